From an optimization exercise on the open Yosys and OpenROAD flow, aimed at a short achievable clock period and few clock cycles; shortcuts taken in it are not production practice. Only simulation tests tie the RTL to the original design; equivalence was not proved. Order is by start time. A run may have started before the one above it ended, and the first run may already hold edits. The series may have gaps, and a smaller design here may also do less where the tests do not look.

File: flow/design.v
module CHIP(clk,
            rst_n,
            mem_wen_D,
            mem_addr_D,
            mem_wdata_D,
            mem_rdata_D,
            mem_addr_I,
            mem_rdata_I);
    input         clk, rst_n ;
    output        mem_wen_D  ;
    output [31:0] mem_addr_D ;
    output [31:0] mem_wdata_D;
    input  [31:0] mem_rdata_D;
    output [31:0] mem_addr_I ;
    input  [31:0] mem_rdata_I;
    reg    [31:0] PC          ;              
    reg    [31:0] PC_nxt      ;              
    wire          regWrite    ;              
    wire   [ 4:0] rs1, rs2, rd;              
    wire   [31:0] rs1_data    ;              
    wire   [31:0] rs2_data    ;              
    wire   [31:0] rd_data     ;              
	wire [31 : 0] PC_nxt_wire;
	wire[31 : 0] mux_for_jump;  
	reg [31 : 0] PC_plusfour;
	reg [31 : 0] PC_shift;
	reg [31 : 0] jump_address;
	integer i;
    wire Branch_control;
    wire MemRead_control;
    wire MemWrite_control;
	wire  [1 : 0] MemtoReg_control;
    wire  [1 : 0] MemtoReg_control_reg;
    wire  [1 : 0] ALUOp_control;
    wire ALUSrc_control_1;
    wire ALUSrc_control_2;
    wire jump_select;
    wire [31 : 0] imm_gen_output;
    wire [3 : 0]  ALU_operation;
    wire [31 : 0] ALU_input_1;
    wire [31 : 0] ALU_input_2;
    wire ALU_zero;
    wire [31 : 0] ALU_output;
    wire muldiv_ready;
	reg muldiv_valid;
	assign rs1 = mem_rdata_I[19 : 15];
    assign rs2 = mem_rdata_I[24 : 20];
    assign rd = mem_rdata_I[11 : 7];
	assign mem_wen_D = MemWrite_control;
    assign mem_addr_D = ALU_output; 
    assign mem_wdata_D = rs2_data;
    reg [31 : 0] mem_addr_I_reg;
    assign mem_addr_I = mem_addr_I_reg;
    reg [1 : 0] state;
    reg [1 : 0] state_nxt;
	always @(*)
    begin
        if ((state == 2'd2))
        begin
            mem_addr_I_reg = PC - 4;
			PC_nxt = PC_nxt_wire;
            PC_nxt = PC_nxt - 4;
        end
        else
        begin
            mem_addr_I_reg = PC;
			PC_nxt = PC_nxt_wire;
        end
    end
    reg_file reg0(                           
        .clk(clk),                           
        .rst_n(rst_n),                       
        .wen(regWrite),                      
        .a1(rs1),                            
        .a2(rs2),                            
        .aw(rd),                             
        .d(rd_data),                         
        .q1(rs1_data),                       
        .q2(rs2_data));                      
    Control Control (
        .rst_n(rst_n),
        .Op_input(mem_rdata_I[6 : 0]),
        .Branch_output(Branch_control),
        .MemRead_output(MemRead_control),
        .MemWrite_output(MemWrite_control),
        .MemtoReg_output(MemtoReg_control),
        .ALUOp_output(ALUOp_control),
        .ALUSrc_output_1(ALUSrc_control_1),
        .ALUSrc_output_2(ALUSrc_control_2),
        .RegWrite_output(regWrite),
        .jump_select_output(jump_select)
    );
    Sign_Extend Sign_Extend(
        .rst_n(rst_n),
        .inst_input (mem_rdata_I[31 : 0]),
        .imm_output (imm_gen_output)
    );
    MUX_2_to_1 MUX_reg_to_ALU(
        .data1_input(rs1_data),
        .data2_input(PC),
        .select_input(ALUSrc_control_1),
        .data_output(ALU_input_1)                 
    );
    MUX_2_to_1 MUX_reg_to_ALU_1(
        .data1_input(rs2_data),
        .data2_input(imm_gen_output),
        .select_input(ALUSrc_control_2),
        .data_output(ALU_input_2)                 
    );
    ALU_Control ALU_Control(
        .rst_n(rst_n),
        .ALUControl_op_input(ALUOp_control),
        .ALUControl_instruction_input(mem_rdata_I[31 : 0]),
        .ALUControl_output(ALU_operation)    
    );
    ALU ALU(
        .clk(clk),
        .rst_n(rst_n),
        .ALU_input_1(ALU_input_1),
        .ALU_input_2(ALU_input_2),
        .ALU_control_op_input(ALU_operation),
        .muldiv_valid(muldiv_valid),
        .muldiv_ready(muldiv_ready),
        .ALU_zero(ALU_zero),
        .ALU_output(ALU_output)
    );
    MUX_3_to_1 MUX_mem_to_reg(
        .data1_input(ALU_output),
        .data2_input(mem_rdata_D),
        .data3_input(PC_plusfour),                  
        .select_input(MemtoReg_control),
        .data_output(rd_data)            
    );
    wire branch_select;
    assign branch_select = Branch_control & ALU_zero;
	MUX_2_to_1 MUX_branch(
        .data1_input(PC_plusfour),
        .data2_input(PC_shift),
        .select_input(branch_select),
        .data_output(mux_for_jump)               
    );
	MUX_2_to_1 MUX_jump(
        .data1_input(mux_for_jump),
        .data2_input(ALU_output),
        .select_input(jump_select),
        .data_output(PC_nxt_wire)               
    );
	reg [5 : 0] counter;
	reg [5 : 0] counter_nxt;
	parameter IDLE = 2'd0;
    parameter SINGLE  = 2'd1;
    parameter MULTIPLE  = 2'd2;
    parameter OUT = 2'd3;
	always @(*) begin
		case(state)
			IDLE : begin
				case(ALU_operation)
					1 : begin
						state_nxt = SINGLE;
						muldiv_valid = 0;
					end
					2 : begin
						state_nxt = SINGLE;
						muldiv_valid = 0;
					end
					3 : begin
						state_nxt = SINGLE;
						muldiv_valid = 0;
					end
					4 : begin
						state_nxt = SINGLE;
						muldiv_valid = 0;
					end
					5 : begin
						state_nxt = SINGLE;
						muldiv_valid = 0;
					end
					6 : begin
						state_nxt = MULTIPLE;
						muldiv_valid = 1;
					end
					7 : begin
						state_nxt = MULTIPLE;
						muldiv_valid = 1;
					end
					default : begin
						state_nxt = state;
						muldiv_valid = 0;
					end
				endcase
			end
			SINGLE : begin
				case(ALU_operation)
					1 : begin
						state_nxt = IDLE;
						muldiv_valid = 0;
					end
					2 : begin
						state_nxt = IDLE;
						muldiv_valid = 0;
					end
					3 : begin
						state_nxt = IDLE;
						muldiv_valid = 0;
					end
					4 : begin
						state_nxt = IDLE;
						muldiv_valid = 0;
					end
					5 : begin
						state_nxt = IDLE;
						muldiv_valid = 0;
					end
					6 : begin
						state_nxt = MULTIPLE;
						muldiv_valid = 1;
					end
					7 : begin
						state_nxt = MULTIPLE;
						muldiv_valid = 1;
					end
					default : begin
						state_nxt = state;
						muldiv_valid = 0;
					end
				endcase
			end
			MULTIPLE : begin
				if(counter == 33)begin
					state_nxt = IDLE;
					muldiv_valid = 0;
				end
				else begin
					state_nxt = MULTIPLE;
					muldiv_valid = 0;
				end
			end
			default : begin
				state_nxt = state;
				muldiv_valid = 0;
			end
		endcase
	end
	always@(*)begin
		case(state_nxt)
			MULTIPLE : begin
				counter_nxt = counter+1;
			end
			default:begin
				counter_nxt = 0;
			end
		endcase
	end
	always@(*)begin
		PC_plusfour = PC + 4;
		PC_shift = PC + imm_gen_output;
	end
	always@(*)begin
		for(i=28; i<=31; i=i+1)begin
			jump_address[i] = PC_plusfour[i];
		end
		for(i=0; i<=25; i=i+1)begin
			jump_address[i+2] = mem_rdata_I[i];
		end
		for(i=0; i<=1; i=i+1)begin
			jump_address[i] = 0;
		end
	end
    always @(posedge clk or negedge rst_n) begin
        if (!rst_n) begin
            PC <= 32'h00010000;  
            state <= IDLE;
			counter <= 0;
        end
        else begin
            PC <= PC_nxt;
            state <= state_nxt;
			counter <= counter_nxt;
        end
    end
endmodule
module reg_file(clk, rst_n, wen, a1, a2, aw, d, q1, q2);
    parameter BITS = 32;
    parameter word_depth = 32;
    parameter addr_width = 5;  
    input clk, rst_n, wen;  
    input [BITS-1:0] d;
    input [addr_width-1:0] a1, a2, aw;
    output [BITS-1:0] q1, q2;
    reg [BITS-1:0] mem [0:word_depth-1];
    reg [BITS-1:0] mem_nxt [0:word_depth-1];
    integer i;
    assign q1 = mem[a1];
    assign q2 = mem[a2];
    always @(*) begin
        for (i=0; i<word_depth; i=i+1)
            mem_nxt[i] = (wen && (aw == i)) ? d : mem[i];
    end
    always @(posedge clk or negedge rst_n) begin
        if (!rst_n) begin
            mem[0] <= 0;
            for (i=1; i<word_depth; i=i+1) begin
                case(i)
                    32'd2: mem[i] <= 32'hbffffff0;
                    32'd3: mem[i] <= 32'h10008000;
                    default: mem[i] <= 32'h0;
                endcase
            end
        end
        else begin
            mem[0] <= 0;
            for (i=1; i<word_depth; i=i+1)
                mem[i] <= mem_nxt[i];
        end
    end
endmodule
module Control
(   rst_n,
    Op_input,
    Branch_output,
    MemRead_output,
    MemWrite_output,
    MemtoReg_output,
    ALUOp_output,
    ALUSrc_output_1,
	ALUSrc_output_2,
	RegWrite_output,
    jump_select_output
);
input rst_n;
input  [6 : 0] Op_input;
output reg [1 : 0] ALUOp_output;
output reg ALUSrc_output_1;
output reg ALUSrc_output_2;
output reg Branch_output;
output reg MemRead_output;
output reg MemWrite_output;
output reg [1 : 0] MemtoReg_output;
output reg RegWrite_output;
output reg jump_select_output;
always @(*)
begin
    ALUSrc_output_1 = (Op_input == 7'b0010111 || Op_input == 7'b1101111)? 1'b1 : 1'b0;  
    ALUSrc_output_2 = (Op_input == 7'b0000011 || Op_input == 7'b0100011 || Op_input == 7'b0010011 || Op_input == 7'b0010111 || Op_input == 7'b1100111 || Op_input == 7'b1101111)? 1'b1 : 1'b0;  
    Branch_output = (Op_input == 7'b1100011)? 1'b1 : 1'b0;                                                                                                                                       
    MemRead_output = (Op_input == 7'b0000011)? 1'b1 : 1'b0;                                                                                                                                      
    MemWrite_output = (Op_input == 7'b0100011)? 1'b1 : 1'b0;
    RegWrite_output = (Op_input == 7'b0000011 || Op_input == 7'b0110011 || Op_input == 7'b0010011 || Op_input == 7'b0010111 || Op_input == 7'b1100111 || Op_input == 7'b1101111)? 1'b1 : 1'b0;  
    jump_select_output = (Op_input == 7'b1100111 || Op_input == 7'b1101111)? 1'b1 : 1'b0;  
    if (Op_input == 7'b0110011)  
    begin
        ALUOp_output = 2'b10; 
        MemtoReg_output = 2'b00;  
    end
    else if (Op_input == 7'b0010011 || Op_input == 7'b0010111)  
    begin
        ALUOp_output = 2'b11;
        MemtoReg_output = 2'b00;  
    end
    else if (Op_input == 7'b0000011)  
    begin
        ALUOp_output = 2'b00;
        MemtoReg_output = 2'b01;  
    end
    else if (Op_input == 7'b0100011)  
    begin
        ALUOp_output = 2'b00;
		MemtoReg_output = 2'b00;
    end
    else if (Op_input == 7'b1100011)  
    begin
        ALUOp_output = 2'b01;
		MemtoReg_output = 2'b00;
    end
	else
    begin
        ALUOp_output = 2'b11;    
        MemtoReg_output = 2'b10;  
    end
end
endmodule
module Sign_Extend   
(   
    rst_n,
	inst_input,
	imm_output
);
    input rst_n;
	input  [31 : 0] inst_input;
	output [31 : 0] imm_output;
	reg [11 : 0] imm_reg;
    reg [19 : 0] imm_21_reg;
	reg [31 : 0] imm_output_reg;
    reg [31 : 0] imm_output_reg_temp;
	assign imm_output = imm_output_reg;
	always @(inst_input)
	begin
		imm_reg = 12'b0;
		imm_21_reg = 20'b0;
		imm_output_reg_temp = 32'b0;
		if (inst_input[6 : 0] == 7'b0010011 || inst_input[6 : 0] == 7'b0000011 || inst_input[6 : 0] == 7'b1100111)  
		begin
			imm_reg[11 : 0] = inst_input[31 : 20];
			imm_output_reg = {{20{imm_reg[11]}} , imm_reg[11 : 0]};
		end
		else if (inst_input[6 : 0] == 7'b0100011)  
		begin
			imm_reg[4 : 0] = inst_input[11 : 7];
			imm_reg[11 : 5] = inst_input[31 : 25];
			imm_output_reg = {{20{imm_reg[11]}} , imm_reg[11 : 0]};
		end
		else if (inst_input[6 : 0] == 7'b1100011)  
		begin
			imm_reg[3 : 0] = inst_input[11 : 8];
			imm_reg[9 : 4] = inst_input[30 : 25];
			imm_reg[10] = inst_input[7];
			imm_reg[11] = inst_input[31];
			imm_output_reg_temp = {{20{imm_reg[11]}} , imm_reg[11 : 0]};
            imm_output_reg = imm_output_reg_temp << 1;
		end
		else if (inst_input[6 : 0] == 7'b0010111)  
		begin
			imm_output_reg = {inst_input[31 : 12] , {12'b0}};
		end
		else if (inst_input[6 : 0] == 7'b1101111)  
		begin
            imm_21_reg[9 : 0] = inst_input[30 : 21];
			imm_21_reg[10] = inst_input[20];
			imm_21_reg[18 : 11] = inst_input[19 : 12];
			imm_21_reg[19] = inst_input[31];
			imm_output_reg_temp = {{12{imm_21_reg[19]}} , imm_21_reg[19 : 0] };
            imm_output_reg = imm_output_reg_temp << 1;
		end
        else
        begin
            imm_output_reg = 0;
        end
	end
endmodule
module MUX_2_to_1
(
	data1_input,
	data2_input,
	select_input,
	data_output
);
	input  [31 : 0] data1_input;
	input  [31 : 0] data2_input;
	input           select_input;
	output [31 : 0] data_output;
	assign data_output = (select_input == 1'b0)? data1_input : data2_input;
endmodule
module ALU_Control(
    rst_n,
    ALUControl_op_input,
    ALUControl_instruction_input,
    ALUControl_output
);
    input   rst_n;
    input  [1 : 0] ALUControl_op_input;
    input  [31 : 0] ALUControl_instruction_input;
    output [3 : 0] ALUControl_output;
    reg  [3 : 0] ALUControl_output_reg;
    assign ALUControl_output = ALUControl_output_reg;
    always @(ALUControl_op_input or ALUControl_instruction_input)
    begin
        case(ALUControl_op_input)
            2'b00: ALUControl_output_reg = 4'b0001; 
            2'b01: ALUControl_output_reg = 4'b0010; 
            2'b10: begin
                if      ({ALUControl_instruction_input[31:25],ALUControl_instruction_input[14:12]} == 10'b0000000000) ALUControl_output_reg = 4'b0001; 
                else if ({ALUControl_instruction_input[31:25],ALUControl_instruction_input[14:12]} == 10'b0100000000) ALUControl_output_reg = 4'b0010; 
                else if ({ALUControl_instruction_input[31:25],ALUControl_instruction_input[14:12]} == 10'b0000000111) ALUControl_output_reg = 4'b0011; 
                else if ({ALUControl_instruction_input[31:25],ALUControl_instruction_input[14:12]} == 10'b0000000110) ALUControl_output_reg = 4'b0100; 
                else if ({ALUControl_instruction_input[31:25],ALUControl_instruction_input[14:12]} == 10'b0000000100) ALUControl_output_reg = 4'b0101; 
                else if ({ALUControl_instruction_input[31:25],ALUControl_instruction_input[14:12]} == 10'b0000001000) ALUControl_output_reg = 4'b0110; 
				else  ALUControl_output_reg = 4'b0111; 
            end
            2'b11: begin
                if      ({ALUControl_instruction_input[14:12],ALUControl_instruction_input[6:0]} == 10'b0100010011)   ALUControl_output_reg = 4'b1000; 
                else if ({ALUControl_instruction_input[31:25],ALUControl_instruction_input[14:12]} == 10'b0100000101 && ALUControl_instruction_input[6:0] == 7'b0010011) ALUControl_output_reg = 4'b1001; 
                else if ({ALUControl_instruction_input[31:25],ALUControl_instruction_input[14:12]} == 10'b0000000001 && ALUControl_instruction_input[6:0] == 7'b0010011) ALUControl_output_reg = 4'b1010; 
                else ALUControl_output_reg = 4'b0001; 
            end
            default:
                ALUControl_output_reg = 4'b0;
        endcase
    end
endmodule
module mulDiv(clk, rst_n, valid, ready, mode, in_A, in_B, out);
    input         clk, rst_n;
    input         valid;
    input  [3:0]  mode;  
    output        ready;
    input  [31:0] in_A, in_B;
    output [31:0] out;
    parameter IDLE = 2'd0;
    parameter MUL  = 2'd1;
    parameter DIV  = 2'd2;
    parameter OUT  = 2'd3;
    reg  [ 2:0] state, state_nxt;
    reg  [ 4:0] counter, counter_nxt;
    reg  [63:0] shreg, shreg_nxt;
    reg  [31:0] alu_in, alu_in_nxt;
    reg  [32:0] alu_out;
    assign ready = (state == OUT) ? 1 : 0;
    assign out = (state == OUT) ? shreg[31:0] : 0;
    always @(*) begin
        case(state)
            IDLE: begin
                if (valid == 0) state_nxt = state;
                else begin
                    case(mode)
                        4'b0110: state_nxt = MUL;
                        4'b0111: state_nxt = DIV;
                        default: state_nxt = IDLE;
                    endcase
                end
            end
            MUL : begin
                if (counter != 31) state_nxt = MUL;
                else               state_nxt = OUT;
            end
            DIV : begin
                if (counter != 31) state_nxt = DIV;
                else               state_nxt = OUT;
            end
            OUT : state_nxt = IDLE;
            default : state_nxt = state;
        endcase
    end
    always @(*) begin
        if (state == MUL || state == DIV) counter_nxt = counter + 1;
        else                              counter_nxt = 0;
    end
    always @(*) begin
        case(state)
            IDLE: begin
                if (valid) alu_in_nxt = in_B;
                else       alu_in_nxt = 0;
            end
            OUT : alu_in_nxt = 0;
            default: alu_in_nxt = alu_in;
        endcase
    end
    always @(*) begin
        case(state)
            IDLE: alu_out = 0;
            MUL: begin
                if (shreg[0] == 1) alu_out = {33'b0} + (alu_in + shreg[63:32]);
                else               alu_out = {1'b0,shreg[63:32]};
            end
            DIV: begin
                if (shreg[63:32] >= alu_in) alu_out = {1'b1,shreg[63:32]-alu_in};
                else                        alu_out = {1'b0,shreg[63:32]};
            end
            OUT: alu_out = 0;
            default: alu_out = 0;
        endcase
    end
    always @(*) begin
        case(state)
            IDLE: begin
                if (valid) shreg_nxt = {32'b0,in_A};
                else       shreg_nxt = 0;
            end
            MUL: shreg_nxt = ({32'b0,shreg[31:0]} >> 1) + {alu_out,31'b0};
            DIV: begin
                if (alu_out[32] == 0) shreg_nxt = shreg << 1;
                else                  shreg_nxt = ({alu_out[31:0],shreg[31:0]} << 1) + {64'b1};
                if (counter == 31) begin
                    if (shreg_nxt[63:32] >= alu_in) begin
                        shreg_nxt[63:32] = shreg_nxt[63:32] - alu_in;
                        shreg_nxt[31:0] = (shreg_nxt[31:0] << 1) + {32'b1};
                    end
                    else shreg_nxt[31:0] = (shreg_nxt[31:0] << 1) + {32'b0};
                end
            end
            OUT: shreg_nxt = 0;
            default: shreg_nxt = 0;
        endcase
    end
    always @(posedge clk or negedge rst_n) begin
        if (!rst_n) begin
            state <= IDLE;
            counter <= 0;
            shreg <= 0;
        end
        else begin
            state <= state_nxt;
            counter <= counter_nxt;
            alu_in <= alu_in_nxt;
            shreg <= shreg_nxt;
        end
    end
endmodule
module ALU(
    clk,
    rst_n,
    ALU_input_1,
    ALU_input_2,
    ALU_control_op_input,
    muldiv_valid,
    muldiv_ready,
    ALU_zero,
    ALU_output
);
    input clk, rst_n;    
    input  [31 : 0] ALU_input_1;
    input  [31 : 0] ALU_input_2;
    input  [3 : 0] ALU_control_op_input;
    input  muldiv_valid;
    output muldiv_ready;
    output ALU_zero;
    output [31 : 0] ALU_output;
    reg ALU_zero_reg;
    reg  [31 : 0] ALU_output_reg;
    wire [31 : 0] ALU_output_wire;
    wire muldiv_ready_wire;
    assign ALU_zero = ALU_zero_reg;  
    assign muldiv_ready = muldiv_ready_wire;
    assign ALU_output = (muldiv_ready) ? ALU_output_wire : ALU_output_reg;
    mulDiv mulDiv(
        .clk(clk), 
        .rst_n(rst_n), 
        .valid(muldiv_valid),            
        .ready(muldiv_ready_wire), 
        .mode(ALU_control_op_input),   
        .in_A(ALU_input_1), 
        .in_B(ALU_input_2), 
        .out(ALU_output_wire)
    );
    always @(ALU_input_1, ALU_input_2, ALU_control_op_input)
    begin
        case(ALU_control_op_input)
            4'b0001: begin 
                ALU_output_reg = ALU_input_1 + ALU_input_2;
                ALU_zero_reg = 0;
            end
            4'b0010: begin
                ALU_output_reg = ALU_input_1 - ALU_input_2;
                if (ALU_output_reg == 32'b0) ALU_zero_reg = 1;
                else                         ALU_zero_reg = 0;
            end
            4'b0011: begin
                ALU_output_reg = ALU_input_1 & ALU_input_2;
                ALU_zero_reg = 0;
            end
            4'b0100: begin
                ALU_output_reg = ALU_input_1 | ALU_input_2;
                ALU_zero_reg = 0;
            end
            4'b0101: begin
                ALU_output_reg = ALU_input_1 ^ ALU_input_2;
                ALU_zero_reg = 0;
            end
            4'b1000: begin
                ALU_output_reg = ($signed(ALU_input_1) < $signed(ALU_input_2)) ? 32'd1 : 0;
                ALU_zero_reg = 0;
            end
            4'b1001: begin
                ALU_output_reg = $signed(ALU_input_1) >>> ALU_input_2[4:0];    
                ALU_zero_reg = 0;
            end
            4'b1010: begin
                ALU_output_reg = ALU_input_1 << ALU_input_2;
                ALU_zero_reg = 0;
            end
            default: begin
                ALU_output_reg = 0;
                ALU_zero_reg = 0;
            end
        endcase
    end
endmodule
module MUX_3_to_1(
    data1_input,
    data2_input,
    data3_input,
    select_input,
    data_output
);
    input  [31 : 0] data1_input;
    input  [31 : 0] data2_input;
    input  [31 : 0] data3_input;
    input  [1 : 0]  select_input;
    output [31 : 0] data_output;
    reg [31 : 0] data_output_reg;
    assign data_output = data_output_reg;
    always @(data1_input, data2_input, data3_input, select_input) begin
        case(select_input)
            2'b00: data_output_reg = data1_input;
            2'b01: data_output_reg = data2_input;
            2'b10: data_output_reg = data3_input;
            2'b11: data_output_reg = 0;
        endcase
    end
endmodule
File: flow/run.sh
#!/bin/bash
# synth_recipe.tcl (not shown) runs the flow's synth.tcl, then flattens the netlist and writes it again
# the make line also repeats each setting of config.mk as NAME=value (left out here)
make -C /OpenROAD-flow-scripts/flow DESIGN_CONFIG=/design/flow/config.mk WORK_HOME=/design/flow/orfs CLKGATE_MAP_FILE= SYNTH_SCRIPT=/design/flow/synth_recipe.tcl finish
File: flow/config.mk
export PLATFORM = sky130hd
export DESIGN_NAME = CHIP
export DESIGN_NICKNAME = CHIP
export VERILOG_FILES = /design/flow/design.v
export SDC_FILE = /design/flow/constraint.sdc
export NUM_CORES = 4
export LEC_CHECK = 0
export ABC_CLOCK_PERIOD_IN_PS = 9000
export CAP_MARGIN = 20
export CELL_PAD_IN_SITES_DETAIL_PLACEMENT = 1
export CELL_PAD_IN_SITES_GLOBAL_PLACEMENT = 2
export CORE_MARGIN = 2
export CORE_UTILIZATION = 30
export PLACE_DENSITY = 0.4
export SETUP_SLACK_MARGIN = 0.3
export SLEW_MARGIN = 20
File: flow/constraint.sdc
create_clock -name core_clock -period 13.0 [get_ports {clk}]
set_input_delay 2.6000 -clock core_clock [delete_from_list [all_inputs] [get_ports {clk}]]
set_output_delay 2.6000 -clock core_clock [all_outputs]
set_load 0.01 [all_outputs]
==> impl_metrics.env, run 1 <==
export IMPL_arrival_ns=10.05
export IMPL_met2_wirelength_mm=244
export IMPL_slew_violations=0
export IMPL_viasPerCell=6.51
export IMPL_hold_viol_final=0
export IMPL_area_delta_synth_final_pct=20.0
export IMPL_routed_top_layer="met5"
export IMPL_gp_congestion=1.03
export IMPL_avgSynthCellArea_sq_um=8.16
export IMPL_cp_end_kind="output pin"
export IMPL_wl_met1_mm=225
export IMPL_status="finished clean"
export IMPL_rsz0062_at_grt="yes"
export IMPL_cts_buffers=147
export IMPL_clk_latency_ns=0.87
export IMPL_final_nets=9997
export IMPL_hpwl_mm=405
export IMPL_dr_pass1_iters=7
export IMPL_final_area_sq_um=92500
export IMPL_setup_violations_final=0
export IMPL_final_seq_area_sq_um=28600
export IMPL_rows=186
export IMPL_multi_input_area_sq_um=45800
export IMPL_grt_antenna_before_repair=44
export IMPL_max_slew_margin_pct=17.6
export IMPL_syn_area_sq_um=77100
export IMPL_setup_tns_ns=0
export IMPL_synth_ff_type="dfrtp_1"
export IMPL_io_buffers=162
export IMPL_ios=163
export IMPL_antenna_left=0
export IMPL_core_area_sq_um=256000
export IMPL_cp_required_ns=10.40
export IMPL_hp_class="reg2reg"
export IMPL_vias=86100
export IMPL_drv_cap=0
export IMPL_clkSinkCount=1135
export IMPL_clockBufferDepth=3
export IMPL_async_reset_ff_share_pct=97.2
export IMPL_totalWireLength_mm=561
export IMPL_drc=0
export IMPL_synth_nets=9753
export IMPL_cp_max_fo=25
export IMPL_skew_ns=0.0627
export IMPL_start_kind="input pin"
export IMPL_dieWidth_um=511
export IMPL_fin_crit_ns=12.65
export IMPL_ys_types=120
export IMPL_met3_length_mm=44.7
export IMPL_grt_ovfl_total=0
export IMPL_synthCells=9446
export IMPL_worst_pin_slew_ns=1.23
export IMPL_grt_max_degree=158
export IMPL_synth_edf_count=32
export IMPL_yosysSeqAreaShare_pct=37.1
export IMPL_grt_pass1_vias=84200
export IMPL_fillers=29900
export IMPL_layout_worst_path_cycle_share_pct=97.3
export IMPL_layout_drive_gt1_share_pct=14.2
export IMPL_die_area_sq_um=261000
export IMPL_placed_cell_area_sq_um=87000
export IMPL_initial_core_util_pct=30.1
export IMPL_grt_first_pass_wirelength_mm=756
export IMPL_ctsHoldBuffers=0
export IMPL_wire_per_inst_um=42.5
export IMPL_root_buffer="clkbuf_16"
export IMPL_die_y_um=511
export IMPL_cts_max_level=4
export IMPL_clk_pin_slew_ns=0.06
export IMPL_ys_warnings_count=10
export IMPL_synth_seq_cells=1135
export IMPL_crit_type="in2out"
export IMPL_fmax_mhz=79.0
export IMPL_drt_initial_drc_count=10400
export IMPL_grt_usage_pct=41.6
export IMPL_cts_tree="done"
## path summary, 6_finish.rpt
kind | start | slack [ns] | cells past startpoint | endpoint
max | mem_rdata_I[15] | 0.35 | 28 | mem_addr_D[0]
min | ALU.mulDiv.counter[0] | 0.49 | 1 | ALU.mulDiv.counter[0]
max reg2reg | ALU.mulDiv.alu_in[0] | 2.14 | 31 | ALU.mulDiv.shreg[62]
min reg2reg | ALU.mulDiv.counter[0] | 0.49 | 1 | ALU.mulDiv.counter[0]
max in group asynchronous | rst_n | 8.68 | 3 | reg0.mem[13][15]
min in group asynchronous | rst_n | 1.62 | 1 | counter[2]
## logic make-up after synthesis
logic type	count (synthesis)	share of synthesized area [%]
AO/OA/AOI/OAI	3124	26.6
multiplexers	184	2.60
XOR/XNOR	230	2.61
buffers and inverters	1033	5.42
flip-flops	1135	37.1
adder cells (fa/ha/maj)	241	3.97
AND/OR/NAND/NOR	3499	21.8
## state kept, by name, indices dropped and copies added (netlist names)
name and flops:
ALU.mulDiv.alu_in 32, ALU.mulDiv.counter 5, ALU.mulDiv.shreg 64, ALU.mulDiv.state 2, PC 32, counter 6
reg0.mem 992, state 2
## layout by cell type (no fill, tap or decap), types with 85 or more instances in the layout
cell	synthesis	final
nor2_1	611	538
mux2i_1	109	107
ha_1	235	231
and3_1	322	321
clkbuf_16	0	147
xor2_1	85	85
a21oi_1	418	403
buf_4	17	707
a2111oi_0	95	90
inv_1	208	207
a22o_1	105	105
nand2_1	1353	1340
nor3_1	220	215
dfrtp_1	1073	1072
clkdlybuf4s50_1	0	151
nand4_1	170	170
a221oi_1	113	90
nand3_1	322	309
xnor2_1	145	145
a22oi_1	438	438
o21ai_0	1186	1184
## worst max-delay path, cell delays in order
cell	delay, ns
buf_6	0.27
buf_4	0.23
nand3_2	0.47
nor2_4	0.53
buf_4	0.58
a22oi_1	0.19
nand3_1	0.11
or4_1	0.42
a22oi_1	0.14
buf_4	0.20
inv_1	0.10
ha_1	0.33
o211ai_1	0.17
o211ai_1	0.18
o211ai_1	0.13
buf_4	0.18
o31ai_2	0.47
a311o_1	0.31
and2_1	0.21
nand3_1	0.08
a21boi_0	0.19
nor3_1	0.09
mux2i_4	0.38
buf_4	0.21
nor3_1	0.04
a2111oi_0	0.49
a21oi_1	0.14
clkdlybuf4s50_1	0.55
## metrics by stage
stage | utilization [%] | std cells | setup slack, ns | hold slack (ns)
after floorplan | - | 9446 | 2.04 | 0.432
after global placement | 33.9 | 12900 | -0.647 | 0.455
after detailed placement | 33.9 | 12900 | -0.498 | 0.485
after CTS | 36.0 | 13200 | 0.296 | 0.498
after global routing | 36.1 | 13200 | 0.299 | 0.516
final | 36.1 | 13200 | 0.346 | 0.493
## cell usage after synthesis, types with 27 or more instances
master / n / share of area, %
nand2_1: 1353 / 6.6
o21ai_0: 1186 / 7.7
dfrtp_1: 1073 / 35
clkbuf_1: 628 / 3.1
nor2_1: 611 / 3.0
a22oi_1: 438 / 4.3
a21oi_1: 418 / 2.7
and3_1: 322 / 2.6
nand3_1: 322 / 2.1
ha_1: 235 / 3.8
nor3_1: 220 / 1.4
inv_1: 208 / 1.0
nand4_1: 170 / 1.4
xnor2_1: 145 / 1.6
a221oi_1: 113 / 1.3
mux2i_1: 109 / 1.4
a22o_1: 105 / 1.2
buf_2: 96 / 0.62
a2111oi_0: 95 / 1.1
xor2_1: 85 / 0.97
a211oi_1: 83 / 0.81
a21o_1: 73 / 0.71
nor4_1: 73 / 0.59
mux2_2: 68 / 0.99
buf_1: 61 / 0.30
nand2b_1: 60 / 0.49
o211ai_1: 60 / 0.58
and2_1: 54 / 0.44
or3_1: 47 / 0.38
nor2b_1: 44 / 0.36
a31oi_1: 42 / 0.34
o31ai_1: 39 / 0.38
a221o_1: 37 / 0.48
nand3b_1: 36 / 0.35
o21a_1: 34 / 0.33
o21bai_1: 33 / 0.32
edfxtp_1: 32 / 1.2
dfstp_2: 30 / 1.0
or4_1: 28 / 0.27
o22ai_1: 27 / 0.22
## routing by layer
| metal | global-route usage [%] | vias to the layer above |
|---|---|---|
| met4 | 29.2 | 28 |
| li1 | - | 35200 |
| met3 | 7.76 | 1508 |
| met2 | 63.9 | 5066 |
| met5 | 0 | - |
| met1 | 52.7 | 44200 |
## final cells by class
type                       count  area share (%)
sequential                  1135            30.9
multi-input combinational   7278            49.5
tap                         3384            4.58
inverter                     215           0.875
timing repair buffer         913            8.42
antenna                       27          0.0730
clock inverter                64            1.25
clock buffer                 199            4.42
## timing repair
item	in CTS	in global routing
pin swaps	2	8
setup buffers	3	11
setup endpoints to repair	8	9
resized for setup	13	37
Testbench counts, summed over its fixed seeds: cycles 77,798.
Power of run 1 is not shown: the default activity estimate is doubtful for this run.
==> inputs of run 2 (changes only) <==
==> flow/design.v (replaced) <==
module CHIP(clk,
            rst_n,
            mem_wen_D,
            mem_addr_D,
            mem_wdata_D,
            mem_rdata_D,
            mem_addr_I,
            mem_rdata_I);
    input         clk, rst_n ;
    output        mem_wen_D  ;
    output [31:0] mem_addr_D ;
    output [31:0] mem_wdata_D;
    input  [31:0] mem_rdata_D;
    output [31:0] mem_addr_I ;
    input  [31:0] mem_rdata_I;
    integer i;
    function [5:0] clz32;
        input [31:0] v;
        integer k;
        begin
            clz32 = 6'd32;
            for (k = 0; k < 32; k = k + 1)
                if (v[k]) clz32 = 31 - k;
        end
    endfunction
    reg  [31:0] pc;                  
    reg  [31:0] rf [1:31];           
    reg         x_valid;
    reg  [31:0] x_pc, x_link, x_imm;
    reg  [31:0] x_a, x_b, x_sd;      
    reg         x_fwa, x_fwb;        
    reg  [4:0]  x_rd, x_rs2;
    reg         x_we;
    reg         x_lw, x_sw, x_mul, x_div, x_beq, x_jal, x_jalr;
    reg         x_radd, x_rsub, x_rand, x_ror, x_rxor, x_rslt, x_rsra, x_rsll, x_rpci, x_rlink;
    reg         m_valid;
    reg  [31:0] m_res, m_sd, m_ms, m_mc;
    reg  [4:0]  m_rd;
    reg         m_we, m_lw, m_sw, m_mul, m_sfw;
    reg  [31:0] w_data;
    reg         d_busy;
    reg  [31:0] d_r, d_q;
    reg  [34:0] d_d1, d_d3, d_d5, d_d7;
    reg  [3:0]  d_cnt;
    wire        m_rfwe  = m_valid & m_we & (m_rd != 5'd0);
    wire [31:0] m_prod  = m_ms + m_mc;
    wire [31:0] m_wdata = m_lw ? mem_rdata_D : (m_mul ? m_prod : m_res);
    assign mem_wen_D   = m_valid & m_sw;
    assign mem_addr_D  = m_res;
    assign mem_wdata_D = m_sfw ? w_data : m_sd;
    wire [31:0] ins = mem_rdata_I;
    assign mem_addr_I = pc;
    wire [6:0]  op  = ins[6:0];
    wire [2:0]  f3  = ins[14:12];
    wire [4:0]  f_rs1 = ins[19:15];
    wire [4:0]  f_rs2 = ins[24:20];
    wire [4:0]  f_rd  = ins[11:7];
    wire f_opr  = (op == 7'b0110011);
    wire f_opi  = (op == 7'b0010011);
    wire f_aui  = (op == 7'b0010111);
    wire f_lw   = (op == 7'b0000011);
    wire f_sw   = (op == 7'b0100011);
    wire f_beq  = (op == 7'b1100011);
    wire f_jal  = (op == 7'b1101111);
    wire f_jalr = (op == 7'b1100111);
    wire f_md   = f_opr & ins[25];
    wire f_mul  = f_md & ~f3[2];
    wire f_div  = f_md & f3[2];
    wire f_alur = f_opr & ~ins[25];
    wire f_use1 = f_opr | f_opi | f_lw | f_sw | f_beq | f_jalr;
    wire f_use2 = f_opr | f_beq;
    wire f_useimm = f_opi | f_lw | f_sw | f_jalr;
    wire f_we   = f_opr | f_opi | f_aui | f_lw | f_jal | f_jalr;
    reg [31:0] f_imm;
    always @(*) begin
        if (f_sw)       f_imm = {{20{ins[31]}}, ins[31:25], ins[11:7]};
        else if (f_beq) f_imm = {{20{ins[31]}}, ins[7], ins[30:25], ins[11:8], 1'b0};
        else if (f_jal) f_imm = {{12{ins[31]}}, ins[19:12], ins[20], ins[30:21], 1'b0};
        else if (f_aui) f_imm = {ins[31:12], 12'b0};
        else            f_imm = {{20{ins[31]}}, ins[31:20]};
    end
    wire [31:0] rf1 = (f_rs1 == 5'd0) ? 32'd0 : rf[f_rs1];
    wire [31:0] rf2 = (f_rs2 == 5'd0) ? 32'd0 : rf[f_rs2];
    wire [31:0] f_v1 = (m_rfwe && m_rd == f_rs1) ? m_wdata : rf1;
    wire [31:0] f_v2 = (m_rfwe && m_rd == f_rs2) ? m_wdata : rf2;
    wire x_wr   = x_valid & x_we & (x_rd != 5'd0);
    wire hit1   = x_wr & (x_rd == f_rs1);
    wire hit2   = x_wr & (x_rd == f_rs2);
    wire ld_use = (x_lw | x_mul) & ((f_use1 & hit1) | (f_use2 & hit2));
    wire [31:0] pc4 = pc + 32'd4;
    wire [31:0] a_v = x_fwa ? m_res : x_a;
    wire [31:0] b_v = x_fwb ? m_res : x_b;
    wire [31:0] sum  = a_v + b_v;
    wire [31:0] diff = a_v - b_v;
    wire        slt  = (a_v[31] ^ b_v[31]) ? a_v[31] : diff[31];
    wire [31:0] sra  = $signed(a_v) >>> x_b[4:0];
    wire [31:0] sll  = a_v << x_b[4:0];
    wire [31:0] pci  = x_pc + x_imm;
    wire        eq   = (a_v == b_v);
    wire        redirect = x_valid & (x_jal | x_jalr | (x_beq & eq));
    wire [31:0] target   = x_jalr ? sum : pci;
    wire [31:0] mul_a = a_v;
    wire [31:0] mul_b = b_v;
    wire [31:0] mt_p0 = {32{mul_b[0]}} & {mul_a[31:0]};
    wire [31:0] mt_p1 = {32{mul_b[1]}} & {mul_a[30:0], 1'b0};
    wire [31:0] mt_p2 = {32{mul_b[2]}} & {mul_a[29:0], 2'b0};
    wire [31:0] mt_p3 = {32{mul_b[3]}} & {mul_a[28:0], 3'b0};
    wire [31:0] mt_p4 = {32{mul_b[4]}} & {mul_a[27:0], 4'b0};
    wire [31:0] mt_p5 = {32{mul_b[5]}} & {mul_a[26:0], 5'b0};
    wire [31:0] mt_p6 = {32{mul_b[6]}} & {mul_a[25:0], 6'b0};
    wire [31:0] mt_p7 = {32{mul_b[7]}} & {mul_a[24:0], 7'b0};
    wire [31:0] mt_p8 = {32{mul_b[8]}} & {mul_a[23:0], 8'b0};
    wire [31:0] mt_p9 = {32{mul_b[9]}} & {mul_a[22:0], 9'b0};
    wire [31:0] mt_p10 = {32{mul_b[10]}} & {mul_a[21:0], 10'b0};
    wire [31:0] mt_p11 = {32{mul_b[11]}} & {mul_a[20:0], 11'b0};
    wire [31:0] mt_p12 = {32{mul_b[12]}} & {mul_a[19:0], 12'b0};
    wire [31:0] mt_p13 = {32{mul_b[13]}} & {mul_a[18:0], 13'b0};
    wire [31:0] mt_p14 = {32{mul_b[14]}} & {mul_a[17:0], 14'b0};
    wire [31:0] mt_p15 = {32{mul_b[15]}} & {mul_a[16:0], 15'b0};
    wire [31:0] mt_p16 = {32{mul_b[16]}} & {mul_a[15:0], 16'b0};
    wire [31:0] mt_p17 = {32{mul_b[17]}} & {mul_a[14:0], 17'b0};
    wire [31:0] mt_p18 = {32{mul_b[18]}} & {mul_a[13:0], 18'b0};
    wire [31:0] mt_p19 = {32{mul_b[19]}} & {mul_a[12:0], 19'b0};
    wire [31:0] mt_p20 = {32{mul_b[20]}} & {mul_a[11:0], 20'b0};
    wire [31:0] mt_p21 = {32{mul_b[21]}} & {mul_a[10:0], 21'b0};
    wire [31:0] mt_p22 = {32{mul_b[22]}} & {mul_a[9:0], 22'b0};
    wire [31:0] mt_p23 = {32{mul_b[23]}} & {mul_a[8:0], 23'b0};
    wire [31:0] mt_p24 = {32{mul_b[24]}} & {mul_a[7:0], 24'b0};
    wire [31:0] mt_p25 = {32{mul_b[25]}} & {mul_a[6:0], 25'b0};
    wire [31:0] mt_p26 = {32{mul_b[26]}} & {mul_a[5:0], 26'b0};
    wire [31:0] mt_p27 = {32{mul_b[27]}} & {mul_a[4:0], 27'b0};
    wire [31:0] mt_p28 = {32{mul_b[28]}} & {mul_a[3:0], 28'b0};
    wire [31:0] mt_p29 = {32{mul_b[29]}} & {mul_a[2:0], 29'b0};
    wire [31:0] mt_p30 = {32{mul_b[30]}} & {mul_a[1:0], 30'b0};
    wire [31:0] mt_p31 = {32{mul_b[31]}} & {mul_a[0:0], 31'b0};
    wire [31:0] mt_s0_0 = mt_p0 ^ mt_p1 ^ mt_p2;
    wire [31:0] mt_c0_0 = {((mt_p0[30:0] & mt_p1[30:0]) | (mt_p0[30:0] & mt_p2[30:0]) | (mt_p1[30:0] & mt_p2[30:0])), 1'b0};
    wire [31:0] mt_s0_1 = mt_p3 ^ mt_p4 ^ mt_p5;
    wire [31:0] mt_c0_1 = {((mt_p3[30:0] & mt_p4[30:0]) | (mt_p3[30:0] & mt_p5[30:0]) | (mt_p4[30:0] & mt_p5[30:0])), 1'b0};
    wire [31:0] mt_s0_2 = mt_p6 ^ mt_p7 ^ mt_p8;
    wire [31:0] mt_c0_2 = {((mt_p6[30:0] & mt_p7[30:0]) | (mt_p6[30:0] & mt_p8[30:0]) | (mt_p7[30:0] & mt_p8[30:0])), 1'b0};
    wire [31:0] mt_s0_3 = mt_p9 ^ mt_p10 ^ mt_p11;
    wire [31:0] mt_c0_3 = {((mt_p9[30:0] & mt_p10[30:0]) | (mt_p9[30:0] & mt_p11[30:0]) | (mt_p10[30:0] & mt_p11[30:0])), 1'b0};
    wire [31:0] mt_s0_4 = mt_p12 ^ mt_p13 ^ mt_p14;
    wire [31:0] mt_c0_4 = {((mt_p12[30:0] & mt_p13[30:0]) | (mt_p12[30:0] & mt_p14[30:0]) | (mt_p13[30:0] & mt_p14[30:0])), 1'b0};
    wire [31:0] mt_s0_5 = mt_p15 ^ mt_p16 ^ mt_p17;
    wire [31:0] mt_c0_5 = {((mt_p15[30:0] & mt_p16[30:0]) | (mt_p15[30:0] & mt_p17[30:0]) | (mt_p16[30:0] & mt_p17[30:0])), 1'b0};
    wire [31:0] mt_s0_6 = mt_p18 ^ mt_p19 ^ mt_p20;
    wire [31:0] mt_c0_6 = {((mt_p18[30:0] & mt_p19[30:0]) | (mt_p18[30:0] & mt_p20[30:0]) | (mt_p19[30:0] & mt_p20[30:0])), 1'b0};
    wire [31:0] mt_s0_7 = mt_p21 ^ mt_p22 ^ mt_p23;
    wire [31:0] mt_c0_7 = {((mt_p21[30:0] & mt_p22[30:0]) | (mt_p21[30:0] & mt_p23[30:0]) | (mt_p22[30:0] & mt_p23[30:0])), 1'b0};
    wire [31:0] mt_s0_8 = mt_p24 ^ mt_p25 ^ mt_p26;
    wire [31:0] mt_c0_8 = {((mt_p24[30:0] & mt_p25[30:0]) | (mt_p24[30:0] & mt_p26[30:0]) | (mt_p25[30:0] & mt_p26[30:0])), 1'b0};
    wire [31:0] mt_s0_9 = mt_p27 ^ mt_p28 ^ mt_p29;
    wire [31:0] mt_c0_9 = {((mt_p27[30:0] & mt_p28[30:0]) | (mt_p27[30:0] & mt_p29[30:0]) | (mt_p28[30:0] & mt_p29[30:0])), 1'b0};
    wire [31:0] mt_s1_10 = mt_s0_0 ^ mt_c0_0 ^ mt_s0_1;
    wire [31:0] mt_c1_10 = {((mt_s0_0[30:0] & mt_c0_0[30:0]) | (mt_s0_0[30:0] & mt_s0_1[30:0]) | (mt_c0_0[30:0] & mt_s0_1[30:0])), 1'b0};
    wire [31:0] mt_s1_11 = mt_c0_1 ^ mt_s0_2 ^ mt_c0_2;
    wire [31:0] mt_c1_11 = {((mt_c0_1[30:0] & mt_s0_2[30:0]) | (mt_c0_1[30:0] & mt_c0_2[30:0]) | (mt_s0_2[30:0] & mt_c0_2[30:0])), 1'b0};
    wire [31:0] mt_s1_12 = mt_s0_3 ^ mt_c0_3 ^ mt_s0_4;
    wire [31:0] mt_c1_12 = {((mt_s0_3[30:0] & mt_c0_3[30:0]) | (mt_s0_3[30:0] & mt_s0_4[30:0]) | (mt_c0_3[30:0] & mt_s0_4[30:0])), 1'b0};
    wire [31:0] mt_s1_13 = mt_c0_4 ^ mt_s0_5 ^ mt_c0_5;
    wire [31:0] mt_c1_13 = {((mt_c0_4[30:0] & mt_s0_5[30:0]) | (mt_c0_4[30:0] & mt_c0_5[30:0]) | (mt_s0_5[30:0] & mt_c0_5[30:0])), 1'b0};
    wire [31:0] mt_s1_14 = mt_s0_6 ^ mt_c0_6 ^ mt_s0_7;
    wire [31:0] mt_c1_14 = {((mt_s0_6[30:0] & mt_c0_6[30:0]) | (mt_s0_6[30:0] & mt_s0_7[30:0]) | (mt_c0_6[30:0] & mt_s0_7[30:0])), 1'b0};
    wire [31:0] mt_s1_15 = mt_c0_7 ^ mt_s0_8 ^ mt_c0_8;
    wire [31:0] mt_c1_15 = {((mt_c0_7[30:0] & mt_s0_8[30:0]) | (mt_c0_7[30:0] & mt_c0_8[30:0]) | (mt_s0_8[30:0] & mt_c0_8[30:0])), 1'b0};
    wire [31:0] mt_s1_16 = mt_s0_9 ^ mt_c0_9 ^ mt_p30;
    wire [31:0] mt_c1_16 = {((mt_s0_9[30:0] & mt_c0_9[30:0]) | (mt_s0_9[30:0] & mt_p30[30:0]) | (mt_c0_9[30:0] & mt_p30[30:0])), 1'b0};
    wire [31:0] mt_s2_17 = mt_s1_10 ^ mt_c1_10 ^ mt_s1_11;
    wire [31:0] mt_c2_17 = {((mt_s1_10[30:0] & mt_c1_10[30:0]) | (mt_s1_10[30:0] & mt_s1_11[30:0]) | (mt_c1_10[30:0] & mt_s1_11[30:0])), 1'b0};
    wire [31:0] mt_s2_18 = mt_c1_11 ^ mt_s1_12 ^ mt_c1_12;
    wire [31:0] mt_c2_18 = {((mt_c1_11[30:0] & mt_s1_12[30:0]) | (mt_c1_11[30:0] & mt_c1_12[30:0]) | (mt_s1_12[30:0] & mt_c1_12[30:0])), 1'b0};
    wire [31:0] mt_s2_19 = mt_s1_13 ^ mt_c1_13 ^ mt_s1_14;
    wire [31:0] mt_c2_19 = {((mt_s1_13[30:0] & mt_c1_13[30:0]) | (mt_s1_13[30:0] & mt_s1_14[30:0]) | (mt_c1_13[30:0] & mt_s1_14[30:0])), 1'b0};
    wire [31:0] mt_s2_20 = mt_c1_14 ^ mt_s1_15 ^ mt_c1_15;
    wire [31:0] mt_c2_20 = {((mt_c1_14[30:0] & mt_s1_15[30:0]) | (mt_c1_14[30:0] & mt_c1_15[30:0]) | (mt_s1_15[30:0] & mt_c1_15[30:0])), 1'b0};
    wire [31:0] mt_s2_21 = mt_s1_16 ^ mt_c1_16 ^ mt_p31;
    wire [31:0] mt_c2_21 = {((mt_s1_16[30:0] & mt_c1_16[30:0]) | (mt_s1_16[30:0] & mt_p31[30:0]) | (mt_c1_16[30:0] & mt_p31[30:0])), 1'b0};
    wire [31:0] mt_s3_22 = mt_s2_17 ^ mt_c2_17 ^ mt_s2_18;
    wire [31:0] mt_c3_22 = {((mt_s2_17[30:0] & mt_c2_17[30:0]) | (mt_s2_17[30:0] & mt_s2_18[30:0]) | (mt_c2_17[30:0] & mt_s2_18[30:0])), 1'b0};
    wire [31:0] mt_s3_23 = mt_c2_18 ^ mt_s2_19 ^ mt_c2_19;
    wire [31:0] mt_c3_23 = {((mt_c2_18[30:0] & mt_s2_19[30:0]) | (mt_c2_18[30:0] & mt_c2_19[30:0]) | (mt_s2_19[30:0] & mt_c2_19[30:0])), 1'b0};
    wire [31:0] mt_s3_24 = mt_s2_20 ^ mt_c2_20 ^ mt_s2_21;
    wire [31:0] mt_c3_24 = {((mt_s2_20[30:0] & mt_c2_20[30:0]) | (mt_s2_20[30:0] & mt_s2_21[30:0]) | (mt_c2_20[30:0] & mt_s2_21[30:0])), 1'b0};
    wire [31:0] mt_s4_25 = mt_s3_22 ^ mt_c3_22 ^ mt_s3_23;
    wire [31:0] mt_c4_25 = {((mt_s3_22[30:0] & mt_c3_22[30:0]) | (mt_s3_22[30:0] & mt_s3_23[30:0]) | (mt_c3_22[30:0] & mt_s3_23[30:0])), 1'b0};
    wire [31:0] mt_s4_26 = mt_c3_23 ^ mt_s3_24 ^ mt_c3_24;
    wire [31:0] mt_c4_26 = {((mt_c3_23[30:0] & mt_s3_24[30:0]) | (mt_c3_23[30:0] & mt_c3_24[30:0]) | (mt_s3_24[30:0] & mt_c3_24[30:0])), 1'b0};
    wire [31:0] mt_s5_27 = mt_s4_25 ^ mt_c4_25 ^ mt_s4_26;
    wire [31:0] mt_c5_27 = {((mt_s4_25[30:0] & mt_c4_25[30:0]) | (mt_s4_25[30:0] & mt_s4_26[30:0]) | (mt_c4_25[30:0] & mt_s4_26[30:0])), 1'b0};
    wire [31:0] mt_s6_28 = mt_s5_27 ^ mt_c5_27 ^ mt_c4_26;
    wire [31:0] mt_c6_28 = {((mt_s5_27[30:0] & mt_c5_27[30:0]) | (mt_s5_27[30:0] & mt_c4_26[30:0]) | (mt_c5_27[30:0] & mt_c4_26[30:0])), 1'b0};
    wire [31:0] mt_s7_29 = mt_s6_28 ^ mt_c6_28 ^ mt_c2_21;
    wire [31:0] mt_c7_29 = {((mt_s6_28[30:0] & mt_c6_28[30:0]) | (mt_s6_28[30:0] & mt_c2_21[30:0]) | (mt_c6_28[30:0] & mt_c2_21[30:0])), 1'b0};
    wire [31:0] mt_s = mt_s7_29;
    wire [31:0] mt_c = mt_c7_29;
    wire        dv_zero = (b_v == 32'd0);
    wire        dv_lt   = (a_v < b_v);
    wire        dv_triv = dv_zero | dv_lt;
    wire        dv_start = x_valid & x_div & ~d_busy & ~dv_triv;
    wire [5:0]  clza = clz32(a_v);
    wire [5:0]  clzb = clz32(b_v);
    wire [4:0]  dv_s = clzb[4:0] - clza[4:0];
    reg  [4:0]  dv_low;
    reg  [3:0]  dv_n;
    always @(*) begin
        dv_low = 5'd0; dv_n = 4'd1;
        for (i = 0; i < 32; i = i + 1)
            if (dv_s == i) begin dv_low = (i / 3) * 3; dv_n = i / 3 + 1; end
    end
    wire [34:0] b3 = {3'b0, b_v} + {2'b0, b_v, 1'b0};
    wire [34:0] b5 = {3'b0, b_v} + {1'b0, b_v, 2'b0};
    wire [34:0] b7 = {b_v, 3'b0} - {3'b0, b_v};
    wire [35:0] dr1 = {4'b0, d_r} - {1'b0, d_d1};
    wire [35:0] dr2 = {4'b0, d_r} - {d_d1, 1'b0};
    wire [35:0] dr3 = {4'b0, d_r} - {1'b0, d_d3};
    wire [35:0] dr4 = {4'b0, d_r} - {d_d1[33:0], 2'b0};
    wire [35:0] dr5 = {4'b0, d_r} - {1'b0, d_d5};
    wire [35:0] dr6 = {4'b0, d_r} - {d_d3, 1'b0};
    wire [35:0] dr7 = {4'b0, d_r} - {1'b0, d_d7};
    reg  [2:0]  dq;
    reg  [31:0] dr_n;
    always @(*) begin
        if (!dr7[35])      begin dq = 3'd7; dr_n = dr7[31:0]; end
        else if (!dr6[35]) begin dq = 3'd6; dr_n = dr6[31:0]; end
        else if (!dr5[35]) begin dq = 3'd5; dr_n = dr5[31:0]; end
        else if (!dr4[35]) begin dq = 3'd4; dr_n = dr4[31:0]; end
        else if (!dr3[35]) begin dq = 3'd3; dr_n = dr3[31:0]; end
        else if (!dr2[35]) begin dq = 3'd2; dr_n = dr2[31:0]; end
        else if (!dr1[35]) begin dq = 3'd1; dr_n = dr1[31:0]; end
        else               begin dq = 3'd0; dr_n = d_r;        end
    end
    wire [31:0] dq_n  = {d_q[28:0], dq};
    wire        d_last = d_busy & (d_cnt == 4'd1);
    wire        x_stall = dv_start | (d_busy & ~d_last);
    wire [31:0] div_res = d_busy ? dq_n : (dv_zero ? 32'hffffffff : 32'd0);
    wire [31:0] x_res =
          ({32{x_radd}}  & sum)
        | ({32{x_rsub}}  & diff)
        | ({32{x_rand}}  & (a_v & b_v))
        | ({32{x_ror}}   & (a_v | b_v))
        | ({32{x_rxor}}  & (a_v ^ b_v))
        | ({32{x_rslt}}  & {31'd0, slt})
        | ({32{x_rsra}}  & sra)
        | ({32{x_rsll}}  & sll)
        | ({32{x_rpci}}  & pci)
        | ({32{x_rlink}} & x_link)
        | ({32{x_div}}   & div_res);
    wire x_sfw = (x_rs2 == m_rd) & m_rfwe;
    always @(posedge clk or negedge rst_n) begin
        if (!rst_n) begin
            pc      <= 32'h00010000;
            x_valid <= 1'b0;
            m_valid <= 1'b0;
            d_busy  <= 1'b0;
        end else begin
            if (redirect)                 pc <= target;
            else if (!(x_stall | ld_use)) pc <= pc4;
            if (!x_stall) x_valid <= ~(redirect | ld_use);
            m_valid <= x_valid & ~x_stall;
            if (dv_start)    d_busy <= 1'b1;
            else if (d_last) d_busy <= 1'b0;
        end
    end
    always @(posedge clk) begin
        if (!x_stall) begin
            x_pc   <= pc;
            x_link <= pc4;
            x_imm  <= f_imm;
            x_a    <= f_v1;
            x_b    <= f_useimm ? f_imm : f_v2;
            x_sd   <= f_v2;
            x_fwa  <= hit1;
            x_fwb  <= hit2 & ~f_useimm;
            x_rd   <= f_rd;
            x_rs2  <= f_rs2;
            x_we   <= f_we;
            x_lw   <= f_lw;
            x_sw   <= f_sw;
            x_mul  <= f_mul;
            x_div  <= f_div;
            x_beq  <= f_beq;
            x_jal  <= f_jal;
            x_jalr <= f_jalr;
            x_radd <= (f_alur & (f3 == 3'b000) & ~ins[30]) | (f_opi & (f3 == 3'b000)) | f_lw | f_sw;
            x_rsub <= f_alur & (f3 == 3'b000) & ins[30];
            x_rand <= f_alur & (f3 == 3'b111);
            x_ror  <= f_alur & (f3 == 3'b110);
            x_rxor <= f_alur & (f3 == 3'b100);
            x_rslt <= f_opi & (f3 == 3'b010);
            x_rsra <= f_opi & (f3 == 3'b101);
            x_rsll <= f_opi & (f3 == 3'b001);
            x_rpci <= f_aui;
            x_rlink <= f_jal | f_jalr;
        end
        m_res <= x_res;
        m_sd  <= x_sd;
        m_sfw <= x_sfw;
        m_ms  <= mt_s;
        m_mc  <= mt_c;
        m_rd  <= x_rd;
        m_we  <= x_we;
        m_lw  <= x_lw;
        m_sw  <= x_sw;
        m_mul <= x_mul;
        w_data <= m_wdata;
        if (dv_start) begin
            d_r   <= a_v;
            d_q   <= 32'd0;
            d_d1  <= {3'b0, b_v} << dv_low;
            d_d3  <= b3 << dv_low;
            d_d5  <= b5 << dv_low;
            d_d7  <= b7 << dv_low;
            d_cnt <= dv_n;
        end else if (d_busy) begin
            d_r   <= dr_n;
            d_q   <= dq_n;
            d_d1  <= d_d1 >> 3;
            d_d3  <= d_d3 >> 3;
            d_d5  <= d_d5 >> 3;
            d_d7  <= d_d7 >> 3;
            d_cnt <= d_cnt - 4'd1;
        end
    end
    always @(posedge clk or negedge rst_n) begin
        if (!rst_n) begin
            for (i = 1; i < 32; i = i + 1)
                rf[i] <= (i == 2) ? 32'hbffffff0 : (i == 3) ? 32'h10008000 : 32'd0;
        end else begin
            for (i = 1; i < 32; i = i + 1)
                if (m_rfwe && m_rd == i) rf[i] <= m_wdata;
        end
    end
endmodule
--- a/flow/config.mk
+++ b/flow/config.mk
@@ -5,7 +5,7 @@
 export SDC_FILE = /design/flow/constraint.sdc
 export NUM_CORES = 4
 export LEC_CHECK = 0
-export ABC_CLOCK_PERIOD_IN_PS = 9000
+export ABC_CLOCK_PERIOD_IN_PS = 3000
 export CAP_MARGIN = 20
 export CELL_PAD_IN_SITES_DETAIL_PLACEMENT = 1
 export CELL_PAD_IN_SITES_GLOBAL_PLACEMENT = 2
==> impl_metrics.env, run 2 <==
export IMPL_status="finished clean"
export IMPL_slew_violations=0
export IMPL_worst_pin_slew_ns=1.25
export IMPL_synth_edf_count=396
export IMPL_rsz0062_at_grt="no"
export IMPL_yosys_top_cells_count="nand2_1 (1626), o21ai_0 (1516), dfrtp_1 (997)"
export IMPL_hp_class="reg2reg"
export IMPL_min_path_cells=0
export IMPL_grt_pass1_vias=117000
export IMPL_crit_type="reg2reg"
export IMPL_yosysSeqAreaShare_pct=34.9
export IMPL_setup_violations_final=0
export IMPL_die_y_um=633
export IMPL_synth_area_leader_cell="dfrtp_1"
export IMPL_final_nets=14300
export IMPL_holdCritStartpoint="x_sd[5]"
export IMPL_hpwl_mm=546
export IMPL_synth_ff_type="dfrtp_1"
export IMPL_final_seq_area_sq_um=41400
export IMPL_clk_latency_ns=0.98
export IMPL_rows=231
export IMPL_path_buf_inv=3
export IMPL_cp_end_kind="flop"
export IMPL_fillers=45200
export IMPL_root_buffer="clkbuf_16"
export IMPL_holdPathEnd="m_sd[5]"
export IMPL_drc=0
export IMPL_cp_required_ns=13.71
export IMPL_critPathMaxStageDelay_ns=1.05
export IMPL_viasPerCell=6.15
export IMPL_area_delta_synth_final_pct=14.3
export IMPL_multi_input_area_sq_um=72400
export IMPL_worst_path_most_repeated_cell="o21ai_0"
export IMPL_synthCells=13300
export IMPL_ys_warnings_count=34
export IMPL_final_cell_mix="nand2_1 (1590), o21ai_0 (1515), dfrtp_1 (996)"
export IMPL_cp_max_fo=95
export IMPL_final_core_util_pct=34.4
export IMPL_post_cts_resized=0
export IMPL_worstReg2RegStart="x_b[4]"
export IMPL_layout_commonest_cell="nand2_1"
export IMPL_ctsHoldBuffers=0
export IMPL_synth_nets=14400
export IMPL_drv_cap=0
export IMPL_antenna_left=0
export IMPL_core_area_sq_um=395000
export IMPL_vias=115000
export IMPL_grt_antenna_before_repair=57
export IMPL_fin_hold_ws_ns=0.340
export IMPL_cpMaxStageDelayCell="o21ai_0"
export IMPL_dieWidth_um=633
export IMPL_layout_drive_gt1_share_pct=9.62
export IMPL_setup_tns_ns=0
export IMPL_largest_register_ffs=992
export IMPL_drt_initial_drc_count=12200
export IMPL_io_buffers=162
export IMPL_grt_first_pass_wirelength_mm=1040
export IMPL_clk_pin_slew_ns=0.07
export IMPL_r2r_end="d_d3[18]"
export IMPL_reg2reg_depth=26
export IMPL_cts_max_level=4
export IMPL_ios=163
export IMPL_synth_top_area_share_pct=21.0
export IMPL_clkSinkCount=1613
export IMPL_crit_family="compound AO/OA/AOI/OAI gates"
export IMPL_fmax_mhz=99.0
export IMPL_synth_most_common_cell="nand2_1"
export IMPL_start_kind="flop"
export IMPL_initial_core_util_pct=30.1
export IMPL_grt_ovfl_total=0
export IMPL_cp_num_cells=26
export IMPL_wire_per_inst_um=41.2
export IMPL_dr_pass1_iters=9
export IMPL_avgSynthCellArea_sq_um=8.91
export IMPL_skew_ns=0.0906
export IMPL_fin_crit_ns=10.10
export IMPL_syn_area_sq_um=119000
export IMPL_max_slew_margin_pct=15.8
export IMPL_layout_worst_path_cycle_share_pct=77.7
export IMPL_totalWireLength_mm=769
export IMPL_clockBufferDepth=4
export IMPL_synth_seq_cells=1613
export IMPL_postCtsSetupRepairBufs=0
export IMPL_cts_buffers=210
export IMPL_r2r_setup_slack_ns=2.90
export IMPL_grt_max_degree=158
export IMPL_hold_viol_final=0
export IMPL_gp_congestion=0.967
export IMPL_synthTopCellsByArea="dfrtp_1 (21%), edfxtp_1 (10%), fa_1 (7.2%)"
export IMPL_die_area_sq_um=401000
export IMPL_async_reset_ff_share_pct=63.7
export IMPL_cts_tree="done"
export IMPL_arrival_ns=10.81
export IMPL_largest_register="rf"
export IMPL_ys_types=105
export IMPL_grt_usage_pct=37.5
-- run 2: cells by family (layout without fill, tap and decap cells) --
kind of cell	after synthesis	in the layout	share of synthesized area, %
buf+inv	1696	1749	5.53
simple gates	3589	3589	13.2
compound gates	4314	4314	23.7
flops	1613	1613	34.9
fa+ha+maj	1010	1010	13.4
mux	606	606	5.61
other cells	0	26	0
xor+xnor	499	499	3.71
-- run 2: worst register-to-register path, cell delays in order (launching register included) --
cell and delay [ns]:
edfxtp_1 0.33, buf_4 0.58, mux2_2 0.35, buf_4 0.34, clkinv_1 0.70, a21oi_1 0.33, o21ai_0 0.10, a21oi_1 0.19
o21ai_0 0.12, a21oi_1 0.19, o21ai_0 0.10, a21oi_1 0.50, o31ai_1 0.12, a41oi_1 0.25, o21ai_0 0.14, ha_1 0.33
fa_1 0.53, nor2b_1 0.15, o21ai_0 0.08, nand2b_1 0.17, xnor3_1 0.70, and2_1 0.30, o31ai_4 0.49, nand2_8 0.53
o21ai_0 1.17, nand3_1 0.82, o221ai_1 0.30
-- run 2: through the flow --
step	cell area, sq um	setup WS, ns	std cells
final	136000	2.90	18600
after floorplan	119000	3.91	13300
after CTS	136000	3.11	18600
after detailed placement	129000	3.21	18200
after global routing	136000	2.54	18600
after global placement	129000	3.05	18200
-- run 2: how the worst max path moves through the flow --
| stage | startpoint | end |
|---|---|---|
| finish | x_b[4] | d_d3[18] |
| global route | x_b[4] | d_d1[26] |
| CTS | x_fwa | d_d5[25] |
| detailed placement | x_fwa | d_d5[25] |
| global placement | x_fwa | d_d1[26] |
| floorplan | x_fwa | x_a[0] |
-- run 2: per-layer routing --
metal | up-vias | track usage, % | wire, um
met5 | - | 0 | 191
met4 | 28 | 20.8 | 50400
met3 | 1544 | 6.90 | 51800
met2 | 5010 | 59.7 | 348000
met1 | 60200 | 47.8 | 319000
li1 | 48000 | - | -
-- run 2: final cells by class --
cell class	count	share of cell area, %
multi-input cells	10000	53.4
inverters	744	2.06
well taps	5242	4.83
clock buffers	287	4.44
diodes	26	0.0479
repair buffers	617	3.94
flip-flops and latches	1613	30.5
clock inverters	101	0.793
Testbench counts for the RTL of run 2, summed over its fixed seeds: cycles 20,906.
Power of run 2 is not shown: default switching activity piles up to over one toggle a cycle in this logic, so the estimate is an artifact.
==> inputs of run 3 (changes only) <==
==> flow/design.v (replaced) <==
module CHIP(clk,
            rst_n,
            mem_wen_D,
            mem_addr_D,
            mem_wdata_D,
            mem_rdata_D,
            mem_addr_I,
            mem_rdata_I);
    input         clk, rst_n ;
    output        mem_wen_D  ;
    output [31:0] mem_addr_D ;
    output [31:0] mem_wdata_D;
    input  [31:0] mem_rdata_D;
    output [31:0] mem_addr_I ;
    input  [31:0] mem_rdata_I;
    integer i;
    function [5:0] clz32;
        input [31:0] v;
        integer k;
        begin
            clz32 = 6'd32;
            for (k = 0; k < 32; k = k + 1)
                if (v[k]) clz32 = 31 - k;
        end
    endfunction
    reg  [31:0] pc;                  
    reg  [31:0] rf [1:31];           
    reg         x_valid;
    reg  [31:0] x_pc, x_link, x_imm;
    reg  [31:0] x_a, x_b, x_sd;      
    reg         x_fwa, x_fwb;        
    reg  [31:0] x_ma, x_mb;          
    reg         x_mfa, x_mfb;
    reg  [4:0]  x_rd, x_rs2;
    reg         x_we;
    reg         x_lw, x_sw, x_mul, x_div, x_beq, x_jal, x_jalr;
    reg         x_radd, x_rsub, x_rand, x_ror, x_rxor, x_rslt, x_rsra, x_rsll, x_rpci, x_rlink;
    reg         x_mp2;               
    reg  [31:0] mp_r0;
    reg  [31:0] mp_r1;
    reg  [31:0] mp_r2;
    reg  [31:0] mp_r3;
    reg  [31:0] mp_r4;
    reg  [31:0] mp_r5;
    reg  [31:0] mp_r6;
    reg         m_valid;
    reg  [31:0] m_res, m_addr, m_sd, m_ms, m_mc;
    reg  [4:0]  m_rd;
    reg         m_we, m_lw, m_wen, m_mul;
    localparam NB = 8;
    reg  [NB-1:0] bt_v;
    reg  [31:2] bt_tag [0:NB-1];
    reg  [31:2] bt_tgt [0:NB-1];
    reg  [2:0]  bt_rr;
    reg         x_pred;
    reg  [31:2] x_ptgt;
    reg  [2:0]  x_pidx;
    reg         d_busy, d_setup;
    reg  [4:0]  d_clza, d_clzb;
    reg  [31:0] d_r, d_q;
    reg  [34:0] d_d1, d_d3, d_d5, d_d7;
    reg  [3:0]  d_cnt;
    wire        m_rfwe  = m_valid & m_we & (m_rd != 5'd0);
    wire [31:0] m_prod  = m_ms + m_mc;
    wire [31:0] m_wdata = m_lw ? mem_rdata_D : (m_mul ? m_prod : m_res);
    assign mem_wen_D   = m_wen;
    assign mem_addr_D  = m_addr;
    assign mem_wdata_D = m_sd;
    wire [31:0] ins = mem_rdata_I;
    assign mem_addr_I = pc;
    wire [6:0]  op  = ins[6:0];
    wire [2:0]  f3  = ins[14:12];
    wire [4:0]  f_rs1 = ins[19:15];
    wire [4:0]  f_rs2 = ins[24:20];
    wire [4:0]  f_rd  = ins[11:7];
    wire f_opr  = (op == 7'b0110011);
    wire f_opi  = (op == 7'b0010011);
    wire f_aui  = (op == 7'b0010111);
    wire f_lw   = (op == 7'b0000011);
    wire f_sw   = (op == 7'b0100011);
    wire f_beq  = (op == 7'b1100011);
    wire f_jal  = (op == 7'b1101111);
    wire f_jalr = (op == 7'b1100111);
    wire f_md   = f_opr & ins[25];
    wire f_mul  = f_md & ~f3[2];
    wire f_div  = f_md & f3[2];
    wire f_alur = f_opr & ~ins[25];
    wire f_use1 = f_opr | f_opi | f_lw | f_sw | f_beq | f_jalr;
    wire f_use2 = f_opr | f_beq;
    wire f_useimm = f_opi | f_lw | f_sw | f_jalr;
    wire f_we   = f_opr | f_opi | f_aui | f_lw | f_jal | f_jalr;
    reg [31:0] f_imm;
    always @(*) begin
        if (f_sw)       f_imm = {{20{ins[31]}}, ins[31:25], ins[11:7]};
        else if (f_beq) f_imm = {{20{ins[31]}}, ins[7], ins[30:25], ins[11:8], 1'b0};
        else if (f_jal) f_imm = {{12{ins[31]}}, ins[19:12], ins[20], ins[30:21], 1'b0};
        else if (f_aui) f_imm = {ins[31:12], 12'b0};
        else            f_imm = {{20{ins[31]}}, ins[31:20]};
    end
    reg  [31:1] m_wsel;
    reg  [31:1] sel1, sel2;
    reg         byp1, byp2;
    reg  [31:0] f_v1, f_v2, f_vb;
    always @(*) begin
        for (i = 1; i < 32; i = i + 1) begin
            m_wsel[i] = m_valid & m_we & (m_rd == i);
            sel1[i] = (f_rs1 == i);
            sel2[i] = (f_rs2 == i);
        end
        byp1 = |(sel1 & m_wsel);
        byp2 = |(sel2 & m_wsel);
        f_v1 = {32{byp1}} & m_wdata;
        f_v2 = {32{byp2}} & m_wdata;
        f_vb = ({32{byp2 & ~f_useimm}} & m_wdata) | ({32{f_useimm}} & f_imm);
        for (i = 1; i < 32; i = i + 1) begin
            f_v1 = f_v1 | ({32{sel1[i] & ~m_wsel[i]}} & rf[i]);
            f_v2 = f_v2 | ({32{sel2[i] & ~m_wsel[i]}} & rf[i]);
            f_vb = f_vb | ({32{sel2[i] & ~m_wsel[i] & ~f_useimm}} & rf[i]);
        end
    end
    wire x_wr   = x_valid & x_we & (x_rd != 5'd0);
    wire hit1   = x_wr & (x_rd == f_rs1);
    wire hit2   = x_wr & (x_rd == f_rs2);
    wire ld_use = (x_lw | x_mul) & ((f_use1 & hit1) | (f_use2 & hit2));
    wire [31:0] pc4 = pc + 32'd4;
    reg  [NB-1:0] bt_hit;
    reg  [31:2]   f_ptgt;
    reg  [2:0]    f_pidx;
    always @(*) begin
        f_ptgt = 30'd0;
        f_pidx = 3'd0;
        for (i = 0; i < NB; i = i + 1) begin
            bt_hit[i] = bt_v[i] & (bt_tag[i] == pc[31:2]);
            if (bt_hit[i]) begin
                f_ptgt = f_ptgt | bt_tgt[i];
                f_pidx = f_pidx | i;
            end
        end
    end
    wire f_pred = |bt_hit;
    wire [31:0] a_v = x_fwa ? m_res : x_a;
    wire [31:0] b_v = x_fwb ? m_res : x_b;
    wire [31:0] ma_v = x_mfa ? m_res : x_ma;
    wire [31:0] mb_v = x_mfb ? m_res : x_mb;
    wire [31:0] sum  = a_v + b_v;
    wire [31:0] diff = a_v - b_v;
    wire        slt  = (a_v[31] ^ b_v[31]) ? a_v[31] : diff[31];
    wire [31:0] sra  = $signed(a_v) >>> x_b[4:0];
    wire [31:0] sll  = a_v << x_b[4:0];
    wire [31:0] pci  = x_pc + x_imm;
    wire        eq   = (a_v == b_v);
    wire        taken    = x_jal | x_jalr | (x_beq & eq);
    wire [31:0] target   = x_jalr ? sum : pci;
    wire        pred_ok  = taken ? (x_pred & (target[31:2] == x_ptgt)) : ~x_pred;
    wire        redirect = x_valid & ~pred_ok;
    wire [31:0] rtarget  = taken ? target : x_link;
    wire [31:0] mul_a = ma_v;
    wire [31:0] mul_b = mb_v;
    wire [31:0] mt_p0 = {32{mul_b[0]}} & {mul_a[31:0]};
    wire [31:0] mt_p1 = {32{mul_b[1]}} & {mul_a[30:0], 1'b0};
    wire [31:0] mt_p2 = {32{mul_b[2]}} & {mul_a[29:0], 2'b0};
    wire [31:0] mt_p3 = {32{mul_b[3]}} & {mul_a[28:0], 3'b0};
    wire [31:0] mt_p4 = {32{mul_b[4]}} & {mul_a[27:0], 4'b0};
    wire [31:0] mt_p5 = {32{mul_b[5]}} & {mul_a[26:0], 5'b0};
    wire [31:0] mt_p6 = {32{mul_b[6]}} & {mul_a[25:0], 6'b0};
    wire [31:0] mt_p7 = {32{mul_b[7]}} & {mul_a[24:0], 7'b0};
    wire [31:0] mt_p8 = {32{mul_b[8]}} & {mul_a[23:0], 8'b0};
    wire [31:0] mt_p9 = {32{mul_b[9]}} & {mul_a[22:0], 9'b0};
    wire [31:0] mt_p10 = {32{mul_b[10]}} & {mul_a[21:0], 10'b0};
    wire [31:0] mt_p11 = {32{mul_b[11]}} & {mul_a[20:0], 11'b0};
    wire [31:0] mt_p12 = {32{mul_b[12]}} & {mul_a[19:0], 12'b0};
    wire [31:0] mt_p13 = {32{mul_b[13]}} & {mul_a[18:0], 13'b0};
    wire [31:0] mt_p14 = {32{mul_b[14]}} & {mul_a[17:0], 14'b0};
    wire [31:0] mt_p15 = {32{mul_b[15]}} & {mul_a[16:0], 15'b0};
    wire [31:0] mt_p16 = {32{mul_b[16]}} & {mul_a[15:0], 16'b0};
    wire [31:0] mt_p17 = {32{mul_b[17]}} & {mul_a[14:0], 17'b0};
    wire [31:0] mt_p18 = {32{mul_b[18]}} & {mul_a[13:0], 18'b0};
    wire [31:0] mt_p19 = {32{mul_b[19]}} & {mul_a[12:0], 19'b0};
    wire [31:0] mt_p20 = {32{mul_b[20]}} & {mul_a[11:0], 20'b0};
    wire [31:0] mt_p21 = {32{mul_b[21]}} & {mul_a[10:0], 21'b0};
    wire [31:0] mt_p22 = {32{mul_b[22]}} & {mul_a[9:0], 22'b0};
    wire [31:0] mt_p23 = {32{mul_b[23]}} & {mul_a[8:0], 23'b0};
    wire [31:0] mt_p24 = {32{mul_b[24]}} & {mul_a[7:0], 24'b0};
    wire [31:0] mt_p25 = {32{mul_b[25]}} & {mul_a[6:0], 25'b0};
    wire [31:0] mt_p26 = {32{mul_b[26]}} & {mul_a[5:0], 26'b0};
    wire [31:0] mt_p27 = {32{mul_b[27]}} & {mul_a[4:0], 27'b0};
    wire [31:0] mt_p28 = {32{mul_b[28]}} & {mul_a[3:0], 28'b0};
    wire [31:0] mt_p29 = {32{mul_b[29]}} & {mul_a[2:0], 29'b0};
    wire [31:0] mt_p30 = {32{mul_b[30]}} & {mul_a[1:0], 30'b0};
    wire [31:0] mt_p31 = {32{mul_b[31]}} & {mul_a[0:0], 31'b0};
    wire [31:0] mt1_s0_0 = mt_p0 ^ mt_p1 ^ mt_p2;
    wire [31:0] mt1_c0_0 = {((mt_p0[30:0] & mt_p1[30:0]) | (mt_p0[30:0] & mt_p2[30:0]) | (mt_p1[30:0] & mt_p2[30:0])), 1'b0};
    wire [31:0] mt1_s0_1 = mt_p3 ^ mt_p4 ^ mt_p5;
    wire [31:0] mt1_c0_1 = {((mt_p3[30:0] & mt_p4[30:0]) | (mt_p3[30:0] & mt_p5[30:0]) | (mt_p4[30:0] & mt_p5[30:0])), 1'b0};
    wire [31:0] mt1_s0_2 = mt_p6 ^ mt_p7 ^ mt_p8;
    wire [31:0] mt1_c0_2 = {((mt_p6[30:0] & mt_p7[30:0]) | (mt_p6[30:0] & mt_p8[30:0]) | (mt_p7[30:0] & mt_p8[30:0])), 1'b0};
    wire [31:0] mt1_s0_3 = mt_p9 ^ mt_p10 ^ mt_p11;
    wire [31:0] mt1_c0_3 = {((mt_p9[30:0] & mt_p10[30:0]) | (mt_p9[30:0] & mt_p11[30:0]) | (mt_p10[30:0] & mt_p11[30:0])), 1'b0};
    wire [31:0] mt1_s0_4 = mt_p12 ^ mt_p13 ^ mt_p14;
    wire [31:0] mt1_c0_4 = {((mt_p12[30:0] & mt_p13[30:0]) | (mt_p12[30:0] & mt_p14[30:0]) | (mt_p13[30:0] & mt_p14[30:0])), 1'b0};
    wire [31:0] mt1_s0_5 = mt_p15 ^ mt_p16 ^ mt_p17;
    wire [31:0] mt1_c0_5 = {((mt_p15[30:0] & mt_p16[30:0]) | (mt_p15[30:0] & mt_p17[30:0]) | (mt_p16[30:0] & mt_p17[30:0])), 1'b0};
    wire [31:0] mt1_s0_6 = mt_p18 ^ mt_p19 ^ mt_p20;
    wire [31:0] mt1_c0_6 = {((mt_p18[30:0] & mt_p19[30:0]) | (mt_p18[30:0] & mt_p20[30:0]) | (mt_p19[30:0] & mt_p20[30:0])), 1'b0};
    wire [31:0] mt1_s0_7 = mt_p21 ^ mt_p22 ^ mt_p23;
    wire [31:0] mt1_c0_7 = {((mt_p21[30:0] & mt_p22[30:0]) | (mt_p21[30:0] & mt_p23[30:0]) | (mt_p22[30:0] & mt_p23[30:0])), 1'b0};
    wire [31:0] mt1_s0_8 = mt_p24 ^ mt_p25 ^ mt_p26;
    wire [31:0] mt1_c0_8 = {((mt_p24[30:0] & mt_p25[30:0]) | (mt_p24[30:0] & mt_p26[30:0]) | (mt_p25[30:0] & mt_p26[30:0])), 1'b0};
    wire [31:0] mt1_s0_9 = mt_p27 ^ mt_p28 ^ mt_p29;
    wire [31:0] mt1_c0_9 = {((mt_p27[30:0] & mt_p28[30:0]) | (mt_p27[30:0] & mt_p29[30:0]) | (mt_p28[30:0] & mt_p29[30:0])), 1'b0};
    wire [31:0] mt1_s1_10 = mt1_s0_0 ^ mt1_c0_0 ^ mt1_s0_1;
    wire [31:0] mt1_c1_10 = {((mt1_s0_0[30:0] & mt1_c0_0[30:0]) | (mt1_s0_0[30:0] & mt1_s0_1[30:0]) | (mt1_c0_0[30:0] & mt1_s0_1[30:0])), 1'b0};
    wire [31:0] mt1_s1_11 = mt1_c0_1 ^ mt1_s0_2 ^ mt1_c0_2;
    wire [31:0] mt1_c1_11 = {((mt1_c0_1[30:0] & mt1_s0_2[30:0]) | (mt1_c0_1[30:0] & mt1_c0_2[30:0]) | (mt1_s0_2[30:0] & mt1_c0_2[30:0])), 1'b0};
    wire [31:0] mt1_s1_12 = mt1_s0_3 ^ mt1_c0_3 ^ mt1_s0_4;
    wire [31:0] mt1_c1_12 = {((mt1_s0_3[30:0] & mt1_c0_3[30:0]) | (mt1_s0_3[30:0] & mt1_s0_4[30:0]) | (mt1_c0_3[30:0] & mt1_s0_4[30:0])), 1'b0};
    wire [31:0] mt1_s1_13 = mt1_c0_4 ^ mt1_s0_5 ^ mt1_c0_5;
    wire [31:0] mt1_c1_13 = {((mt1_c0_4[30:0] & mt1_s0_5[30:0]) | (mt1_c0_4[30:0] & mt1_c0_5[30:0]) | (mt1_s0_5[30:0] & mt1_c0_5[30:0])), 1'b0};
    wire [31:0] mt1_s1_14 = mt1_s0_6 ^ mt1_c0_6 ^ mt1_s0_7;
    wire [31:0] mt1_c1_14 = {((mt1_s0_6[30:0] & mt1_c0_6[30:0]) | (mt1_s0_6[30:0] & mt1_s0_7[30:0]) | (mt1_c0_6[30:0] & mt1_s0_7[30:0])), 1'b0};
    wire [31:0] mt1_s1_15 = mt1_c0_7 ^ mt1_s0_8 ^ mt1_c0_8;
    wire [31:0] mt1_c1_15 = {((mt1_c0_7[30:0] & mt1_s0_8[30:0]) | (mt1_c0_7[30:0] & mt1_c0_8[30:0]) | (mt1_s0_8[30:0] & mt1_c0_8[30:0])), 1'b0};
    wire [31:0] mt1_s1_16 = mt1_s0_9 ^ mt1_c0_9 ^ mt_p30;
    wire [31:0] mt1_c1_16 = {((mt1_s0_9[30:0] & mt1_c0_9[30:0]) | (mt1_s0_9[30:0] & mt_p30[30:0]) | (mt1_c0_9[30:0] & mt_p30[30:0])), 1'b0};
    wire [31:0] mt1_s2_17 = mt1_s1_10 ^ mt1_c1_10 ^ mt1_s1_11;
    wire [31:0] mt1_c2_17 = {((mt1_s1_10[30:0] & mt1_c1_10[30:0]) | (mt1_s1_10[30:0] & mt1_s1_11[30:0]) | (mt1_c1_10[30:0] & mt1_s1_11[30:0])), 1'b0};
    wire [31:0] mt1_s2_18 = mt1_c1_11 ^ mt1_s1_12 ^ mt1_c1_12;
    wire [31:0] mt1_c2_18 = {((mt1_c1_11[30:0] & mt1_s1_12[30:0]) | (mt1_c1_11[30:0] & mt1_c1_12[30:0]) | (mt1_s1_12[30:0] & mt1_c1_12[30:0])), 1'b0};
    wire [31:0] mt1_s2_19 = mt1_s1_13 ^ mt1_c1_13 ^ mt1_s1_14;
    wire [31:0] mt1_c2_19 = {((mt1_s1_13[30:0] & mt1_c1_13[30:0]) | (mt1_s1_13[30:0] & mt1_s1_14[30:0]) | (mt1_c1_13[30:0] & mt1_s1_14[30:0])), 1'b0};
    wire [31:0] mt1_s2_20 = mt1_c1_14 ^ mt1_s1_15 ^ mt1_c1_15;
    wire [31:0] mt1_c2_20 = {((mt1_c1_14[30:0] & mt1_s1_15[30:0]) | (mt1_c1_14[30:0] & mt1_c1_15[30:0]) | (mt1_s1_15[30:0] & mt1_c1_15[30:0])), 1'b0};
    wire [31:0] mt1_s2_21 = mt1_s1_16 ^ mt1_c1_16 ^ mt_p31;
    wire [31:0] mt1_c2_21 = {((mt1_s1_16[30:0] & mt1_c1_16[30:0]) | (mt1_s1_16[30:0] & mt_p31[30:0]) | (mt1_c1_16[30:0] & mt_p31[30:0])), 1'b0};
    wire [31:0] mt1_s3_22 = mt1_s2_17 ^ mt1_c2_17 ^ mt1_s2_18;
    wire [31:0] mt1_c3_22 = {((mt1_s2_17[30:0] & mt1_c2_17[30:0]) | (mt1_s2_17[30:0] & mt1_s2_18[30:0]) | (mt1_c2_17[30:0] & mt1_s2_18[30:0])), 1'b0};
    wire [31:0] mt1_s3_23 = mt1_c2_18 ^ mt1_s2_19 ^ mt1_c2_19;
    wire [31:0] mt1_c3_23 = {((mt1_c2_18[30:0] & mt1_s2_19[30:0]) | (mt1_c2_18[30:0] & mt1_c2_19[30:0]) | (mt1_s2_19[30:0] & mt1_c2_19[30:0])), 1'b0};
    wire [31:0] mt1_s3_24 = mt1_s2_20 ^ mt1_c2_20 ^ mt1_s2_21;
    wire [31:0] mt1_c3_24 = {((mt1_s2_20[30:0] & mt1_c2_20[30:0]) | (mt1_s2_20[30:0] & mt1_s2_21[30:0]) | (mt1_c2_20[30:0] & mt1_s2_21[30:0])), 1'b0};
    wire [31:0] mt2_s0_0 = mp_r0 ^ mp_r1 ^ mp_r2;
    wire [31:0] mt2_c0_0 = {((mp_r0[30:0] & mp_r1[30:0]) | (mp_r0[30:0] & mp_r2[30:0]) | (mp_r1[30:0] & mp_r2[30:0])), 1'b0};
    wire [31:0] mt2_s0_1 = mp_r3 ^ mp_r4 ^ mp_r5;
    wire [31:0] mt2_c0_1 = {((mp_r3[30:0] & mp_r4[30:0]) | (mp_r3[30:0] & mp_r5[30:0]) | (mp_r4[30:0] & mp_r5[30:0])), 1'b0};
    wire [31:0] mt2_s1_2 = mt2_s0_0 ^ mt2_c0_0 ^ mt2_s0_1;
    wire [31:0] mt2_c1_2 = {((mt2_s0_0[30:0] & mt2_c0_0[30:0]) | (mt2_s0_0[30:0] & mt2_s0_1[30:0]) | (mt2_c0_0[30:0] & mt2_s0_1[30:0])), 1'b0};
    wire [31:0] mt2_s2_3 = mt2_s1_2 ^ mt2_c1_2 ^ mt2_c0_1;
    wire [31:0] mt2_c2_3 = {((mt2_s1_2[30:0] & mt2_c1_2[30:0]) | (mt2_s1_2[30:0] & mt2_c0_1[30:0]) | (mt2_c1_2[30:0] & mt2_c0_1[30:0])), 1'b0};
    wire [31:0] mt2_s3_4 = mt2_s2_3 ^ mt2_c2_3 ^ mp_r6;
    wire [31:0] mt2_c3_4 = {((mt2_s2_3[30:0] & mt2_c2_3[30:0]) | (mt2_s2_3[30:0] & mp_r6[30:0]) | (mt2_c2_3[30:0] & mp_r6[30:0])), 1'b0};
    wire [31:0] mt_s = mt2_s3_4;
    wire [31:0] mt_c = mt2_c3_4;
    wire        dv_zero = (mb_v == 32'd0);
    wire        dv_lt   = (ma_v < mb_v);
    wire        dv_triv = dv_zero | dv_lt;
    wire        dv_start = x_valid & x_div & ~d_busy & ~d_setup & ~dv_triv;
    wire [5:0]  clza = clz32(ma_v);
    wire [5:0]  clzb = clz32(mb_v);
    wire [4:0]  dv_s = d_clzb - d_clza;
    reg  [4:0]  dv_low;
    reg  [3:0]  dv_n;
    always @(*) begin
        dv_low = 5'd0; dv_n = 4'd1;
        for (i = 0; i < 32; i = i + 1)
            if (dv_s == i) begin dv_low = (i / 3) * 3; dv_n = i / 3 + 1; end
    end
    wire [34:0] b3 = {3'b0, mb_v} + {2'b0, mb_v, 1'b0};
    wire [34:0] b5 = {3'b0, mb_v} + {1'b0, mb_v, 2'b0};
    wire [34:0] b7 = {mb_v, 3'b0} - {3'b0, mb_v};
    wire [35:0] dr1 = {4'b0, d_r} - {1'b0, d_d1};
    wire [35:0] dr2 = {4'b0, d_r} - {d_d1, 1'b0};
    wire [35:0] dr3 = {4'b0, d_r} - {1'b0, d_d3};
    wire [35:0] dr4 = {4'b0, d_r} - {d_d1[33:0], 2'b0};
    wire [35:0] dr5 = {4'b0, d_r} - {1'b0, d_d5};
    wire [35:0] dr6 = {4'b0, d_r} - {d_d3, 1'b0};
    wire [35:0] dr7 = {4'b0, d_r} - {1'b0, d_d7};
    reg  [2:0]  dq;
    reg  [31:0] dr_n;
    always @(*) begin
        if (!dr7[35])      begin dq = 3'd7; dr_n = dr7[31:0]; end
        else if (!dr6[35]) begin dq = 3'd6; dr_n = dr6[31:0]; end
        else if (!dr5[35]) begin dq = 3'd5; dr_n = dr5[31:0]; end
        else if (!dr4[35]) begin dq = 3'd4; dr_n = dr4[31:0]; end
        else if (!dr3[35]) begin dq = 3'd3; dr_n = dr3[31:0]; end
        else if (!dr2[35]) begin dq = 3'd2; dr_n = dr2[31:0]; end
        else if (!dr1[35]) begin dq = 3'd1; dr_n = dr1[31:0]; end
        else               begin dq = 3'd0; dr_n = d_r;        end
    end
    wire [31:0] dq_n  = {d_q[28:0], dq};
    wire        d_last = d_busy & (d_cnt == 4'd1);
    wire        x_stall = dv_start | d_setup | (d_busy & ~d_last) | (x_valid & x_mul & ~x_mp2);
    wire [31:0] div_res = d_busy ? dq_n : (dv_zero ? 32'hffffffff : 32'd0);
    wire [31:0] x_res =
          ({32{x_radd}}  & sum)
        | ({32{x_rsub}}  & diff)
        | ({32{x_rand}}  & (a_v & b_v))
        | ({32{x_ror}}   & (a_v | b_v))
        | ({32{x_rxor}}  & (a_v ^ b_v))
        | ({32{x_rslt}}  & {31'd0, slt})
        | ({32{x_rsra}}  & sra)
        | ({32{x_rsll}}  & sll)
        | ({32{x_rpci}}  & pci)
        | ({32{x_rlink}} & x_link)
        | ({32{x_div}}   & div_res);
    wire x_sfw = (x_rs2 == m_rd) & m_rfwe;
    always @(posedge clk or negedge rst_n) begin
        if (!rst_n) begin
            pc      <= 32'h00010000;
            bt_v    <= {NB{1'b0}};
            bt_rr   <= 3'd0;
            x_valid <= 1'b0;
            x_mp2   <= 1'b0;
            m_valid <= 1'b0;
            m_wen   <= 1'b0;
            d_busy  <= 1'b0;
            d_setup <= 1'b0;
        end else begin
            if (redirect)                 pc <= rtarget;
            else if (!(x_stall | ld_use)) pc <= f_pred ? {f_ptgt, 2'b00} : pc4;
            if (x_valid & taken & ~pred_ok & ~x_pred) bt_rr <= bt_rr + 3'd1;
            if (x_valid & ~pred_ok) begin
                if (taken & ~x_pred) bt_v[bt_rr] <= 1'b1;
                if (~taken)          bt_v[x_pidx] <= 1'b0;
            end
            if (!x_stall) x_valid <= ~(redirect | ld_use);
            x_mp2   <= x_valid & x_mul & ~x_mp2;
            m_valid <= x_valid & ~x_stall;
            m_wen   <= x_valid & ~x_stall & x_sw;
            d_setup <= dv_start;
            if (d_setup)     d_busy <= 1'b1;
            else if (d_last) d_busy <= 1'b0;
        end
    end
    always @(posedge clk) begin
        x_pc   <= pc;
        x_link <= pc4;
        x_imm  <= f_imm;
        x_a    <= f_v1;
        x_b    <= f_vb;
        x_sd   <= f_v2;
        x_fwa  <= hit1;
        x_fwb  <= hit2 & ~f_useimm;
        x_rs2  <= f_rs2;
        x_ptgt <= f_ptgt;
        x_pidx <= f_pidx;
        if (!x_stall & f_md) begin
            x_ma   <= f_v1;
            x_mb   <= f_v2;
            x_mfa  <= hit1;
            x_mfb  <= hit2;
        end
        if (!x_stall) begin
            x_rd   <= f_rd;
            x_pred <= f_pred;
            x_we   <= f_we;
            x_lw   <= f_lw;
            x_sw   <= f_sw;
            x_mul  <= f_mul;
            x_div  <= f_div;
            x_beq  <= f_beq;
            x_jal  <= f_jal;
            x_jalr <= f_jalr;
            x_radd <= (f_alur & (f3 == 3'b000) & ~ins[30]) | (f_opi & (f3 == 3'b000)) | f_lw | f_sw;
            x_rsub <= f_alur & (f3 == 3'b000) & ins[30];
            x_rand <= f_alur & (f3 == 3'b111);
            x_ror  <= f_alur & (f3 == 3'b110);
            x_rxor <= f_alur & (f3 == 3'b100);
            x_rslt <= f_opi & (f3 == 3'b010);
            x_rsra <= f_opi & (f3 == 3'b101);
            x_rsll <= f_opi & (f3 == 3'b001);
            x_rpci <= f_aui;
            x_rlink <= f_jal | f_jalr;
        end
        if (x_valid & taken & ~pred_ok) begin
            bt_tag[x_pred ? x_pidx : bt_rr] <= x_pc[31:2];
            bt_tgt[x_pred ? x_pidx : bt_rr] <= target[31:2];
        end
        mp_r0 <= mt1_s3_22;
        mp_r1 <= mt1_c3_22;
        mp_r2 <= mt1_s3_23;
        mp_r3 <= mt1_c3_23;
        mp_r4 <= mt1_s3_24;
        mp_r5 <= mt1_c3_24;
        mp_r6 <= mt1_c2_21;
        m_res  <= x_res;
        m_addr <= sum;
        m_sd   <= x_sfw ? m_wdata : x_sd;
        m_ms   <= mt_s;
        m_mc   <= mt_c;
        m_rd   <= x_rd;
        m_we   <= x_we;
        m_lw   <= x_lw;
        m_mul  <= x_mul;
        if (dv_start) begin
            d_r   <= ma_v;
            d_q   <= 32'd0;
            d_clza <= clza[4:0];
            d_clzb <= clzb[4:0];
            d_d1  <= {3'b0, mb_v};
            d_d3  <= b3;
            d_d5  <= b5;
            d_d7  <= b7;
        end else if (d_setup) begin
            d_d1  <= d_d1 << dv_low;
            d_d3  <= d_d3 << dv_low;
            d_d5  <= d_d5 << dv_low;
            d_d7  <= d_d7 << dv_low;
            d_cnt <= dv_n;
        end else if (d_busy) begin
            d_r   <= dr_n;
            d_q   <= dq_n;
            d_d1  <= d_d1 >> 3;
            d_d3  <= d_d3 >> 3;
            d_d5  <= d_d5 >> 3;
            d_d7  <= d_d7 >> 3;
            d_cnt <= d_cnt - 4'd1;
        end
    end
    always @(posedge clk or negedge rst_n) begin
        if (!rst_n) begin
            for (i = 1; i < 32; i = i + 1)
                rf[i] <= (i == 2) ? 32'hbffffff0 : (i == 3) ? 32'h10008000 : 32'd0;
        end else begin
            for (i = 1; i < 32; i = i + 1)
                if (m_rfwe && m_rd == i) rf[i] <= m_wdata;
        end
    end
endmodule
==> flow/flow/run.sh (new file) <==
#!/bin/bash
# Standard ORFS layout (standard.sh, standard synthesis unchanged),
# with timing repair asked to leave more setup slack than the default.
set -euo pipefail
bash standard.sh SETUP_SLACK_MARGIN=8 finish > run_make.log 2>&1
==> flow/standard.sh (new file) <==
#!/bin/bash
# synth_recipe.tcl (not shown) runs the flow's synth.tcl, then flattens the netlist and writes it again
# the make line also repeats each setting of config.mk as NAME=value (left out here)
make -C /OpenROAD-flow-scripts/flow DESIGN_CONFIG=/design/flow/config.mk WORK_HOME=/design/flow/orfs CLKGATE_MAP_FILE= SYNTH_SCRIPT=/design/flow/synth_recipe.tcl "${@:-finish}"
--- a/flow/config.mk
+++ b/flow/config.mk
@@ -12,5 +12,4 @@
 export CORE_MARGIN = 2
 export CORE_UTILIZATION = 30
 export PLACE_DENSITY = 0.4
-export SETUP_SLACK_MARGIN = 0.3
 export SLEW_MARGIN = 20
removed: flow/run.sh
==> impl_metrics.env, run 3 <==
export IMPL_cp_required_ns=13.89
export IMPL_yosys_top_cells_count="nand2_1 (1844), o21ai_0 (1619), nor2_1 (1036)"
export IMPL_clk_pin_slew_ns=0.06
export IMPL_setup_tns_ns=0
export IMPL_wire_per_inst_um=41.1
export IMPL_grt_usage_pct=36.7
export IMPL_synth_edf_count=753
export IMPL_synth_most_common_cell="nand2_1"
export IMPL_synth_seq_cells=2332
export IMPL_final_nets=17100
export IMPL_grt_pass1_vias=140000
export IMPL_reg2reg_depth=18
export IMPL_status="finished clean"
export IMPL_crit_family="simple AND/OR/NAND/NOR gates"
export IMPL_cp_max_fo=5
export IMPL_slew_violations=0
export IMPL_min_path_cells=0
export IMPL_critPathMaxStageDelay_ns=0.74
export IMPL_hold_viol_final=0
export IMPL_cp_num_cells=18
export IMPL_fmax_mhz=167
export IMPL_yosysSeqAreaShare_pct=40.8
export IMPL_skew_ns=0.121
export IMPL_start_kind="flop"
export IMPL_gr_usage_met2_pct=56.5
export IMPL_cts_buffers=296
export IMPL_antenna_left=0
export IMPL_multi_input_area_sq_um=84700
export IMPL_rows=256
export IMPL_grt_ovfl_total=0
export IMPL_reg_top3="rf (992), bt_tag (240), bt_tgt (240)"
export IMPL_setup_violations_final=0
export IMPL_r2r_end="pc[3]"
export IMPL_clk_latency_ns=1.07
export IMPL_clockBufferDepth=4
export IMPL_layout_commonest_cell="nand2_1"
export IMPL_grt_antenna_before_repair=98
export IMPL_grt_use_met1_pct=49.6
export IMPL_crit_type="reg2reg"
export IMPL_layout_worst_path_cycle_share_pct=45.9
export IMPL_clkSinkCount=2332
export IMPL_max_slew_margin_pct=15.0
export IMPL_ys_warnings_count=2
export IMPL_synthTopCellsByArea="dfrtp_1 (17%), edfxtp_1 (15%), dfxtp_1 (7.4%)"
export IMPL_grt_max_degree=160
export IMPL_hpwl_mm=628
export IMPL_worstReg2RegStart="m_res[14]"
export IMPL_path_buf_inv=3
export IMPL_ios=163
export IMPL_dieWidth_um=701
export IMPL_met3_usage_pct=6.96
export IMPL_vias=139000
export IMPL_io_buffers=162
export IMPL_final_cell_mix="nand2_1 (1802), o21ai_0 (1532), nor2_1 (1006)"
export IMPL_crit_path_cell_trace="mux2i_4, ha_4, or4_4, and4b_1, a311o_2, a21bo_1, or4_4, a211o_1, a2111o_1, nor3_2, nor4bb_1, or4b_1, or3_4, o31ai_4, buf_6, buf_12, buf_12, mux2i_2"
export IMPL_syn_area_sq_um=146000
export IMPL_die_area_sq_um=492000
export IMPL_arrival_ns=6.86
export IMPL_synth_ff_type="dfrtp_1"
export IMPL_avgSynthCellArea_sq_um=9.35
export IMPL_layout_drive_gt1_share_pct=15.3
export IMPL_drt_initial_drc_count=16700
export IMPL_drv_cap=0
export IMPL_cpMaxStageDelayCell="dfxtp_2"
export IMPL_cts_max_level=5
export IMPL_core_area_sq_um=485000
export IMPL_crit_start="m_res[14]"
export IMPL_dr_pass1_iters=7
export IMPL_ys_types=93
export IMPL_largest_register="rf"
export IMPL_r2r_setup_slack_ns=7.03
export IMPL_endpoint="pc[3]"
export IMPL_grt_first_pass_wirelength_mm=1250
export IMPL_drc=0
export IMPL_fillers=53800
export IMPL_area_delta_synth_final_pct=22.5
export IMPL_worst_pin_slew_ns=1.27
export IMPL_top_usage_layer="met2"
export IMPL_initial_core_util_pct=30.1
export IMPL_synth_top_area_share_pct=17.3
export IMPL_root_buffer="clkbuf_16"
export IMPL_cp_end_kind="flop"
export IMPL_totalWireLength_mm=934
export IMPL_synth_area_leader_cell="dfrtp_1"
export IMPL_largest_register_ffs=992
export IMPL_gp_congestion=0.937
export IMPL_die_y_um=701
export IMPL_ctsHoldBuffers=0
export IMPL_viasPerCell=6.13
export IMPL_synthCells=15600
export IMPL_fin_crit_ns=5.97
export IMPL_hp_class="reg2reg"
export IMPL_rsz0062_at_grt="yes"
export IMPL_synth_nets=16700
export IMPL_cts_tree="done"
export IMPL_final_seq_area_sq_um=59600
export IMPL_async_reset_ff_share_pct=44.6
==> run 3: changes by cell type after synthesis, sizes merged, moves of 60 or more <==
cell	change
dfxtp	+348
nand4	+90
o21ai	+103
edfxtp	+357
inv	+95
a22oi	+256
mux2	-76
xnor2	+195
a21oi	+60
mux2i	+71
clkbuf	+158
nand2	+217
nor2	+104
==> run 3: metrics by stage <==
| stage | setup WS, ns | hold slack, ns | cells | util, % | area, sq um |
|---|---|---|---|---|---|
| 4_1_cts | 7.14 | 0.323 | 22500 | 36.2 | 176000 |
| 5_1_grt | 7.04 | 0.330 | 22700 | 36.8 | 179000 |
| 3_3_place_gp | 3.82 | 0.318 | 21600 | 32.5 | 158000 |
| 2_1_floorplan | 6.72 | 0.310 | 15600 | - | 147000 |
| 6_report | 7.03 | 0.321 | 22700 | 36.8 | 179000 |
| 3_5_place_dp | 5.25 | 0.315 | 21700 | 32.6 | 158000 |
==> run 3: layout make-up <==
class | count | share of cell area [%]
tap | 6450 | 4.51
inverter | 842 | 1.88
antenna | 42 | 0.0588
multi-input combinational | 11400 | 47.4
clock buffer | 413 | 4.66
timing repair buffer | 1154 | 7.20
clock inverter | 131 | 0.975
sequential | 2332 | 33.3
timing repair inverter | 3 | 0.0140
==> run 3: cell families after synthesis <==
logic type / count (synthesis) / share of synthesized area, %
compound gates: 4784 / 21.5
simple gates: 4167 / 12.7
flops: 2332 / 40.8
buf+inv: 1927 / 4.98
fa+ha+maj: 1064 / 11.3
xor+xnor: 731 / 4.42
mux: 601 / 4.42
==> run 3: worst min-delay path by stage <==
stage / startpoint / end / slack (ns)
floorplan: mp_r0[0] / m_ms[0] / 0.31
global placement: mp_r0[0] / m_ms[0] / 0.32
detailed placement: mp_r0[1] / m_ms[1] / 0.32
CTS: mp_r0[4] / m_ms[4] / 0.32
global route: mp_r0[1] / m_ms[1] / 0.33
finish: mp_r0[4] / m_ms[4] / 0.32
==> run 3: what timing repair did <==
action | CTS | global route
cloned | 73 | 18
resized for setup | 894 | 315
buffers inserted | 246 | 140
endpoints found under the setup margin | 1301 | 934
pin swaps | 80 | 81
==> run 3: routing by layer <==
layer  wire [um]  up-vias
li1            -    57300
met1      401000    73200
met2      408000     6927
met3       71600     1766
met4       53000       32
met5         310        -
==> run 3: worst register-to-register path, delay by kind of cell (launching register included) <==
| kind | cells | cell delay (ns) |
|---|---|---|
| mux | 2 | 0.44 |
| compound gates | 5 | 1.36 |
| flops | 1 | 0.74 |
| fa+ha+maj | 1 | 0.30 |
| buf+inv | 3 | 0.42 |
| simple gates | 7 | 2.61 |
Testbench counts for the RTL of run 3, summed over its fixed seeds: cycles 21,280.
Power of run 3 is not shown: the default activity estimate is doubtful for this run.
==> inputs of run 4 (changes only) <==
--- a/flow/design.v
+++ b/flow/design.v
@@ -43,18 +43,22 @@
     reg  [31:0] mp_r4;
     reg  [31:0] mp_r5;
     reg  [31:0] mp_r6;
+    reg  [31:0] mp_r7;
+    reg  [31:0] mp_r8;
+    reg  [31:0] mp_r9;
     reg         m_valid;
     reg  [31:0] m_res, m_addr, m_sd, m_ms, m_mc;
     reg  [4:0]  m_rd;
     reg         m_we, m_lw, m_wen, m_mul;
-    localparam NB = 8;
+    localparam NB = 4;
     reg  [NB-1:0] bt_v;
     reg  [31:2] bt_tag [0:NB-1];
     reg  [31:2] bt_tgt [0:NB-1];
-    reg  [2:0]  bt_rr;
+    reg  [1:0]  bt_rr;
     reg         x_pred;
     reg  [31:2] x_ptgt;
-    reg  [2:0]  x_pidx;
+    reg  [1:0]  x_pidx;
+    reg  [31:0] x_pcmp;              
     reg         d_busy, d_setup;
     reg  [4:0]  d_clza, d_clzb;
     reg  [31:0] d_r, d_q;
@@ -125,10 +129,10 @@
     wire [31:0] pc4 = pc + 32'd4;
     reg  [NB-1:0] bt_hit;
     reg  [31:2]   f_ptgt;
-    reg  [2:0]    f_pidx;
+    reg  [1:0]    f_pidx;
     always @(*) begin
         f_ptgt = 30'd0;
-        f_pidx = 3'd0;
+        f_pidx = 2'd0;
         for (i = 0; i < NB; i = i + 1) begin
             bt_hit[i] = bt_v[i] & (bt_tag[i] == pc[31:2]);
             if (bt_hit[i]) begin
@@ -151,7 +155,12 @@
     wire        eq   = (a_v == b_v);
     wire        taken    = x_jal | x_jalr | (x_beq & eq);
     wire [31:0] target   = x_jalr ? sum : pci;
-    wire        pred_ok  = taken ? (x_pred & (target[31:2] == x_ptgt)) : ~x_pred;
+    wire        tgt_ok   = (pci[31:2] == x_ptgt);
+    wire        jr_ok    = (a_v == x_pcmp);
+    wire        pred_ok  = x_jalr ? (x_pred & jr_ok)
+                         : x_jal  ? (x_pred & tgt_ok)
+                         : x_beq  ? (eq ? (x_pred & tgt_ok) : ~x_pred)
+                         : ~x_pred;
     wire        redirect = x_valid & ~pred_ok;
     wire [31:0] rtarget  = taken ? target : x_link;
     wire [31:0] mul_a = ma_v;
@@ -232,24 +241,24 @@
     wire [31:0] mt1_c2_20 = {((mt1_c1_14[30:0] & mt1_s1_15[30:0]) | (mt1_c1_14[30:0] & mt1_c1_15[30:0]) | (mt1_s1_15[30:0] & mt1_c1_15[30:0])), 1'b0};
     wire [31:0] mt1_s2_21 = mt1_s1_16 ^ mt1_c1_16 ^ mt_p31;
     wire [31:0] mt1_c2_21 = {((mt1_s1_16[30:0] & mt1_c1_16[30:0]) | (mt1_s1_16[30:0] & mt_p31[30:0]) | (mt1_c1_16[30:0] & mt_p31[30:0])), 1'b0};
-    wire [31:0] mt1_s3_22 = mt1_s2_17 ^ mt1_c2_17 ^ mt1_s2_18;
-    wire [31:0] mt1_c3_22 = {((mt1_s2_17[30:0] & mt1_c2_17[30:0]) | (mt1_s2_17[30:0] & mt1_s2_18[30:0]) | (mt1_c2_17[30:0] & mt1_s2_18[30:0])), 1'b0};
-    wire [31:0] mt1_s3_23 = mt1_c2_18 ^ mt1_s2_19 ^ mt1_c2_19;
-    wire [31:0] mt1_c3_23 = {((mt1_c2_18[30:0] & mt1_s2_19[30:0]) | (mt1_c2_18[30:0] & mt1_c2_19[30:0]) | (mt1_s2_19[30:0] & mt1_c2_19[30:0])), 1'b0};
-    wire [31:0] mt1_s3_24 = mt1_s2_20 ^ mt1_c2_20 ^ mt1_s2_21;
-    wire [31:0] mt1_c3_24 = {((mt1_s2_20[30:0] & mt1_c2_20[30:0]) | (mt1_s2_20[30:0] & mt1_s2_21[30:0]) | (mt1_c2_20[30:0] & mt1_s2_21[30:0])), 1'b0};
     wire [31:0] mt2_s0_0 = mp_r0 ^ mp_r1 ^ mp_r2;
     wire [31:0] mt2_c0_0 = {((mp_r0[30:0] & mp_r1[30:0]) | (mp_r0[30:0] & mp_r2[30:0]) | (mp_r1[30:0] & mp_r2[30:0])), 1'b0};
     wire [31:0] mt2_s0_1 = mp_r3 ^ mp_r4 ^ mp_r5;
     wire [31:0] mt2_c0_1 = {((mp_r3[30:0] & mp_r4[30:0]) | (mp_r3[30:0] & mp_r5[30:0]) | (mp_r4[30:0] & mp_r5[30:0])), 1'b0};
-    wire [31:0] mt2_s1_2 = mt2_s0_0 ^ mt2_c0_0 ^ mt2_s0_1;
-    wire [31:0] mt2_c1_2 = {((mt2_s0_0[30:0] & mt2_c0_0[30:0]) | (mt2_s0_0[30:0] & mt2_s0_1[30:0]) | (mt2_c0_0[30:0] & mt2_s0_1[30:0])), 1'b0};
-    wire [31:0] mt2_s2_3 = mt2_s1_2 ^ mt2_c1_2 ^ mt2_c0_1;
-    wire [31:0] mt2_c2_3 = {((mt2_s1_2[30:0] & mt2_c1_2[30:0]) | (mt2_s1_2[30:0] & mt2_c0_1[30:0]) | (mt2_c1_2[30:0] & mt2_c0_1[30:0])), 1'b0};
-    wire [31:0] mt2_s3_4 = mt2_s2_3 ^ mt2_c2_3 ^ mp_r6;
-    wire [31:0] mt2_c3_4 = {((mt2_s2_3[30:0] & mt2_c2_3[30:0]) | (mt2_s2_3[30:0] & mp_r6[30:0]) | (mt2_c2_3[30:0] & mp_r6[30:0])), 1'b0};
-    wire [31:0] mt_s = mt2_s3_4;
-    wire [31:0] mt_c = mt2_c3_4;
+    wire [31:0] mt2_s0_2 = mp_r6 ^ mp_r7 ^ mp_r8;
+    wire [31:0] mt2_c0_2 = {((mp_r6[30:0] & mp_r7[30:0]) | (mp_r6[30:0] & mp_r8[30:0]) | (mp_r7[30:0] & mp_r8[30:0])), 1'b0};
+    wire [31:0] mt2_s1_3 = mt2_s0_0 ^ mt2_c0_0 ^ mt2_s0_1;
+    wire [31:0] mt2_c1_3 = {((mt2_s0_0[30:0] & mt2_c0_0[30:0]) | (mt2_s0_0[30:0] & mt2_s0_1[30:0]) | (mt2_c0_0[30:0] & mt2_s0_1[30:0])), 1'b0};
+    wire [31:0] mt2_s1_4 = mt2_c0_1 ^ mt2_s0_2 ^ mt2_c0_2;
+    wire [31:0] mt2_c1_4 = {((mt2_c0_1[30:0] & mt2_s0_2[30:0]) | (mt2_c0_1[30:0] & mt2_c0_2[30:0]) | (mt2_s0_2[30:0] & mt2_c0_2[30:0])), 1'b0};
+    wire [31:0] mt2_s2_5 = mt2_s1_3 ^ mt2_c1_3 ^ mt2_s1_4;
+    wire [31:0] mt2_c2_5 = {((mt2_s1_3[30:0] & mt2_c1_3[30:0]) | (mt2_s1_3[30:0] & mt2_s1_4[30:0]) | (mt2_c1_3[30:0] & mt2_s1_4[30:0])), 1'b0};
+    wire [31:0] mt2_s3_6 = mt2_s2_5 ^ mt2_c2_5 ^ mt2_c1_4;
+    wire [31:0] mt2_c3_6 = {((mt2_s2_5[30:0] & mt2_c2_5[30:0]) | (mt2_s2_5[30:0] & mt2_c1_4[30:0]) | (mt2_c2_5[30:0] & mt2_c1_4[30:0])), 1'b0};
+    wire [31:0] mt2_s4_7 = mt2_s3_6 ^ mt2_c3_6 ^ mp_r9;
+    wire [31:0] mt2_c4_7 = {((mt2_s3_6[30:0] & mt2_c3_6[30:0]) | (mt2_s3_6[30:0] & mp_r9[30:0]) | (mt2_c3_6[30:0] & mp_r9[30:0])), 1'b0};
+    wire [31:0] mt_s = mt2_s4_7;
+    wire [31:0] mt_c = mt2_c4_7;
     wire        dv_zero = (mb_v == 32'd0);
     wire        dv_lt   = (ma_v < mb_v);
     wire        dv_triv = dv_zero | dv_lt;
@@ -290,10 +299,8 @@
     wire        d_last = d_busy & (d_cnt == 4'd1);
     wire        x_stall = dv_start | d_setup | (d_busy & ~d_last) | (x_valid & x_mul & ~x_mp2);
     wire [31:0] div_res = d_busy ? dq_n : (dv_zero ? 32'hffffffff : 32'd0);
-    wire [31:0] x_res =
-          ({32{x_radd}}  & sum)
-        | ({32{x_rsub}}  & diff)
-        | ({32{x_rand}}  & (a_v & b_v))
+    wire [31:0] x_res_e =
+          ({32{x_rand}}  & (a_v & b_v))
         | ({32{x_ror}}   & (a_v | b_v))
         | ({32{x_rxor}}  & (a_v ^ b_v))
         | ({32{x_rslt}}  & {31'd0, slt})
@@ -302,12 +309,13 @@
         | ({32{x_rpci}}  & pci)
         | ({32{x_rlink}} & x_link)
         | ({32{x_div}}   & div_res);
+    wire [31:0] x_res = ({32{x_radd}} & sum) | ({32{x_rsub}} & diff) | x_res_e;
     wire x_sfw = (x_rs2 == m_rd) & m_rfwe;
     always @(posedge clk or negedge rst_n) begin
         if (!rst_n) begin
             pc      <= 32'h00010000;
             bt_v    <= {NB{1'b0}};
-            bt_rr   <= 3'd0;
+            bt_rr   <= 2'd0;
             x_valid <= 1'b0;
             x_mp2   <= 1'b0;
             m_valid <= 1'b0;
@@ -317,7 +325,7 @@
         end else begin
             if (redirect)                 pc <= rtarget;
             else if (!(x_stall | ld_use)) pc <= f_pred ? {f_ptgt, 2'b00} : pc4;
-            if (x_valid & taken & ~pred_ok & ~x_pred) bt_rr <= bt_rr + 3'd1;
+            if (x_valid & taken & ~pred_ok & ~x_pred) bt_rr <= bt_rr + 2'd1;
             if (x_valid & ~pred_ok) begin
                 if (taken & ~x_pred) bt_v[bt_rr] <= 1'b1;
                 if (~taken)          bt_v[x_pidx] <= 1'b0;
@@ -343,6 +351,7 @@
         x_rs2  <= f_rs2;
         x_ptgt <= f_ptgt;
         x_pidx <= f_pidx;
+        x_pcmp <= {f_ptgt, 2'b00} - {{20{ins[31]}}, ins[31:20]};
         if (!x_stall & f_md) begin
             x_ma   <= f_v1;
             x_mb   <= f_v2;
@@ -375,13 +384,16 @@
             bt_tag[x_pred ? x_pidx : bt_rr] <= x_pc[31:2];
             bt_tgt[x_pred ? x_pidx : bt_rr] <= target[31:2];
         end
-        mp_r0 <= mt1_s3_22;
-        mp_r1 <= mt1_c3_22;
-        mp_r2 <= mt1_s3_23;
-        mp_r3 <= mt1_c3_23;
-        mp_r4 <= mt1_s3_24;
-        mp_r5 <= mt1_c3_24;
-        mp_r6 <= mt1_c2_21;
+        mp_r0 <= mt1_s2_17;
+        mp_r1 <= mt1_c2_17;
+        mp_r2 <= mt1_s2_18;
+        mp_r3 <= mt1_c2_18;
+        mp_r4 <= mt1_s2_19;
+        mp_r5 <= mt1_c2_19;
+        mp_r6 <= mt1_s2_20;
+        mp_r7 <= mt1_c2_20;
+        mp_r8 <= mt1_s2_21;
+        mp_r9 <= mt1_c2_21;
         m_res  <= x_res;
         m_addr <= sum;
         m_sd   <= x_sfw ? m_wdata : x_sd;
==> flow/flow/run.sh (replaced) <==
#!/bin/bash
# The standard ORFS layout (standard.sh), with two changes:
#  - the full and half adder cells are added to DONT_USE_CELLS, so synthesis
#    leaves adders as plain gates for ABC to map for delay (the registers and
#    their cell types are the same as in the standard synthesis);
#  - timing repair is asked to leave more setup slack than the default.
set -euo pipefail
W=$(pwd)
cat > "$W/flow_config.mk" <<EOC
include $W/config.mk
export DONT_USE_CELLS += sky130_fd_sc_hd__fa_1 sky130_fd_sc_hd__fa_2 sky130_fd_sc_hd__fa_4 sky130_fd_sc_hd__ha_1 sky130_fd_sc_hd__ha_2 sky130_fd_sc_hd__ha_4
EOC
sed "s|DESIGN_CONFIG=[^ ]*|DESIGN_CONFIG=$W/flow_config.mk|" standard.sh > flow_standard.sh
bash flow_standard.sh SETUP_SLACK_MARGIN=8 finish > run_make.log 2>&1
==> impl_metrics.env, run 4 <==
export IMPL_status="finished clean"
export IMPL_synth_ff_type="dfrtp_1"
export IMPL_start_kind="input pin"
export IMPL_r2r_setup_slack_ns=7.93
export IMPL_clk_pin_slew_ns=0.06
export IMPL_r2r_end="bt_tgt[2][1]"
export IMPL_cp_max_fo=18
export IMPL_avgSynthCellArea_sq_um=8.60
export IMPL_gp_congestion=0.952
export IMPL_drc=0
export IMPL_synth_seq_cells=2165
export IMPL_dieWidth_um=696
export IMPL_layout_commonest_cell="nand2_1"
export IMPL_slew_violations=0
export IMPL_drv_cap=0
export IMPL_grt_usage_pct=38.2
export IMPL_layout_worst_path_cycle_share_pct=39.7
export IMPL_ios=163
export IMPL_instances_no_fill=23500
export IMPL_grt_pass1_vias=146000
export IMPL_final_core_util_pct=36.6
export IMPL_ctsHoldBuffers=0
export IMPL_drt_initial_drc_count=15700
export IMPL_totalWireLength_mm=961
export IMPL_synth_top_area_share_pct=17.5
export IMPL_numPlacedInstances=22500
export IMPL_viasPerCell=6.22
export IMPL_largest_register_ffs=992
export IMPL_die_y_um=696
export IMPL_die_area_sq_um=484000
export IMPL_synth_edf_count=513
export IMPL_syn_area_sq_um=143000
export IMPL_worstReg2RegStart="x_link[1]"
export IMPL_ys_types=119
export IMPL_final_nets=16900
export IMPL_hp_class="reg2reg"
export IMPL_fin_crit_ns=5.16
export IMPL_reg_top3="rf (992), bt_tag (120), bt_tgt (120)"
export IMPL_io_buffers=162
export IMPL_met2_wirelength_mm=432
export IMPL_grt_first_pass_wirelength_mm=1280
export IMPL_cp_required_ns=13.72
export IMPL_met3_length_mm=68.4
export IMPL_reg2reg_depth=17
export IMPL_worst_path_most_repeated_cell="buf_12"
export IMPL_synth_area_leader_cell="dfrtp_1"
export IMPL_rows=254
export IMPL_area_delta_synth_final_pct=21.6
export IMPL_clockBufferDepth=4
export IMPL_cts_buffers=285
export IMPL_yosys_top_cells_count="nand2_1 (2045), o21ai_0 (1732), nor2_1 (1436)"
export IMPL_fmax_mhz=194
export IMPL_synthCells=16700
export IMPL_max_slew_margin_pct=12.0
export IMPL_wl_met1_mm=379
export IMPL_worst_pin_slew_ns=1.28
export IMPL_antenna_left=0
export IMPL_hpwl_mm=656
export IMPL_grt_max_degree=148
export IMPL_fin_ws_ns=7.84
export IMPL_ys_warnings_count=2
export IMPL_root_buffer="clkbuf_16"
export IMPL_vias=146000
export IMPL_synth_most_common_cell="nand2_1"
export IMPL_dr_pass1_iters=10
export IMPL_final_cell_mix="nand2_1 (2003), o21ai_0 (1662), nor2_1 (1416)"
export IMPL_endpoint="x_ma[12]"
export IMPL_crit_family="buffers and inverters"
export IMPL_skew_ns=0.0934
export IMPL_rsz0062_at_grt="yes"
export IMPL_grt_antenna_before_repair=82
export IMPL_clk_latency_ns=1.02
export IMPL_synthTopCellsByArea="dfrtp_1 (18%), edfxtp_1 (11%), dfxtp_1 (8.6%)"
export IMPL_arrival_ns=5.89
export IMPL_crit_start="mem_rdata_I[19]"
export IMPL_setup_violations_final=0
export IMPL_cts_tree="done"
export IMPL_hold_viol_final=0
export IMPL_cpMaxStageDelayCell="clkdlybuf4s50_1"
export IMPL_core_area_sq_um=477000
export IMPL_wire_per_inst_um=40.9
export IMPL_layout_drive_gt1_share_pct=15.2
export IMPL_clkSinkCount=2165
export IMPL_routed_top_layer="met5"
export IMPL_critPathMaxStageDelay_ns=0.49
export IMPL_cts_max_level=5
export IMPL_largest_register="rf"
export IMPL_crit_type="in2reg"
export IMPL_setup_tns_ns=0
export IMPL_grt_ovfl_total=0
export IMPL_crit_path_cell_trace="clkdlybuf4s50_1, buf_6, or3b_4, buf_12, a211oi_4, buf_8, buf_12, a22o_1, a221oi_1, nand4_1, nor3_2, buf_4, o21ai_1"
export IMPL_yosysSeqAreaShare_pct=37.4
export IMPL_cp_end_kind="flop"
export IMPL_dp_slack_ns=4.89
export IMPL_cp_num_cells=13
export IMPL_path_buf_inv=6
export IMPL_initial_core_util_pct=30.1
export IMPL_synth_nets=16800
export IMPL_async_reset_ff_share_pct=47.9
[run 4: area by class of cell]
class                   count  area [sq um]
well taps                6400          8010
clock inverters           128          1590
flip-flops and latches   2165         53800
multi-input cells       12900         89200
diodes                     53           133
repair buffers           1165         12500
clock buffers             392          8200
inverters                 258          1050
repair inverters            3          26.3
fillers                 54000        303000
[run 4: layer usage]
layer | GRT usage (%) | vias to the layer above
li1 | - | 60800
met1 | 46.5 | 75500
met2 | 60.8 | 7272
met3 | 7.25 | 2487
met4 | 26.4 | 28
met5 | 0 | -
[run 4: logic make-up after synthesis]
| group | share of synthesized area, % |
|---|---|
| flip-flops | 37.4 |
| XOR/XNOR | 11.3 |
| buffers and inverters | 4.40 |
| multiplexers | 5.99 |
| AND/OR/NAND/NOR | 14.9 |
| adder cells (fa/ha/maj) | 4.09 |
| AO/OA/AOI/OAI | 21.8 |
[run 4: through the flow]
step                hold WS (ns)  area, sq um
finish                     0.328       174000
global route               0.343       174000
CTS                        0.329       171000
detailed placement         0.316       155000
global placement           0.319       155000
floorplan                  0.310       144000
[run 4: repair_timing]
item	4_1_cts	5_1_grt
gates resized for setup	756	334
setup endpoints to repair	1254	681
setup buffers	207	129
pin swaps	63	78
cloned	46	16
[run 4: worst reg2reg max path: stages, from the launching register on]
cell      delay, ns
dfxtp_4        0.40
a31oi_4        0.33
o31ai_4        0.13
a221o_2        0.48
a221o_2        0.45
a21o_1         0.22
maj3_2         0.39
a21boi_4       0.20
maj3_2         0.27
o21ai_2        0.10
xor2_4         0.18
xnor2_1        0.19
a41oi_4        0.30
o21ai_4        0.12
buf_12         0.18
nor3_4         0.35
buf_6          0.22
buf_12         0.18
[run 4: worst min-delay path by stage]
| stage | cells past startpoint | startpoint | slack [ns] | to |
|---|---|---|---|---|
| after CTS | 0 | mp_r0[3] | 0.33 | m_ms[3] |
| after detailed placement | 0 | mp_r0[3] | 0.32 | m_ms[3] |
| after floorplan | 0 | mp_r0[0] | 0.31 | m_ms[0] |
| after global placement | 0 | mp_r0[3] | 0.32 | m_ms[3] |
| final | 0 | mp_r0[3] | 0.33 | m_ms[3] |
| after global routing | 0 | mp_r0[2] | 0.34 | m_ms[2] |
Testbench counts for the RTL of run 4, summed over its fixed seeds: cycles 21,280.
Power of run 4 is not shown: the default activity estimate is doubtful for this run.
==> inputs of run 5 (changes only) <==
--- a/flow/design.v
+++ b/flow/design.v
@@ -13,7 +13,7 @@
     input  [31:0] mem_rdata_D;
     output [31:0] mem_addr_I ;
     input  [31:0] mem_rdata_I;
-    integer i;
+    integer i, k;
     function [5:0] clz32;
         input [31:0] v;
         integer k;
@@ -28,9 +28,7 @@
     reg         x_valid;
     reg  [31:0] x_pc, x_link, x_imm;
     reg  [31:0] x_a, x_b, x_sd;      
-    reg         x_fwa, x_fwb;        
     reg  [31:0] x_ma, x_mb;          
-    reg         x_mfa, x_mfb;
     reg  [4:0]  x_rd, x_rs2;
     reg         x_we;
     reg         x_lw, x_sw, x_mul, x_div, x_beq, x_jal, x_jalr;
@@ -142,10 +140,10 @@
         end
     end
     wire f_pred = |bt_hit;
-    wire [31:0] a_v = x_fwa ? m_res : x_a;
-    wire [31:0] b_v = x_fwb ? m_res : x_b;
-    wire [31:0] ma_v = x_mfa ? m_res : x_ma;
-    wire [31:0] mb_v = x_mfb ? m_res : x_mb;
+    wire [31:0] a_v = x_a;
+    wire [31:0] b_v = x_b;
+    wire [31:0] ma_v = x_ma;
+    wire [31:0] mb_v = x_mb;
     wire [31:0] sum  = a_v + b_v;
     wire [31:0] diff = a_v - b_v;
     wire        slt  = (a_v[31] ^ b_v[31]) ? a_v[31] : diff[31];
@@ -261,7 +259,22 @@
     wire [31:0] mt_c = mt2_c4_7;
     wire        dv_zero = (mb_v == 32'd0);
     wire        dv_lt   = (ma_v < mb_v);
-    wire        dv_triv = dv_zero | dv_lt;
+    reg  [31:0] dv_any, dv_two;      
+    reg  [31:0] dv_sh;
+    always @(*) begin
+        dv_any = mb_v;
+        dv_two = 32'd0;
+        for (i = 1; i < 32; i = i * 2)
+            for (k = 0; k + i < 32; k = k + 2 * i) begin
+                dv_two[k] = dv_two[k] | dv_two[k + i] | (dv_any[k] & dv_any[k + i]);
+                dv_any[k] = dv_any[k] | dv_any[k + i];
+            end
+        dv_sh = 32'd0;
+        for (k = 0; k < 32; k = k + 1)
+            dv_sh = dv_sh | ({32{mb_v[k]}} & (ma_v >> k));
+    end
+    wire        dv_p2   = ~dv_two[0];
+    wire        dv_triv = dv_zero | dv_lt | dv_p2;
     wire        dv_start = x_valid & x_div & ~d_busy & ~d_setup & ~dv_triv;
     wire [5:0]  clza = clz32(ma_v);
     wire [5:0]  clzb = clz32(mb_v);
@@ -298,7 +311,7 @@
     wire [31:0] dq_n  = {d_q[28:0], dq};
     wire        d_last = d_busy & (d_cnt == 4'd1);
     wire        x_stall = dv_start | d_setup | (d_busy & ~d_last) | (x_valid & x_mul & ~x_mp2);
-    wire [31:0] div_res = d_busy ? dq_n : (dv_zero ? 32'hffffffff : 32'd0);
+    wire [31:0] div_res = d_busy ? dq_n : dv_zero ? 32'hffffffff : dv_lt ? 32'd0 : dv_sh;
     wire [31:0] x_res_e =
           ({32{x_rand}}  & (a_v & b_v))
         | ({32{x_ror}}   & (a_v | b_v))
@@ -343,20 +356,16 @@
         x_pc   <= pc;
         x_link <= pc4;
         x_imm  <= f_imm;
-        x_a    <= f_v1;
-        x_b    <= f_vb;
-        x_sd   <= f_v2;
-        x_fwa  <= hit1;
-        x_fwb  <= hit2 & ~f_useimm;
+        x_a    <= hit1 ? x_res : f_v1;
+        x_b    <= (hit2 & ~f_useimm) ? x_res : f_vb;
+        x_sd   <= hit2 ? x_res : f_v2;
         x_rs2  <= f_rs2;
         x_ptgt <= f_ptgt;
         x_pidx <= f_pidx;
         x_pcmp <= {f_ptgt, 2'b00} - {{20{ins[31]}}, ins[31:20]};
         if (!x_stall & f_md) begin
-            x_ma   <= f_v1;
-            x_mb   <= f_v2;
-            x_mfa  <= hit1;
-            x_mfb  <= hit2;
+            x_ma   <= hit1 ? x_res : f_v1;
+            x_mb   <= hit2 ? x_res : f_v2;
         end
         if (!x_stall) begin
             x_rd   <= f_rd;
==> impl_metrics.env, run 5 <==
export IMPL_largest_register_ffs=992
export IMPL_synth_compound_area_share_pct=21.9
export IMPL_worst_pin_slew_ns=1.20
export IMPL_grt_pass1_vias=145000
export IMPL_root_buffer="clkbuf_16"
export IMPL_final_cell_mix="nand2_1 (2486), o21ai_0 (1570), xnor2_1 (1283)"
export IMPL_die_area_sq_um=481000
export IMPL_fin_crit_ns=5.13
export IMPL_grt_ovfl_total=0
export IMPL_vias=147000
export IMPL_synth_adder_area_share_pct=4.25
export IMPL_synthCells=16700
export IMPL_drc=0
export IMPL_cp_max_fo=5
export IMPL_reg2reg_depth=15
export IMPL_grt_antenna_before_repair=109
export IMPL_arrival_ns=5.95
export IMPL_initial_core_util_pct=30.1
export IMPL_clkSinkCount=2161
export IMPL_synth_simple_gate_area_share_pct=15.5
export IMPL_largest_register="rf"
export IMPL_crit_type="reg2reg"
export IMPL_rsz0062_at_grt="yes"
export IMPL_final_seq_area_sq_um=53700
export IMPL_max_slew_margin_pct=19.2
export IMPL_die_y_um=693
export IMPL_dr_pass1_iters=6
export IMPL_final_core_util_pct=36.6
export IMPL_r2r_setup_slack_ns=7.87
export IMPL_dieWidth_um=693
export IMPL_clockBufferDepth=4
export IMPL_worstReg2RegStart="x_b[1]"
export IMPL_cts_max_level=5
export IMPL_layout_drive_gt1_share_pct=15.3
export IMPL_synth_area_leader_cell="dfrtp_1"
export IMPL_synth_ff_type="dfrtp_1"
export IMPL_async_reset_ff_share_pct=47.9
export IMPL_grt_usage_pct=38.7
export IMPL_drt_initial_drc_count=17800
export IMPL_rows=253
export IMPL_ys_types=124
export IMPL_fillers=53800
export IMPL_yosysSeqAreaShare_pct=37.6
export IMPL_start_kind="flop"
export IMPL_r2r_end="x_mb[22]"
export IMPL_ios=163
export IMPL_viasPerCell=6.30
export IMPL_drv_cap=0
export IMPL_layout_commonest_cell="nand2_1"
export IMPL_synth_most_common_cell="nand2_1"
export IMPL_core_area_sq_um=474000
export IMPL_setup_violations_final=0
export IMPL_slew_violations=0
export IMPL_cp_required_ns=13.82
export IMPL_grt_first_pass_wirelength_mm=1300
export IMPL_syn_area_sq_um=143000
export IMPL_synth_nets=16800
export IMPL_grt_max_degree=156
export IMPL_cp_end_kind="flop"
export IMPL_final_nets=16900
export IMPL_hpwl_mm=666
export IMPL_instances_no_fill=23400
export IMPL_hp_class="reg2reg"
export IMPL_cts_buffers=283
export IMPL_numPlacedInstances=22400
export IMPL_fmax_mhz=195
export IMPL_hold_viol_final=0
export IMPL_synthTopCellsByArea="dfrtp_1 (18%), edfxtp_1 (11%), dfxtp_1 (8.6%)"
export IMPL_wire_per_inst_um=41.4
export IMPL_clk_pin_slew_ns=0.07
export IMPL_yosys_top_cells_count="nand2_1 (2533), o21ai_0 (1608), xnor2_1 (1350)"
export IMPL_skew_ns=0.0909
export IMPL_synth_top_area_share_pct=17.7
export IMPL_dp_slack_ns=5.13
export IMPL_multi_input_area_sq_um=88100
export IMPL_totalWireLength_mm=969
export IMPL_antenna_left=0
export IMPL_avgSynthCellArea_sq_um=8.52
export IMPL_synth_top_family_by_area="compound AO/OA/AOI/OAI gates"
export IMPL_io_buffers=162
export IMPL_synth_seq_cells=2161
export IMPL_clk_latency_ns=1.05
export IMPL_fin_ws_ns=7.87
export IMPL_gp_congestion=0.976
export IMPL_status="finished clean"
export IMPL_reg_top3="rf (992), bt_tag (120), bt_tgt (120)"
export IMPL_synth_edf_count=511
export IMPL_cts_tree="done"
export IMPL_synthMuxAreaShare_pct=4.46
export IMPL_layout_worst_path_cycle_share_pct=39.5
export IMPL_crit_start="x_b[1]"
export IMPL_synth_xor_area_share_pct=11.5
export IMPL_setup_tns_ns=0
export IMPL_area_delta_synth_final_pct=21.9
export IMPL_ys_warnings_count=2
export IMPL_endpoint="x_mb[22]"
## run 5: changes by cell type after synthesis, moves of 63 or more
cell      change
nand2_1     +488
nor2_1      -528
a21oi_1      +94
o21ai_0     -124
a211oi_1     -83
nand4_1      +81
mux2i_1     -108
clkbuf_1    +103
mux2_2      -145
a22oi_1     +105
xor2_1       +63
## run 5: layout make-up
cell class | instances | share of cell area (%)
sequential | 2161 | 30.9
clock inverter | 107 | 0.684
multi-input combinational | 12800 | 50.7
inverter | 325 | 0.774
tap | 6247 | 4.50
timing repair buffer | 1242 | 7.55
antenna | 93 | 0.134
clock buffer | 408 | 4.67
timing repair inverter | 2 | 0.00792
## run 5: worst max-delay path, cell delays in order, from the launching register on
cell,delay (ns)
dfxtp_4,0.39
buf_6,0.14
o211a_4,0.26
o311ai_4,0.31
a41oi_2,0.25
o211ai_2,0.20
nand3b_1,0.21
a31oi_4,0.37
a21boi_1,0.23
maj3_1,0.45
xnor2_1,0.95
a2111oi_4,0.21
buf_4,0.29
a22oi_2,0.24
buf_6,0.21
buf_6,0.20
## run 5: worst min path at each step
stage          startpoint      end  slack [ns]  cells past startpoint
2_1_floorplan    mp_r0[0]  m_ms[0]        0.31                      0
3_5_place_dp     mp_r0[0]  m_ms[0]        0.31                      0
3_3_place_gp     mp_r0[3]  m_ms[3]        0.33                      0
5_1_grt          mp_r0[3]  m_ms[3]        0.34                      0
4_1_cts          mp_r0[3]  m_ms[3]        0.33                      0
6_report         mp_r0[3]  m_ms[3]        0.33                      0
## run 5: cells by family (layout without fill, tap and decap cells)
kind of cell	after synthesis	in the layout
adder cells (fa/ha/maj)	603	603
flip-flops	2161	2161
other	0	93
XOR/XNOR	1870	1870
multiplexers	570	570
buffers and inverters	1756	2084
AND/OR/NAND/NOR	4979	4983
AO/OA/AOI/OAI	4793	4796
## run 5: stage by stage
stage | cell area [sq um] | hold slack, ns
2_1_floorplan | 143000 | 0.310
5_1_grt | 174000 | 0.342
3_3_place_gp | 153000 | 0.326
6_report | 174000 | 0.329
4_1_cts | 170000 | 0.334
3_5_place_dp | 153000 | 0.313
## run 5: per-layer routing
metal | track usage, % | vias to the layer above | part of all wire, %
met5 | 0 | - | 0.030
met4 | 24.0 | 40 | 7.3
met3 | 7.21 | 2342 | 7.9
met2 | 60.7 | 7921 | 45
met1 | 49.1 | 76400 | 40
li1 | - | 60800 | -
## run 5: what timing repair did
action	CTS	global route
setup endpoints to repair	1183	761
hold buffers	0	0
gates cloned	36	24
pin swaps	119	104
resized for setup	927	378
buffers inserted	258	121
Testbench counts for the RTL of run 5, summed over its fixed seeds: cycles 20,066.
Power of run 5 is not shown: the default activity estimate is doubtful for this run.
==> inputs of run 6 (changes only) <==
--- a/flow/design.v
+++ b/flow/design.v
@@ -33,7 +33,6 @@
     reg         x_we;
     reg         x_lw, x_sw, x_mul, x_div, x_beq, x_jal, x_jalr;
     reg         x_radd, x_rsub, x_rand, x_ror, x_rxor, x_rslt, x_rsra, x_rsll, x_rpci, x_rlink;
-    reg         x_mp2;               
     reg  [31:0] mp_r0;
     reg  [31:0] mp_r1;
     reg  [31:0] mp_r2;
@@ -45,26 +44,33 @@
     reg  [31:0] mp_r8;
     reg  [31:0] mp_r9;
     reg         m_valid;
-    reg  [31:0] m_res, m_addr, m_sd, m_ms, m_mc;
+    reg  [31:0] m_res, m_addr, m_sd;
     reg  [4:0]  m_rd;
     reg         m_we, m_lw, m_wen, m_mul;
+    reg         w_mv;
+    reg  [4:0]  w_rd;
+    reg  [31:0] w_ms, w_mc;
     localparam NB = 4;
     reg  [NB-1:0] bt_v;
     reg  [31:2] bt_tag [0:NB-1];
     reg  [31:2] bt_tgt [0:NB-1];
+    reg  [31:0] bt_off [0:NB-1];      
     reg  [1:0]  bt_rr;
     reg         x_pred;
     reg  [31:2] x_ptgt;
+    reg  [31:0] x_poff;
     reg  [1:0]  x_pidx;
     reg  [31:0] x_pcmp;              
     reg         d_busy, d_setup;
-    reg  [4:0]  d_clza, d_clzb;
+    reg  [4:0]  d_low;
+    reg  [3:0]  d_n;
     reg  [31:0] d_r, d_q;
     reg  [34:0] d_d1, d_d3, d_d5, d_d7;
     reg  [3:0]  d_cnt;
     wire        m_rfwe  = m_valid & m_we & (m_rd != 5'd0);
-    wire [31:0] m_prod  = m_ms + m_mc;
-    wire [31:0] m_wdata = m_lw ? mem_rdata_D : (m_mul ? m_prod : m_res);
+    wire [31:0] m_wdata = m_lw ? mem_rdata_D : m_res;
+    wire [31:0] w_prod  = w_ms + w_mc;
+    wire        w_rfwe  = w_mv & (w_rd != 5'd0);
     assign mem_wen_D   = m_wen;
     assign mem_addr_D  = m_addr;
     assign mem_wdata_D = m_sd;
@@ -89,6 +95,7 @@
     wire f_alur = f_opr & ~ins[25];
     wire f_use1 = f_opr | f_opi | f_lw | f_sw | f_beq | f_jalr;
     wire f_use2 = f_opr | f_beq;
+    wire f_use2s = f_use2 | f_sw;
     wire f_useimm = f_opi | f_lw | f_sw | f_jalr;
     wire f_we   = f_opr | f_opi | f_aui | f_lw | f_jal | f_jalr;
     reg [31:0] f_imm;
@@ -99,47 +106,67 @@
         else if (f_aui) f_imm = {ins[31:12], 12'b0};
         else            f_imm = {{20{ins[31]}}, ins[31:20]};
     end
-    reg  [31:1] m_wsel;
+    reg  [31:1] m_wsel, w_wsel, k_sel;
     reg  [31:1] sel1, sel2;
-    reg         byp1, byp2;
+    reg         byp1, byp2, wbyp1, wbyp2;
     reg  [31:0] f_v1, f_v2, f_vb;
     always @(*) begin
         for (i = 1; i < 32; i = i + 1) begin
             m_wsel[i] = m_valid & m_we & (m_rd == i);
+            w_wsel[i] = w_mv & (w_rd == i) & ~m_wsel[i];
+            k_sel[i]  = m_wsel[i] | w_wsel[i];
             sel1[i] = (f_rs1 == i);
             sel2[i] = (f_rs2 == i);
         end
         byp1 = |(sel1 & m_wsel);
         byp2 = |(sel2 & m_wsel);
-        f_v1 = {32{byp1}} & m_wdata;
-        f_v2 = {32{byp2}} & m_wdata;
-        f_vb = ({32{byp2 & ~f_useimm}} & m_wdata) | ({32{f_useimm}} & f_imm);
+        wbyp1 = |(sel1 & w_wsel);
+        wbyp2 = |(sel2 & w_wsel);
+        f_v1 = ({32{byp1}} & m_wdata) | ({32{wbyp1}} & w_prod);
+        f_v2 = ({32{byp2}} & m_wdata) | ({32{wbyp2}} & w_prod);
+        f_vb = ({32{byp2 & ~f_useimm}} & m_wdata) | ({32{wbyp2 & ~f_useimm}} & w_prod) | ({32{f_useimm}} & f_imm);
         for (i = 1; i < 32; i = i + 1) begin
-            f_v1 = f_v1 | ({32{sel1[i] & ~m_wsel[i]}} & rf[i]);
-            f_v2 = f_v2 | ({32{sel2[i] & ~m_wsel[i]}} & rf[i]);
-            f_vb = f_vb | ({32{sel2[i] & ~m_wsel[i] & ~f_useimm}} & rf[i]);
+            f_v1 = f_v1 | ({32{sel1[i] & ~k_sel[i]}} & rf[i]);
+            f_v2 = f_v2 | ({32{sel2[i] & ~k_sel[i]}} & rf[i]);
+            f_vb = f_vb | ({32{sel2[i] & ~k_sel[i] & ~f_useimm}} & rf[i]);
         end
     end
     wire x_wr   = x_valid & x_we & (x_rd != 5'd0);
     wire hit1   = x_wr & (x_rd == f_rs1);
     wire hit2   = x_wr & (x_rd == f_rs2);
-    wire ld_use = (x_lw | x_mul) & ((f_use1 & hit1) | (f_use2 & hit2));
+    wire m_mwr  = m_valid & m_mul & (m_rd != 5'd0);
+    wire ld_use = (x_lw & ((f_use1 & hit1) | (f_use2 & hit2)))
+                | (x_mul & ((f_use1 & hit1) | (f_use2s & hit2)))
+                | (m_mwr & ((f_use1 & (m_rd == f_rs1)) | (f_use2s & (m_rd == f_rs2))));
     wire [31:0] pc4 = pc + 32'd4;
     reg  [NB-1:0] bt_hit;
     reg  [31:2]   f_ptgt;
+    reg  [31:0]   f_poff;
     reg  [1:0]    f_pidx;
     always @(*) begin
         f_ptgt = 30'd0;
+        f_poff = 32'd0;
         f_pidx = 2'd0;
         for (i = 0; i < NB; i = i + 1) begin
             bt_hit[i] = bt_v[i] & (bt_tag[i] == pc[31:2]);
             if (bt_hit[i]) begin
                 f_ptgt = f_ptgt | bt_tgt[i];
+                f_poff = f_poff | bt_off[i];
                 f_pidx = f_pidx | i;
             end
         end
     end
-    wire f_pred = |bt_hit;
+    wire f_bpred = |bt_hit;
+    wire [12:0] f_jlo  = {1'b0, pc[11:0]} + {1'b0, ins[20], ins[30:21], 1'b0};
+    wire        f_jfit = (ins[19:12] == {8{ins[31]}}) & (ins[20] == ins[31]) & (f_jlo[12] == ins[31]);
+    wire        f_jf   = f_jal & f_jfit;
+    wire [31:0] f_jtgt = {pc[31:12], f_jlo[11:0]};
+    wire        f_pred = f_bpred | f_jf;
+    wire [12:0] f_plo  = {1'b0, f_ptgt[11:2], 2'b00} - {1'b0, ins[31:20]};
+    wire [19:0] f_php  = f_ptgt[31:12] + 20'd1;
+    wire [19:0] f_phm  = f_ptgt[31:12] - 20'd1;
+    wire [19:0] f_phi  = (ins[31] == f_plo[12]) ? f_ptgt[31:12] : (ins[31] ? f_php : f_phm);
+    wire [31:0] f_pcmp = {f_phi, f_plo[11:0]};
     wire [31:0] a_v = x_a;
     wire [31:0] b_v = x_b;
     wire [31:0] ma_v = x_ma;
@@ -153,7 +180,7 @@
     wire        eq   = (a_v == b_v);
     wire        taken    = x_jal | x_jalr | (x_beq & eq);
     wire [31:0] target   = x_jalr ? sum : pci;
-    wire        tgt_ok   = (pci[31:2] == x_ptgt);
+    wire        tgt_ok   = (x_poff == x_imm);
     wire        jr_ok    = (a_v == x_pcmp);
     wire        pred_ok  = x_jalr ? (x_pred & jr_ok)
                          : x_jal  ? (x_pred & tgt_ok)
@@ -278,7 +305,7 @@
     wire        dv_start = x_valid & x_div & ~d_busy & ~d_setup & ~dv_triv;
     wire [5:0]  clza = clz32(ma_v);
     wire [5:0]  clzb = clz32(mb_v);
-    wire [4:0]  dv_s = d_clzb - d_clza;
+    wire [4:0]  dv_s = clzb[4:0] - clza[4:0];
     reg  [4:0]  dv_low;
     reg  [3:0]  dv_n;
     always @(*) begin
@@ -310,7 +337,7 @@
     end
     wire [31:0] dq_n  = {d_q[28:0], dq};
     wire        d_last = d_busy & (d_cnt == 4'd1);
-    wire        x_stall = dv_start | d_setup | (d_busy & ~d_last) | (x_valid & x_mul & ~x_mp2);
+    wire        x_stall = dv_start | d_setup | (d_busy & ~d_last);
     wire [31:0] div_res = d_busy ? dq_n : dv_zero ? 32'hffffffff : dv_lt ? 32'd0 : dv_sh;
     wire [31:0] x_res_e =
           ({32{x_rand}}  & (a_v & b_v))
@@ -330,21 +357,21 @@
             bt_v    <= {NB{1'b0}};
             bt_rr   <= 2'd0;
             x_valid <= 1'b0;
-            x_mp2   <= 1'b0;
+            w_mv    <= 1'b0;
             m_valid <= 1'b0;
             m_wen   <= 1'b0;
             d_busy  <= 1'b0;
             d_setup <= 1'b0;
         end else begin
             if (redirect)                 pc <= rtarget;
-            else if (!(x_stall | ld_use)) pc <= f_pred ? {f_ptgt, 2'b00} : pc4;
+            else if (!(x_stall | ld_use)) pc <= f_jf ? f_jtgt : f_bpred ? {f_ptgt, 2'b00} : pc4;
             if (x_valid & taken & ~pred_ok & ~x_pred) bt_rr <= bt_rr + 2'd1;
             if (x_valid & ~pred_ok) begin
                 if (taken & ~x_pred) bt_v[bt_rr] <= 1'b1;
                 if (~taken)          bt_v[x_pidx] <= 1'b0;
             end
             if (!x_stall) x_valid <= ~(redirect | ld_use);
-            x_mp2   <= x_valid & x_mul & ~x_mp2;
+            w_mv    <= m_valid & m_mul;
             m_valid <= x_valid & ~x_stall;
             m_wen   <= x_valid & ~x_stall & x_sw;
             d_setup <= dv_start;
@@ -360,13 +387,12 @@
         x_b    <= (hit2 & ~f_useimm) ? x_res : f_vb;
         x_sd   <= hit2 ? x_res : f_v2;
         x_rs2  <= f_rs2;
-        x_ptgt <= f_ptgt;
+        x_ptgt <= f_jf ? f_jtgt[31:2] : f_ptgt;
+        x_poff <= f_jf ? f_imm : f_poff;
         x_pidx <= f_pidx;
-        x_pcmp <= {f_ptgt, 2'b00} - {{20{ins[31]}}, ins[31:20]};
-        if (!x_stall & f_md) begin
-            x_ma   <= hit1 ? x_res : f_v1;
-            x_mb   <= hit2 ? x_res : f_v2;
-        end
+        x_pcmp <= f_pcmp;
+        x_ma   <= {32{f_md}} & (hit1 ? x_res : f_v1);
+        x_mb   <= {32{f_md}} & (hit2 ? x_res : f_v2);
         if (!x_stall) begin
             x_rd   <= f_rd;
             x_pred <= f_pred;
@@ -392,6 +418,7 @@
         if (x_valid & taken & ~pred_ok) begin
             bt_tag[x_pred ? x_pidx : bt_rr] <= x_pc[31:2];
             bt_tgt[x_pred ? x_pidx : bt_rr] <= target[31:2];
+            bt_off[x_pred ? x_pidx : bt_rr] <= x_imm;
         end
         mp_r0 <= mt1_s2_17;
         mp_r1 <= mt1_c2_17;
@@ -406,27 +433,28 @@
         m_res  <= x_res;
         m_addr <= sum;
         m_sd   <= x_sfw ? m_wdata : x_sd;
-        m_ms   <= mt_s;
-        m_mc   <= mt_c;
+        w_ms   <= mt_s;
+        w_mc   <= mt_c;
+        w_rd   <= m_rd;
         m_rd   <= x_rd;
-        m_we   <= x_we;
+        m_we   <= x_we & ~x_mul;
         m_lw   <= x_lw;
         m_mul  <= x_mul;
         if (dv_start) begin
             d_r   <= ma_v;
             d_q   <= 32'd0;
-            d_clza <= clza[4:0];
-            d_clzb <= clzb[4:0];
+            d_low <= dv_low;
+            d_n   <= dv_n;
             d_d1  <= {3'b0, mb_v};
             d_d3  <= b3;
             d_d5  <= b5;
             d_d7  <= b7;
         end else if (d_setup) begin
-            d_d1  <= d_d1 << dv_low;
-            d_d3  <= d_d3 << dv_low;
-            d_d5  <= d_d5 << dv_low;
-            d_d7  <= d_d7 << dv_low;
-            d_cnt <= dv_n;
+            d_d1  <= d_d1 << d_low;
+            d_d3  <= d_d3 << d_low;
+            d_d5  <= d_d5 << d_low;
+            d_d7  <= d_d7 << d_low;
+            d_cnt <= d_n;
         end else if (d_busy) begin
             d_r   <= dr_n;
             d_q   <= dq_n;
@@ -444,6 +472,7 @@
         end else begin
             for (i = 1; i < 32; i = i + 1)
                 if (m_rfwe && m_rd == i) rf[i] <= m_wdata;
+                else if (w_rfwe && w_rd == i) rf[i] <= w_prod;
         end
     end
 endmodule
==> flow/flow/run.sh (replaced) <==
#!/bin/bash
# The standard ORFS layout (standard.sh), with these changes:
#  - the full and half adder cells are added to DONT_USE_CELLS, so synthesis
#    leaves adders as plain gates for ABC to map for delay (the registers and
#    their cell types are the same as in the standard synthesis);
#  - ports are buffered with buf_4 (buffer_ports otherwise picks a delay
#    cell, clkdlybuf4s50_1, that footprint-matched sizing cannot leave);
#  - timing repair is asked to leave more setup slack than the default.
set -euo pipefail
W=$(pwd)
cat > "$W/flow_config.mk" <<EOC
include $W/config.mk
export BUFFER_PORTS_ARGS = -buffer_cell sky130_fd_sc_hd__buf_4
export DONT_USE_CELLS += sky130_fd_sc_hd__fa_1 sky130_fd_sc_hd__fa_2 sky130_fd_sc_hd__fa_4 sky130_fd_sc_hd__ha_1 sky130_fd_sc_hd__ha_2 sky130_fd_sc_hd__ha_4
EOC
sed "s|DESIGN_CONFIG=[^ ]*|DESIGN_CONFIG=$W/flow_config.mk|" standard.sh > flow_standard.sh
bash flow_standard.sh SETUP_SLACK_MARGIN=8 finish > run_make.log 2>&1
--- a/flow/config.mk
+++ b/flow/config.mk
@@ -10,6 +10,6 @@
 export CELL_PAD_IN_SITES_DETAIL_PLACEMENT = 1
 export CELL_PAD_IN_SITES_GLOBAL_PLACEMENT = 2
 export CORE_MARGIN = 2
-export CORE_UTILIZATION = 30
-export PLACE_DENSITY = 0.4
+export CORE_UTILIZATION = 45
+export PLACE_DENSITY = 0.55
 export SLEW_MARGIN = 20
==> impl_metrics.env, run 6 <==
export IMPL_rsz0062_at_grt="yes"
export IMPL_grt_max_degree=168
export IMPL_arrival_ns=6.01
export IMPL_cp_max_fo=6
export IMPL_critPathMaxStageDelay_ns=0.72
export IMPL_synth_edf_count=574
export IMPL_layout_worst_path_cycle_share_pct=39.8
export IMPL_cts_tree="done"
export IMPL_path_buf_inv=0
export IMPL_start_kind="flop"
export IMPL_yosys_top_cells_count="nand2_1 (2435), nor2_1 (1716), a21oi_1 (1472)"
export IMPL_cp_required_ns=13.84
export IMPL_synth_ff_type="dfrtp_1"
export IMPL_cts_max_level=5
export IMPL_numPlacedInstances=22500
export IMPL_grt_pass1_vias=163000
export IMPL_final_nets=18500
export IMPL_async_reset_ff_share_pct=45.1
export IMPL_skew_ns=0.0905
export IMPL_grt_usage_pct=52.7
export IMPL_crit_family="compound AO/OA/AOI/OAI gates"
export IMPL_viasPerCell=7.45
export IMPL_initial_core_util_pct=45.2
export IMPL_cp_end_kind="flop"
export IMPL_setup_tns_ns=0
export IMPL_synthCells=18900
export IMPL_fillers=40000
export IMPL_drt_initial_drc_count=31700
export IMPL_area_delta_synth_final_pct=14.3
export IMPL_yosysSeqAreaShare_pct=36.4
export IMPL_instances_no_fill=23300
export IMPL_dieWidth_um=593
export IMPL_fin_crit_ns=5.17
export IMPL_layout_drive_gt1_share_pct=13.3
export IMPL_ys_types=115
export IMPL_crit_type="reg2reg"
export IMPL_final_cell_mix="nand2_1 (2378), nor2_1 (1653), a21oi_1 (1448)"
export IMPL_multi_input_area_sq_um=95300
export IMPL_io_buffers=162
export IMPL_final_seq_area_sq_um=57100
export IMPL_clkSinkCount=2295
export IMPL_grt_antenna_before_repair=102
export IMPL_fin_hold_ws_ns=0.322
export IMPL_grt_ovfl_total=0
export IMPL_synthTopCellsByArea="dfrtp_1 (16%), edfxtp_1 (11%), dfxtp_1 (8.8%)"
export IMPL_gp_congestion=1.08
export IMPL_cpMaxStageDelayCell="dfxtp_1"
export IMPL_die_area_sq_um=352000
export IMPL_ys_warnings_count=2
export IMPL_worst_pin_slew_ns=1.35
export IMPL_cts_buffers=277
export IMPL_wire_per_inst_um=41.5
export IMPL_rows=216
export IMPL_max_slew_margin_pct=9.21
export IMPL_syn_area_sq_um=156000
export IMPL_reg_top3="rf (992), bt_off (128)"
export IMPL_drc=0
export IMPL_clk_latency_ns=1.00
export IMPL_synth_seq_cells=2295
export IMPL_largest_register="rf"
export IMPL_core_area_sq_um=346000
export IMPL_synth_nets=19000
export IMPL_antenna_left=0
export IMPL_hold_viol_final=0
export IMPL_vias=174000
export IMPL_hpwl_mm=639
export IMPL_die_y_um=593
export IMPL_clk_pin_slew_ns=0.06
export IMPL_grt_first_pass_wirelength_mm=1310
export IMPL_root_buffer="clkbuf_16"
export IMPL_ios=163
export IMPL_clockBufferDepth=4
export IMPL_setup_violations_final=0
export IMPL_hp_class="reg2reg"
export IMPL_layout_commonest_cell="nand2_1"
export IMPL_totalWireLength_mm=969
export IMPL_avgSynthCellArea_sq_um=8.26
export IMPL_dr_pass1_iters=13
export IMPL_slew_violations=0
export IMPL_drv_cap=0
export IMPL_status="finished clean"
export IMPL_largest_register_ffs=992
export IMPL_synth_most_common_cell="nand2_1"
export IMPL_crit_path_cell_trace="xnor2_2, nand4_1, or4_1, or2_1, o211ai_2, a2bb2oi_1, maj3_2, maj3_2, o21ai_2, o32a_1, o311a_1, nand3_2, o21a_2, nor2b_1"
export IMPL_fmax_mhz=193
export IMPL_synth_top_area_share_pct=16.1
export IMPL_synth_area_leader_cell="dfrtp_1"
export IMPL_worst_path_most_repeated_cell="maj3_2"
run 6: changes by cell type after synthesis, moves of 151 or more:
cell,delta
nor2_1,+808
a21oi_1,+690
a211oi_1,+461
o21ai_0,-417
clkbuf_1,+249
mux2i_1,-203
a22oi_1,+192
a31oi_1,+151
run 6: final cells by class:
cell class	count	share of cell area [%]
multi-input cells	14500	53.4
flip-flops and latches	2295	32.0
repair buffers	1045	5.12
clock buffers	396	4.52
well taps	4578	3.21
clock inverters	111	0.839
inverters	362	0.799
diodes	78	0.109
run 6: final timing paths:
check                              start  slack, ns  cells after the start         end
worst max-delay path             x_b[13]       7.83                     14    x_ma[31]
worst min-delay path            mp_r0[1]       0.32                      0     w_ms[1]
worst max register to register   x_b[13]       7.83                     14    x_ma[31]
worst min register to register  mp_r0[1]       0.32                      0     w_ms[1]
max in group asynchronous          rst_n       9.13                      3  rf[28][17]
min in group asynchronous          rst_n       1.66                      1    rf[3][7]
run 6: cell families (layout without fill, tap and decap cells):
family	count (synthesis)	after routing	synth area share [%]
compound gates	5860	5860	24.5
xor+xnor	1847	1847	10.4
fa+ha+maj	604	604	3.89
buf+inv	2123	1914	5.21
flops	2295	2295	36.4
mux	422	422	3.52
other cells	0	78	0
simple gates	5743	5751	16.1
run 6: worst reg2reg max path, stage by stage, from the launching register on:
cell	delay (ns)
dfxtp_1	0.72
xnor2_2	0.26
nand4_1	0.18
or4_1	0.56
or2_1	0.27
o211ai_2	0.36
a2bb2oi_1	0.22
maj3_2	0.37
maj3_2	0.43
o21ai_2	0.33
o32a_1	0.22
o311a_1	0.42
nand3_2	0.21
o21a_2	0.33
nor2b_1	0.15
run 6: timing repair:
| item | in CTS | in global routing |
|---|---|---|
| pin swaps | 52 | 84 |
| gates cloned | 13 | 8 |
| endpoints found under the hold margin | 0 | 0 |
| setup endpoints to repair | 1022 | 616 |
| hold buffers | 0 | 0 |
| resized for setup | 379 | 301 |
| buffers inserted | 119 | 157 |
run 6: layer usage:
metal,wire [um],vias up,global-route usage [%]
li1,-,67700,-
met1,352000,86500,65.7
met2,377000,15000,72.0
met3,146000,4670,22.5
met4,92200,74,38.3
met5,1530,-,2.80
run 6: through the flow:
step	setup WS [ns]	util, %	cell area (sq um)
CTS	7.93	50.7	175000
global route	7.78	51.6	178000
detailed placement	5.84	47.1	163000
floorplan	7.20	-	157000
global placement	5.85	47.1	163000
finish	7.83	51.6	178000
Testbench counts for the RTL of run 6, summed over its fixed seeds: cycles 19,436.
Power of run 6 is not shown: the default activity estimate is doubtful for this run.
==> inputs of run 7 (changes only) <==
--- a/flow/design.v
+++ b/flow/design.v
@@ -29,6 +29,7 @@
     reg  [31:0] x_pc, x_link, x_imm;
     reg  [31:0] x_a, x_b, x_sd;      
     reg  [31:0] x_ma, x_mb;          
+    reg  [31:0] x_da, x_db;          
     reg  [4:0]  x_rd, x_rs2;
     reg         x_we;
     reg         x_lw, x_sw, x_mul, x_div, x_beq, x_jal, x_jalr;
@@ -59,8 +60,8 @@
     reg         x_pred;
     reg  [31:2] x_ptgt;
     reg  [31:0] x_poff;
+    reg         x_jok;               
     reg  [1:0]  x_pidx;
-    reg  [31:0] x_pcmp;              
     reg         d_busy, d_setup;
     reg  [4:0]  d_low;
     reg  [3:0]  d_n;
@@ -157,20 +158,18 @@
         end
     end
     wire f_bpred = |bt_hit;
-    wire [12:0] f_jlo  = {1'b0, pc[11:0]} + {1'b0, ins[20], ins[30:21], 1'b0};
-    wire        f_jfit = (ins[19:12] == {8{ins[31]}}) & (ins[20] == ins[31]) & (f_jlo[12] == ins[31]);
-    wire        f_jf   = f_jal & f_jfit;
-    wire [31:0] f_jtgt = {pc[31:12], f_jlo[11:0]};
+    wire [8:0]  f_jlo  = {1'b0, pc[7:0]} + {1'b0, ins[27:21], 1'b0};
+    wire        f_jf   = f_jal & (ins[19:12] == {8{ins[31]}}) & (ins[20] == ins[31])
+                       & (ins[30:28] == {3{ins[31]}});
+    wire        f_jok  = (f_jlo[8] == ins[31]);
+    wire [31:0] f_jtgt = {pc[31:8], f_jlo[7:0]};
     wire        f_pred = f_bpred | f_jf;
-    wire [12:0] f_plo  = {1'b0, f_ptgt[11:2], 2'b00} - {1'b0, ins[31:20]};
-    wire [19:0] f_php  = f_ptgt[31:12] + 20'd1;
-    wire [19:0] f_phm  = f_ptgt[31:12] - 20'd1;
-    wire [19:0] f_phi  = (ins[31] == f_plo[12]) ? f_ptgt[31:12] : (ins[31] ? f_php : f_phm);
-    wire [31:0] f_pcmp = {f_phi, f_plo[11:0]};
     wire [31:0] a_v = x_a;
     wire [31:0] b_v = x_b;
     wire [31:0] ma_v = x_ma;
     wire [31:0] mb_v = x_mb;
+    wire [31:0] da_v = x_da;
+    wire [31:0] db_v = x_db;
     wire [31:0] sum  = a_v + b_v;
     wire [31:0] diff = a_v - b_v;
     wire        slt  = (a_v[31] ^ b_v[31]) ? a_v[31] : diff[31];
@@ -180,8 +179,8 @@
     wire        eq   = (a_v == b_v);
     wire        taken    = x_jal | x_jalr | (x_beq & eq);
     wire [31:0] target   = x_jalr ? sum : pci;
-    wire        tgt_ok   = (x_poff == x_imm);
-    wire        jr_ok    = (a_v == x_pcmp);
+    wire        tgt_ok   = (x_poff == x_imm) & x_jok;
+    wire        jr_ok    = (a_v == x_poff);
     wire        pred_ok  = x_jalr ? (x_pred & jr_ok)
                          : x_jal  ? (x_pred & tgt_ok)
                          : x_beq  ? (eq ? (x_pred & tgt_ok) : ~x_pred)
@@ -284,12 +283,12 @@
     wire [31:0] mt2_c4_7 = {((mt2_s3_6[30:0] & mt2_c3_6[30:0]) | (mt2_s3_6[30:0] & mp_r9[30:0]) | (mt2_c3_6[30:0] & mp_r9[30:0])), 1'b0};
     wire [31:0] mt_s = mt2_s4_7;
     wire [31:0] mt_c = mt2_c4_7;
-    wire        dv_zero = (mb_v == 32'd0);
-    wire        dv_lt   = (ma_v < mb_v);
+    wire        dv_zero = (db_v == 32'd0);
+    wire        dv_lt   = (da_v < db_v);
     reg  [31:0] dv_any, dv_two;      
     reg  [31:0] dv_sh;
     always @(*) begin
-        dv_any = mb_v;
+        dv_any = db_v;
         dv_two = 32'd0;
         for (i = 1; i < 32; i = i * 2)
             for (k = 0; k + i < 32; k = k + 2 * i) begin
@@ -298,13 +297,13 @@
             end
         dv_sh = 32'd0;
         for (k = 0; k < 32; k = k + 1)
-            dv_sh = dv_sh | ({32{mb_v[k]}} & (ma_v >> k));
+            dv_sh = dv_sh | ({32{db_v[k]}} & (da_v >> k));
     end
     wire        dv_p2   = ~dv_two[0];
     wire        dv_triv = dv_zero | dv_lt | dv_p2;
     wire        dv_start = x_valid & x_div & ~d_busy & ~d_setup & ~dv_triv;
-    wire [5:0]  clza = clz32(ma_v);
-    wire [5:0]  clzb = clz32(mb_v);
+    wire [5:0]  clza = clz32(da_v);
+    wire [5:0]  clzb = clz32(db_v);
     wire [4:0]  dv_s = clzb[4:0] - clza[4:0];
     reg  [4:0]  dv_low;
     reg  [3:0]  dv_n;
@@ -313,9 +312,9 @@
         for (i = 0; i < 32; i = i + 1)
             if (dv_s == i) begin dv_low = (i / 3) * 3; dv_n = i / 3 + 1; end
     end
-    wire [34:0] b3 = {3'b0, mb_v} + {2'b0, mb_v, 1'b0};
-    wire [34:0] b5 = {3'b0, mb_v} + {1'b0, mb_v, 2'b0};
-    wire [34:0] b7 = {mb_v, 3'b0} - {3'b0, mb_v};
+    wire [34:0] b3 = {3'b0, db_v} + {2'b0, db_v, 1'b0};
+    wire [34:0] b5 = {3'b0, db_v} + {1'b0, db_v, 2'b0};
+    wire [34:0] b7 = {db_v, 3'b0} - {3'b0, db_v};
     wire [35:0] dr1 = {4'b0, d_r} - {1'b0, d_d1};
     wire [35:0] dr2 = {4'b0, d_r} - {d_d1, 1'b0};
     wire [35:0] dr3 = {4'b0, d_r} - {1'b0, d_d3};
@@ -389,10 +388,12 @@
         x_rs2  <= f_rs2;
         x_ptgt <= f_jf ? f_jtgt[31:2] : f_ptgt;
         x_poff <= f_jf ? f_imm : f_poff;
+        x_jok  <= ~f_jf | f_jok;
         x_pidx <= f_pidx;
-        x_pcmp <= f_pcmp;
-        x_ma   <= {32{f_md}} & (hit1 ? x_res : f_v1);
-        x_mb   <= {32{f_md}} & (hit2 ? x_res : f_v2);
+        x_ma   <= {32{f_mul}} & (hit1 ? x_res : f_v1);
+        x_mb   <= {32{f_mul}} & (hit2 ? x_res : f_v2);
+        x_da   <= {32{f_div}} & (hit1 ? x_res : f_v1);
+        x_db   <= {32{f_div}} & (hit2 ? x_res : f_v2);
         if (!x_stall) begin
             x_rd   <= f_rd;
             x_pred <= f_pred;
@@ -418,7 +419,7 @@
         if (x_valid & taken & ~pred_ok) begin
             bt_tag[x_pred ? x_pidx : bt_rr] <= x_pc[31:2];
             bt_tgt[x_pred ? x_pidx : bt_rr] <= target[31:2];
-            bt_off[x_pred ? x_pidx : bt_rr] <= x_imm;
+            bt_off[x_pred ? x_pidx : bt_rr] <= x_jalr ? a_v : x_imm;
         end
         mp_r0 <= mt1_s2_17;
         mp_r1 <= mt1_c2_17;
@@ -440,29 +441,27 @@
         m_we   <= x_we & ~x_mul;
         m_lw   <= x_lw;
         m_mul  <= x_mul;
-        if (dv_start) begin
-            d_r   <= ma_v;
-            d_q   <= 32'd0;
-            d_low <= dv_low;
-            d_n   <= dv_n;
-            d_d1  <= {3'b0, mb_v};
-            d_d3  <= b3;
-            d_d5  <= b5;
-            d_d7  <= b7;
-        end else if (d_setup) begin
+        if (dv_start)    d_r <= da_v;
+        else if (d_busy) d_r <= dr_n;
+        d_q   <= d_busy ? dq_n : 32'd0;
+        d_low <= dv_low;
+        d_n   <= dv_n;
+        d_cnt <= d_setup ? d_n : d_cnt - 4'd1;
+        if (d_setup) begin
             d_d1  <= d_d1 << d_low;
             d_d3  <= d_d3 << d_low;
             d_d5  <= d_d5 << d_low;
             d_d7  <= d_d7 << d_low;
-            d_cnt <= d_n;
         end else if (d_busy) begin
-            d_r   <= dr_n;
-            d_q   <= dq_n;
             d_d1  <= d_d1 >> 3;
             d_d3  <= d_d3 >> 3;
             d_d5  <= d_d5 >> 3;
             d_d7  <= d_d7 >> 3;
-            d_cnt <= d_cnt - 4'd1;
+        end else begin
+            d_d1  <= {3'b0, db_v};
+            d_d3  <= b3;
+            d_d5  <= b5;
+            d_d7  <= b7;
         end
     end
     always @(posedge clk or negedge rst_n) begin
==> impl_metrics.env, run 7 <==
export IMPL_status="finished clean"
export IMPL_ys_types=134
export IMPL_async_reset_ff_share_pct=44.5
export IMPL_final_cell_mix="nand2_1 (2399), nor2_1 (1729), xnor2_1 (1276)"
export IMPL_totalWireLength_mm=996
export IMPL_synth_nets=18900
export IMPL_initial_core_util_pct=45.3
export IMPL_root_buffer="clkbuf_16"
export IMPL_fmax_mhz=191
export IMPL_max_slew_margin_pct=5.23
export IMPL_layout_commonest_cell="nand2_1"
export IMPL_crit_path_cell_trace="buf_4, clkinv_2, a21oi_1, nand3_1, nor4_2, nand2_1, a31oi_2, o31ai_4, buf_6, nor2_1, nor2_1, o2111ai_1, o21ai_0, nor2_1"
export IMPL_hp_class="reg2reg"
export IMPL_min_path_cells=0
export IMPL_grt_max_degree=156
export IMPL_wire_per_inst_um=42.9
export IMPL_setup_violations_final=0
export IMPL_fin_crit_ns=5.23
export IMPL_cp_required_ns=13.96
export IMPL_fin_hold_ws_ns=0.334
export IMPL_synth_ff_type="dfrtp_1"
export IMPL_final_area_sq_um=176000
export IMPL_holdPathEnd="w_ms[3]"
export IMPL_grt_antenna_before_repair=161
export IMPL_grt_ovfl_total=0
export IMPL_core_area_sq_um=344000
export IMPL_clk_pin_slew_ns=0.07
export IMPL_synth_seq_cells=2329
export IMPL_numPlacedInstances=22400
export IMPL_drv_cap=0
export IMPL_cp_end_kind="flop"
export IMPL_worst_path_most_repeated_cell="nor2_1"
export IMPL_synth_most_common_cell="nand2_1"
export IMPL_area_delta_synth_final_pct=13.2
export IMPL_clk_latency_ns=1.06
export IMPL_viasPerCell=7.48
export IMPL_reg_top3="rf (992), bt_off (128)"
export IMPL_grt_pass1_vias=163000
export IMPL_synthTopCellsByArea="dfrtp_1 (16%), dfxtp_1 (11%), edfxtp_1 (8.3%)"
export IMPL_rows=215
export IMPL_final_nets=18300
export IMPL_synthCells=18900
export IMPL_die_y_um=592
export IMPL_largest_register="rf"
export IMPL_cts_buffers=277
export IMPL_antenna_left=0
export IMPL_largest_register_ffs=992
export IMPL_slew_violations=0
export IMPL_placed_cell_area_sq_um=162000
export IMPL_drt_initial_drc_count=29900
export IMPL_r2r_end="x_ma[3]"
export IMPL_setup_tns_ns=0
export IMPL_synth_top_area_share_pct=16.2
export IMPL_avgSynthCellArea_sq_um=8.25
export IMPL_dieWidth_um=592
export IMPL_syn_area_sq_um=156000
export IMPL_clockBufferDepth=4
export IMPL_layout_worst_path_cycle_share_pct=40.2
export IMPL_yosys_top_cells_count="nand2_1 (2446), nor2_1 (1801), clkbuf_1 (1502)"
export IMPL_io_buffers=162
export IMPL_reg2reg_depth=14
export IMPL_gp_congestion=1.08
export IMPL_clkSinkCount=2329
export IMPL_grt_usage_pct=54.7
export IMPL_cpMaxStageDelayCell="o2111ai_1"
export IMPL_skew_ns=0.119
export IMPL_crit_type="reg2reg"
export IMPL_yosysSeqAreaShare_pct=36.1
export IMPL_grt_first_pass_wirelength_mm=1350
export IMPL_critPathMaxStageDelay_ns=1.13
export IMPL_dr_pass1_iters=13
export IMPL_start_kind="flop"
export IMPL_holdCritStartpoint="mp_r0[3]"
export IMPL_instances_no_fill=23200
export IMPL_ys_warnings_count=2
export IMPL_drc=0
export IMPL_worstReg2RegStart="x_da[25]"
export IMPL_cts_tree="done"
export IMPL_cp_max_fo=31
export IMPL_die_area_sq_um=350000
export IMPL_vias=174000
export IMPL_synth_edf_count=429
export IMPL_worst_pin_slew_ns=1.42
export IMPL_layout_drive_gt1_share_pct=13.0
export IMPL_ios=163
export IMPL_synth_area_leader_cell="dfrtp_1"
export IMPL_cts_max_level=5
export IMPL_hold_viol_final=0
export IMPL_r2r_setup_slack_ns=7.77
export IMPL_rsz0062_at_grt="yes"
export IMPL_arrival_ns=6.19
export IMPL_hpwl_mm=656
[run 7: cell types whose count changed after synthesis, sizes merged, moves of 65 or more]
cell,delta
a21oi,-243
dfxtp,+179
a221oi,+151
clkbuf,+108
nor2,+82
a31oi,+126
and2,+65
a22o,+104
o211ai,+120
o22ai,+68
a22oi,-195
edfxtp,-145
o21ai,-135
[run 7: per-layer routing]
layer  GRT usage (%)  up-vias  part of all wire [%]
li1                -    67200                     -
met1            64.7    86000                    35
met2            73.4    15100                    39
met3            25.8     5001                    15
met4            47.2      115                    11
met5            5.19        -                  0.26
[run 7: what timing repair did]
item                       4_1_cts  5_1_grt
buffers inserted                69       77
pin swaps                       35       48
hold buffers                     0        0
gates cloned                     6        3
setup endpoints to repair      813      521
gates resized for setup        277      269
hold endpoints to repair         0        0
[run 7: kinds of logic (layout without fill, tap and decap cells)]
logic type	Yosys count	count (layout)	synth area share, %
compound gates	5755	5755	24.8
simple gates	5732	5736	16.0
flops	2329	2329	36.1
buf+inv	2183	1839	5.39
xor+xnor	1808	1808	10.2
fa+ha+maj	604	604	3.93
mux	439	439	3.54
other cells	0	141	0
[run 7: worst max path at each step]
stage	startpoint	to	slack [ns]	depth (start not counted)
2_1_floorplan	x_b[21]	bt_off[1][0]	7.54	11
3_3_place_gp	mem_rdata_I[22]	x_b[29]	6.12	11
3_5_place_dp	mem_rdata_I[15]	x_ma[9]	6.10	12
4_1_cts	mem_rdata_I[16]	x_ma[14]	7.95	11
5_1_grt	x_a[7]	x_mb[16]	7.89	14
6_report	x_da[25]	x_ma[3]	7.77	14
[run 7: cell type report]
class	count	area, sq um
clock buffer	372	7820
multi-input combinational	14300	94600
fill	39800	167000
inverter	349	1390
antenna	141	353
sequential	2329	56300
timing repair buffer	981	8410
clock inverter	137	1520
tap	4557	5700
[run 7: critical path, delay by kind of cell, from the launching register on]
kind | cells | cell delay, ns
compound gates | 5 | 2.57
flops | 1 | 0.31
simple gates | 6 | 1.22
buf+inv | 3 | 1.07
[run 7: metrics by stage]
step	setup WS (ns)	util [%]
CTS	7.95	50.6
global route	7.89	51.2
finish	7.77	51.2
floorplan	7.54	-
global placement	6.12	47.3
detailed placement	6.10	47.3
Testbench counts for the RTL of run 7, summed over its fixed seeds: cycles 19,509.
Power of run 7 is not shown: the default activity estimate is doubtful for this run.

separate check: timing with driven ports:
The flow's constraints put no driver on any port. The routed layouts listed below were extracted and timed again, unchanged, in two steps.
Step 1, drivers: a clkbuf_16 drives clk and a buf_2 each remaining input, both assumed.
Step 2 also shifts input and output timing later by t, the mid clock arrival at the registers, as if the neighbouring blocks saw the same clock.
Three values: ideal, step 1, step 2; two values: the first two.
run | t, ns | slack for setup (ns) | worst setup path after step 2 | worst slew at a driven data input, ns
run 1 | 0.948 | 0.346 / 0.308 / 0.308 | input to output | 0.06
run 2 | 1.040 | 2.900 / 2.900 / 2.900 | register to register | 0.25
run 3 | 1.127 | 7.029 / 7.029 / 6.833 | input to register | 0.07
run 4 | 1.104 | 7.836 / 7.927 / 6.836 | input to register | 0.14
run 5 | 1.124 | 7.870 / 7.822 / 6.698 | input to register | 0.30
run 6 | 1.081 | 7.830 / 7.827 / 6.746 | input to register | 0.31
run 7 | 1.133 | 7.775 / 7.673 / 6.540 | input to register | 0.29
After both steps setup and hold are still met in every run listed. For run 7, which loses most, drivers alone change the setup slack by -0.102 ns; drivers and shift together by -1.235 ns.
